Context: an optimization exercise on an open-source flow, tuned for small area and a short achievable clock period. The choices shown serve that exercise and are no tape-out recipe. Where RTL was checked, it was by simulation tests only, not by an equivalence proof against the original. The runs stand in the order in which they began. Some may have run side by side, so a run need not build on the results above it, and the first need not be the original design. Some runs may be left out. An edit can pass the tests and still lose a function that they never use. The RTL of runs 3, 4, 9, 11 and 18 was laid out without a check of its function. Power and IR drop assume default switching activity.

## flow/config.mk

```make
export PLATFORM = sky130hd
export DESIGN_NAME = Execution
export DESIGN_NICKNAME = Execution
export VERILOG_FILES = /design/flow/design.v
export SDC_FILE = /design/flow/constraint.sdc
export NUM_CORES = 4
export LEC_CHECK = 0
export CAP_MARGIN = 20
export CORE_MARGIN = 2
export CORE_UTILIZATION = 40
export SLEW_MARGIN = 20
```

## flow/constraint.sdc

```tcl
create_clock -name core_clock -period 9.0 [get_ports {clk}]
set_input_delay 1.8000 -clock core_clock [delete_from_list [all_inputs] [get_ports {clk}]]
set_output_delay 1.8000 -clock core_clock [all_outputs]
set_load 0.01 [all_outputs]
```

## flow/design.v

```verilog
module Execution(
    input wire clk,
    input wire rst,  
    input wire [6:0] opcode,
    input wire [4:0] dstin,
    input wire [31:0] src1,
    input wire [31:0] src2,
    input wire [9:0] offsetlo,
    output reg [31:0] result,
    output reg [6:0] memOp,
    output reg [9:0]MemAddr,  
    input wire enable, 
    output wire Nop21     
    );
    reg Nop21_reg;
    reg doneMult;  
    reg multing;
    assign Nop21 = (doneMult==1'b1) ? 1'b0 : (opcode == 7'h02) ? 1'b1: Nop21_reg;
    reg [31:0]reg0;
    reg [31:0]reg1;
    reg [31:0]reg2;
    reg [31:0]reg3;
    reg [2:0]count;
    always @(posedge clk)begin
        if (rst==1'b1) begin  
            doneMult<=1'b0;
            multing<=1'b0;
            count<=3'd0;
            Nop21_reg<=1'b0;
            result<=32'd0;
        end else if(enable==1'b1) begin
            case(opcode)
                7'h00: result<=src1+src2;
                7'h01: result<=src1-src2;
                7'h02: begin  
                    if (multing==1'b0) begin
                        reg0<=src1*src2;
                        multing<=1'b1;
                        Nop21_reg<=1'b1;
                        count<=3'd0;
                    end else if (count==3'd4)begin
                        doneMult<=1'b1;
                        multing<=1'b0;
                        Nop21_reg<=1'b0;
                        count<=3'd0;
                    end else begin
                        count<=count+1;
                        reg1<=reg0;
                        reg2<=reg1;
                        reg3<=reg2;
                        result<=reg3;
                    end
                end
                7'h10: begin  
                    result<=src1;
                    MemAddr<=offsetlo+dstin;
                    memOp<=7'h10;
                end
                7'h11: begin  
                    result<=src1;
                    MemAddr<=offsetlo+dstin;
                    memOp<=7'h11;
                end
                7'h12: begin  
                    result<=src1;
                    MemAddr<=offsetlo+dstin;
                    memOp<=7'h12;
                end
                7'h13: begin  
                    result<=src1;
                    MemAddr<=offsetlo+dstin;
                    memOp<=7'h13;
                end
                7'h3F: ;
                default: result<=32'hFFFFFFFF;
            endcase
        end
    end
endmodule
```

## flow/run.sh

```bash
#!/bin/bash
# synth_recipe.tcl (not shown) runs the flow's synth.tcl, then flattens the netlist and writes it again
# the make line also repeats each setting of config.mk as NAME=value (left out here)
make -C /OpenROAD-flow-scripts/flow DESIGN_CONFIG=/design/flow/config.mk WORK_HOME=/design/flow/orfs CLKGATE_MAP_FILE= SYNTH_SCRIPT=/design/flow/synth_recipe.tcl finish
```

==> impl_summary.txt, run 1 <==
----------------------------------------------------
[Critical path]
  Cell type of the slowest stage on the worst timing path ... sky130_fd_sc_hd__fa_1
  Critical path data required time ... 9180 ps
  Dominant delay contributor by cell family on the critical path ... adder cells
  Data arrival time of the critical path ... 8840 ps
  CP Class ... in2reg
  Max FO, Critical Path ... 11
  Crit path buffers/inverters ... 8
  Endpoint kind of the worst setup timing path ... flip-flop
  Startpoint class of the critical path ... primary input
  Most frequent CP cell ... sky130_fd_sc_hd__fa_1
  Longest individual stage delay on the worst path ... 550 ps

[Final layout]
  Share of the core filled with cells ... 0.4703
  # diodes ... 0
  Fill cell count ... 5728
  Signed area change from the synthesized netlist to the final layout ... 16.60%
  Multi-input combinational cell area ... 17210 um^2
  Final Net Count ... 3330
  Layout cell share with drive strength beyond 1 ... 0.08619
  Footprint of the flip-flops and latches ... 4965 um^2

[CTS]
  Number of buffers created by CTS ... 17
  CTS tree ... yes
  CTS Root Cell ... sky130_fd_sc_hd__clkbuf_16
  Worst-skew pair later-pin latency ... 440 ps
  Deepest clock path buffer count ... 2
  CTS resizes ... 0
  Num Clock Sinks ... 178
  Hold buffer count at CTS ... 0
  Setup Fix Bufs, Post-CTS ... 0
  Clk slew on worst S/H paths ... 70 ps
  H-tree level count ... 4

[Global route]
  Overall track demand over capacity in global routing ... 0.2358
  Most crowded layer after global routing ... met2
  Pin count of the biggest net entering global routing ... 55
  Number of antenna violations at the first check in global routing ... 3
  Met2 usage in global routing ... 0.4040
  Overflow left after global routing ... 0
  Via count of the first global-routing pass ... 19390
  GRT met1 Usage ... 0.3199
  Met3 capacity usage during global routing ... 0.03284
  Global-route wire length before repair ... 113.0 mm

[Routing]
  Router iterations before antenna repair ... 7
  Via count ... 18090
  First DRT Iteration DRCs ... 1307
  Number of remaining DRC errors ... 0
  Via count normalized by instance count ... 5.224
  Post-DRT Antenna Nets ... 0
  Routed wire length ... 72.12 mm
  Wire length per cell ... 20.83 um

[Min path]
  Class of the worst hold path ... reg2reg

[Timing]
  Final hold slack ... 414.3 ps
  Number of endpoints failing setup at the final stage ... 0
  Post-route clock skew ... 10.86 ps
  Number of hold-slack violations in the final timing report ... 0
  Final number of max-transition violations ... 0
  Tcrit/Tclk final ... 0.9616
  Shortest period the worst path allows ... 8654 ps
  Rel. slew slack ... 0.4975
  Highest achievable clock rate ... 0.1156 GHz
  RSZ-0062 raised after global routing ... no
  Transition time at the pin with the least slew margin ... 752.0 ps

[Floorplan]
  Die area ... 62620 um^2
  Floorplan row count ... 90
  CORE AREA ... 60130 um^2
  Initial core utilization ... 0.4033
  Vert. Die Dim ... 250.2 um
  Horizontal die dimension ... 250.2 um
  I/O pins ... 139

[Synth]
  Number of warnings reported in the yosys synthesis log ... 1
  Main flop type after synthesis ... sky130_fd_sc_hd__edfxtp_1
  Fraction of synthesis flops using an asynchronous set or reset pin ... 0
  Number of distinct library cells after synthesis ... 67
  Post-synthesis cell count ... 2474
  Cell area after technology mapping ... 24250 um^2
  Post-synth EDFFs ... 140
  Synthesized area divided by synthesized cell count ... 9.803 um^2
  Post-synthesis sequential area ratio ... 0.2047
  Total of flip-flops plus latches after synthesis ... 178

[Placement]
  HPWL reported at the end of detailed placement ... 58.66 mm
  Routability Congestion ... 0.9266
  Number of I/O port buffers ... 133

[Job]
  Max-cap viol count ... 0

[Status]
  Outcome ... no timing/DRC/antenna violations

----------------------------------------------------
==> synth_stat cells, types with 27 or more instances <==
master | n | area, um^2
sky130_fd_sc_hd__and2_1 | 291 | 1821
sky130_fd_sc_hd__ha_1 | 163 | 2039
sky130_fd_sc_hd__xnor2_1 | 101 | 884.6
sky130_fd_sc_hd__dfxtp_1 | 38 | 760.7
sky130_fd_sc_hd__clkbuf_1 | 117 | 439.2
sky130_fd_sc_hd__o21ai_0 | 68 | 340.3
sky130_fd_sc_hd__a21oi_1 | 82 | 410.4
sky130_fd_sc_hd__edfxtp_1 | 140 | 4204
sky130_fd_sc_hd__nand2_1 | 298 | 1119
sky130_fd_sc_hd__a21o_1 | 27 | 202.7
sky130_fd_sc_hd__xor2_1 | 46 | 402.9
sky130_fd_sc_hd__fa_1 | 410 | 8208
sky130_fd_sc_hd__nor2_1 | 51 | 191.4
sky130_fd_sc_hd__a221oi_1 | 29 | 254.0
sky130_fd_sc_hd__inv_1 | 420 | 1577
==> cells by family after synthesis <==
kind of cell | Yosys count | share of synthesized area
buffers and inverters | 556 | 0.08755
XOR/XNOR | 147 | 0.05309
flip-flops | 178 | 0.2047
adder cells (fa/ha/maj) | 573 | 0.4225
other | 2 | 0.0003097
AND/OR/NAND/NOR | 731 | 0.1552
AO/OA/AOI/OAI | 286 | 0.07615
multiplexers | 1 | 0.0004127
==> cells in the final DEF (no fill, tap or decap), types with 38 or more instances in the layout <==
cell type / Yosys / final
sky130_fd_sc_hd__fa_1: 410 / 410
sky130_fd_sc_hd__nand2_1: 298 / 298
sky130_fd_sc_hd__xnor2_1: 101 / 101
sky130_fd_sc_hd__and2_1: 291 / 291
sky130_fd_sc_hd__clkdlybuf4s50_1: 0 / 131
sky130_fd_sc_hd__nor2_1: 51 / 50
sky130_fd_sc_hd__inv_1: 420 / 420
sky130_fd_sc_hd__o21ai_0: 68 / 67
sky130_fd_sc_hd__dfxtp_1: 38 / 38
sky130_fd_sc_hd__xor2_1: 46 / 46
sky130_fd_sc_hd__a21oi_1: 82 / 82
sky130_fd_sc_hd__edfxtp_1: 140 / 140
sky130_fd_sc_hd__buf_4: 5 / 150
sky130_fd_sc_hd__ha_1: 163 / 163
==> cell type report <==
| class | count | share of cell area |
|---|---|---|
| tap | 782 | 0.03460 |
| clock buffer | 17 | 0.01504 |
| multi-input combinational | 1743 | 0.6086 |
| clock inverter | 14 | 0.005398 |
| inverter | 420 | 0.05575 |
| sequential | 178 | 0.1756 |
| timing repair buffer | 308 | 0.1050 |
==> path summary, 6_finish.rpt <==
path / from / end / slack, ps / cells after the start
worst max-delay path: src1[15] / reg0[31]$_DFFE_PP_ / 350 / 27
worst min-delay path: reg2[30]$_DFFE_PP_ / reg3[30]$_DFFE_PP_ / 410 / 0
worst max register to register: count[0]$_SDFFE_PP0P_ / reg3[19]$_DFFE_PP_ / 6290 / 7
worst min register to register: reg2[30]$_DFFE_PP_ / reg3[30]$_DFFE_PP_ / 410 / 0
==> per-layer routing <==
layer	wire length, um	share of wire
met3	4289	0.059
met1	31340	0.43
met5	0	0
met2	34990	0.49
met4	1499	0.021
==> per-stage QoR <==
step                      setup TNS [ps]  cells  instance area [um^2]  worst slack (ps)
final                                  0   3462                 28280             345.8
after floorplan                        0   2477                 24270             548.9
after CTS                              0   3461                 28240             165.4
after global routing                   0   3462                 28280             1.163
after detailed placement           -1023   3430                 27660            -283.1
after global placement            -446.7   3430                 27660            -194.8
Power of run 1 is left out: the tool's default activity adds up to more than one toggle a clock period on the data nets, which glitch-free logic cannot reach.
==> inputs of run 2 (changes only) <==
==> flow/design.v (replaced) <==
module Execution(
    input wire clk,
    input wire rst,
    input wire [6:0] opcode,
    input wire [4:0] dstin,
    input wire [31:0] src1,
    input wire [31:0] src2,
    input wire [9:0] offsetlo,
    output reg [31:0] result,
    output wire [6:0] memOp,
    output reg [9:0] MemAddr,
    input wire enable,
    output wire Nop21
    );
    reg doneMult;
    reg [2:0] phase;    
    reg [31:0] ma;      
    reg [31:0] mb;      
    reg [1:0] mop;      
    wire multing = (phase != 3'd0);
    wire isMul = (opcode == 7'h02);
    assign Nop21 = ~doneMult & (isMul | multing);
    assign memOp = {5'b00100, mop};
    wire isLS = (opcode[6:2] == 5'b00100);
    wire [31:0] mac = result + ma * mb[7:0];
    always @(posedge clk) begin
        if (rst) begin
            doneMult <= 1'b0;
            phase <= 3'd0;
            result <= 32'd0;
        end else if (enable) begin
            case (opcode)
                7'h00: result <= src1 + src2;
                7'h01: result <= src1 - src2;
                7'h02: begin
                    if (phase == 3'd0) begin
                        result <= 32'd0;
                        phase <= 3'd1;
                    end else if (phase == 3'd5) begin
                        doneMult <= 1'b1;
                        phase <= 3'd0;
                    end else begin
                        result <= mac;
                        phase <= phase + 3'd1;
                    end
                end
                7'h10, 7'h11, 7'h12, 7'h13: result <= src1;
                7'h3F: ;
                default: result <= 32'hFFFFFFFF;
            endcase
        end
    end
    always @(posedge clk) begin
        if (enable & isMul) begin
            if (phase == 3'd0) begin
                ma <= src1;
                mb <= src2;
            end else begin
                ma <= {ma[23:0], 8'd0};
                mb <= {8'd0, mb[31:8]};
            end
        end
    end
    always @(posedge clk) begin
        if (~rst & enable & isLS) begin
            MemAddr <= offsetlo + {5'd0, dstin};
            mop <= opcode[1:0];
        end
    end
endmodule
==> run 2 against run 1 <==
Net effect: non-clock buffer count decreased by 160; first-iteration DRC count is 50% lower; utilization shrank 0.53 points; cell count shrank 36%; sequential share of layout area is essentially flat; critical endpoint is now result[28]$_SDFFE_PP0P_.
==> impl_summary.txt, run 2 <==
----------------------------------------------------
[Timing]
  Shortest period the worst path allows ... 6254 ps
  Final number of max-transition violations ... 0
  Transition time at the pin with the least slew margin ... 989.8 ps
  Post-route clock skew ... 8.872 ps
  RSZ-0062 raised after global routing ... no
  Setup total negative slack ... 0 ps
  Tcrit/Tclk final ... 0.6949
  Rel. slew slack ... 0.3401
  Highest achievable clock rate ... 0.1599 GHz
  Number of endpoints failing setup at the final stage ... 0
  Number of hold-slack violations in the final timing report ... 0

[Routing]
  Via count normalized by instance count ... 5.437
  Post-DRT Antenna Nets ... 0
  Routed wire length ... 42.72 mm
  Number of remaining DRC errors ... 0
  Via count ... 12080
  First DRT Iteration DRCs ... 647
  Wire length per cell ... 19.23 um
  Router iterations before antenna repair ... 5

[CTS]
  Setup Fix Bufs, Post-CTS ... 0
  Hold buffer count at CTS ... 0
  CTS tree ... yes
  CTS Root Cell ... sky130_fd_sc_hd__clkbuf_16
  Deepest clock path buffer count ... 2
  H-tree level count ... 3
  CTS resizes ... 0
  Number of buffers created by CTS ... 9
  Worst-skew pair later-pin latency ... 370 ps
  Clk slew on worst S/H paths ... 80 ps
  Num Clock Sinks ... 112

[Final layout]
  Area of all placed cells without fillers ... 17060 um^2
  Signed area change from the synthesized netlist to the final layout ... 14.09%
  # diodes ... 0
  Final Net Count ... 2104
  Commonest non-fill, non-tap cells in the layout ... sky130_fd_sc_hd__inv_1, sky130_fd_sc_hd__fa_1, sky130_fd_sc_hd__and2_1
  Footprint of the flip-flops and latches ... 3003 um^2
  Layout cell share with drive strength beyond 1 ... 0.05473
  Multi-input combinational cell area ... 10740 um^2
  Registers with the highest flip-flop counts ... ma: 32 flops, mb: 32 flops, result: 32 flops
  Most frequent standard cell in the layout excluding fill and tap cells ... sky130_fd_sc_hd__inv_1
  Fill cell count ... 3487

[Synth]
  Number of warnings reported in the yosys synthesis log ... 1
  Most area-hungry cell type in the Yosys netlist ... sky130_fd_sc_hd__fa_1
  Total of flip-flops plus latches after synthesis ... 112
  Number of distinct library cells after synthesis ... 71
  Most used standard cell by instance count after synthesis ... sky130_fd_sc_hd__inv_1
  Synthesized area divided by synthesized cell count ... 9.070 um^2
  Cell area after technology mapping ... 14960 um^2
  Post-synthesis cell count ... 1649
  Area share of the largest cell type after synthesis ... 0.2516
  Main flop type after synthesis ... sky130_fd_sc_hd__edfxtp_1
  Most frequent cells after synthesis ... sky130_fd_sc_hd__inv_1, sky130_fd_sc_hd__fa_1, sky130_fd_sc_hd__and2_1, sky130_fd_sc_hd__nand2_1, sky130_fd_sc_hd__a21oi_1
  Fraction of synthesis flops using an asynchronous set or reset pin ... 0
  Post-synth EDFFs ... 76
  Top area cells in the synthesized netlist ... sky130_fd_sc_hd__fa_1, sky130_fd_sc_hd__edfxtp_1, sky130_fd_sc_hd__and2_1, sky130_fd_sc_hd__inv_1, sky130_fd_sc_hd__ha_1
  Post-synthesis sequential area ratio ... 0.2008

[Pwr]
  Leakage power figure ... 0.007402 uW
  PwrDens ... 94.25 nW/um^2
  Worst vdd ir ... 75.67 uV

[Placement]
  Routability Congestion ... 0.8931
  Number of I/O port buffers ... 133
  HPWL reported at the end of detailed placement ... 33.36 mm
  Area after DPL ... 16780 um^2

[Floorplan]
  Initial core utilization ... 0.4076
  Floorplan row count ... 70
  I/O pins ... 139
  Die area ... 38950 um^2
  Horizontal die dimension ... 197.4 um
  CORE AREA ... 36700 um^2
  Vert. Die Dim ... 197.4 um

[Critical path]
  Cell count of the worst reg-to-reg path ... 17
  Dominant delay contributor by cell family on the critical path ... simple AND/OR/NAND/NOR gates
  Startpoint class of the critical path ... primary input
  Reg-to-Reg End ... result[28]$_SDFFE_PP0P_
  Cell type of the slowest stage on the worst timing path ... sky130_fd_sc_hd__and2_1
  Endpoint kind of the worst setup timing path ... flip-flop
  Critical path data required time ... 9250 ps
  Max FO, Critical Path ... 32
  Longest individual stage delay on the worst path ... 480 ps
  CP Cell Sequence ... clkdlybuf4s50_1 > nor4_1 > nor3b_2 > buf_4 > and2_1 > mux2i_1 > fa_1 > a211oi_1 > o21ai_0 > o211a_1 > o21ai_1 > a211oi_1 > or4_1 > a31oi_1 > o21ai_0
  Critical Path Stages ... 15
  CP Class ... in2reg
  Flop2flop setup slack ... 2980 ps
  Launch instance of the worst register-to-register path ... mb[7]$_DFFE_PP_
  Crit path buffers/inverters ... 2
  Data arrival time of the critical path ... 6500 ps
  First element of the critical path ... opcode[5]
  Setup crit end ... result[28]$_SDFFE_PP0P_

[Global route]
  Overall track demand over capacity in global routing ... 0.2275
  Overflow left after global routing ... 0
  Via count of the first global-routing pass ... 12310
  Number of antenna violations at the first check in global routing ... 0
  Global-route wire length before repair ... 68.57 mm
  Pin count of the biggest net entering global routing ... 68

[Job]
  Max-cap viol count ... 0

[Min path]
  Class of the worst hold path ... reg2reg

[Status]
  Outcome ... no timing/DRC/antenna violations

----------------------------------------------------
==> run 2: cell count changes after synthesis, moves of 48 or more <==
| cell | change |
|---|---|
| sky130_fd_sc_hd__fa_1 | -222 |
| sky130_fd_sc_hd__nand2_1 | -154 |
| sky130_fd_sc_hd__inv_1 | -152 |
| sky130_fd_sc_hd__and2_1 | -122 |
| sky130_fd_sc_hd__ha_1 | -85 |
| sky130_fd_sc_hd__edfxtp_1 | -64 |
| sky130_fd_sc_hd__clkbuf_1 | -63 |
| sky130_fd_sc_hd__xnor2_1 | -52 |
| sky130_fd_sc_hd__mux2_2 | +48 |
==> run 2: per-layer routing <==
metal | vias up | global-route usage | share of wire
met5 | - | 0 | 0
met4 | 0 | 0.05653 | 0.021
met3 | 56 | 0.02971 | 0.058
met2 | 394 | 0.3726 | 0.46
met1 | 5956 | 0.3194 | 0.46
li1 | 5675 | - | -
==> run 2: worst register-to-register path, delay by kind of cell (launching register included) <==
family                   cells  cell delay [ps]
adder cells (fa/ha/maj)      5             2280
AND/OR/NAND/NOR              3             1080
flip-flops                   1              980
AO/OA/AOI/OAI                4              960
buffers and inverters        4              350
multiplexers                 1              240
==> run 2: worst min-delay path by stage <==
| stage | depth (start not counted) | from | slack [ps] | endpoint |
|---|---|---|---|---|
| floorplan | 2 | doneMult$_SDFFE_PP0P_ | 440 | doneMult$_SDFFE_PP0P_ |
| global placement | 2 | doneMult$_SDFFE_PP0P_ | 450 | doneMult$_SDFFE_PP0P_ |
| detailed placement | 2 | doneMult$_SDFFE_PP0P_ | 450 | doneMult$_SDFFE_PP0P_ |
| CTS | 2 | doneMult$_SDFFE_PP0P_ | 470 | doneMult$_SDFFE_PP0P_ |
| global route | 2 | doneMult$_SDFFE_PP0P_ | 530 | doneMult$_SDFFE_PP0P_ |
| finish | 2 | doneMult$_SDFFE_PP0P_ | 470 | doneMult$_SDFFE_PP0P_ |
==> run 2: cell type report <==
class	count	share of cell area
well taps	468	0.03432
clock inverters	7	0.003666
clock buffers	9	0.01320
flip-flops and latches	112	0.1760
repair buffers	148	0.08462
multi-input cells	1210	0.6293
inverters	268	0.05895
==> run 2: through the flow <==
stage	utilization	power, uW	setup WS, ps	std cells	hold slack (ps)
after CTS	0.4650	1615	2796	2222	471.7
final	0.4650	1608	2746	2222	468.0
after global placement	0.4571	1201	2528	2206	454.4
after detailed placement	0.4571	1205	2402	2206	454.4
after floorplan	-	1008	3528	1652	437.6
after global routing	0.4650	1712	2305	2222	526.9
==> run 2: kinds of logic after synthesis <==
| logic type | share of synthesized area |
|---|---|
| AND/OR/NAND/NOR | 0.1784 |
| buffers and inverters | 0.08416 |
| other | 0.0005021 |
| AO/OA/AOI/OAI | 0.1276 |
| XOR/XNOR | 0.05028 |
| flip-flops | 0.2008 |
| adder cells (fa/ha/maj) | 0.3169 |
| multiplexers | 0.04149 |
==> run 2: report_power, final <==
group	switching (uW)	leakage, uW	internal, uW
Sequential	16.0	0.000984	561
Clock	194	0.000136	213
Combinational	350	0.00628	274
==> inputs of run 3 (changes only) <==
--- a/flow/design.v
+++ b/flow/design.v
@@ -16,13 +16,275 @@
     reg [2:0] phase;    
     reg [31:0] ma;      
     reg [31:0] mb;      
+    reg mbp;            
     reg [1:0] mop;      
     wire multing = (phase != 3'd0);
     wire isMul = (opcode == 7'h02);
     assign Nop21 = ~doneMult & (isMul | multing);
     assign memOp = {5'b00100, mop};
     wire isLS = (opcode[6:2] == 5'b00100);
-    wire [31:0] mac = result + ma * mb[7:0];
+    wire [8:0] bw = {mb[7:0], mbp};
+    wire [3:0] neg;
+    wire [31:0] pp0, pp1, pp2, pp3;
+    wire [32:0] ma0 = {ma, 1'b0};
+    genvar k;
+    generate for (k = 0; k < 4; k = k + 1) begin : g_booth
+        wire b0 = bw[2*k], b1 = bw[2*k+1], b2 = bw[2*k+2];
+        wire one = b1 ^ b0;
+        wire two = (b2 & ~b1 & ~b0) | (~b2 & b1 & b0);
+        assign neg[k] = b2;
+        wire [31:0] row;
+        genvar i;
+        for (i = 0; i < 32; i = i + 1) begin : g_bit
+            if (i < 2*k) begin : g_z
+                assign row[i] = 1'b0;
+            end else begin : g_s
+                assign row[i] = ((one & ma0[i-2*k+1]) | (two & ma0[i-2*k])) ^ b2;
+            end
+        end
+        if (k == 0) begin : g_r0 assign pp0 = row; end
+        if (k == 1) begin : g_r1 assign pp1 = row; end
+        if (k == 2) begin : g_r2 assign pp2 = row; end
+        if (k == 3) begin : g_r3 assign pp3 = row; end
+    end endgenerate
+    wire t1 = result[4] ^ pp0[4];
+    wire t2 = result[4] & pp0[4];
+    wire t3 = result[5] ^ pp0[5];
+    wire t4 = result[5] & pp0[5];
+    wire t5 = result[6] ^ pp0[6] ^ pp1[6];
+    wire t6 = (result[6] & pp0[6]) | (result[6] & pp1[6]) | (pp0[6] & pp1[6]);
+    wire t7 = pp2[6] ^ pp3[6];
+    wire t8 = pp2[6] & pp3[6];
+    wire t9 = result[7] ^ pp0[7] ^ pp1[7];
+    wire t10 = (result[7] & pp0[7]) | (result[7] & pp1[7]) | (pp0[7] & pp1[7]);
+    wire t11 = pp2[7] ^ pp3[7];
+    wire t12 = pp2[7] & pp3[7];
+    wire t13 = result[8] ^ pp0[8] ^ pp1[8];
+    wire t14 = (result[8] & pp0[8]) | (result[8] & pp1[8]) | (pp0[8] & pp1[8]);
+    wire t15 = pp2[8] ^ pp3[8];
+    wire t16 = pp2[8] & pp3[8];
+    wire t17 = result[9] ^ pp0[9] ^ pp1[9];
+    wire t18 = (result[9] & pp0[9]) | (result[9] & pp1[9]) | (pp0[9] & pp1[9]);
+    wire t19 = pp2[9] ^ pp3[9];
+    wire t20 = pp2[9] & pp3[9];
+    wire t21 = result[10] ^ pp0[10] ^ pp1[10];
+    wire t22 = (result[10] & pp0[10]) | (result[10] & pp1[10]) | (pp0[10] & pp1[10]);
+    wire t23 = pp2[10] ^ pp3[10];
+    wire t24 = pp2[10] & pp3[10];
+    wire t25 = result[11] ^ pp0[11] ^ pp1[11];
+    wire t26 = (result[11] & pp0[11]) | (result[11] & pp1[11]) | (pp0[11] & pp1[11]);
+    wire t27 = pp2[11] ^ pp3[11];
+    wire t28 = pp2[11] & pp3[11];
+    wire t29 = result[12] ^ pp0[12] ^ pp1[12];
+    wire t30 = (result[12] & pp0[12]) | (result[12] & pp1[12]) | (pp0[12] & pp1[12]);
+    wire t31 = pp2[12] ^ pp3[12];
+    wire t32 = pp2[12] & pp3[12];
+    wire t33 = result[13] ^ pp0[13] ^ pp1[13];
+    wire t34 = (result[13] & pp0[13]) | (result[13] & pp1[13]) | (pp0[13] & pp1[13]);
+    wire t35 = pp2[13] ^ pp3[13];
+    wire t36 = pp2[13] & pp3[13];
+    wire t37 = result[14] ^ pp0[14] ^ pp1[14];
+    wire t38 = (result[14] & pp0[14]) | (result[14] & pp1[14]) | (pp0[14] & pp1[14]);
+    wire t39 = pp2[14] ^ pp3[14];
+    wire t40 = pp2[14] & pp3[14];
+    wire t41 = result[15] ^ pp0[15] ^ pp1[15];
+    wire t42 = (result[15] & pp0[15]) | (result[15] & pp1[15]) | (pp0[15] & pp1[15]);
+    wire t43 = pp2[15] ^ pp3[15];
+    wire t44 = pp2[15] & pp3[15];
+    wire t45 = result[16] ^ pp0[16] ^ pp1[16];
+    wire t46 = (result[16] & pp0[16]) | (result[16] & pp1[16]) | (pp0[16] & pp1[16]);
+    wire t47 = pp2[16] ^ pp3[16];
+    wire t48 = pp2[16] & pp3[16];
+    wire t49 = result[17] ^ pp0[17] ^ pp1[17];
+    wire t50 = (result[17] & pp0[17]) | (result[17] & pp1[17]) | (pp0[17] & pp1[17]);
+    wire t51 = pp2[17] ^ pp3[17];
+    wire t52 = pp2[17] & pp3[17];
+    wire t53 = result[18] ^ pp0[18] ^ pp1[18];
+    wire t54 = (result[18] & pp0[18]) | (result[18] & pp1[18]) | (pp0[18] & pp1[18]);
+    wire t55 = pp2[18] ^ pp3[18];
+    wire t56 = pp2[18] & pp3[18];
+    wire t57 = result[19] ^ pp0[19] ^ pp1[19];
+    wire t58 = (result[19] & pp0[19]) | (result[19] & pp1[19]) | (pp0[19] & pp1[19]);
+    wire t59 = pp2[19] ^ pp3[19];
+    wire t60 = pp2[19] & pp3[19];
+    wire t61 = result[20] ^ pp0[20] ^ pp1[20];
+    wire t62 = (result[20] & pp0[20]) | (result[20] & pp1[20]) | (pp0[20] & pp1[20]);
+    wire t63 = pp2[20] ^ pp3[20];
+    wire t64 = pp2[20] & pp3[20];
+    wire t65 = result[21] ^ pp0[21] ^ pp1[21];
+    wire t66 = (result[21] & pp0[21]) | (result[21] & pp1[21]) | (pp0[21] & pp1[21]);
+    wire t67 = pp2[21] ^ pp3[21];
+    wire t68 = pp2[21] & pp3[21];
+    wire t69 = result[22] ^ pp0[22] ^ pp1[22];
+    wire t70 = (result[22] & pp0[22]) | (result[22] & pp1[22]) | (pp0[22] & pp1[22]);
+    wire t71 = pp2[22] ^ pp3[22];
+    wire t72 = pp2[22] & pp3[22];
+    wire t73 = result[23] ^ pp0[23] ^ pp1[23];
+    wire t74 = (result[23] & pp0[23]) | (result[23] & pp1[23]) | (pp0[23] & pp1[23]);
+    wire t75 = pp2[23] ^ pp3[23];
+    wire t76 = pp2[23] & pp3[23];
+    wire t77 = result[24] ^ pp0[24] ^ pp1[24];
+    wire t78 = (result[24] & pp0[24]) | (result[24] & pp1[24]) | (pp0[24] & pp1[24]);
+    wire t79 = pp2[24] ^ pp3[24];
+    wire t80 = pp2[24] & pp3[24];
+    wire t81 = result[25] ^ pp0[25] ^ pp1[25];
+    wire t82 = (result[25] & pp0[25]) | (result[25] & pp1[25]) | (pp0[25] & pp1[25]);
+    wire t83 = pp2[25] ^ pp3[25];
+    wire t84 = pp2[25] & pp3[25];
+    wire t85 = result[26] ^ pp0[26] ^ pp1[26];
+    wire t86 = (result[26] & pp0[26]) | (result[26] & pp1[26]) | (pp0[26] & pp1[26]);
+    wire t87 = pp2[26] ^ pp3[26];
+    wire t88 = pp2[26] & pp3[26];
+    wire t89 = result[27] ^ pp0[27] ^ pp1[27];
+    wire t90 = (result[27] & pp0[27]) | (result[27] & pp1[27]) | (pp0[27] & pp1[27]);
+    wire t91 = pp2[27] ^ pp3[27];
+    wire t92 = pp2[27] & pp3[27];
+    wire t93 = result[28] ^ pp0[28] ^ pp1[28];
+    wire t94 = (result[28] & pp0[28]) | (result[28] & pp1[28]) | (pp0[28] & pp1[28]);
+    wire t95 = pp2[28] ^ pp3[28];
+    wire t96 = pp2[28] & pp3[28];
+    wire t97 = result[29] ^ pp0[29] ^ pp1[29];
+    wire t98 = (result[29] & pp0[29]) | (result[29] & pp1[29]) | (pp0[29] & pp1[29]);
+    wire t99 = pp2[29] ^ pp3[29];
+    wire t100 = pp2[29] & pp3[29];
+    wire t101 = result[30] ^ pp0[30] ^ pp1[30];
+    wire t102 = (result[30] & pp0[30]) | (result[30] & pp1[30]) | (pp0[30] & pp1[30]);
+    wire t103 = pp2[30] ^ pp3[30];
+    wire t104 = pp2[30] & pp3[30];
+    wire t105 = result[31] ^ pp0[31] ^ pp1[31];
+    wire t106 = (result[31] & pp0[31]) | (result[31] & pp1[31]) | (pp0[31] & pp1[31]);
+    wire t107 = pp2[31] ^ pp3[31];
+    wire t108 = pp2[31] & pp3[31];
+    wire t109 = result[2] ^ pp0[2];
+    wire t110 = result[2] & pp0[2];
+    wire t111 = result[3] ^ pp0[3];
+    wire t112 = result[3] & pp0[3];
+    wire t113 = t1 ^ pp1[4] ^ pp2[4];
+    wire t114 = (t1 & pp1[4]) | (t1 & pp2[4]) | (pp1[4] & pp2[4]);
+    wire t115 = t2 ^ t3 ^ pp1[5];
+    wire t116 = (t2 & t3) | (t2 & pp1[5]) | (t3 & pp1[5]);
+    wire t117 = t4 ^ t5 ^ t7;
+    wire t118 = (t4 & t5) | (t4 & t7) | (t5 & t7);
+    wire t119 = t6 ^ t8 ^ t9;
+    wire t120 = (t6 & t8) | (t6 & t9) | (t8 & t9);
+    wire t121 = t10 ^ t12 ^ t13;
+    wire t122 = (t10 & t12) | (t10 & t13) | (t12 & t13);
+    wire t123 = t14 ^ t16 ^ t17;
+    wire t124 = (t14 & t16) | (t14 & t17) | (t16 & t17);
+    wire t125 = t18 ^ t20 ^ t21;
+    wire t126 = (t18 & t20) | (t18 & t21) | (t20 & t21);
+    wire t127 = t22 ^ t24 ^ t25;
+    wire t128 = (t22 & t24) | (t22 & t25) | (t24 & t25);
+    wire t129 = t26 ^ t28 ^ t29;
+    wire t130 = (t26 & t28) | (t26 & t29) | (t28 & t29);
+    wire t131 = t30 ^ t32 ^ t33;
+    wire t132 = (t30 & t32) | (t30 & t33) | (t32 & t33);
+    wire t133 = t34 ^ t36 ^ t37;
+    wire t134 = (t34 & t36) | (t34 & t37) | (t36 & t37);
+    wire t135 = t38 ^ t40 ^ t41;
+    wire t136 = (t38 & t40) | (t38 & t41) | (t40 & t41);
+    wire t137 = t42 ^ t44 ^ t45;
+    wire t138 = (t42 & t44) | (t42 & t45) | (t44 & t45);
+    wire t139 = t46 ^ t48 ^ t49;
+    wire t140 = (t46 & t48) | (t46 & t49) | (t48 & t49);
+    wire t141 = t50 ^ t52 ^ t53;
+    wire t142 = (t50 & t52) | (t50 & t53) | (t52 & t53);
+    wire t143 = t54 ^ t56 ^ t57;
+    wire t144 = (t54 & t56) | (t54 & t57) | (t56 & t57);
+    wire t145 = t58 ^ t60 ^ t61;
+    wire t146 = (t58 & t60) | (t58 & t61) | (t60 & t61);
+    wire t147 = t62 ^ t64 ^ t65;
+    wire t148 = (t62 & t64) | (t62 & t65) | (t64 & t65);
+    wire t149 = t66 ^ t68 ^ t69;
+    wire t150 = (t66 & t68) | (t66 & t69) | (t68 & t69);
+    wire t151 = t70 ^ t72 ^ t73;
+    wire t152 = (t70 & t72) | (t70 & t73) | (t72 & t73);
+    wire t153 = t74 ^ t76 ^ t77;
+    wire t154 = (t74 & t76) | (t74 & t77) | (t76 & t77);
+    wire t155 = t78 ^ t80 ^ t81;
+    wire t156 = (t78 & t80) | (t78 & t81) | (t80 & t81);
+    wire t157 = t82 ^ t84 ^ t85;
+    wire t158 = (t82 & t84) | (t82 & t85) | (t84 & t85);
+    wire t159 = t86 ^ t88 ^ t89;
+    wire t160 = (t86 & t88) | (t86 & t89) | (t88 & t89);
+    wire t161 = t90 ^ t92 ^ t93;
+    wire t162 = (t90 & t92) | (t90 & t93) | (t92 & t93);
+    wire t163 = t94 ^ t96 ^ t97;
+    wire t164 = (t94 & t96) | (t94 & t97) | (t96 & t97);
+    wire t165 = t98 ^ t100 ^ t101;
+    wire t166 = (t98 & t100) | (t98 & t101) | (t100 & t101);
+    wire t167 = t102 ^ t104 ^ t105;
+    wire t168 = (t102 & t104) | (t102 & t105) | (t104 & t105);
+    wire t169 = result[0] ^ pp0[0];
+    wire t170 = result[0] & pp0[0];
+    wire t171 = result[1] ^ pp0[1];
+    wire t172 = result[1] & pp0[1];
+    wire t173 = t109 ^ pp1[2] ^ neg[1];
+    wire t174 = (t109 & pp1[2]) | (t109 & neg[1]) | (pp1[2] & neg[1]);
+    wire t175 = t110 ^ t111 ^ pp1[3];
+    wire t176 = (t110 & t111) | (t110 & pp1[3]) | (t111 & pp1[3]);
+    wire t177 = t112 ^ t113 ^ neg[2];
+    wire t178 = (t112 & t113) | (t112 & neg[2]) | (t113 & neg[2]);
+    wire t179 = t114 ^ t115 ^ pp2[5];
+    wire t180 = (t114 & t115) | (t114 & pp2[5]) | (t115 & pp2[5]);
+    wire t181 = t116 ^ t117 ^ neg[3];
+    wire t182 = (t116 & t117) | (t116 & neg[3]) | (t117 & neg[3]);
+    wire t183 = t118 ^ t119 ^ t11;
+    wire t184 = (t118 & t119) | (t118 & t11) | (t119 & t11);
+    wire t185 = t120 ^ t121 ^ t15;
+    wire t186 = (t120 & t121) | (t120 & t15) | (t121 & t15);
+    wire t187 = t122 ^ t123 ^ t19;
+    wire t188 = (t122 & t123) | (t122 & t19) | (t123 & t19);
+    wire t189 = t124 ^ t125 ^ t23;
+    wire t190 = (t124 & t125) | (t124 & t23) | (t125 & t23);
+    wire t191 = t126 ^ t127 ^ t27;
+    wire t192 = (t126 & t127) | (t126 & t27) | (t127 & t27);
+    wire t193 = t128 ^ t129 ^ t31;
+    wire t194 = (t128 & t129) | (t128 & t31) | (t129 & t31);
+    wire t195 = t130 ^ t131 ^ t35;
+    wire t196 = (t130 & t131) | (t130 & t35) | (t131 & t35);
+    wire t197 = t132 ^ t133 ^ t39;
+    wire t198 = (t132 & t133) | (t132 & t39) | (t133 & t39);
+    wire t199 = t134 ^ t135 ^ t43;
+    wire t200 = (t134 & t135) | (t134 & t43) | (t135 & t43);
+    wire t201 = t136 ^ t137 ^ t47;
+    wire t202 = (t136 & t137) | (t136 & t47) | (t137 & t47);
+    wire t203 = t138 ^ t139 ^ t51;
+    wire t204 = (t138 & t139) | (t138 & t51) | (t139 & t51);
+    wire t205 = t140 ^ t141 ^ t55;
+    wire t206 = (t140 & t141) | (t140 & t55) | (t141 & t55);
+    wire t207 = t142 ^ t143 ^ t59;
+    wire t208 = (t142 & t143) | (t142 & t59) | (t143 & t59);
+    wire t209 = t144 ^ t145 ^ t63;
+    wire t210 = (t144 & t145) | (t144 & t63) | (t145 & t63);
+    wire t211 = t146 ^ t147 ^ t67;
+    wire t212 = (t146 & t147) | (t146 & t67) | (t147 & t67);
+    wire t213 = t148 ^ t149 ^ t71;
+    wire t214 = (t148 & t149) | (t148 & t71) | (t149 & t71);
+    wire t215 = t150 ^ t151 ^ t75;
+    wire t216 = (t150 & t151) | (t150 & t75) | (t151 & t75);
+    wire t217 = t152 ^ t153 ^ t79;
+    wire t218 = (t152 & t153) | (t152 & t79) | (t153 & t79);
+    wire t219 = t154 ^ t155 ^ t83;
+    wire t220 = (t154 & t155) | (t154 & t83) | (t155 & t83);
+    wire t221 = t156 ^ t157 ^ t87;
+    wire t222 = (t156 & t157) | (t156 & t87) | (t157 & t87);
+    wire t223 = t158 ^ t159 ^ t91;
+    wire t224 = (t158 & t159) | (t158 & t91) | (t159 & t91);
+    wire t225 = t160 ^ t161 ^ t95;
+    wire t226 = (t160 & t161) | (t160 & t95) | (t161 & t95);
+    wire t227 = t162 ^ t163 ^ t99;
+    wire t228 = (t162 & t163) | (t162 & t99) | (t163 & t99);
+    wire t229 = t164 ^ t165 ^ t103;
+    wire t230 = (t164 & t165) | (t164 & t103) | (t165 & t103);
+    wire t231 = t166 ^ t167 ^ t107;
+    wire t232 = (t166 & t167) | (t166 & t107) | (t167 & t107);
+    wire [31:0] csa = {t230, t228, t226, t224, t222, t220, t218, t216, t214, t212, t210, t208, t206, t204, t202, t200, t198, t196, t194, t192, t190, t188, t186, t184, t182, t180, t178, t176, t174, t172, t170, t169};
+    wire [31:0] csb = {t231, t229, t227, t225, t223, t221, t219, t217, t215, t213, t211, t209, t207, t205, t203, t201, t199, t197, t195, t193, t191, t189, t187, t185, t183, t181, t179, t177, t175, t173, t171, neg[0]};
+    wire [31:0] mac = csa + csb;
+    wire sub = opcode[0];
+    wire [32:0] alu33 = {src1, 1'b1} + {src2 ^ {32{sub}}, sub};
+    wire [31:0] alu = alu33[32:1];
     always @(posedge clk) begin
         if (rst) begin
             doneMult <= 1'b0;
@@ -30,8 +292,7 @@
             result <= 32'd0;
         end else if (enable) begin
             case (opcode)
-                7'h00: result <= src1 + src2;
-                7'h01: result <= src1 - src2;
+                7'h00, 7'h01: result <= alu;
                 7'h02: begin
                     if (phase == 3'd0) begin
                         result <= 32'd0;
@@ -55,9 +316,11 @@
             if (phase == 3'd0) begin
                 ma <= src1;
                 mb <= src2;
+                mbp <= 1'b0;
             end else begin
                 ma <= {ma[23:0], 8'd0};
                 mb <= {8'd0, mb[31:8]};
+                mbp <= mb[7];
             end
         end
     end
==> run 3 against run 2 <==
Net effect: combinational power grew 15%; clock-buffer cell count increased by 13; clock power increased by 73%; largest cell class unchanged.
==> impl_summary.txt, run 3 <==
----------------------------------------------------
[Global route]
  Pin count of the biggest net entering global routing ... 71
  Global-route wire length before repair ... 82.33 mm
  Number of antenna violations at the first check in global routing ... 0
  Overflow left after global routing ... 0
  Overall track demand over capacity in global routing ... 0.2572
  Via count of the first global-routing pass ... 14250

[Pwr]
  Worst vdd ir ... 105.1 uV
  Switching portion of total power ... 0.3372
  Internal power ... 1332 uW
  Sequential power share ... 0.291
  Share of power burned in combinational logic ... 0.357
  PwrDens ... 113.6 nW/um^2
  Leakage power figure ... 0.007138 uW
  Part of the power in the clock network ... 0.351
  Sw power ... 677.4 uW

[Critical path]
  Most frequent CP cell ... sky130_fd_sc_hd__fa_1
  Endpoint kind of the worst setup timing path ... flip-flop
  Startpoint class of the critical path ... flip-flop
  Reg-to-Reg End ... result[31]$_SDFFE_PP0P_
  Cell type of the slowest stage on the worst timing path ... sky130_fd_sc_hd__edfxtp_1
  Longest individual stage delay on the worst path ... 970 ps
  Launch instance of the worst register-to-register path ... mb[1]$_DFFE_PP_
  Data arrival time of the critical path ... 7330 ps
  Critical path data required time ... 9280 ps
  Max FO, Critical Path ... 28
  CP Class ... reg2reg
  First element of the critical path ... mb[1]$_DFFE_PP_
  Setup crit end ... result[31]$_SDFFE_PP0P_
  CP Cell Sequence ... nand2_1 > o22ai_1 > nor2_1 > nor2_1 > a221oi_1 > fa_1 > fa_1 > inv_1 > fa_1 > inv_1 > ha_1 > a21oi_1 > a21boi_0 > o31a_1 > o31ai_4 > a2111oi_4 > o41ai_1 > nand2b_1 > nor2b_1 > o21a_1 > a211oi_2
  Cell count of the worst reg-to-reg path ... 21
  Flop2flop setup slack ... 1950 ps

[Routing]
  Routed wire length ... 53.01 mm
  Via count ... 14810
  First DRT Iteration DRCs ... 1282
  Via count normalized by instance count ... 5.958
  Wire length per cell ... 21.33 um
  Number of remaining DRC errors ... 0
  Router iterations before antenna repair ... 7
  Post-DRT Antenna Nets ... 0

[Placement]
  Worst slack after detailed placement ... 2007 ps
  Number of I/O port buffers ... 133
  # placed instances ... 2453
  Routability Congestion ... 1.006
  HPWL reported at the end of detailed placement ... 39.95 mm

[CTS]
  Clk slew on worst S/H paths ... 60 ps
  CTS resizes ... 0
  Hold buffer count at CTS ... 0
  CTS Root Cell ... sky130_fd_sc_hd__clkbuf_16
  Deepest clock path buffer count ... 2
  CTS tree ... yes
  Number of buffers created by CTS ... 17
  Worst-skew pair later-pin latency ... 440 ps
  Num Clock Sinks ... 113
  H-tree level count ... 4
  Setup Fix Bufs, Post-CTS ... 0

[Synth]
  Area share of the largest cell type after synthesis ... 0.1481
  Post-synthesis cell count ... 1963
  Post-synthesis sequential area ratio ... 0.1943
  Fraction of synthesis flops using an asynchronous set or reset pin ... 0
  Synthesized area divided by synthesized cell count ... 7.952 um^2
  Top area cells in the synthesized netlist ... sky130_fd_sc_hd__edfxtp_1, sky130_fd_sc_hd__fa_1, sky130_fd_sc_hd__ha_1, sky130_fd_sc_hd__a21oi_1, sky130_fd_sc_hd__dfxtp_1
  Most used standard cell by instance count after synthesis ... sky130_fd_sc_hd__a21oi_1
  Total of flip-flops plus latches after synthesis ... 113
  Most area-hungry cell type in the Yosys netlist ... sky130_fd_sc_hd__edfxtp_1
  Cell area after technology mapping ... 15610 um^2
  Post-synth EDFFs ... 77
  Most frequent cells after synthesis ... sky130_fd_sc_hd__a21oi_1, sky130_fd_sc_hd__nor2_1, sky130_fd_sc_hd__inv_1, sky130_fd_sc_hd__clkbuf_1, sky130_fd_sc_hd__nand2_1
  Number of distinct library cells after synthesis ... 87
  Number of warnings reported in the yosys synthesis log ... 1
  Main flop type after synthesis ... sky130_fd_sc_hd__edfxtp_1

[Timing]
  Rel. slew slack ... 0.2238
  Final worst setup slack ... 1953 ps
  Highest achievable clock rate ... 0.1419 GHz
  Shortest period the worst path allows ... 7047 ps
  Final number of max-transition violations ... 0
  Setup total negative slack ... 0 ps
  Number of hold-slack violations in the final timing report ... 0
  Transition time at the pin with the least slew margin ... 1164 ps
  Post-route clock skew ... 6.839 ps
  RSZ-0062 raised after global routing ... no
  Final hold slack ... 475.8 ps
  Tcrit/Tclk final ... 0.7830
  Number of endpoints failing setup at the final stage ... 0

[Final layout]
  Final instance count without filler cells ... 2485
  Commonest non-fill, non-tap cells in the layout ... sky130_fd_sc_hd__a21oi_1, sky130_fd_sc_hd__inv_1, sky130_fd_sc_hd__nor2_1
  Final Net Count ... 2223
  Layout cell share with drive strength beyond 1 ... 0.07117
  Most frequent standard cell in the layout excluding fill and tap cells ... sky130_fd_sc_hd__a21oi_1
  Signed area change from the synthesized netlist to the final layout ... 13.24%
  Share of the core filled with cells ... 0.4585
  Registers with the highest flip-flop counts ... ma: 32 flops, mb: 32 flops, result: 32 flops
  # diodes ... 0

[Min path]
  Class of the worst hold path ... reg2reg

[Floorplan]
  Floorplan row count ... 72
  Die area ... 40620 um^2
  Vert. Die Dim ... 201.5 um
  CORE AREA ... 38560 um^2
  Horizontal die dimension ... 201.5 um
  Initial core utilization ... 0.4049
  I/O pins ... 139

[Job]
  Max-cap viol count ... 0

[Status]
  Outcome ... no timing/DRC/antenna violations

----------------------------------------------------
## run 3: how the worst min path moves through the flow
| stage | depth (start not counted) | endpoint | slack, ps | start |
|---|---|---|---|---|
| final | 2 | doneMult$_SDFFE_PP0P_ | 480 | doneMult$_SDFFE_PP0P_ |
| after global routing | 2 | doneMult$_SDFFE_PP0P_ | 500 | doneMult$_SDFFE_PP0P_ |
| after CTS | 2 | doneMult$_SDFFE_PP0P_ | 480 | doneMult$_SDFFE_PP0P_ |
| after detailed placement | 2 | doneMult$_SDFFE_PP0P_ | 470 | doneMult$_SDFFE_PP0P_ |
| after global placement | 2 | doneMult$_SDFFE_PP0P_ | 460 | doneMult$_SDFFE_PP0P_ |
| after floorplan | 2 | doneMult$_SDFFE_PP0P_ | 440 | doneMult$_SDFFE_PP0P_ |
## run 3: final cells by class
| class | instances | area (um^2) |
|---|---|---|
| fill | 3873 | 20880 |
| multi-input combinational | 1476 | 11180 |
| sequential | 113 | 3033 |
| timing repair buffer | 156 | 1494 |
| inverter | 190 | 713.2 |
| tap | 518 | 648.1 |
| clock buffer | 22 | 474.2 |
| clock inverter | 10 | 132.6 |
## run 3: metrics by stage
stage          cell area (um^2)  total power, uW
2_1_floorplan             15620             1074
3_3_place_gp              17060             1292
3_5_place_dp              17070             1298
4_1_cts                   17680             2007
5_1_grt                   17680             2111
6_report                  17680             2009
## run 3: cells by family (layout without fill, tap and decap cells)
logic type	Yosys count	in the layout	synth area share
fa+ha+maj	203	203	0.1985
other cells	2	5	0.0004811
mux	51	51	0.03663
simple gates	470	470	0.1404
xor+xnor	108	108	0.06148
flops	113	113	0.1943
buf+inv	377	378	0.09322
compound gates	639	639	0.2751
## run 3: worst max-delay path, delay by kind of cell, from the launching register on
kind                       cells  cell delay, ps
and+or+nand+nor                5            1400
DFF                            1             970
AOI/OAI and AO/OA             10            2460
adders and majority gates      4            1940
buffers and inverters          2             100
## run 3: metal layers
layer	up-vias	track usage	wire [um]
met5	-	0	0
met4	0	0.05252	693
met3	50	0.03110	3615
met2	593	0.4206	24720
met1	7188	0.3651	23980
li1	6974	-	-
## run 3: power by group through the flow
stage,Sequential (uW),Combinational (uW),Clock [uW]
4_1_cts,585,709,713
3_5_place_dp,596,703,0
3_3_place_gp,596,696,0
6_report,585,718,706
2_1_floorplan,592,482,0
5_1_grt,586,790,735
==> inputs of run 4 (changes only) <==
--- a/flow/config.mk
+++ b/flow/config.mk
@@ -8,4 +8,5 @@
 export CAP_MARGIN = 20
 export CORE_MARGIN = 2
 export CORE_UTILIZATION = 40
+export SETUP_SLACK_MARGIN = 4.5
 export SLEW_MARGIN = 20
==> run 4 against run 3 <==
Net effect: utilization rose by 6.3 points; final area rose by 14%; area after synthesis did not move; worst setup slack improved by 1400 ps; global-route usage rose by 3.2 points; still clean; power rose by 7.9%.
==> impl_summary.txt, run 4 <==
----------------------------------------------------
[Status]
  Outcome ... no timing/DRC/antenna violations

[Timing]
  Final worst setup slack ... 3387 ps
  Highest achievable clock rate ... 0.1782 GHz
  Rel. slew slack ... 0.3335
  Final hold slack ... 507.2 ps
  Post-route clock skew ... 11.71 ps
  Number of endpoints failing setup at the final stage ... 0
  Setup total negative slack ... 0 ps
  Tcrit/Tclk final ... 0.6237
  Number of hold-slack violations in the final timing report ... 0
  Transition time at the pin with the least slew margin ... 999.8 ps
  Shortest period the worst path allows ... 5613 ps
  RSZ-0062 raised after global routing ... yes
  Final number of max-transition violations ... 0

[Pwr]
  Leakage power figure ... 0.008146 uW
  PwrDens ... 107.8 nW/um^2
  Worst vdd ir ... 138.3 uV

[Final layout]
  Most frequent standard cell in the layout excluding fill and tap cells ... sky130_fd_sc_hd__inv_1
  Layout cell share with drive strength beyond 1 ... 0.1934
  Share of the core filled with cells ... 0.5214
  Final Net Count ... 2345
  Registers with the highest flip-flop counts ... ma: 32 flops, mb: 32 flops, result: 32 flops
  Fill cell count ... 3658
  Commonest non-fill, non-tap cells in the layout ... sky130_fd_sc_hd__inv_1, sky130_fd_sc_hd__nor2_1, sky130_fd_sc_hd__a21oi_1
  Signed area change from the synthesized netlist to the final layout ... 28.79%
  # diodes ... 0
  Final instance count without filler cells ... 2607

[Floorplan]
  CORE AREA ... 38560 um^2
  Horizontal die dimension ... 201.5 um
  Die area ... 40620 um^2
  Floorplan row count ... 72
  Vert. Die Dim ... 201.5 um
  I/O pins ... 139
  Initial core utilization ... 0.4049

[Critical path]
  Critical path data required time ... 9300 ps
  Longest individual stage delay on the worst path ... 560 ps
  Endpoint kind of the worst setup timing path ... flip-flop
  CP Class ... reg2reg
  Most frequent CP cell ... sky130_fd_sc_hd__buf_6
  Dominant delay contributor by cell family on the critical path ... adder cells
  Crit path buffers/inverters ... 8
  Cell type of the slowest stage on the worst timing path ... sky130_fd_sc_hd__fa_1
  Startpoint class of the critical path ... flip-flop
  Max FO, Critical Path ... 4
  Data arrival time of the critical path ... 5910 ps

[CTS]
  Clk slew on worst S/H paths ... 60 ps
  Deepest clock path buffer count ... 2
  CTS tree ... yes
  Number of buffers created by CTS ... 17
  CTS Root Cell ... sky130_fd_sc_hd__clkbuf_16
  Num Clock Sinks ... 113
  H-tree level count ... 4
  Worst-skew pair later-pin latency ... 440 ps

[Global route]
  Overall track demand over capacity in global routing ... 0.2887
  Pin count of the biggest net entering global routing ... 69
  Via count of the first global-routing pass ... 14960
  Number of antenna violations at the first check in global routing ... 0
  Global-route wire length before repair ... 90.58 mm
  Overflow left after global routing ... 0

[Synth]
  Most frequent cells after synthesis ... sky130_fd_sc_hd__a21oi_1, sky130_fd_sc_hd__nor2_1, sky130_fd_sc_hd__inv_1, sky130_fd_sc_hd__clkbuf_1, sky130_fd_sc_hd__nand2_1
  Compound-cell area share of the yosys netlist ... 0.2751
  Post-synthesis cell count ... 1963
  Most used standard cell by instance count after synthesis ... sky130_fd_sc_hd__a21oi_1
  Area share of the largest cell type after synthesis ... 0.1481
  Cell area after technology mapping ... 15610 um^2
  Number of warnings reported in the yosys synthesis log ... 1
  Fraction of synthesized area in multiplexers ... 0.03663
  Dominant combinational cell family by area after synthesis ... compound AO/OA/AOI/OAI gates
  XOR/XNOR share of the synthesized area ... 0.06148
  Adder and majority cell fraction of the synthesized area ... 0.1985
  Total of flip-flops plus latches after synthesis ... 113
  Fraction of synthesis flops using an asynchronous set or reset pin ... 0
  Number of distinct library cells after synthesis ... 87
  Main flop type after synthesis ... sky130_fd_sc_hd__edfxtp_1
  Most area-hungry cell type in the Yosys netlist ... sky130_fd_sc_hd__edfxtp_1
  Post-synth EDFFs ... 77
  Synthesized area divided by synthesized cell count ... 7.952 um^2
  Top area cells in the synthesized netlist ... sky130_fd_sc_hd__edfxtp_1, sky130_fd_sc_hd__fa_1, sky130_fd_sc_hd__ha_1, sky130_fd_sc_hd__a21oi_1, sky130_fd_sc_hd__dfxtp_1
  Post-synthesis sequential area ratio ... 0.1943
  Simple-gate area share of the yosys netlist ... 0.1403

[Routing]
  First DRT Iteration DRCs ... 1298
  Via count normalized by instance count ... 6.043
  Router iterations before antenna repair ... 5
  Routed wire length ... 60.58 mm
  Via count ... 15760
  Number of remaining DRC errors ... 0
  Wire length per cell ... 23.24 um
  Post-DRT Antenna Nets ... 0

[Placement]
  Routability Congestion ... 0.9065
  Number of I/O port buffers ... 133
  Worst slack after detailed placement ... 2335 ps
  # placed instances ... 2454
  HPWL reported at the end of detailed placement ... 40.11 mm

[Min path]
  Class of the worst hold path ... reg2reg

[Job]
  Max-cap viol count ... 0

----------------------------------------------------
## run 4: logic make-up after synthesis
| logic type | count (synthesis) |
|---|---|
| buf+inv | 377 |
| compound gates | 639 |
| xor+xnor | 108 |
| other cells | 2 |
| flops | 113 |
| fa+ha+maj | 203 |
| simple gates | 470 |
| mux | 51 |
## run 4: layout make-up
class | instances | area [um^2] | share of cell area
Inverter | 190 | 721.9 | 0.03591
Multi-Input combinational cell | 1478 | 12190 | 0.6065
Clock buffer | 18 | 429.2 | 0.02135
Tap cell | 518 | 648.1 | 0.03224
Clock inverter | 14 | 122.6 | 0.006099
Sequential cell | 113 | 3033 | 0.1509
Timing Repair Buffer | 276 | 2955 | 0.1470
## run 4: repair_timing
item,4_1_cts,5_1_grt
endpoints found under the setup margin,83,27
gates resized for setup,188,96
pin swaps,50,81
hold buffers,0,0
cloned,14,1
setup buffers,78,28
## run 4: through the flow
step	instance area, um^2	total power, uW
floorplan	15830	1095
global placement	17210	1319
detailed placement	17210	1322
CTS	19400	2064
global route	20100	2262
finish	20100	2167
## run 4: tightest hold or removal path, cell delays in order, from the launching register on
cell and delay, ps:
sky130_fd_sc_hd__dfxtp_1 350, sky130_fd_sc_hd__a21oi_1 50, sky130_fd_sc_hd__nor2_1 70
## run 4: where the power goes
part	internal, uW	total, uW	leakage, uW	switching [uW]
clock network	400	667	0.000265	267
registers	567	586	0.000995	18.6
logic	421	914	0.00689	494
total	1390	2170	0.00815	780
## run 4: worst paths after layout
| kind | start | end | slack, ps | cells after the start |
|---|---|---|---|---|
| worst min register to register | doneMult$_SDFFE_PP0P_ | doneMult$_SDFFE_PP0P_ | 510 | 2 |
| worst max register to register | mb[2]$_DFFE_PP_ | result[29]$_SDFFE_PP0P_ | 3390 | 26 |
| worst min-delay path | doneMult$_SDFFE_PP0P_ | doneMult$_SDFFE_PP0P_ | 510 | 2 |
| worst max-delay path | mb[2]$_DFFE_PP_ | result[29]$_SDFFE_PP0P_ | 3390 | 26 |
## run 4: routing by layer
metal	wire [um]	global-route usage	vias up
met5	0	0	-
met4	2123	0.09244	0
met3	4648	0.04211	126
met2	27550	0.4658	762
met1	26260	0.3980	7643
li1	-	-	7224
==> inputs of run 5 (changes only) <==
==> flow/design.v (replaced) <==
module Execution(
    input wire clk,
    input wire rst,
    input wire [6:0] opcode,
    input wire [4:0] dstin,
    input wire [31:0] src1,
    input wire [31:0] src2,
    input wire [9:0] offsetlo,
    output reg [31:0] result,
    output wire [6:0] memOp,
    output reg [9:0] MemAddr,
    input wire enable,
    output wire Nop21
    );
    reg doneMult;
    reg [2:0] phase;    
    reg [31:0] ma;      
    reg [23:0] mb;      
    reg [8:0] bq;       
    reg [23:0] cs;      
    reg cy;             
    reg [1:0] mop;      
    wire multing = (phase != 3'd0);
    wire isMul = (opcode == 7'h02);
    assign Nop21 = ~doneMult & (isMul | multing);
    assign memOp = {5'b00100, mop};
    wire isLS = (opcode[6:2] == 5'b00100);
    wire [3:0] neg;
    wire [31:0] pp0, pp1, pp2, pp3;
    wire [32:0] ma0 = {ma, 1'b0};
    genvar k, i;
    generate for (k = 0; k < 4; k = k + 1) begin : g_booth
        wire b0 = bq[2*k], b1 = bq[2*k+1], b2 = bq[2*k+2];
        wire one = b1 ^ b0;
        wire two = (b2 & ~b1 & ~b0) | (~b2 & b1 & b0);
        assign neg[k] = b2;
        wire [31:0] row;
        for (i = 0; i < 32; i = i + 1) begin : g_bit
            if (i < 2*k) begin : g_z
                assign row[i] = 1'b0;
            end else begin : g_s
                assign row[i] = ((one & ma0[i-2*k+1]) | (two & ma0[i-2*k])) ^ b2;
            end
        end
        if (k == 0) begin : g_r0 assign pp0 = row; end
        if (k == 1) begin : g_r1 assign pp1 = row; end
        if (k == 2) begin : g_r2 assign pp2 = row; end
        if (k == 3) begin : g_r3 assign pp3 = row; end
    end endgenerate
    wire t1 = result[6] ^ cs[6];
    wire t2 = result[6] & cs[6];
    wire t3 = result[7] ^ cs[7];
    wire t4 = result[7] & cs[7];
    wire t5 = result[8] ^ cs[8];
    wire t6 = result[8] & cs[8];
    wire t7 = result[9] ^ cs[9];
    wire t8 = result[9] & cs[9];
    wire t9 = result[10] ^ cs[10];
    wire t10 = result[10] & cs[10];
    wire t11 = result[11] ^ cs[11];
    wire t12 = result[11] & cs[11];
    wire t13 = result[12] ^ cs[12];
    wire t14 = result[12] & cs[12];
    wire t15 = result[13] ^ cs[13];
    wire t16 = result[13] & cs[13];
    wire t17 = result[14] ^ cs[14];
    wire t18 = result[14] & cs[14];
    wire t19 = result[15] ^ cs[15];
    wire t20 = result[15] & cs[15];
    wire t21 = result[16] ^ cs[16];
    wire t22 = result[16] & cs[16];
    wire t23 = result[17] ^ cs[17];
    wire t24 = result[17] & cs[17];
    wire t25 = result[18] ^ cs[18];
    wire t26 = result[18] & cs[18];
    wire t27 = result[19] ^ cs[19];
    wire t28 = result[19] & cs[19];
    wire t29 = result[20] ^ cs[20];
    wire t30 = result[20] & cs[20];
    wire t31 = result[21] ^ cs[21];
    wire t32 = result[21] & cs[21];
    wire t33 = result[22] ^ cs[22];
    wire t34 = result[22] & cs[22];
    wire t35 = result[23] ^ cs[23];
    wire t36 = result[23] & cs[23];
    wire t37 = result[2] ^ cs[2];
    wire t38 = result[2] & cs[2];
    wire t39 = result[3] ^ cs[3];
    wire t40 = result[3] & cs[3];
    wire t41 = result[4] ^ cs[4] ^ pp0[4];
    wire t42 = (result[4] & cs[4]) | (result[4] & pp0[4]) | (cs[4] & pp0[4]);
    wire t43 = pp1[4] ^ pp2[4];
    wire t44 = pp1[4] & pp2[4];
    wire t45 = result[5] ^ cs[5] ^ pp0[5];
    wire t46 = (result[5] & cs[5]) | (result[5] & pp0[5]) | (cs[5] & pp0[5]);
    wire t47 = pp1[5] ^ pp2[5];
    wire t48 = pp1[5] & pp2[5];
    wire t49 = t1 ^ pp0[6] ^ pp1[6];
    wire t50 = (t1 & pp0[6]) | (t1 & pp1[6]) | (pp0[6] & pp1[6]);
    wire t51 = pp2[6] ^ pp3[6] ^ neg[3];
    wire t52 = (pp2[6] & pp3[6]) | (pp2[6] & neg[3]) | (pp3[6] & neg[3]);
    wire t53 = t2 ^ t3 ^ pp0[7];
    wire t54 = (t2 & t3) | (t2 & pp0[7]) | (t3 & pp0[7]);
    wire t55 = pp1[7] ^ pp2[7] ^ pp3[7];
    wire t56 = (pp1[7] & pp2[7]) | (pp1[7] & pp3[7]) | (pp2[7] & pp3[7]);
    wire t57 = t4 ^ t5 ^ pp0[8];
    wire t58 = (t4 & t5) | (t4 & pp0[8]) | (t5 & pp0[8]);
    wire t59 = pp1[8] ^ pp2[8] ^ pp3[8];
    wire t60 = (pp1[8] & pp2[8]) | (pp1[8] & pp3[8]) | (pp2[8] & pp3[8]);
    wire t61 = t6 ^ t7 ^ pp0[9];
    wire t62 = (t6 & t7) | (t6 & pp0[9]) | (t7 & pp0[9]);
    wire t63 = pp1[9] ^ pp2[9] ^ pp3[9];
    wire t64 = (pp1[9] & pp2[9]) | (pp1[9] & pp3[9]) | (pp2[9] & pp3[9]);
    wire t65 = t8 ^ t9 ^ pp0[10];
    wire t66 = (t8 & t9) | (t8 & pp0[10]) | (t9 & pp0[10]);
    wire t67 = pp1[10] ^ pp2[10] ^ pp3[10];
    wire t68 = (pp1[10] & pp2[10]) | (pp1[10] & pp3[10]) | (pp2[10] & pp3[10]);
    wire t69 = t10 ^ t11 ^ pp0[11];
    wire t70 = (t10 & t11) | (t10 & pp0[11]) | (t11 & pp0[11]);
    wire t71 = pp1[11] ^ pp2[11] ^ pp3[11];
    wire t72 = (pp1[11] & pp2[11]) | (pp1[11] & pp3[11]) | (pp2[11] & pp3[11]);
    wire t73 = t12 ^ t13 ^ pp0[12];
    wire t74 = (t12 & t13) | (t12 & pp0[12]) | (t13 & pp0[12]);
    wire t75 = pp1[12] ^ pp2[12] ^ pp3[12];
    wire t76 = (pp1[12] & pp2[12]) | (pp1[12] & pp3[12]) | (pp2[12] & pp3[12]);
    wire t77 = t14 ^ t15 ^ pp0[13];
    wire t78 = (t14 & t15) | (t14 & pp0[13]) | (t15 & pp0[13]);
    wire t79 = pp1[13] ^ pp2[13] ^ pp3[13];
    wire t80 = (pp1[13] & pp2[13]) | (pp1[13] & pp3[13]) | (pp2[13] & pp3[13]);
    wire t81 = t16 ^ t17 ^ pp0[14];
    wire t82 = (t16 & t17) | (t16 & pp0[14]) | (t17 & pp0[14]);
    wire t83 = pp1[14] ^ pp2[14] ^ pp3[14];
    wire t84 = (pp1[14] & pp2[14]) | (pp1[14] & pp3[14]) | (pp2[14] & pp3[14]);
    wire t85 = t18 ^ t19 ^ pp0[15];
    wire t86 = (t18 & t19) | (t18 & pp0[15]) | (t19 & pp0[15]);
    wire t87 = pp1[15] ^ pp2[15] ^ pp3[15];
    wire t88 = (pp1[15] & pp2[15]) | (pp1[15] & pp3[15]) | (pp2[15] & pp3[15]);
    wire t89 = t20 ^ t21 ^ pp0[16];
    wire t90 = (t20 & t21) | (t20 & pp0[16]) | (t21 & pp0[16]);
    wire t91 = pp1[16] ^ pp2[16] ^ pp3[16];
    wire t92 = (pp1[16] & pp2[16]) | (pp1[16] & pp3[16]) | (pp2[16] & pp3[16]);
    wire t93 = t22 ^ t23 ^ pp0[17];
    wire t94 = (t22 & t23) | (t22 & pp0[17]) | (t23 & pp0[17]);
    wire t95 = pp1[17] ^ pp2[17] ^ pp3[17];
    wire t96 = (pp1[17] & pp2[17]) | (pp1[17] & pp3[17]) | (pp2[17] & pp3[17]);
    wire t97 = t24 ^ t25 ^ pp0[18];
    wire t98 = (t24 & t25) | (t24 & pp0[18]) | (t25 & pp0[18]);
    wire t99 = pp1[18] ^ pp2[18] ^ pp3[18];
    wire t100 = (pp1[18] & pp2[18]) | (pp1[18] & pp3[18]) | (pp2[18] & pp3[18]);
    wire t101 = t26 ^ t27 ^ pp0[19];
    wire t102 = (t26 & t27) | (t26 & pp0[19]) | (t27 & pp0[19]);
    wire t103 = pp1[19] ^ pp2[19] ^ pp3[19];
    wire t104 = (pp1[19] & pp2[19]) | (pp1[19] & pp3[19]) | (pp2[19] & pp3[19]);
    wire t105 = t28 ^ t29 ^ pp0[20];
    wire t106 = (t28 & t29) | (t28 & pp0[20]) | (t29 & pp0[20]);
    wire t107 = pp1[20] ^ pp2[20] ^ pp3[20];
    wire t108 = (pp1[20] & pp2[20]) | (pp1[20] & pp3[20]) | (pp2[20] & pp3[20]);
    wire t109 = t30 ^ t31 ^ pp0[21];
    wire t110 = (t30 & t31) | (t30 & pp0[21]) | (t31 & pp0[21]);
    wire t111 = pp1[21] ^ pp2[21] ^ pp3[21];
    wire t112 = (pp1[21] & pp2[21]) | (pp1[21] & pp3[21]) | (pp2[21] & pp3[21]);
    wire t113 = t32 ^ t33 ^ pp0[22];
    wire t114 = (t32 & t33) | (t32 & pp0[22]) | (t33 & pp0[22]);
    wire t115 = pp1[22] ^ pp2[22] ^ pp3[22];
    wire t116 = (pp1[22] & pp2[22]) | (pp1[22] & pp3[22]) | (pp2[22] & pp3[22]);
    wire t117 = t34 ^ t35 ^ pp0[23];
    wire t118 = (t34 & t35) | (t34 & pp0[23]) | (t35 & pp0[23]);
    wire t119 = pp1[23] ^ pp2[23] ^ pp3[23];
    wire t120 = (pp1[23] & pp2[23]) | (pp1[23] & pp3[23]) | (pp2[23] & pp3[23]);
    wire t121 = t36 ^ result[24] ^ pp0[24];
    wire t122 = (t36 & result[24]) | (t36 & pp0[24]) | (result[24] & pp0[24]);
    wire t123 = pp1[24] ^ pp2[24] ^ pp3[24];
    wire t124 = (pp1[24] & pp2[24]) | (pp1[24] & pp3[24]) | (pp2[24] & pp3[24]);
    wire t125 = result[25] ^ pp0[25] ^ pp1[25];
    wire t126 = (result[25] & pp0[25]) | (result[25] & pp1[25]) | (pp0[25] & pp1[25]);
    wire t127 = pp2[25] ^ pp3[25];
    wire t128 = pp2[25] & pp3[25];
    wire t129 = result[26] ^ pp0[26] ^ pp1[26];
    wire t130 = (result[26] & pp0[26]) | (result[26] & pp1[26]) | (pp0[26] & pp1[26]);
    wire t131 = pp2[26] ^ pp3[26];
    wire t132 = pp2[26] & pp3[26];
    wire t133 = result[27] ^ pp0[27] ^ pp1[27];
    wire t134 = (result[27] & pp0[27]) | (result[27] & pp1[27]) | (pp0[27] & pp1[27]);
    wire t135 = pp2[27] ^ pp3[27];
    wire t136 = pp2[27] & pp3[27];
    wire t137 = result[28] ^ pp0[28] ^ pp1[28];
    wire t138 = (result[28] & pp0[28]) | (result[28] & pp1[28]) | (pp0[28] & pp1[28]);
    wire t139 = pp2[28] ^ pp3[28];
    wire t140 = pp2[28] & pp3[28];
    wire t141 = result[29] ^ pp0[29] ^ pp1[29];
    wire t142 = (result[29] & pp0[29]) | (result[29] & pp1[29]) | (pp0[29] & pp1[29]);
    wire t143 = pp2[29] ^ pp3[29];
    wire t144 = pp2[29] & pp3[29];
    wire t145 = result[30] ^ pp0[30] ^ pp1[30];
    wire t146 = (result[30] & pp0[30]) | (result[30] & pp1[30]) | (pp0[30] & pp1[30]);
    wire t147 = pp2[30] ^ pp3[30];
    wire t148 = pp2[30] & pp3[30];
    wire t149 = result[31] ^ pp0[31] ^ pp1[31];
    wire t150 = (result[31] & pp0[31]) | (result[31] & pp1[31]) | (pp0[31] & pp1[31]);
    wire t151 = pp2[31] ^ pp3[31];
    wire t152 = pp2[31] & pp3[31];
    wire t153 = result[0] ^ cs[0];
    wire t154 = result[0] & cs[0];
    wire t155 = result[1] ^ cs[1];
    wire t156 = result[1] & cs[1];
    wire t157 = t37 ^ pp0[2] ^ pp1[2];
    wire t158 = (t37 & pp0[2]) | (t37 & pp1[2]) | (pp0[2] & pp1[2]);
    wire t159 = t38 ^ t39 ^ pp0[3];
    wire t160 = (t38 & t39) | (t38 & pp0[3]) | (t39 & pp0[3]);
    wire t161 = t40 ^ t41 ^ t43;
    wire t162 = (t40 & t41) | (t40 & t43) | (t41 & t43);
    wire t163 = t42 ^ t44 ^ t45;
    wire t164 = (t42 & t44) | (t42 & t45) | (t44 & t45);
    wire t165 = t46 ^ t48 ^ t49;
    wire t166 = (t46 & t48) | (t46 & t49) | (t48 & t49);
    wire t167 = t50 ^ t52 ^ t53;
    wire t168 = (t50 & t52) | (t50 & t53) | (t52 & t53);
    wire t169 = t54 ^ t56 ^ t57;
    wire t170 = (t54 & t56) | (t54 & t57) | (t56 & t57);
    wire t171 = t58 ^ t60 ^ t61;
    wire t172 = (t58 & t60) | (t58 & t61) | (t60 & t61);
    wire t173 = t62 ^ t64 ^ t65;
    wire t174 = (t62 & t64) | (t62 & t65) | (t64 & t65);
    wire t175 = t66 ^ t68 ^ t69;
    wire t176 = (t66 & t68) | (t66 & t69) | (t68 & t69);
    wire t177 = t70 ^ t72 ^ t73;
    wire t178 = (t70 & t72) | (t70 & t73) | (t72 & t73);
    wire t179 = t74 ^ t76 ^ t77;
    wire t180 = (t74 & t76) | (t74 & t77) | (t76 & t77);
    wire t181 = t78 ^ t80 ^ t81;
    wire t182 = (t78 & t80) | (t78 & t81) | (t80 & t81);
    wire t183 = t82 ^ t84 ^ t85;
    wire t184 = (t82 & t84) | (t82 & t85) | (t84 & t85);
    wire t185 = t86 ^ t88 ^ t89;
    wire t186 = (t86 & t88) | (t86 & t89) | (t88 & t89);
    wire t187 = t90 ^ t92 ^ t93;
    wire t188 = (t90 & t92) | (t90 & t93) | (t92 & t93);
    wire t189 = t94 ^ t96 ^ t97;
    wire t190 = (t94 & t96) | (t94 & t97) | (t96 & t97);
    wire t191 = t98 ^ t100 ^ t101;
    wire t192 = (t98 & t100) | (t98 & t101) | (t100 & t101);
    wire t193 = t102 ^ t104 ^ t105;
    wire t194 = (t102 & t104) | (t102 & t105) | (t104 & t105);
    wire t195 = t106 ^ t108 ^ t109;
    wire t196 = (t106 & t108) | (t106 & t109) | (t108 & t109);
    wire t197 = t110 ^ t112 ^ t113;
    wire t198 = (t110 & t112) | (t110 & t113) | (t112 & t113);
    wire t199 = t114 ^ t116 ^ t117;
    wire t200 = (t114 & t116) | (t114 & t117) | (t116 & t117);
    wire t201 = t118 ^ t120 ^ t121;
    wire t202 = (t118 & t120) | (t118 & t121) | (t120 & t121);
    wire t203 = t122 ^ t124 ^ t125;
    wire t204 = (t122 & t124) | (t122 & t125) | (t124 & t125);
    wire t205 = t126 ^ t128 ^ t129;
    wire t206 = (t126 & t128) | (t126 & t129) | (t128 & t129);
    wire t207 = t130 ^ t132 ^ t133;
    wire t208 = (t130 & t132) | (t130 & t133) | (t132 & t133);
    wire t209 = t134 ^ t136 ^ t137;
    wire t210 = (t134 & t136) | (t134 & t137) | (t136 & t137);
    wire t211 = t138 ^ t140 ^ t141;
    wire t212 = (t138 & t140) | (t138 & t141) | (t140 & t141);
    wire t213 = t142 ^ t144 ^ t145;
    wire t214 = (t142 & t144) | (t142 & t145) | (t144 & t145);
    wire t215 = t146 ^ t148 ^ t149;
    wire t216 = (t146 & t148) | (t146 & t149) | (t148 & t149);
    wire t217 = t153 ^ pp0[0];
    wire t218 = t153 & pp0[0];
    wire t219 = t154 ^ t155 ^ pp0[1];
    wire t220 = (t154 & t155) | (t154 & pp0[1]) | (t155 & pp0[1]);
    wire t221 = t156 ^ t157 ^ neg[1];
    wire t222 = (t156 & t157) | (t156 & neg[1]) | (t157 & neg[1]);
    wire t223 = t158 ^ t159 ^ pp1[3];
    wire t224 = (t158 & t159) | (t158 & pp1[3]) | (t159 & pp1[3]);
    wire t225 = t160 ^ t161 ^ neg[2];
    wire t226 = (t160 & t161) | (t160 & neg[2]) | (t161 & neg[2]);
    wire t227 = t162 ^ t163 ^ t47;
    wire t228 = (t162 & t163) | (t162 & t47) | (t163 & t47);
    wire t229 = t164 ^ t165 ^ t51;
    wire t230 = (t164 & t165) | (t164 & t51) | (t165 & t51);
    wire t231 = t166 ^ t167 ^ t55;
    wire t232 = (t166 & t167) | (t166 & t55) | (t167 & t55);
    wire t233 = t168 ^ t169 ^ t59;
    wire t234 = (t168 & t169) | (t168 & t59) | (t169 & t59);
    wire t235 = t170 ^ t171 ^ t63;
    wire t236 = (t170 & t171) | (t170 & t63) | (t171 & t63);
    wire t237 = t172 ^ t173 ^ t67;
    wire t238 = (t172 & t173) | (t172 & t67) | (t173 & t67);
    wire t239 = t174 ^ t175 ^ t71;
    wire t240 = (t174 & t175) | (t174 & t71) | (t175 & t71);
    wire t241 = t176 ^ t177 ^ t75;
    wire t242 = (t176 & t177) | (t176 & t75) | (t177 & t75);
    wire t243 = t178 ^ t179 ^ t79;
    wire t244 = (t178 & t179) | (t178 & t79) | (t179 & t79);
    wire t245 = t180 ^ t181 ^ t83;
    wire t246 = (t180 & t181) | (t180 & t83) | (t181 & t83);
    wire t247 = t182 ^ t183 ^ t87;
    wire t248 = (t182 & t183) | (t182 & t87) | (t183 & t87);
    wire t249 = t184 ^ t185 ^ t91;
    wire t250 = (t184 & t185) | (t184 & t91) | (t185 & t91);
    wire t251 = t186 ^ t187 ^ t95;
    wire t252 = (t186 & t187) | (t186 & t95) | (t187 & t95);
    wire t253 = t188 ^ t189 ^ t99;
    wire t254 = (t188 & t189) | (t188 & t99) | (t189 & t99);
    wire t255 = t190 ^ t191 ^ t103;
    wire t256 = (t190 & t191) | (t190 & t103) | (t191 & t103);
    wire t257 = t192 ^ t193 ^ t107;
    wire t258 = (t192 & t193) | (t192 & t107) | (t193 & t107);
    wire t259 = t194 ^ t195 ^ t111;
    wire t260 = (t194 & t195) | (t194 & t111) | (t195 & t111);
    wire t261 = t196 ^ t197 ^ t115;
    wire t262 = (t196 & t197) | (t196 & t115) | (t197 & t115);
    wire t263 = t198 ^ t199 ^ t119;
    wire t264 = (t198 & t199) | (t198 & t119) | (t199 & t119);
    wire t265 = t200 ^ t201 ^ t123;
    wire t266 = (t200 & t201) | (t200 & t123) | (t201 & t123);
    wire t267 = t202 ^ t203 ^ t127;
    wire t268 = (t202 & t203) | (t202 & t127) | (t203 & t127);
    wire t269 = t204 ^ t205 ^ t131;
    wire t270 = (t204 & t205) | (t204 & t131) | (t205 & t131);
    wire t271 = t206 ^ t207 ^ t135;
    wire t272 = (t206 & t207) | (t206 & t135) | (t207 & t135);
    wire t273 = t208 ^ t209 ^ t139;
    wire t274 = (t208 & t209) | (t208 & t139) | (t209 & t139);
    wire t275 = t210 ^ t211 ^ t143;
    wire t276 = (t210 & t211) | (t210 & t143) | (t211 & t143);
    wire t277 = t212 ^ t213 ^ t147;
    wire t278 = (t212 & t213) | (t212 & t147) | (t213 & t147);
    wire t279 = t214 ^ t215 ^ t151;
    wire t280 = (t214 & t215) | (t214 & t151) | (t215 & t151);
    wire [31:0] sa = {t278, t276, t274, t272, t270, t268, t266, t264, t262, t260, t258, t256, t254, t252, t250, t248, t246, t244, t242, t240, t238, t236, t234, t232, t230, t228, t226, t224, t222, t220, t218, t217};
    wire [31:0] sb = {t279, t277, t275, t273, t271, t269, t267, t265, t263, t261, t259, t257, t255, t253, t251, t249, t247, t245, t243, t241, t239, t237, t235, t233, t231, t229, t227, t225, t223, t221, t219, neg[0]};
    wire [8:0] fin = sa[7:0] + sb[7:0] + {7'd0, cy};
    wire [31:0] keep = (phase == 3'd2) ? 32'hFF000000 :
                       (phase == 3'd3) ? 32'hFFFF0000 :
                       (phase == 3'd4) ? 32'hFFFFFF00 : 32'h00000000;
    wire [31:0] acc = {(keep[31:8] & result[31:8]) | (~keep[31:8] & sa[31:8]), fin[7:0]};
    wire [31:0] accr = {acc[7:0], acc[31:8]};
    wire [7:0] nb = (phase == 3'd1) ? mb[7:0] : (phase == 3'd2) ? mb[15:8] : mb[23:16];
    wire sub = opcode[0];
    wire [32:0] alu33 = {src1, 1'b1} + {src2 ^ {32{sub}}, sub};
    wire [31:0] alu = alu33[32:1];
    always @(posedge clk) begin
        if (rst) begin
            doneMult <= 1'b0;
            phase <= 3'd0;
            result <= 32'd0;
        end else if (enable) begin
            case (opcode)
                7'h00, 7'h01: result <= alu;
                7'h02: begin
                    if (phase == 3'd0) begin
                        result <= 32'd0;
                        phase <= 3'd1;
                    end else if (phase == 3'd5) begin
                        doneMult <= 1'b1;
                        phase <= 3'd0;
                    end else begin
                        result <= accr;
                        phase <= phase + 3'd1;
                    end
                end
                7'h10, 7'h11, 7'h12, 7'h13: result <= src1;
                7'h3F: ;
                default: result <= 32'hFFFFFFFF;
            endcase
        end
    end
    always @(posedge clk) begin
        if (enable & isMul) begin
            if (phase == 3'd0) begin
                ma <= src1;
                mb <= src2[31:8];
                bq <= {src2[7:0], 1'b0};
                cs <= 24'd0;
                cy <= 1'b0;
            end else begin
                bq <= {nb, bq[8]};
                cs <= sb[31:8];
                cy <= fin[8];
            end
        end
    end
    always @(posedge clk) begin
        if (~rst & enable & isLS) begin
            MemAddr <= offsetlo + {5'd0, dstin};
            mop <= opcode[1:0];
        end
    end
endmodule
--- a/flow/config.mk
+++ b/flow/config.mk
@@ -8,5 +8,4 @@
 export CAP_MARGIN = 20
 export CORE_MARGIN = 2
 export CORE_UTILIZATION = 40
-export SETUP_SLACK_MARGIN = 4.5
 export SLEW_MARGIN = 20
==> run 5 against run 4 <==
Net effect: still clean; worst setup slack got worse by 500 ps; final area fell by 11%; critical path depth fell by 21; critical path type is now in2out; largest cell class unchanged; routed wire length fell by 9.6%; flip-flop and latch count rose by 25; cell count fell by 6.9%; register-to-register slack got worse by 140 ps.
==> impl_summary.txt, run 5 <==
----------------------------------------------------
[Timing]
  Highest achievable clock rate ... 0.1635 GHz
  Final worst setup slack ... 2882 ps
  Shortest period the worst path allows ... 6118 ps
  Number of hold-slack violations in the final timing report ... 0
  Transition time at the pin with the least slew margin ... 1071 ps
  Rel. slew slack ... 0.2860
  Final number of max-transition violations ... 0
  RSZ-0062 raised after global routing ... no
  Tcrit/Tclk final ... 0.6797
  Setup total negative slack ... 0 ps
  Number of endpoints failing setup at the final stage ... 0
  Post-route clock skew ... 12.93 ps

[CTS]
  Hold buffer count at CTS ... 0
  CTS tree ... yes
  Clk slew on worst S/H paths ... 70 ps
  Setup Fix Bufs, Post-CTS ... 0
  Deepest clock path buffer count ... 2
  H-tree level count ... 4
  Number of buffers created by CTS ... 17
  CTS Root Cell ... sky130_fd_sc_hd__clkbuf_16
  CTS resizes ... 0
  Worst-skew pair later-pin latency ... 450 ps
  Num Clock Sinks ... 138

[Placement]
  Number of I/O port buffers ... 133
  HPWL reported at the end of detailed placement ... 40.76 mm
  Routability Congestion ... 0.9398
  Worst slack after detailed placement ... 2908 ps

[Synth]
  Post-synthesis sequential area ratio ... 0.2413
  Most frequent cells after synthesis ... sky130_fd_sc_hd__a21oi_1, sky130_fd_sc_hd__nand2_1, sky130_fd_sc_hd__inv_1, sky130_fd_sc_hd__clkbuf_1, sky130_fd_sc_hd__nor2_1
  Total of flip-flops plus latches after synthesis ... 138
  Area share of the largest cell type after synthesis ... 0.1954
  Fraction of synthesis flops using an asynchronous set or reset pin ... 0
  Number of distinct library cells after synthesis ... 69
  Most area-hungry cell type in the Yosys netlist ... sky130_fd_sc_hd__edfxtp_1
  Number of warnings reported in the yosys synthesis log ... 1
  Most used standard cell by instance count after synthesis ... sky130_fd_sc_hd__a21oi_1
  Post-synth EDFFs ... 102
  Post-synthesis cell count ... 1901
  Top area cells in the synthesized netlist ... sky130_fd_sc_hd__edfxtp_1, sky130_fd_sc_hd__fa_1, sky130_fd_sc_hd__a21oi_1, sky130_fd_sc_hd__ha_1, sky130_fd_sc_hd__dfxtp_1
  Synthesized area divided by synthesized cell count ... 8.247 um^2
  Main flop type after synthesis ... sky130_fd_sc_hd__edfxtp_1
  Cell area after technology mapping ... 15680 um^2

[Critical path]
  Startpoint class of the critical path ... primary input
  Critical path data required time ... 7200 ps
  Reg-to-Reg End ... result[30]$_SDFFE_PP0P_
  Data arrival time of the critical path ... 4320 ps
  Max FO, Critical Path ... 11
  Endpoint kind of the worst setup timing path ... output pin
  Cell count of the worst reg-to-reg path ... 16
  Flop2flop setup slack ... 3250 ps
  Launch instance of the worst register-to-register path ... bq[1]$_DFFE_PP_
  CP Class ... in2out

[Floorplan]
  Initial core utilization ... 0.4057
  Vert. Die Dim ... 202.0 um
  CORE AREA ... 38650 um^2
  Floorplan row count ... 72
  Die area ... 40790 um^2
  I/O pins ... 139
  Horizontal die dimension ... 202.0 um

[Routing]
  Wire length per cell ... 22.57 um
  Router iterations before antenna repair ... 6
  Post-DRT Antenna Nets ... 0
  First DRT Iteration DRCs ... 1547
  Routed wire length ... 54.75 mm
  Via count normalized by instance count ... 6.033
  Number of remaining DRC errors ... 0
  Via count ... 14640

[Global route]
  Overflow left after global routing ... 0
  Global-route wire length before repair ... 83.23 mm
  Via count of the first global-routing pass ... 13750
  Number of antenna violations at the first check in global routing ... 0
  Pin count of the biggest net entering global routing ... 81
  Overall track demand over capacity in global routing ... 0.2661

[Min path]
  WHS Path Cells ... 2
  Worst Min Path Start ... doneMult$_SDFFE_PP0P_
  Class of the worst hold path ... reg2reg
  End point of the worst hold path ... doneMult$_SDFFE_PP0P_

[Final layout]
  Fill cell count ... 3701
  Most frequent standard cell in the layout excluding fill and tap cells ... sky130_fd_sc_hd__a21oi_1
  Signed area change from the synthesized netlist to the final layout ... 13.55%
  Registers with the highest flip-flop counts ... ma: 32 flops, result: 32 flops
  Layout cell share with drive strength beyond 1 ... 0.04717
  # diodes ... 0
  Commonest non-fill, non-tap cells in the layout ... sky130_fd_sc_hd__a21oi_1, sky130_fd_sc_hd__nand2_1, sky130_fd_sc_hd__inv_1
  Final Net Count ... 2165

[Pwr]
  Leakage power figure ... 0.006866 uW
  Worst vdd ir ... 106.9 uV
  PwrDens ... 113.6 nW/um^2

[Job]
  Max-cap viol count ... 0

[Status]
  Outcome ... no timing/DRC/antenna violations

----------------------------------------------------
[run 5: cell types whose count changed after synthesis, sizes merged, moves of 25 or more]
| cell | before | now |
|---|---|---|
| nor2 | 191 | 120 |
| inv | 189 | 163 |
| edfxtp | 77 | 102 |
| fa | 82 | 107 |
| nor2b | 29 | 61 |
| nand2 | 110 | 180 |
| mux2 | 49 | 9 |
[run 5: logic make-up (layout without fill, tap and decap cells)]
| group | after synthesis | count (layout) | synth area share |
|---|---|---|---|
| XOR/XNOR | 81 | 81 | 0.04525 |
| adder cells (fa/ha/maj) | 225 | 225 | 0.2238 |
| other | 2 | 5 | 0.0004790 |
| buffers and inverters | 356 | 360 | 0.08715 |
| AND/OR/NAND/NOR | 463 | 463 | 0.1359 |
| flip-flops | 138 | 138 | 0.2413 |
| multiplexers | 22 | 22 | 0.01476 |
| AO/OA/AOI/OAI | 614 | 614 | 0.2513 |
[run 5: area by class of cell]
cell class	instances	area, um^2	area share
inverters	164	615.6	0.03458
flip-flops and latches	138	3784	0.2125
multi-input cells	1410	10600	0.5954
clock inverters	15	170.2	0.009559
repair buffers	164	1559	0.08757
clock buffers	17	425.4	0.02390
well taps	518	648.1	0.03641
[run 5: power breakdown]
part	switching (uW)	internal [uW]
logic	329	250
registers	28.0	694
clock network	346	375
total	703	1320
[run 5: worst max-delay path, stage by stage]
cell                              delay, ps
sky130_fd_sc_hd__clkdlybuf4s50_1        420
sky130_fd_sc_hd__or3_1                  490
sky130_fd_sc_hd__or4_1                  760
sky130_fd_sc_hd__a21oi_1                270
sky130_fd_sc_hd__clkdlybuf4s50_1        570
[run 5: worst max path at each step]
stage,to,cells after the start,from
5_1_grt,Nop21,5,opcode[3]
3_5_place_dp,Nop21,5,opcode[3]
2_1_floorplan,phase[1]$_SDFFE_PP0P_,9,opcode[3]
3_3_place_gp,Nop21,5,opcode[3]
4_1_cts,Nop21,5,opcode[3]
6_report,Nop21,5,opcode[3]
[run 5: stage by stage]
stage                     instances  cell area (um^2)    util  hold slack [ps]  power (uW)
final                          2426             17800  0.4606            475.9        2023
after global routing           2426             17800  0.4606            498.2        2108
after CTS                      2426             17800  0.4606            476.7        2027
after detailed placement       2394             17210  0.4452            460.0        1308
after global placement         2394             17210  0.4452            467.1        1305
after floorplan                1904             15690       -            437.6        1072
[run 5: layer usage]
layer / track usage / up-vias / wire length (um) / part of all wire
li1: - / 6698 / - / -
met1: 0.3522 / 7116 / 22420 / 0.41
met2: 0.4491 / 727 / 26340 / 0.48
met3: 0.03612 / 96 / 4240 / 0.077
met4: 0.08745 / 0 / 1749 / 0.032
met5: 0 / - / 0 / 0
==> inputs of run 6 (changes only) <==
--- a/flow/config.mk
+++ b/flow/config.mk
@@ -8,4 +8,5 @@
 export CAP_MARGIN = 20
 export CORE_MARGIN = 2
 export CORE_UTILIZATION = 40
+export SETUP_SLACK_MARGIN = 4.5
 export SLEW_MARGIN = 20
==> run 6 against run 5 <==
Net effect: synthesized cell count stayed put; area after synthesis stayed put; largest power group is now the clock network; clock skew is 3.3 ps lower; clock-buffer cell count stayed put; power is 4.4% higher; utilization is 1.3 points higher; flip-flop and latch count stayed put; cell count is 1.2% higher; global-route usage is 0.22 points higher; critical path depth stayed put; largest cell class unchanged.
==> impl_summary.txt, run 6 <==
----------------------------------------------------
[Pwr]
  PwrDens ... 115.3 nW/um^2
  Total power of the final layout ... 2112 uW
  Leakage power figure ... 0.007120 uW
  Worst vdd ir ... 92.37 uV

[Critical path]
  Data arrival time of the critical path ... 2960 ps
  Startpoint class of the critical path ... primary input
  Cell type of the slowest stage on the worst timing path ... sky130_fd_sc_hd__or4_4
  Endpoint kind of the worst setup timing path ... output pin
  Flop2flop setup slack ... 4530 ps
  Dominant delay contributor by cell family on the critical path ... simple AND/OR/NAND/NOR gates
  CP Class ... in2out
  Reg-to-Reg End ... result[30]$_SDFFE_PP0P_
  Crit path buffers/inverters ... 2
  CP Cell Sequence ... buf_6 > or3_4 > or4_4 > a21oi_4 > buf_6
  Critical path data required time ... 7200 ps
  Cell count of the worst reg-to-reg path ... 18
  Longest individual stage delay on the worst path ... 440 ps
  Most frequent CP cell ... sky130_fd_sc_hd__buf_6
  Max FO, Critical Path ... 2
  Launch instance of the worst register-to-register path ... bq[1]$_DFFE_PP_

[Timing]
  RSZ-0062 raised after global routing ... yes
  Transition time at the pin with the least slew margin ... 920.4 ps
  Number of endpoints failing setup at the final stage ... 0
  Post-route clock skew ... 9.647 ps
  Setup total negative slack ... 0 ps
  Final worst setup slack ... 4240 ps
  Rel. slew slack ... 0.3856
  Shortest period the worst path allows ... 4760 ps
  Number of hold-slack violations in the final timing report ... 0
  Final number of max-transition violations ... 0
  Highest achievable clock rate ... 0.2101 GHz
  Tcrit/Tclk final ... 0.5289

[Synth]
  Post-synthesis cell count ... 1901
  Area share of the largest cell type after synthesis ... 0.1954
  Total of flip-flops plus latches after synthesis ... 138
  Number of warnings reported in the yosys synthesis log ... 1
  Top area cells in the synthesized netlist ... sky130_fd_sc_hd__edfxtp_1, sky130_fd_sc_hd__fa_1, sky130_fd_sc_hd__a21oi_1, sky130_fd_sc_hd__ha_1, sky130_fd_sc_hd__dfxtp_1
  Post-synth EDFFs ... 102
  Most area-hungry cell type in the Yosys netlist ... sky130_fd_sc_hd__edfxtp_1
  Main flop type after synthesis ... sky130_fd_sc_hd__edfxtp_1
  Number of distinct library cells after synthesis ... 69
  Most frequent cells after synthesis ... sky130_fd_sc_hd__a21oi_1, sky130_fd_sc_hd__nand2_1, sky130_fd_sc_hd__inv_1, sky130_fd_sc_hd__clkbuf_1, sky130_fd_sc_hd__nor2_1
  Cell area after technology mapping ... 15680 um^2
  Post-synthesis sequential area ratio ... 0.2413
  Fraction of synthesis flops using an asynchronous set or reset pin ... 0
  Most used standard cell by instance count after synthesis ... sky130_fd_sc_hd__a21oi_1
  Synthesized area divided by synthesized cell count ... 8.247 um^2

[Min path]
  Class of the worst hold path ... reg2reg
  WHS Path Cells ... 2
  Worst Min Path Start ... mb[22]$_DFFE_PP_
  End point of the worst hold path ... bq[7]$_DFFE_PP_

[Floorplan]
  Vert. Die Dim ... 202.0 um
  Initial core utilization ... 0.4057
  CORE AREA ... 38650 um^2
  I/O pins ... 139
  Horizontal die dimension ... 202.0 um
  Floorplan row count ... 72
  Die area ... 40790 um^2

[Placement]
  Routability Congestion ... 0.9253
  HPWL reported at the end of detailed placement ... 40.92 mm
  Worst slack after detailed placement ... 3120 ps
  Number of I/O port buffers ... 133

[Global route]
  Overflow left after global routing ... 0
  Pin count of the biggest net entering global routing ... 89
  Global-route wire length before repair ... 84.16 mm
  Via count of the first global-routing pass ... 13840
  Number of antenna violations at the first check in global routing ... 0
  Overall track demand over capacity in global routing ... 0.2683

[CTS]
  H-tree level count ... 4
  Clk slew on worst S/H paths ... 60 ps
  Deepest clock path buffer count ... 2
  CTS tree ... yes
  CTS Root Cell ... sky130_fd_sc_hd__clkbuf_16
  Number of buffers created by CTS ... 17
  Worst-skew pair later-pin latency ... 440 ps
  Num Clock Sinks ... 138
  Hold buffer count at CTS ... 0

[Final layout]
  Signed area change from the synthesized netlist to the final layout ... 16.86%
  Registers with the highest flip-flop counts ... ma: 32 flops, result: 32 flops
  Final Net Count ... 2194
  Commonest non-fill, non-tap cells in the layout ... sky130_fd_sc_hd__a21oi_1, sky130_fd_sc_hd__nand2_1, sky130_fd_sc_hd__inv_1
  Most frequent standard cell in the layout excluding fill and tap cells ... sky130_fd_sc_hd__a21oi_1
  Layout cell share with drive strength beyond 1 ... 0.07537

[Routing]
  Met2 WL ... 26.47 mm
  Length of routed wiring on met1 ... 23.40 mm
  Wire length per cell ... 22.77 um
  Post-DRT Antenna Nets ... 0
  Router iterations before antenna repair ... 9
  Routed wire length ... 55.93 mm
  Uppermost layer routed ... met4
  First DRT Iteration DRCs ... 1341
  Wire length on met3 ... 4.343 mm
  Number of remaining DRC errors ... 0
  Via count normalized by instance count ... 6.004
  Via count ... 14750

[Job]
  Max-cap viol count ... 0

[Status]
  Outcome ... no timing/DRC/antenna violations

----------------------------------------------------
## run 6: cell types whose count changed in the layout (fill, tap and decap cells not counted), moves of 3 or more
| cell | previous run | this run |
|---|---|---|
| sky130_fd_sc_hd__buf_4 | 31 | 48 |
| sky130_fd_sc_hd__clkdlybuf4s50_1 | 132 | 123 |
| sky130_fd_sc_hd__buf_6 | 0 | 7 |
| sky130_fd_sc_hd__buf_12 | 0 | 5 |
| sky130_fd_sc_hd__inv_8 | 7 | 2 |
| sky130_fd_sc_hd__bufinv_16 | 0 | 4 |
| sky130_fd_sc_hd__a21oi_1 | 203 | 200 |
| sky130_fd_sc_hd__clkinv_8 | 3 | 0 |
## run 6: per-layer routing
metal | up-vias | global-route usage
met5 | - | 0
met4 | 0 | 0.08535
met3 | 87 | 0.03934
met2 | 670 | 0.4412
met1 | 7210 | 0.3638
li1 | 6779 | -
## run 6: worst reg2reg max path, stage by stage (launching register included)
cell and delay [ps]:
sky130_fd_sc_hd__edfxtp_1 370, sky130_fd_sc_hd__buf_4 200, sky130_fd_sc_hd__xor2_1 170, sky130_fd_sc_hd__and2_4 240, sky130_fd_sc_hd__buf_16 180, sky130_fd_sc_hd__a22oi_1 160, sky130_fd_sc_hd__o21ai_0 160, sky130_fd_sc_hd__fa_1 500
sky130_fd_sc_hd__inv_1 50, sky130_fd_sc_hd__fa_1 530, sky130_fd_sc_hd__inv_1 50, sky130_fd_sc_hd__fa_1 490, sky130_fd_sc_hd__inv_1 40, sky130_fd_sc_hd__ha_1 340, sky130_fd_sc_hd__a21oi_2 250, sky130_fd_sc_hd__xnor2_2 160
sky130_fd_sc_hd__o21ai_2 100, sky130_fd_sc_hd__a311oi_1 240, sky130_fd_sc_hd__a21oi_1 100
## run 6: cells by family (layout without fill, tap and decap cells)
| kind of cell | after synthesis | after routing | share of synthesized area |
|---|---|---|---|
| other | 2 | 6 | 0.0004790 |
| DFF | 138 | 138 | 0.2413 |
| adders and majority gates | 225 | 225 | 0.2238 |
| muxes | 22 | 22 | 0.01476 |
| and+or+nand+nor | 463 | 464 | 0.1359 |
| AOI/OAI and AO/OA | 614 | 614 | 0.2513 |
| buffers and inverters | 356 | 388 | 0.08715 |
| xor gates and xnor gates | 81 | 81 | 0.04525 |
## run 6: area by class of cell
type	instances	area, um^2
Fill cell	3743	20330
Multi-Input combinational cell	1411	10750
Clock buffer	17	425.4
Inverter	164	615.6
Sequential cell	138	3784
Antenna cell	1	2.502
Timing Repair Buffer	192	1887
Clock inverter	15	209.0
Tap cell	518	648.1
## run 6: worst max path at each step
| stage | cells after the start | slack [ps] | endpoint | startpoint |
|---|---|---|---|---|
| finish | 5 | 4240 | Nop21 | opcode[5] |
| floorplan | 5 | 4100 | Nop21 | opcode[3] |
| global route | 5 | 4210 | Nop21 | opcode[5] |
| global placement | 5 | 3140 | Nop21 | opcode[3] |
| detailed placement | 5 | 3120 | Nop21 | opcode[3] |
| CTS | 5 | 4230 | Nop21 | opcode[5] |
## run 6: through the flow
stage	std cells	cell area, um^2	hold WS (ps)	util
floorplan	1904	15750	496.3	-
global placement	2391	17200	526.1	0.4451
detailed placement	2392	17230	531.5	0.4458
CTS	2436	18040	546.8	0.4667
global route	2455	18320	578.3	0.4740
finish	2456	18320	542.8	0.4740
## run 6: power breakdown
part           switching, uW  internal [uW]
Clock                    316            470
Sequential              28.8            694
Combinational            337            266
Total                    682           1430
## run 6: what timing repair did
action,in CTS,in global routing
hold endpoints to repair,0,0
setup endpoints to repair,65,13
pin swaps,6,9
gates cloned,0,3
setup buffers,12,16
gates resized for setup,49,28
==> inputs of run 7 (changes only) <==
==> flow/design.v (replaced) <==
module Execution(
    input wire clk,
    input wire rst,
    input wire [6:0] opcode,
    input wire [4:0] dstin,
    input wire [31:0] src1,
    input wire [31:0] src2,
    input wire [9:0] offsetlo,
    output reg [31:0] result,
    output wire [6:0] memOp,
    output reg [9:0] MemAddr,
    input wire enable,
    output wire Nop21
    );
    reg doneMult;       
    reg multing;        
    reg [2:0] phase;    
    reg [31:0] ma;      
    reg [23:0] mb;      
    reg [3:0] bone, btwo, neg;   
    reg bprev;          
    reg [23:0] cs;      
    reg cy;             
    reg [1:0] mop;      
    wire isMul = (opcode == 7'h02);
    assign Nop21 = ~doneMult & (isMul | multing);
    assign memOp = {5'b00100, mop};
    wire isLS = (opcode[6:2] == 5'b00100);
    wire [31:0] pp0, pp1, pp2, pp3;
    wire [32:0] ma0 = {ma, 1'b0};
    genvar k, i;
    generate for (k = 0; k < 4; k = k + 1) begin : g_booth
        wire [31:0] row;
        for (i = 0; i < 32; i = i + 1) begin : g_bit
            if (i < 2*k) begin : g_z
                assign row[i] = 1'b0;
            end else begin : g_s
                assign row[i] = ((bone[k] & ma0[i-2*k+1]) | (btwo[k] & ma0[i-2*k])) ^ neg[k];
            end
        end
        if (k == 0) begin : g_r0 assign pp0 = row; end
        if (k == 1) begin : g_r1 assign pp1 = row; end
        if (k == 2) begin : g_r2 assign pp2 = row; end
        if (k == 3) begin : g_r3 assign pp3 = row; end
    end endgenerate
    wire t1, t2;
    assign {t2, t1} = cs[0] + result[0] + neg[0];
    wire t3, t4;
    assign {t4, t3} = cs[1] + result[1] + t2;
    wire t5, t6;
    assign {t6, t5} = cs[2] + result[2] + neg[1];
    wire t7, t8;
    assign {t8, t7} = t5 + pp0[2] + pp1[2];
    wire t9, t10;
    assign {t10, t9} = cs[3] + result[3] + t6;
    wire t11, t12;
    assign {t12, t11} = pp0[3] + pp1[3] + t9;
    wire t13, t14;
    assign {t14, t13} = cs[4] + result[4] + neg[2];
    wire t15, t16;
    assign {t16, t15} = t13 + pp0[4] + pp1[4];
    wire t17, t18;
    assign {t18, t17} = pp2[4] + t10 + t15;
    wire t19, t20;
    assign {t20, t19} = cs[5] + result[5] + t14;
    wire t21, t22;
    assign {t22, t21} = pp0[5] + pp1[5] + pp2[5];
    wire t23, t24;
    assign {t24, t23} = t19 + t16 + t21;
    wire t25, t26;
    assign {t26, t25} = cs[6] + result[6] + neg[3];
    wire t27, t28;
    assign {t28, t27} = t25 + pp0[6] + pp1[6];
    wire t29, t30;
    assign {t30, t29} = pp2[6] + pp3[6] + t20;
    wire t31, t32;
    assign {t32, t31} = t22 + t27 + t29;
    wire t33, t34;
    assign {t34, t33} = cs[7] + result[7] + t26;
    wire t35, t36;
    assign {t36, t35} = pp0[7] + pp1[7] + pp2[7];
    wire t37, t38;
    assign {t38, t37} = pp3[7] + t33 + t28;
    wire t39, t40;
    assign {t40, t39} = t35 + t30 + t37;
    wire t41, t42;
    assign {t42, t41} = cs[8] + result[8] + pp0[8];
    wire t43, t44;
    assign {t44, t43} = pp1[8] + pp2[8] + pp3[8];
    wire t45, t46;
    assign {t46, t45} = t34 + t36 + t41;
    wire t47, t48;
    assign {t48, t47} = t43 + t38 + t45;
    wire t49, t50;
    assign {t50, t49} = cs[9] + result[9] + pp0[9];
    wire t51, t52;
    assign {t52, t51} = pp1[9] + pp2[9] + pp3[9];
    wire t53, t54;
    assign {t54, t53} = t42 + t44 + t49;
    wire t55, t56;
    assign {t56, t55} = t51 + t46 + t53;
    wire t57, t58;
    assign {t58, t57} = cs[10] + result[10] + pp0[10];
    wire t59, t60;
    assign {t60, t59} = pp1[10] + pp2[10] + pp3[10];
    wire t61, t62;
    assign {t62, t61} = t50 + t52 + t57;
    wire t63, t64;
    assign {t64, t63} = t59 + t54 + t61;
    wire t65, t66;
    assign {t66, t65} = cs[11] + result[11] + pp0[11];
    wire t67, t68;
    assign {t68, t67} = pp1[11] + pp2[11] + pp3[11];
    wire t69, t70;
    assign {t70, t69} = t58 + t60 + t65;
    wire t71, t72;
    assign {t72, t71} = t67 + t62 + t69;
    wire t73, t74;
    assign {t74, t73} = cs[12] + result[12] + pp0[12];
    wire t75, t76;
    assign {t76, t75} = pp1[12] + pp2[12] + pp3[12];
    wire t77, t78;
    assign {t78, t77} = t66 + t68 + t73;
    wire t79, t80;
    assign {t80, t79} = t75 + t70 + t77;
    wire t81, t82;
    assign {t82, t81} = cs[13] + result[13] + pp0[13];
    wire t83, t84;
    assign {t84, t83} = pp1[13] + pp2[13] + pp3[13];
    wire t85, t86;
    assign {t86, t85} = t74 + t76 + t81;
    wire t87, t88;
    assign {t88, t87} = t83 + t78 + t85;
    wire t89, t90;
    assign {t90, t89} = cs[14] + result[14] + pp0[14];
    wire t91, t92;
    assign {t92, t91} = pp1[14] + pp2[14] + pp3[14];
    wire t93, t94;
    assign {t94, t93} = t82 + t84 + t89;
    wire t95, t96;
    assign {t96, t95} = t91 + t86 + t93;
    wire t97, t98;
    assign {t98, t97} = cs[15] + result[15] + pp0[15];
    wire t99, t100;
    assign {t100, t99} = pp1[15] + pp2[15] + pp3[15];
    wire t101, t102;
    assign {t102, t101} = t90 + t92 + t97;
    wire t103, t104;
    assign {t104, t103} = t99 + t94 + t101;
    wire t105, t106;
    assign {t106, t105} = cs[16] + result[16] + pp0[16];
    wire t107, t108;
    assign {t108, t107} = pp1[16] + pp2[16] + pp3[16];
    wire t109, t110;
    assign {t110, t109} = t100 + t98 + t105;
    wire t111, t112;
    assign {t112, t111} = t107 + t102 + t109;
    wire t113, t114;
    assign {t114, t113} = cs[17] + result[17] + pp0[17];
    wire t115, t116;
    assign {t116, t115} = pp1[17] + pp2[17] + pp3[17];
    wire t117, t118;
    assign {t118, t117} = t106 + t108 + t113;
    wire t119, t120;
    assign {t120, t119} = t115 + t110 + t117;
    wire t121, t122;
    assign {t122, t121} = cs[18] + result[18] + pp0[18];
    wire t123, t124;
    assign {t124, t123} = pp1[18] + pp2[18] + pp3[18];
    wire t125, t126;
    assign {t126, t125} = t114 + t116 + t121;
    wire t127, t128;
    assign {t128, t127} = t123 + t118 + t125;
    wire t129, t130;
    assign {t130, t129} = cs[19] + result[19] + pp0[19];
    wire t131, t132;
    assign {t132, t131} = pp1[19] + pp2[19] + pp3[19];
    wire t133, t134;
    assign {t134, t133} = t122 + t124 + t129;
    wire t135, t136;
    assign {t136, t135} = t131 + t126 + t133;
    wire t137, t138;
    assign {t138, t137} = cs[20] + result[20] + pp0[20];
    wire t139, t140;
    assign {t140, t139} = pp1[20] + pp2[20] + pp3[20];
    wire t141, t142;
    assign {t142, t141} = t130 + t132 + t137;
    wire t143, t144;
    assign {t144, t143} = t139 + t134 + t141;
    wire t145, t146;
    assign {t146, t145} = cs[21] + result[21] + pp0[21];
    wire t147, t148;
    assign {t148, t147} = pp1[21] + pp2[21] + pp3[21];
    wire t149, t150;
    assign {t150, t149} = t138 + t140 + t145;
    wire t151, t152;
    assign {t152, t151} = t147 + t142 + t149;
    wire t153, t154;
    assign {t154, t153} = cs[22] + result[22] + pp0[22];
    wire t155, t156;
    assign {t156, t155} = pp1[22] + pp2[22] + pp3[22];
    wire t157, t158;
    assign {t158, t157} = t146 + t148 + t153;
    wire t159, t160;
    assign {t160, t159} = t155 + t150 + t157;
    wire t161, t162;
    assign {t162, t161} = cs[23] + result[23] + pp0[23];
    wire t163, t164;
    assign {t164, t163} = pp1[23] + pp2[23] + pp3[23];
    wire t165, t166;
    assign {t166, t165} = t154 + t156 + t161;
    wire t167, t168;
    assign {t168, t167} = t163 + t158 + t165;
    wire t169, t170;
    assign {t170, t169} = result[24] + pp0[24] + pp1[24];
    wire t171, t172;
    assign {t172, t171} = pp2[24] + pp3[24] + t162;
    wire t173, t174;
    assign {t174, t173} = t164 + t169 + t166;
    wire t175, t176;
    assign {t176, t175} = t171 + t168;
    wire t177, t178;
    assign {t178, t177} = result[25] + pp0[25] + pp1[25];
    wire t179, t180;
    assign {t180, t179} = pp2[25] + pp3[25] + t170;
    wire t181, t182;
    assign {t182, t181} = t177 + t172 + t179;
    wire t183, t184;
    assign {t184, t183} = t174 + t181;
    wire t185, t186;
    assign {t186, t185} = result[26] + pp0[26] + pp1[26];
    wire t187, t188;
    assign {t188, t187} = pp2[26] + pp3[26] + t178;
    wire t189, t190;
    assign {t190, t189} = t185 + t180 + t187;
    wire t191, t192;
    assign {t192, t191} = t182 + t189;
    wire t193, t194;
    assign {t194, t193} = result[27] + pp0[27] + pp1[27];
    wire t195, t196;
    assign {t196, t195} = pp2[27] + pp3[27] + t186;
    wire t197, t198;
    assign {t198, t197} = t193 + t188 + t195;
    wire t199, t200;
    assign {t200, t199} = t190 + t197;
    wire t201, t202;
    assign {t202, t201} = result[28] + pp0[28] + pp1[28];
    wire t203, t204;
    assign {t204, t203} = pp2[28] + pp3[28] + t194;
    wire t205, t206;
    assign {t206, t205} = t201 + t196 + t203;
    wire t207, t208;
    assign {t208, t207} = t198 + t205;
    wire t209, t210;
    assign {t210, t209} = result[29] + pp0[29] + pp1[29];
    wire t211, t212;
    assign {t212, t211} = pp2[29] + pp3[29] + t202;
    wire t213, t214;
    assign {t214, t213} = t209 + t204 + t211;
    wire t215, t216;
    assign {t216, t215} = t206 + t213;
    wire t217, t218;
    assign {t218, t217} = result[30] + pp0[30] + pp1[30];
    wire t219, t220;
    assign {t220, t219} = pp2[30] + pp3[30] + t210;
    wire t221, t222;
    assign {t222, t221} = t217 + t212 + t219;
    wire t223, t224;
    assign {t224, t223} = t214 + t221;
    wire t225, t226;
    assign {t226, t225} = result[31] + pp0[31] + pp1[31];
    wire t227, t228;
    assign {t228, t227} = pp2[31] + pp3[31] + t218;
    wire t229, t230;
    assign {t230, t229} = t225 + t220 + t227;
    wire t231, t232;
    assign {t232, t231} = t222 + t229;
    wire [31:0] sa = {t224, t216, t208, t200, t192, t184, t176, t173, t160, t152, t144, t136, t128, t120, t112, t104, t96, t88, t80, t72, t64, t56, t48, t40, t32, t24, t18, t12, t8, t4, pp0[1], pp0[0]};
    wire [31:0] sb = {t231, t223, t215, t207, t199, t191, t183, t175, t167, t159, t151, t143, t135, t127, t119, t111, t103, t95, t87, t79, t71, t63, t55, t47, t39, t31, t23, t17, t11, t7, t3, t1};
    wire [8:0] fin = sa[7:0] + sb[7:0] + {7'd0, cy};
    wire [23:0] keep = (phase == 3'd2) ? 24'hFF0000 :
                       (phase == 3'd3) ? 24'hFFFF00 :
                       (phase == 3'd4) ? 24'hFFFFFF : 24'h000000;
    wire [31:0] acc = {(keep & result[31:8]) | (~keep & sa[31:8]), fin[7:0]};
    wire [31:0] accr = {acc[7:0], acc[31:8]};
    wire [7:0] nbyte = (phase == 3'd0) ? src2[7:0] :
                       (phase == 3'd1) ? mb[7:0] :
                       (phase == 3'd2) ? mb[15:8] : mb[23:16];
    wire [8:0] nw9 = {nbyte, (phase == 3'd0) ? 1'b0 : bprev};
    wire [3:0] none, ntwo, nneg;
    generate for (k = 0; k < 4; k = k + 1) begin : g_enc
        wire b0 = nw9[2*k], b1 = nw9[2*k+1], b2 = nw9[2*k+2];
        assign none[k] = b1 ^ b0;
        assign ntwo[k] = (b2 & ~b1 & ~b0) | (~b2 & b1 & b0);
        assign nneg[k] = b2;
    end endgenerate
    wire sub = opcode[0];
    wire [32:0] alu33 = {src1, 1'b1} + {src2 ^ {32{sub}}, sub};
    wire [31:0] alu = alu33[32:1];
    always @(posedge clk) begin
        if (rst) begin
            doneMult <= 1'b0;
            multing <= 1'b0;
            phase <= 3'd0;
            result <= 32'd0;
        end else if (enable) begin
            case (opcode)
                7'h00, 7'h01: result <= alu;
                7'h02: begin
                    if (phase == 3'd0) begin
                        result <= 32'd0;
                        phase <= 3'd1;
                        multing <= 1'b1;
                    end else if (phase == 3'd5) begin
                        doneMult <= 1'b1;
                        multing <= 1'b0;
                        phase <= 3'd0;
                    end else begin
                        result <= accr;
                        phase <= phase + 3'd1;
                    end
                end
                7'h10, 7'h11, 7'h12, 7'h13: result <= src1;
                7'h3F: ;
                default: result <= 32'hFFFFFFFF;
            endcase
        end
    end
    always @(posedge clk) begin
        if (enable & isMul) begin
            if (phase == 3'd0) begin
                ma <= src1;
                mb <= src2[31:8];
                cs <= 24'd0;
                cy <= 1'b0;
            end else begin
                cs <= sb[31:8];
                cy <= fin[8];
            end
            bone <= none;
            btwo <= ntwo;
            neg <= nneg;
            bprev <= nbyte[7];
        end
    end
    always @(posedge clk) begin
        if (~rst & enable & isLS) begin
            MemAddr <= offsetlo + {5'd0, dstin};
            mop <= opcode[1:0];
        end
    end
endmodule
==> flow/flow/run.sh (new file) <==
#!/bin/bash
# The standard layout, with plain buffers (buf_1) on the ports instead of
# the delay cells buffer_ports picks by default. Timing repair resizes them.
set -euo pipefail
export BUFFER_PORTS_ARGS="-buffer_cell sky130_fd_sc_hd__buf_1"
bash standard.sh > standard_flow.log 2>&1
==> flow/standard.sh (new file) <==
#!/bin/bash
# synth_recipe.tcl (not shown) runs the flow's synth.tcl, then flattens the netlist and writes it again
# the make line also repeats each setting of config.mk as NAME=value (left out here)
make -C /OpenROAD-flow-scripts/flow DESIGN_CONFIG=/design/flow/config.mk WORK_HOME=/design/flow/orfs CLKGATE_MAP_FILE= SYNTH_SCRIPT=/design/flow/synth_recipe.tcl "${@:-finish}"
removed: flow/run.sh
==> run 7 against run 6 <==
Net effect: still clean; critical path depth increased by 2; worst setup slack improved by 33 ps; final area fell by 20%; largest power group is now sequential cells; highest routed layer unchanged.
==> impl_summary.txt, run 7 <==
----------------------------------------------------
[Status]
  Outcome ... no timing/DRC/antenna violations

[Final layout]
  Commonest non-fill, non-tap cells in the layout ... sky130_fd_sc_hd__xor2_1, sky130_fd_sc_hd__buf_1, sky130_fd_sc_hd__inv_1
  Final Net Count ... 1678
  Multi-input combinational cell area ... 8538 um^2
  Area of all placed cells without fillers ... 14670 um^2
  Final instance count without filler cells ... 1885
  Most frequent standard cell in the layout excluding fill and tap cells ... sky130_fd_sc_hd__xor2_1
  Signed area change from the synthesized netlist to the final layout ... 10.97%
  Footprint of the flip-flops and latches ... 3894 um^2
  Layout cell share with drive strength beyond 1 ... 0.06029
  # diodes ... 0
  Fill cell count ... 3199
  Registers with the highest flip-flop counts ... ma: 32 flops, result: 32 flops

[Placement]
  Area after DPL ... 14010 um^2
  # placed instances ... 1848
  Routability Congestion ... 0.9031
  Number of I/O port buffers ... 133
  HPWL reported at the end of detailed placement ... 32.15 mm

[Routing]
  Via count ... 10790
  Post-DRT Antenna Nets ... 0
  Via count normalized by instance count ... 5.725
  Wire length per cell ... 22.84 um
  First DRT Iteration DRCs ... 1073
  Router iterations before antenna repair ... 6
  Routed wire length ... 43.05 mm
  Number of remaining DRC errors ... 0

[Global route]
  Number of antenna violations at the first check in global routing ... 0
  Via count of the first global-routing pass ... 10630
  Overflow left after global routing ... 0
  Overall track demand over capacity in global routing ... 0.2542
  Pin count of the biggest net entering global routing ... 57
  Global-route wire length before repair ... 64.94 mm

[Critical path]
  Cell type of the slowest stage on the worst timing path ... sky130_fd_sc_hd__nor4_4
  Cell count of the worst reg-to-reg path ... 12
  Data arrival time of the critical path ... 2930 ps
  Critical path data required time ... 7200 ps
  Most frequent CP cell ... sky130_fd_sc_hd__nor2_1
  First element of the critical path ... opcode[0]
  Startpoint class of the critical path ... primary input
  Flop2flop setup slack ... 4870 ps
  Launch instance of the worst register-to-register path ... neg[2]$_DFFE_PP_
  CP Cell Sequence ... clkbuf_2 > buf_12 > nand2b_4 > nor4_4 > nor2_1 > nor2_1 > buf_2
  Max FO, Critical Path ... 2
  Reg-to-Reg End ... result[29]$_SDFFE_PP0P_
  Setup crit end ... Nop21
  Endpoint kind of the worst setup timing path ... output pin
  CP Class ... in2out
  Longest individual stage delay on the worst path ... 350 ps

[Synth]
  Post-synthesis cell count ... 1358
  Cell area after technology mapping ... 13220 um^2
  Post-synth EDFFs ... 105
  Post-synthesis sequential area ratio ... 0.2945
  Total of flip-flops plus latches after synthesis ... 142
  Area share of the largest cell type after synthesis ... 0.2385
  Fraction of synthesis flops using an asynchronous set or reset pin ... 0
  Main flop type after synthesis ... sky130_fd_sc_hd__edfxtp_1
  Number of warnings reported in the yosys synthesis log ... 1
  Top area cells in the synthesized netlist ... sky130_fd_sc_hd__edfxtp_1, sky130_fd_sc_hd__fa_1, sky130_fd_sc_hd__xor2_1, sky130_fd_sc_hd__a22oi_1, sky130_fd_sc_hd__dfxtp_1
  Most frequent cells after synthesis ... sky130_fd_sc_hd__xor2_1, sky130_fd_sc_hd__inv_1, sky130_fd_sc_hd__a22oi_1, sky130_fd_sc_hd__fa_1, sky130_fd_sc_hd__edfxtp_1
  Most used standard cell by instance count after synthesis ... sky130_fd_sc_hd__xor2_1
  Number of distinct library cells after synthesis ... 76
  Most area-hungry cell type in the Yosys netlist ... sky130_fd_sc_hd__edfxtp_1
  Synthesized area divided by synthesized cell count ... 9.737 um^2

[CTS]
  CTS tree ... yes
  Number of buffers created by CTS ... 17
  Num Clock Sinks ... 142
  H-tree level count ... 4
  Clk slew on worst S/H paths ... 60 ps
  CTS Root Cell ... sky130_fd_sc_hd__clkbuf_16
  Worst-skew pair later-pin latency ... 430 ps
  Deepest clock path buffer count ... 2

[Floorplan]
  Vert. Die Dim ... 185.8 um
  I/O pins ... 139
  Die area ... 34530 um^2
  Initial core utilization ... 0.4064
  Floorplan row count ... 66
  Horizontal die dimension ... 185.8 um
  CORE AREA ... 32540 um^2

[Timing]
  Post-route clock skew ... 8.446 ps
  Tcrit/Tclk final ... 0.5253
  Number of hold-slack violations in the final timing report ... 0
  Number of endpoints failing setup at the final stage ... 0
  Final number of max-transition violations ... 0
  Setup total negative slack ... 0 ps
  Transition time at the pin with the least slew margin ... 1125 ps
  Rel. slew slack ... 0.2475
  Highest achievable clock rate ... 0.2115 GHz
  Shortest period the worst path allows ... 4727 ps
  RSZ-0062 raised after global routing ... yes

[Pwr]
  Switching portion of total power ... 0.3360
  Internal power ... 1268 uW
  Sw power ... 641.5 uW
  Part of the power in the clock network ... 0.343
  Share of power burned in combinational logic ... 0.269
  PwrDens ... 130.1 nW/um^2
  Sequential power share ... 0.388
  Worst vdd ir ... 80.04 uV
  Leakage power figure ... 0.005671 uW

[Min path]
  WHS Path Cells ... 2
  Class of the worst hold path ... reg2reg
  Worst Min Path Start ... doneMult$_SDFFE_PP0P_

[Job]
  Max-cap viol count ... 0

----------------------------------------------------
==> run 7: cell count changes in the layout (fill, tap and decap cells not counted), sizes merged, moves of 47 or more <==
cell,delta
a21oi,-134
clkdlybuf4s50,-123
nand2,-120
xor2,+96
buf,+92
a22oi,+74
o21ai,-58
inv,-53
o22ai,-52
nor2b,-47
==> run 7: timing repair <==
item | in CTS | in global routing
hold endpoints to repair | 0 | 0
gates cloned | 1 | 1
pin swaps | 3 | 0
gates resized for setup | 6 | 9
buffers inserted | 3 | 0
setup endpoints to repair | 57 | 16
hold buffers | 0 | 0
==> run 7: metrics by stage <==
step             util  hold slack (ps)  total power [uW]  setup slack, ps
2_1_floorplan       -            437.5              1069             4393
3_5_place_dp   0.4305            501.5              1247             3822
4_1_cts        0.4492            516.5              1901             4253
5_1_grt        0.4510            540.7              1990             4215
3_3_place_gp   0.4305            451.3              1243             3842
6_report       0.4510            509.0              1909             4273
==> run 7: cell type report <==
cell class                      instances  area share
Clock buffer                           21     0.03002
Sequential cell                       142      0.2654
Tap cell                              442     0.03769
Timing Repair Buffer                  158     0.04988
Inverter                              114     0.02916
Clock inverter                         11    0.005969
Multi-Input combinational cell        997      0.5819
==> run 7: critical path: cells and delay by family <==
kind,cells,cell delay [ps]
simple gates,4,700
buf+inv,3,430
==> run 7: worst min-delay path by stage <==
stage / endpoint
2_1_floorplan: doneMult$_SDFFE_PP0P_
3_3_place_gp: doneMult$_SDFFE_PP0P_
3_5_place_dp: doneMult$_SDFFE_PP0P_
4_1_cts: doneMult$_SDFFE_PP0P_
5_1_grt: doneMult$_SDFFE_PP0P_
6_report: doneMult$_SDFFE_PP0P_
==> run 7: logic make-up (layout without fill, tap and decap cells) <==
group / Yosys count / in the layout / synth area share
flops: 142 / 142 / 0.2945
buf+inv: 223 / 304 / 0.06851
fa+ha+maj: 159 / 159 / 0.2118
other cells: 2 / 5 / 0.0005680
xor+xnor: 196 / 196 / 0.1298
compound gates: 363 / 364 / 0.1905
mux: 18 / 18 / 0.01381
simple gates: 255 / 255 / 0.09056
==> run 7: power groups by stage <==
| stage | Combinational (uW) | Sequential [uW] | Clock (uW) |
|---|---|---|---|
| CTS | 500 | 741 | 661 |
| finish | 513 | 741 | 655 |
| global route | 562 | 742 | 686 |
| detailed placement | 492 | 755 | 0 |
| global placement | 487 | 755 | 0 |
| floorplan | 323 | 745 | 0 |
==> run 7: layer usage <==
metal | share of wire | vias to the layer above | track usage
li1 | - | 4893 | -
met1 | 0.43 | 5300 | 0.3529
met2 | 0.44 | 540 | 0.3771
met3 | 0.089 | 58 | 0.05654
met4 | 0.045 | 0 | 0.1172
met5 | 0 | - | 0
==> inputs of run 8 (changes only) <==
==> flow/run.sh (new file) <==
#!/bin/bash
# synth_recipe.tcl (not shown) runs the flow's synth.tcl, then flattens the netlist and writes it again
# the make line also repeats each setting of config.mk as NAME=value (left out here)
make -C /OpenROAD-flow-scripts/flow DESIGN_CONFIG=/design/flow/config.mk WORK_HOME=/design/flow/orfs CLKGATE_MAP_FILE= SYNTH_SCRIPT=/design/flow/synth_recipe.tcl finish
removed: flow/flow/run.sh
removed: flow/standard.sh
==> run 8 against run 7 <==
Net effect: utilization increased by 2.6 points; first-iteration DRC count decreased by 4.8%; synthesized cell count unchanged; highest routed layer unchanged; cell count about the same; combinational power increased by 6.6%; largest cell class unchanged; flip-flop and latch count unchanged.
==> impl_summary.txt, run 8 <==
----------------------------------------------------
[Final layout]
  Multi-input combinational cell area ... 8549 um^2
  Footprint of the flip-flops and latches ... 3894 um^2
  Area of all placed cells without fillers ... 15520 um^2
  # diodes ... 0
  Commonest non-fill, non-tap cells in the layout ... sky130_fd_sc_hd__xor2_1, sky130_fd_sc_hd__clkdlybuf4s50_1, sky130_fd_sc_hd__inv_1
  Final Net Count ... 1679
  Registers with the highest flip-flop counts ... ma: 32 flops, result: 32 flops
  Layout cell share with drive strength beyond 1 ... 0.06648
  Signed area change from the synthesized netlist to the final layout ... 17.40%
  Most frequent standard cell in the layout excluding fill and tap cells ... sky130_fd_sc_hd__xor2_1
  Fill cell count ... 3085

[Timing]
  Rel. slew slack ... 0.3183
  RSZ-0062 raised after global routing ... yes
  Number of endpoints failing setup at the final stage ... 0
  Transition time at the pin with the least slew margin ... 1019 ps
  Final hold slack ... 485.9 ps
  Highest achievable clock rate ... 0.2120 GHz
  Setup total negative slack ... 0 ps
  Tcrit/Tclk final ... 0.5241
  Final number of max-transition violations ... 0
  Number of hold-slack violations in the final timing report ... 0
  Shortest period the worst path allows ... 4717 ps
  Post-route clock skew ... 16.90 ps

[Synth]
  Post-synthesis cell count ... 1358
  Top area cells in the synthesized netlist ... sky130_fd_sc_hd__edfxtp_1, sky130_fd_sc_hd__fa_1, sky130_fd_sc_hd__xor2_1, sky130_fd_sc_hd__a22oi_1, sky130_fd_sc_hd__dfxtp_1
  Main flop type after synthesis ... sky130_fd_sc_hd__edfxtp_1
  Area share of the largest cell type after synthesis ... 0.2385
  Post-synth EDFFs ... 105
  Number of warnings reported in the yosys synthesis log ... 1
  Post-synthesis sequential area ratio ... 0.2945
  Number of distinct library cells after synthesis ... 76
  Fraction of synthesis flops using an asynchronous set or reset pin ... 0
  Total of flip-flops plus latches after synthesis ... 142
  Synthesized area divided by synthesized cell count ... 9.737 um^2
  Most area-hungry cell type in the Yosys netlist ... sky130_fd_sc_hd__edfxtp_1
  Cell area after technology mapping ... 13220 um^2
  Most frequent cells after synthesis ... sky130_fd_sc_hd__xor2_1, sky130_fd_sc_hd__inv_1, sky130_fd_sc_hd__a22oi_1, sky130_fd_sc_hd__fa_1, sky130_fd_sc_hd__edfxtp_1
  Most used standard cell by instance count after synthesis ... sky130_fd_sc_hd__xor2_1

[Placement]
  Routability Congestion ... 0.8945
  Area after DPL ... 14840 um^2
  HPWL reported at the end of detailed placement ... 32.02 mm
  Number of I/O port buffers ... 133

[Critical path]
  Cell type of the slowest stage on the worst timing path ... sky130_fd_sc_hd__or3_4
  Flop2flop setup slack ... 4830 ps
  Launch instance of the worst register-to-register path ... neg[2]$_DFFE_PP_
  CP Class ... in2out
  Max FO, Critical Path ... 2
  Cell count of the worst reg-to-reg path ... 12
  Startpoint class of the critical path ... primary input
  Reg-to-Reg End ... result[29]$_SDFFE_PP0P_
  Longest individual stage delay on the worst path ... 390 ps
  Endpoint kind of the worst setup timing path ... output pin
  Most frequent CP cell ... sky130_fd_sc_hd__nor2_1
  Data arrival time of the critical path ... 2920 ps
  CP Cell Sequence ... buf_6 > or3_4 > nor4_4 > buf_4 > nor2_1 > nor2_1 > buf_2
  Critical path data required time ... 7200 ps

[Global route]
  Overall track demand over capacity in global routing ... 0.2564
  Number of antenna violations at the first check in global routing ... 1
  Via count of the first global-routing pass ... 10760
  Global-route wire length before repair ... 65.67 mm
  Overflow left after global routing ... 0
  Pin count of the biggest net entering global routing ... 57

[Min path]
  End point of the worst hold path ... doneMult$_SDFFE_PP0P_
  Worst Min Path Start ... doneMult$_SDFFE_PP0P_
  WHS Path Cells ... 2
  Class of the worst hold path ... reg2reg

[CTS]
  H-tree level count ... 4
  Worst-skew pair later-pin latency ... 440 ps
  Number of buffers created by CTS ... 17
  CTS tree ... yes
  CTS Root Cell ... sky130_fd_sc_hd__clkbuf_16
  Hold buffer count at CTS ... 0
  Deepest clock path buffer count ... 2
  Num Clock Sinks ... 142
  Clk slew on worst S/H paths ... 70 ps

[Routing]
  Via count normalized by instance count ... 5.662
  Number of remaining DRC errors ... 0
  Router iterations before antenna repair ... 6
  Wire length per cell ... 22.70 um
  Via count ... 10680
  First DRT Iteration DRCs ... 1022
  Routed wire length ... 42.82 mm
  Post-DRT Antenna Nets ... 0

[Pwr]
  Leakage power figure ... 0.006071 uW
  Worst vdd ir ... 96.73 uV
  PwrDens ... 127.0 nW/um^2

[Floorplan]
  Vert. Die Dim ... 185.8 um
  Horizontal die dimension ... 185.8 um
  I/O pins ... 139
  CORE AREA ... 32540 um^2
  Initial core utilization ... 0.4064
  Floorplan row count ... 66
  Die area ... 34530 um^2

[Job]
  Max-cap viol count ... 0

[Status]
  Outcome ... no timing/DRC/antenna violations

----------------------------------------------------
-- run 8: cell counts after synthesis --
Identical to the previous run, type by type.
-- run 8: kinds of logic after synthesis --
| group | synth area share |
|---|---|
| AOI/OAI and AO/OA | 0.1905 |
| and+or+nand+nor | 0.09056 |
| buffers and inverters | 0.06851 |
| xor gates and xnor gates | 0.1298 |
| adders and majority gates | 0.2118 |
| DFF | 0.2945 |
| muxes | 0.01381 |
| other | 0.0005680 |
-- run 8: worst max-delay path, delay by kind of cell --
kind,cells,cell delay [ps]
buf+inv,3,420
simple gates,4,690
-- run 8: worst max-delay path by stage --
stage	to	start	cells after the start
2_1_floorplan	Nop21	opcode[3]	4
6_report	Nop21	opcode[5]	7
3_5_place_dp	Nop21	opcode[3]	6
3_3_place_gp	Nop21	opcode[3]	6
4_1_cts	Nop21	opcode[5]	7
5_1_grt	Nop21	opcode[2]	7
-- run 8: per-stage QoR --
| stage | setup WS (ps) | cells | power, uW | utilization |
|---|---|---|---|---|
| after floorplan | 4393 | 1361 | 1069 | - |
| after global placement | 3078 | 1849 | 1278 | 0.4561 |
| after detailed placement | 3095 | 1849 | 1283 | 0.4561 |
| after CTS | 4264 | 1886 | 1968 | 0.4750 |
| after global routing | 4237 | 1886 | 2058 | 0.4771 |
| final | 4283 | 1886 | 1972 | 0.4771 |
-- run 8: power by group --
part,total [uW],internal [uW],switching [uW]
Clock,685,361,324
Sequential,740,714,25.6
Combinational,547,237,310
-- run 8: layer usage --
layer / wire length [um] / global-route usage / up-vias / share of wire
met5: 0 / 0 / - / 0
met4: 1474 / 0.09449 / 0 / 0.034
met3: 4018 / 0.06183 / 54 / 0.094
met2: 19160 / 0.3894 / 520 / 0.45
met1: 18170 / 0.3546 / 5208 / 0.42
li1: - / - / 4896 / -
-- run 8: final cells by class --
cell class,instances,share of cell area
clock inverter,15,0.007738
inverter,114,0.02757
timing repair buffer,160,0.1001
sequential,142,0.2508
clock buffer,17,0.02740
multi-input combinational,996,0.5507
tap,442,0.03563
-- run 8: repair_timing --
item | CTS | global route
resized for setup | 25 | 14
setup buffers | 4 | 0
cloned | 1 | 0
setup endpoints to repair | 57 | 11
pin swaps | 4 | 2
endpoints found under the hold margin | 0 | 0
==> inputs of run 9 (changes only) <==
--- a/flow/design.v
+++ b/flow/design.v
@@ -23,7 +23,7 @@
     reg cy;             
     reg [1:0] mop;      
     wire isMul = (opcode == 7'h02);
-    assign Nop21 = ~doneMult & (isMul | multing);
+    assign Nop21 = ~doneMult & isMul;
     assign memOp = {5'b00100, mop};
     wire isLS = (opcode[6:2] == 5'b00100);
     wire [31:0] pp0, pp1, pp2, pp3;
@@ -283,10 +283,10 @@
                        (phase == 3'd4) ? 24'hFFFFFF : 24'h000000;
     wire [31:0] acc = {(keep & result[31:8]) | (~keep & sa[31:8]), fin[7:0]};
     wire [31:0] accr = {acc[7:0], acc[31:8]};
-    wire [7:0] nbyte = (phase == 3'd0) ? src2[7:0] :
+    wire [7:0] nbyte = ~multing ? src2[7:0] :
                        (phase == 3'd1) ? mb[7:0] :
                        (phase == 3'd2) ? mb[15:8] : mb[23:16];
-    wire [8:0] nw9 = {nbyte, (phase == 3'd0) ? 1'b0 : bprev};
+    wire [8:0] nw9 = {nbyte, multing & bprev};
     wire [3:0] none, ntwo, nneg;
     generate for (k = 0; k < 4; k = k + 1) begin : g_enc
         wire b0 = nw9[2*k], b1 = nw9[2*k+1], b2 = nw9[2*k+2];
@@ -295,7 +295,172 @@
         assign nneg[k] = b2;
     end endgenerate
     wire sub = opcode[0];
-    wire [32:0] alu33 = {src1, 1'b1} + {src2 ^ {32{sub}}, sub};
+    wire [32:0] alu_x = {src1, 1'b1};
+    wire [32:0] alu_y = {src2 ^ {32{sub}}, sub};
+    wire [32:0] alu33_g = alu_x & alu_y;
+    wire [32:0] alu33_p = alu_x ^ alu_y;
+    wire alu33_G1 = alu33_g[1] | (alu33_p[1] & alu33_g[0]);
+    wire alu33_P1 = alu33_p[1] & alu33_p[0];
+    wire alu33_G2 = alu33_g[3] | (alu33_p[3] & alu33_g[2]);
+    wire alu33_P2 = alu33_p[3] & alu33_p[2];
+    wire alu33_G3 = alu33_g[5] | (alu33_p[5] & alu33_g[4]);
+    wire alu33_P3 = alu33_p[5] & alu33_p[4];
+    wire alu33_G4 = alu33_g[7] | (alu33_p[7] & alu33_g[6]);
+    wire alu33_P4 = alu33_p[7] & alu33_p[6];
+    wire alu33_G5 = alu33_g[9] | (alu33_p[9] & alu33_g[8]);
+    wire alu33_P5 = alu33_p[9] & alu33_p[8];
+    wire alu33_G6 = alu33_g[11] | (alu33_p[11] & alu33_g[10]);
+    wire alu33_P6 = alu33_p[11] & alu33_p[10];
+    wire alu33_G7 = alu33_g[13] | (alu33_p[13] & alu33_g[12]);
+    wire alu33_P7 = alu33_p[13] & alu33_p[12];
+    wire alu33_G8 = alu33_g[15] | (alu33_p[15] & alu33_g[14]);
+    wire alu33_P8 = alu33_p[15] & alu33_p[14];
+    wire alu33_G9 = alu33_g[17] | (alu33_p[17] & alu33_g[16]);
+    wire alu33_P9 = alu33_p[17] & alu33_p[16];
+    wire alu33_G10 = alu33_g[19] | (alu33_p[19] & alu33_g[18]);
+    wire alu33_P10 = alu33_p[19] & alu33_p[18];
+    wire alu33_G11 = alu33_g[21] | (alu33_p[21] & alu33_g[20]);
+    wire alu33_P11 = alu33_p[21] & alu33_p[20];
+    wire alu33_G12 = alu33_g[23] | (alu33_p[23] & alu33_g[22]);
+    wire alu33_P12 = alu33_p[23] & alu33_p[22];
+    wire alu33_G13 = alu33_g[25] | (alu33_p[25] & alu33_g[24]);
+    wire alu33_P13 = alu33_p[25] & alu33_p[24];
+    wire alu33_G14 = alu33_g[27] | (alu33_p[27] & alu33_g[26]);
+    wire alu33_P14 = alu33_p[27] & alu33_p[26];
+    wire alu33_G15 = alu33_g[29] | (alu33_p[29] & alu33_g[28]);
+    wire alu33_P15 = alu33_p[29] & alu33_p[28];
+    wire alu33_G16 = alu33_g[31] | (alu33_p[31] & alu33_g[30]);
+    wire alu33_P16 = alu33_p[31] & alu33_p[30];
+    wire alu33_G17 = alu33_g[2] | (alu33_p[2] & alu33_G1);
+    wire alu33_P17 = alu33_p[2] & alu33_P1;
+    wire alu33_G18 = alu33_G2 | (alu33_P2 & alu33_G1);
+    wire alu33_P18 = alu33_P2 & alu33_P1;
+    wire alu33_G19 = alu33_g[6] | (alu33_p[6] & alu33_G3);
+    wire alu33_P19 = alu33_p[6] & alu33_P3;
+    wire alu33_G20 = alu33_G4 | (alu33_P4 & alu33_G3);
+    wire alu33_P20 = alu33_P4 & alu33_P3;
+    wire alu33_G21 = alu33_g[10] | (alu33_p[10] & alu33_G5);
+    wire alu33_P21 = alu33_p[10] & alu33_P5;
+    wire alu33_G22 = alu33_G6 | (alu33_P6 & alu33_G5);
+    wire alu33_P22 = alu33_P6 & alu33_P5;
+    wire alu33_G23 = alu33_g[14] | (alu33_p[14] & alu33_G7);
+    wire alu33_P23 = alu33_p[14] & alu33_P7;
+    wire alu33_G24 = alu33_G8 | (alu33_P8 & alu33_G7);
+    wire alu33_P24 = alu33_P8 & alu33_P7;
+    wire alu33_G25 = alu33_g[18] | (alu33_p[18] & alu33_G9);
+    wire alu33_P25 = alu33_p[18] & alu33_P9;
+    wire alu33_G26 = alu33_G10 | (alu33_P10 & alu33_G9);
+    wire alu33_P26 = alu33_P10 & alu33_P9;
+    wire alu33_G27 = alu33_g[22] | (alu33_p[22] & alu33_G11);
+    wire alu33_P27 = alu33_p[22] & alu33_P11;
+    wire alu33_G28 = alu33_G12 | (alu33_P12 & alu33_G11);
+    wire alu33_P28 = alu33_P12 & alu33_P11;
+    wire alu33_G29 = alu33_g[26] | (alu33_p[26] & alu33_G13);
+    wire alu33_P29 = alu33_p[26] & alu33_P13;
+    wire alu33_G30 = alu33_G14 | (alu33_P14 & alu33_G13);
+    wire alu33_P30 = alu33_P14 & alu33_P13;
+    wire alu33_G31 = alu33_g[30] | (alu33_p[30] & alu33_G15);
+    wire alu33_P31 = alu33_p[30] & alu33_P15;
+    wire alu33_G32 = alu33_G16 | (alu33_P16 & alu33_G15);
+    wire alu33_P32 = alu33_P16 & alu33_P15;
+    wire alu33_G33 = alu33_g[4] | (alu33_p[4] & alu33_G18);
+    wire alu33_P33 = alu33_p[4] & alu33_P18;
+    wire alu33_G34 = alu33_G3 | (alu33_P3 & alu33_G18);
+    wire alu33_P34 = alu33_P3 & alu33_P18;
+    wire alu33_G35 = alu33_G19 | (alu33_P19 & alu33_G18);
+    wire alu33_P35 = alu33_P19 & alu33_P18;
+    wire alu33_G36 = alu33_G20 | (alu33_P20 & alu33_G18);
+    wire alu33_P36 = alu33_P20 & alu33_P18;
+    wire alu33_G37 = alu33_g[12] | (alu33_p[12] & alu33_G22);
+    wire alu33_P37 = alu33_p[12] & alu33_P22;
+    wire alu33_G38 = alu33_G7 | (alu33_P7 & alu33_G22);
+    wire alu33_P38 = alu33_P7 & alu33_P22;
+    wire alu33_G39 = alu33_G23 | (alu33_P23 & alu33_G22);
+    wire alu33_P39 = alu33_P23 & alu33_P22;
+    wire alu33_G40 = alu33_G24 | (alu33_P24 & alu33_G22);
+    wire alu33_P40 = alu33_P24 & alu33_P22;
+    wire alu33_G41 = alu33_g[20] | (alu33_p[20] & alu33_G26);
+    wire alu33_P41 = alu33_p[20] & alu33_P26;
+    wire alu33_G42 = alu33_G11 | (alu33_P11 & alu33_G26);
+    wire alu33_P42 = alu33_P11 & alu33_P26;
+    wire alu33_G43 = alu33_G27 | (alu33_P27 & alu33_G26);
+    wire alu33_P43 = alu33_P27 & alu33_P26;
+    wire alu33_G44 = alu33_G28 | (alu33_P28 & alu33_G26);
+    wire alu33_P44 = alu33_P28 & alu33_P26;
+    wire alu33_G45 = alu33_g[28] | (alu33_p[28] & alu33_G30);
+    wire alu33_P45 = alu33_p[28] & alu33_P30;
+    wire alu33_G46 = alu33_G15 | (alu33_P15 & alu33_G30);
+    wire alu33_P46 = alu33_P15 & alu33_P30;
+    wire alu33_G47 = alu33_G31 | (alu33_P31 & alu33_G30);
+    wire alu33_P47 = alu33_P31 & alu33_P30;
+    wire alu33_G48 = alu33_G32 | (alu33_P32 & alu33_G30);
+    wire alu33_P48 = alu33_P32 & alu33_P30;
+    wire alu33_G49 = alu33_g[8] | (alu33_p[8] & alu33_G36);
+    wire alu33_P49 = alu33_p[8] & alu33_P36;
+    wire alu33_G50 = alu33_G5 | (alu33_P5 & alu33_G36);
+    wire alu33_P50 = alu33_P5 & alu33_P36;
+    wire alu33_G51 = alu33_G21 | (alu33_P21 & alu33_G36);
+    wire alu33_P51 = alu33_P21 & alu33_P36;
+    wire alu33_G52 = alu33_G22 | (alu33_P22 & alu33_G36);
+    wire alu33_P52 = alu33_P22 & alu33_P36;
+    wire alu33_G53 = alu33_G37 | (alu33_P37 & alu33_G36);
+    wire alu33_P53 = alu33_P37 & alu33_P36;
+    wire alu33_G54 = alu33_G38 | (alu33_P38 & alu33_G36);
+    wire alu33_P54 = alu33_P38 & alu33_P36;
+    wire alu33_G55 = alu33_G39 | (alu33_P39 & alu33_G36);
+    wire alu33_P55 = alu33_P39 & alu33_P36;
+    wire alu33_G56 = alu33_G40 | (alu33_P40 & alu33_G36);
+    wire alu33_P56 = alu33_P40 & alu33_P36;
+    wire alu33_G57 = alu33_g[24] | (alu33_p[24] & alu33_G44);
+    wire alu33_P57 = alu33_p[24] & alu33_P44;
+    wire alu33_G58 = alu33_G13 | (alu33_P13 & alu33_G44);
+    wire alu33_P58 = alu33_P13 & alu33_P44;
+    wire alu33_G59 = alu33_G29 | (alu33_P29 & alu33_G44);
+    wire alu33_P59 = alu33_P29 & alu33_P44;
+    wire alu33_G60 = alu33_G30 | (alu33_P30 & alu33_G44);
+    wire alu33_P60 = alu33_P30 & alu33_P44;
+    wire alu33_G61 = alu33_G45 | (alu33_P45 & alu33_G44);
+    wire alu33_P61 = alu33_P45 & alu33_P44;
+    wire alu33_G62 = alu33_G46 | (alu33_P46 & alu33_G44);
+    wire alu33_P62 = alu33_P46 & alu33_P44;
+    wire alu33_G63 = alu33_G47 | (alu33_P47 & alu33_G44);
+    wire alu33_P63 = alu33_P47 & alu33_P44;
+    wire alu33_G64 = alu33_G48 | (alu33_P48 & alu33_G44);
+    wire alu33_P64 = alu33_P48 & alu33_P44;
+    wire alu33_G65 = alu33_g[16] | (alu33_p[16] & alu33_G56);
+    wire alu33_P65 = alu33_p[16] & alu33_P56;
+    wire alu33_G66 = alu33_G9 | (alu33_P9 & alu33_G56);
+    wire alu33_P66 = alu33_P9 & alu33_P56;
+    wire alu33_G67 = alu33_G25 | (alu33_P25 & alu33_G56);
+    wire alu33_P67 = alu33_P25 & alu33_P56;
+    wire alu33_G68 = alu33_G26 | (alu33_P26 & alu33_G56);
+    wire alu33_P68 = alu33_P26 & alu33_P56;
+    wire alu33_G69 = alu33_G41 | (alu33_P41 & alu33_G56);
+    wire alu33_P69 = alu33_P41 & alu33_P56;
+    wire alu33_G70 = alu33_G42 | (alu33_P42 & alu33_G56);
+    wire alu33_P70 = alu33_P42 & alu33_P56;
+    wire alu33_G71 = alu33_G43 | (alu33_P43 & alu33_G56);
+    wire alu33_P71 = alu33_P43 & alu33_P56;
+    wire alu33_G72 = alu33_G44 | (alu33_P44 & alu33_G56);
+    wire alu33_P72 = alu33_P44 & alu33_P56;
+    wire alu33_G73 = alu33_G57 | (alu33_P57 & alu33_G56);
+    wire alu33_P73 = alu33_P57 & alu33_P56;
+    wire alu33_G74 = alu33_G58 | (alu33_P58 & alu33_G56);
+    wire alu33_P74 = alu33_P58 & alu33_P56;
+    wire alu33_G75 = alu33_G59 | (alu33_P59 & alu33_G56);
+    wire alu33_P75 = alu33_P59 & alu33_P56;
+    wire alu33_G76 = alu33_G60 | (alu33_P60 & alu33_G56);
+    wire alu33_P76 = alu33_P60 & alu33_P56;
+    wire alu33_G77 = alu33_G61 | (alu33_P61 & alu33_G56);
+    wire alu33_P77 = alu33_P61 & alu33_P56;
+    wire alu33_G78 = alu33_G62 | (alu33_P62 & alu33_G56);
+    wire alu33_P78 = alu33_P62 & alu33_P56;
+    wire alu33_G79 = alu33_G63 | (alu33_P63 & alu33_G56);
+    wire alu33_P79 = alu33_P63 & alu33_P56;
+    wire alu33_G80 = alu33_G64 | (alu33_P64 & alu33_G56);
+    wire alu33_P80 = alu33_P64 & alu33_P56;
+    wire [32:0] alu33_c = {alu33_G80, alu33_G79, alu33_G78, alu33_G77, alu33_G76, alu33_G75, alu33_G74, alu33_G73, alu33_G72, alu33_G71, alu33_G70, alu33_G69, alu33_G68, alu33_G67, alu33_G66, alu33_G65, alu33_G56, alu33_G55, alu33_G54, alu33_G53, alu33_G52, alu33_G51, alu33_G50, alu33_G49, alu33_G36, alu33_G35, alu33_G34, alu33_G33, alu33_G18, alu33_G17, alu33_G1, alu33_g[0], 1'b0};
+    wire [32:0] alu33 = alu33_p ^ alu33_c;
     wire [31:0] alu = alu33[32:1];
     always @(posedge clk) begin
         if (rst) begin
@@ -327,8 +492,8 @@
         end
     end
     always @(posedge clk) begin
-        if (enable & isMul) begin
-            if (phase == 3'd0) begin
+        if (enable) begin
+            if (~multing) begin
                 ma <= src1;
                 mb <= src2[31:8];
                 cs <= 24'd0;
==> flow/flow/run.sh (new file) <==
#!/bin/bash
# The standard layout, with plain buffers (buf_1) on the ports instead of
# the delay cells buffer_ports picks by default. Timing repair resizes them.
set -euo pipefail
export BUFFER_PORTS_ARGS="-buffer_cell sky130_fd_sc_hd__buf_1"
bash standard.sh > standard_flow.log 2>&1
==> flow/standard.sh (new file) <==
#!/bin/bash
# synth_recipe.tcl (not shown) runs the flow's synth.tcl, then flattens the netlist and writes it again
# the make line also repeats each setting of config.mk as NAME=value (left out here)
make -C /OpenROAD-flow-scripts/flow DESIGN_CONFIG=/design/flow/config.mk WORK_HOME=/design/flow/orfs CLKGATE_MAP_FILE= SYNTH_SCRIPT=/design/flow/synth_recipe.tcl "${@:-finish}"
removed: flow/run.sh
==> run 9 against run 8 <==
Net effect: still clean; critical path depth fell by 2; first-iteration DRC count fell by 5.1%; die area is 0.38% higher; cell count shrank 2.0%; area after synthesis up 0.39%; register-to-register slack better by 30 ps; critical path type unchanged; largest power group is now combinational logic; highest routed layer unchanged.
==> impl_summary.txt, run 9 <==
----------------------------------------------------
[Status]
  Outcome ... no timing/DRC/antenna violations

[Synth]
  Fraction of synthesized area in multiplexers ... 0.01461
  Cell area after technology mapping ... 13270 um^2
  Most used standard cell by instance count after synthesis ... sky130_fd_sc_hd__inv_1
  Post-synthesis sequential area ratio ... 0.2933
  Area share of the largest cell type after synthesis ... 0.2375
  Dominant combinational cell family by area after synthesis ... adder cells
  Top area cells in the synthesized netlist ... sky130_fd_sc_hd__edfxtp_1, sky130_fd_sc_hd__fa_1, sky130_fd_sc_hd__xor2_1, sky130_fd_sc_hd__a22oi_1, sky130_fd_sc_hd__dfxtp_1
  Compound-cell area share of the yosys netlist ... 0.1967
  Number of warnings reported in the yosys synthesis log ... 1
  Number of distinct library cells after synthesis ... 86
  Most frequent cells after synthesis ... sky130_fd_sc_hd__inv_1, sky130_fd_sc_hd__a22oi_1, sky130_fd_sc_hd__xor2_1, sky130_fd_sc_hd__fa_1, sky130_fd_sc_hd__edfxtp_1
  Main flop type after synthesis ... sky130_fd_sc_hd__edfxtp_1
  Synthesized area divided by synthesized cell count ... 10.10 um^2
  XOR/XNOR share of the synthesized area ... 0.1194
  Fraction of synthesis flops using an asynchronous set or reset pin ... 0
  Adder and majority cell fraction of the synthesized area ... 0.2160
  Simple-gate area share of the yosys netlist ... 0.08992
  Most area-hungry cell type in the Yosys netlist ... sky130_fd_sc_hd__edfxtp_1
  Total of flip-flops plus latches after synthesis ... 142
  Post-synth EDFFs ... 105
  Post-synthesis cell count ... 1314

[Floorplan]
  I/O pins ... 139
  Horizontal die dimension ... 186.2 um
  Floorplan row count ... 66
  Vert. Die Dim ... 186.2 um
  Die area ... 34660 um^2
  CORE AREA ... 32620 um^2
  Initial core utilization ... 0.4069

[Routing]
  Uppermost layer routed ... met4
  Wire length on met3 ... 4.006 mm
  Router iterations before antenna repair ... 6
  Met2 WL ... 20.51 mm
  Wire length per cell ... 23.46 um
  First DRT Iteration DRCs ... 970
  Post-DRT Antenna Nets ... 0
  Routed wire length ... 43.36 mm
  Via count normalized by instance count ... 5.840
  Number of remaining DRC errors ... 0
  Length of routed wiring on met1 ... 17.53 mm
  Via count ... 10790

[Timing]
  Final number of max-transition violations ... 0
  Transition time at the pin with the least slew margin ... 1025 ps
  Post-route clock skew ... 9.139 ps
  Number of endpoints failing setup at the final stage ... 0
  RSZ-0062 raised after global routing ... yes
  Number of hold-slack violations in the final timing report ... 0
  Highest achievable clock rate ... 0.2169 GHz
  Shortest period the worst path allows ... 4609 ps
  Setup total negative slack ... 0 ps
  Final worst setup slack ... 4391 ps
  Rel. slew slack ... 0.3130
  Final hold slack ... 491.9 ps
  Tcrit/Tclk final ... 0.5122

[Min path]
  Class of the worst hold path ... reg2reg
  End point of the worst hold path ... doneMult$_SDFFE_PP0P_
  WHS Path Cells ... 2
  Worst Min Path Start ... doneMult$_SDFFE_PP0P_

[Final layout]
  Signed area change from the synthesized netlist to the final layout ... 11.05%
  # diodes ... 0
  Commonest non-fill, non-tap cells in the layout ... sky130_fd_sc_hd__buf_1, sky130_fd_sc_hd__inv_1, sky130_fd_sc_hd__a22oi_1, sky130_fd_sc_hd__xor2_1, sky130_fd_sc_hd__fa_1
  Registers with the highest flip-flop counts ... ma: 32 flops, result: 32 flops
  Final Net Count ... 1644
  Share of the core filled with cells ... 0.4519
  Most frequent standard cell in the layout excluding fill and tap cells ... sky130_fd_sc_hd__buf_1
  Fill cell count ... 3137
  Layout cell share with drive strength beyond 1 ... 0.07326

[Global route]
  Pin count of the biggest net entering global routing ... 57
  Global-route wire length before repair ... 66.03 mm
  Via count of the first global-routing pass ... 10620
  Overall track demand over capacity in global routing ... 0.2584
  Number of antenna violations at the first check in global routing ... 0
  Overflow left after global routing ... 0

[Pwr]
  PwrDens ... 209.0 nW/um^2
  Worst vdd ir ... 131.7 uV
  Leakage power figure ... 0.005643 uW
  Total power of the final layout ... 3081 uW

[Critical path]
  Cell count of the worst reg-to-reg path ... 12
  Startpoint class of the critical path ... primary input
  Critical path data required time ... 7200 ps
  Launch instance of the worst register-to-register path ... neg[2]$_DFFE_PP_
  Max FO, Critical Path ... 2
  Reg-to-Reg End ... result[31]$_SDFFE_PP0P_
  CP Class ... in2out
  Flop2flop setup slack ... 4860 ps
  Endpoint kind of the worst setup timing path ... output pin
  Data arrival time of the critical path ... 2810 ps

[CTS]
  Worst-skew pair later-pin latency ... 440 ps
  Number of buffers created by CTS ... 17
  CTS Root Cell ... sky130_fd_sc_hd__clkbuf_16
  H-tree level count ... 4
  Num Clock Sinks ... 142
  Hold buffer count at CTS ... 0
  CTS tree ... yes
  Clk slew on worst S/H paths ... 70 ps
  Deepest clock path buffer count ... 2

[Placement]
  HPWL reported at the end of detailed placement ... 32.24 mm
  Worst slack after detailed placement ... 3840 ps
  Routability Congestion ... 0.9450
  Number of I/O port buffers ... 133

[Job]
  Max-cap viol count ... 0

----------------------------------------------------
run 9: cell count changes after synthesis, sizes merged, moves of 6 or more:
cell	previous run	this run
nor3	26	14
o211ai	4	15
a21o	22	13
nor2b	14	24
a21oi	69	53
and2	7	13
a221oi	15	22
xnor2	52	68
nand3	10	18
nor2	97	52
a2111oi	0	6
xor2	144	113
run 9: timing repair:
action,in CTS,in global routing
buffers inserted,6,1
pin swaps,4,1
resized for setup,6,5
gates cloned,1,0
setup endpoints to repair,3,7
run 9: cell type report:
cell class                      count  area, um^2  area share
Tap cell                          442       553.0     0.03752
Clock inverter                     11       85.08    0.005772
Timing Repair Buffer              165       788.3     0.05348
Sequential cell                   142        3894      0.2642
Clock buffer                       21       450.4     0.03056
Multi-Input combinational cell    951        8534      0.5790
Inverter                          116       435.4     0.02954
run 9: power breakdown:
| part | switching, uW | internal (uW) | total [uW] | leakage, uW |
|---|---|---|---|---|
| Sequential | 62.2 | 766 | 828 | 0.00134 |
| Clock | 305 | 363 | 668 | 0.000259 |
| Combinational | 927 | 657 | 1580 | 0.00404 |
run 9: worst max path at each step:
stage,depth (start not counted),startpoint,end
5_1_grt,5,opcode[5],Nop21
3_3_place_gp,6,opcode[0],Nop21
3_5_place_dp,6,opcode[0],Nop21
6_report,5,opcode[5],Nop21
4_1_cts,5,opcode[5],Nop21
2_1_floorplan,3,opcode[2],Nop21
run 9: logic make-up after synthesis:
group                      Yosys count
AOI/OAI and AO/OA                  355
buffers and inverters              224
DFF                                142
adders and majority gates          162
muxes                               19
other                                2
and+or+nand+nor                    229
xor gates and xnor gates           181
run 9: routing by layer:
layer | global-route usage | vias to the layer above
li1 | - | 4793
met1 | 0.3478 | 5343
met2 | 0.4177 | 569
met3 | 0.05315 | 87
met4 | 0.08409 | 0
met5 | 0 | -
run 9: through the flow:
step	cells	instance area [um^2]
finish	1848	14740
global route	1848	14740
CTS	1847	14710
detailed placement	1808	14070
global placement	1808	14070
floorplan	1317	13300
run 9: worst max-delay path, stage by stage:
cell,delay [ps]
sky130_fd_sc_hd__buf_1,90
sky130_fd_sc_hd__or3_4,400
sky130_fd_sc_hd__nor4_4,200
sky130_fd_sc_hd__nor2b_1,170
sky130_fd_sc_hd__buf_2,140
==> inputs of run 10 (changes only) <==
--- a/flow/design.v
+++ b/flow/design.v
@@ -295,172 +295,7 @@
         assign nneg[k] = b2;
     end endgenerate
     wire sub = opcode[0];
-    wire [32:0] alu_x = {src1, 1'b1};
-    wire [32:0] alu_y = {src2 ^ {32{sub}}, sub};
-    wire [32:0] alu33_g = alu_x & alu_y;
-    wire [32:0] alu33_p = alu_x ^ alu_y;
-    wire alu33_G1 = alu33_g[1] | (alu33_p[1] & alu33_g[0]);
-    wire alu33_P1 = alu33_p[1] & alu33_p[0];
-    wire alu33_G2 = alu33_g[3] | (alu33_p[3] & alu33_g[2]);
-    wire alu33_P2 = alu33_p[3] & alu33_p[2];
-    wire alu33_G3 = alu33_g[5] | (alu33_p[5] & alu33_g[4]);
-    wire alu33_P3 = alu33_p[5] & alu33_p[4];
-    wire alu33_G4 = alu33_g[7] | (alu33_p[7] & alu33_g[6]);
-    wire alu33_P4 = alu33_p[7] & alu33_p[6];
-    wire alu33_G5 = alu33_g[9] | (alu33_p[9] & alu33_g[8]);
-    wire alu33_P5 = alu33_p[9] & alu33_p[8];
-    wire alu33_G6 = alu33_g[11] | (alu33_p[11] & alu33_g[10]);
-    wire alu33_P6 = alu33_p[11] & alu33_p[10];
-    wire alu33_G7 = alu33_g[13] | (alu33_p[13] & alu33_g[12]);
-    wire alu33_P7 = alu33_p[13] & alu33_p[12];
-    wire alu33_G8 = alu33_g[15] | (alu33_p[15] & alu33_g[14]);
-    wire alu33_P8 = alu33_p[15] & alu33_p[14];
-    wire alu33_G9 = alu33_g[17] | (alu33_p[17] & alu33_g[16]);
-    wire alu33_P9 = alu33_p[17] & alu33_p[16];
-    wire alu33_G10 = alu33_g[19] | (alu33_p[19] & alu33_g[18]);
-    wire alu33_P10 = alu33_p[19] & alu33_p[18];
-    wire alu33_G11 = alu33_g[21] | (alu33_p[21] & alu33_g[20]);
-    wire alu33_P11 = alu33_p[21] & alu33_p[20];
-    wire alu33_G12 = alu33_g[23] | (alu33_p[23] & alu33_g[22]);
-    wire alu33_P12 = alu33_p[23] & alu33_p[22];
-    wire alu33_G13 = alu33_g[25] | (alu33_p[25] & alu33_g[24]);
-    wire alu33_P13 = alu33_p[25] & alu33_p[24];
-    wire alu33_G14 = alu33_g[27] | (alu33_p[27] & alu33_g[26]);
-    wire alu33_P14 = alu33_p[27] & alu33_p[26];
-    wire alu33_G15 = alu33_g[29] | (alu33_p[29] & alu33_g[28]);
-    wire alu33_P15 = alu33_p[29] & alu33_p[28];
-    wire alu33_G16 = alu33_g[31] | (alu33_p[31] & alu33_g[30]);
-    wire alu33_P16 = alu33_p[31] & alu33_p[30];
-    wire alu33_G17 = alu33_g[2] | (alu33_p[2] & alu33_G1);
-    wire alu33_P17 = alu33_p[2] & alu33_P1;
-    wire alu33_G18 = alu33_G2 | (alu33_P2 & alu33_G1);
-    wire alu33_P18 = alu33_P2 & alu33_P1;
-    wire alu33_G19 = alu33_g[6] | (alu33_p[6] & alu33_G3);
-    wire alu33_P19 = alu33_p[6] & alu33_P3;
-    wire alu33_G20 = alu33_G4 | (alu33_P4 & alu33_G3);
-    wire alu33_P20 = alu33_P4 & alu33_P3;
-    wire alu33_G21 = alu33_g[10] | (alu33_p[10] & alu33_G5);
-    wire alu33_P21 = alu33_p[10] & alu33_P5;
-    wire alu33_G22 = alu33_G6 | (alu33_P6 & alu33_G5);
-    wire alu33_P22 = alu33_P6 & alu33_P5;
-    wire alu33_G23 = alu33_g[14] | (alu33_p[14] & alu33_G7);
-    wire alu33_P23 = alu33_p[14] & alu33_P7;
-    wire alu33_G24 = alu33_G8 | (alu33_P8 & alu33_G7);
-    wire alu33_P24 = alu33_P8 & alu33_P7;
-    wire alu33_G25 = alu33_g[18] | (alu33_p[18] & alu33_G9);
-    wire alu33_P25 = alu33_p[18] & alu33_P9;
-    wire alu33_G26 = alu33_G10 | (alu33_P10 & alu33_G9);
-    wire alu33_P26 = alu33_P10 & alu33_P9;
-    wire alu33_G27 = alu33_g[22] | (alu33_p[22] & alu33_G11);
-    wire alu33_P27 = alu33_p[22] & alu33_P11;
-    wire alu33_G28 = alu33_G12 | (alu33_P12 & alu33_G11);
-    wire alu33_P28 = alu33_P12 & alu33_P11;
-    wire alu33_G29 = alu33_g[26] | (alu33_p[26] & alu33_G13);
-    wire alu33_P29 = alu33_p[26] & alu33_P13;
-    wire alu33_G30 = alu33_G14 | (alu33_P14 & alu33_G13);
-    wire alu33_P30 = alu33_P14 & alu33_P13;
-    wire alu33_G31 = alu33_g[30] | (alu33_p[30] & alu33_G15);
-    wire alu33_P31 = alu33_p[30] & alu33_P15;
-    wire alu33_G32 = alu33_G16 | (alu33_P16 & alu33_G15);
-    wire alu33_P32 = alu33_P16 & alu33_P15;
-    wire alu33_G33 = alu33_g[4] | (alu33_p[4] & alu33_G18);
-    wire alu33_P33 = alu33_p[4] & alu33_P18;
-    wire alu33_G34 = alu33_G3 | (alu33_P3 & alu33_G18);
-    wire alu33_P34 = alu33_P3 & alu33_P18;
-    wire alu33_G35 = alu33_G19 | (alu33_P19 & alu33_G18);
-    wire alu33_P35 = alu33_P19 & alu33_P18;
-    wire alu33_G36 = alu33_G20 | (alu33_P20 & alu33_G18);
-    wire alu33_P36 = alu33_P20 & alu33_P18;
-    wire alu33_G37 = alu33_g[12] | (alu33_p[12] & alu33_G22);
-    wire alu33_P37 = alu33_p[12] & alu33_P22;
-    wire alu33_G38 = alu33_G7 | (alu33_P7 & alu33_G22);
-    wire alu33_P38 = alu33_P7 & alu33_P22;
-    wire alu33_G39 = alu33_G23 | (alu33_P23 & alu33_G22);
-    wire alu33_P39 = alu33_P23 & alu33_P22;
-    wire alu33_G40 = alu33_G24 | (alu33_P24 & alu33_G22);
-    wire alu33_P40 = alu33_P24 & alu33_P22;
-    wire alu33_G41 = alu33_g[20] | (alu33_p[20] & alu33_G26);
-    wire alu33_P41 = alu33_p[20] & alu33_P26;
-    wire alu33_G42 = alu33_G11 | (alu33_P11 & alu33_G26);
-    wire alu33_P42 = alu33_P11 & alu33_P26;
-    wire alu33_G43 = alu33_G27 | (alu33_P27 & alu33_G26);
-    wire alu33_P43 = alu33_P27 & alu33_P26;
-    wire alu33_G44 = alu33_G28 | (alu33_P28 & alu33_G26);
-    wire alu33_P44 = alu33_P28 & alu33_P26;
-    wire alu33_G45 = alu33_g[28] | (alu33_p[28] & alu33_G30);
-    wire alu33_P45 = alu33_p[28] & alu33_P30;
-    wire alu33_G46 = alu33_G15 | (alu33_P15 & alu33_G30);
-    wire alu33_P46 = alu33_P15 & alu33_P30;
-    wire alu33_G47 = alu33_G31 | (alu33_P31 & alu33_G30);
-    wire alu33_P47 = alu33_P31 & alu33_P30;
-    wire alu33_G48 = alu33_G32 | (alu33_P32 & alu33_G30);
-    wire alu33_P48 = alu33_P32 & alu33_P30;
-    wire alu33_G49 = alu33_g[8] | (alu33_p[8] & alu33_G36);
-    wire alu33_P49 = alu33_p[8] & alu33_P36;
-    wire alu33_G50 = alu33_G5 | (alu33_P5 & alu33_G36);
-    wire alu33_P50 = alu33_P5 & alu33_P36;
-    wire alu33_G51 = alu33_G21 | (alu33_P21 & alu33_G36);
-    wire alu33_P51 = alu33_P21 & alu33_P36;
-    wire alu33_G52 = alu33_G22 | (alu33_P22 & alu33_G36);
-    wire alu33_P52 = alu33_P22 & alu33_P36;
-    wire alu33_G53 = alu33_G37 | (alu33_P37 & alu33_G36);
-    wire alu33_P53 = alu33_P37 & alu33_P36;
-    wire alu33_G54 = alu33_G38 | (alu33_P38 & alu33_G36);
-    wire alu33_P54 = alu33_P38 & alu33_P36;
-    wire alu33_G55 = alu33_G39 | (alu33_P39 & alu33_G36);
-    wire alu33_P55 = alu33_P39 & alu33_P36;
-    wire alu33_G56 = alu33_G40 | (alu33_P40 & alu33_G36);
-    wire alu33_P56 = alu33_P40 & alu33_P36;
-    wire alu33_G57 = alu33_g[24] | (alu33_p[24] & alu33_G44);
-    wire alu33_P57 = alu33_p[24] & alu33_P44;
-    wire alu33_G58 = alu33_G13 | (alu33_P13 & alu33_G44);
-    wire alu33_P58 = alu33_P13 & alu33_P44;
-    wire alu33_G59 = alu33_G29 | (alu33_P29 & alu33_G44);
-    wire alu33_P59 = alu33_P29 & alu33_P44;
-    wire alu33_G60 = alu33_G30 | (alu33_P30 & alu33_G44);
-    wire alu33_P60 = alu33_P30 & alu33_P44;
-    wire alu33_G61 = alu33_G45 | (alu33_P45 & alu33_G44);
-    wire alu33_P61 = alu33_P45 & alu33_P44;
-    wire alu33_G62 = alu33_G46 | (alu33_P46 & alu33_G44);
-    wire alu33_P62 = alu33_P46 & alu33_P44;
-    wire alu33_G63 = alu33_G47 | (alu33_P47 & alu33_G44);
-    wire alu33_P63 = alu33_P47 & alu33_P44;
-    wire alu33_G64 = alu33_G48 | (alu33_P48 & alu33_G44);
-    wire alu33_P64 = alu33_P48 & alu33_P44;
-    wire alu33_G65 = alu33_g[16] | (alu33_p[16] & alu33_G56);
-    wire alu33_P65 = alu33_p[16] & alu33_P56;
-    wire alu33_G66 = alu33_G9 | (alu33_P9 & alu33_G56);
-    wire alu33_P66 = alu33_P9 & alu33_P56;
-    wire alu33_G67 = alu33_G25 | (alu33_P25 & alu33_G56);
-    wire alu33_P67 = alu33_P25 & alu33_P56;
-    wire alu33_G68 = alu33_G26 | (alu33_P26 & alu33_G56);
-    wire alu33_P68 = alu33_P26 & alu33_P56;
-    wire alu33_G69 = alu33_G41 | (alu33_P41 & alu33_G56);
-    wire alu33_P69 = alu33_P41 & alu33_P56;
-    wire alu33_G70 = alu33_G42 | (alu33_P42 & alu33_G56);
-    wire alu33_P70 = alu33_P42 & alu33_P56;
-    wire alu33_G71 = alu33_G43 | (alu33_P43 & alu33_G56);
-    wire alu33_P71 = alu33_P43 & alu33_P56;
-    wire alu33_G72 = alu33_G44 | (alu33_P44 & alu33_G56);
-    wire alu33_P72 = alu33_P44 & alu33_P56;
-    wire alu33_G73 = alu33_G57 | (alu33_P57 & alu33_G56);
-    wire alu33_P73 = alu33_P57 & alu33_P56;
-    wire alu33_G74 = alu33_G58 | (alu33_P58 & alu33_G56);
-    wire alu33_P74 = alu33_P58 & alu33_P56;
-    wire alu33_G75 = alu33_G59 | (alu33_P59 & alu33_G56);
-    wire alu33_P75 = alu33_P59 & alu33_P56;
-    wire alu33_G76 = alu33_G60 | (alu33_P60 & alu33_G56);
-    wire alu33_P76 = alu33_P60 & alu33_P56;
-    wire alu33_G77 = alu33_G61 | (alu33_P61 & alu33_G56);
-    wire alu33_P77 = alu33_P61 & alu33_P56;
-    wire alu33_G78 = alu33_G62 | (alu33_P62 & alu33_G56);
-    wire alu33_P78 = alu33_P62 & alu33_P56;
-    wire alu33_G79 = alu33_G63 | (alu33_P63 & alu33_G56);
-    wire alu33_P79 = alu33_P63 & alu33_P56;
-    wire alu33_G80 = alu33_G64 | (alu33_P64 & alu33_G56);
-    wire alu33_P80 = alu33_P64 & alu33_P56;
-    wire [32:0] alu33_c = {alu33_G80, alu33_G79, alu33_G78, alu33_G77, alu33_G76, alu33_G75, alu33_G74, alu33_G73, alu33_G72, alu33_G71, alu33_G70, alu33_G69, alu33_G68, alu33_G67, alu33_G66, alu33_G65, alu33_G56, alu33_G55, alu33_G54, alu33_G53, alu33_G52, alu33_G51, alu33_G50, alu33_G49, alu33_G36, alu33_G35, alu33_G34, alu33_G33, alu33_G18, alu33_G17, alu33_G1, alu33_g[0], 1'b0};
-    wire [32:0] alu33 = alu33_p ^ alu33_c;
+    wire [32:0] alu33 = {src1, 1'b1} + {src2 ^ {32{sub}}, sub};
     wire [31:0] alu = alu33[32:1];
     always @(posedge clk) begin
         if (rst) begin
--- a/flow/config.mk
+++ b/flow/config.mk
@@ -8,5 +8,5 @@
 export CAP_MARGIN = 20
 export CORE_MARGIN = 2
 export CORE_UTILIZATION = 40
-export SETUP_SLACK_MARGIN = 4.5
+export SETUP_SLACK_MARGIN = 5.0
 export SLEW_MARGIN = 20
==> run 10 against run 9 <==
Net effect: register-to-register slack improved by 70 ps; critical path type unchanged; highest routed layer is now met5; sequential share of layout area fell by 1.3 points; largest power group unchanged; fmax is 2.9% higher; via count is 1.4% higher; power rose by 8.5%; critical path depth is the same.
==> impl_summary.txt, run 10 <==
----------------------------------------------------
[Floorplan]
  Die area ... 34250 um^2
  Horizontal die dimension ... 185.1 um
  Vert. Die Dim ... 185.1 um
  CORE AREA ... 32370 um^2
  Initial core utilization ... 0.4051
  Floorplan row count ... 66
  I/O pins ... 139

[Critical path]
  Flop2flop setup slack ... 4930 ps
  Critical path data required time ... 7200 ps
  Max FO, Critical Path ... 2
  Data arrival time of the critical path ... 2680 ps
  Startpoint class of the critical path ... primary input
  Endpoint kind of the worst setup timing path ... output pin
  CP Class ... in2out

[Pwr]
  PwrDens ... 215.5 nW/um^2
  Leakage power figure ... 0.006134 uW
  Worst vdd ir ... 114.1 uV

[Timing]
  Shortest period the worst path allows ... 4478 ps
  Transition time at the pin with the least slew margin ... 987.9 ps
  Post-route clock skew ... 11.00 ps
  Number of endpoints failing setup at the final stage ... 0
  Rel. slew slack ... 0.3414
  Number of hold-slack violations in the final timing report ... 0
  Highest achievable clock rate ... 0.2233 GHz
  Setup total negative slack ... 0 ps
  Final hold slack ... 515.6 ps
  Tcrit/Tclk final ... 0.4976
  RSZ-0062 raised after global routing ... yes
  Final number of max-transition violations ... 0
  Final worst setup slack ... 4522 ps

[Placement]
  Number of I/O port buffers ... 133
  Routability Congestion ... 0.9472
  HPWL reported at the end of detailed placement ... 31.81 mm
  Worst slack after detailed placement ... 3911 ps

[Global route]
  Via count of the first global-routing pass ... 10800
  Global-route wire length before repair ... 65.92 mm
  Number of antenna violations at the first check in global routing ... 1
  Overall track demand over capacity in global routing ... 0.2603
  Overflow left after global routing ... 0
  Pin count of the biggest net entering global routing ... 52

[Status]
  Outcome ... no timing/DRC/antenna violations

[Synth]
  Post-synthesis sequential area ratio ... 0.2969
  Most frequent cells after synthesis ... sky130_fd_sc_hd__xor2_1, sky130_fd_sc_hd__inv_1, sky130_fd_sc_hd__a22oi_1, sky130_fd_sc_hd__fa_1, sky130_fd_sc_hd__edfxtp_1
  Most area-hungry cell type in the Yosys netlist ... sky130_fd_sc_hd__edfxtp_1
  Most used standard cell by instance count after synthesis ... sky130_fd_sc_hd__xor2_1
  Post-synthesis cell count ... 1317
  Main flop type after synthesis ... sky130_fd_sc_hd__edfxtp_1
  Number of distinct library cells after synthesis ... 70
  Synthesized area divided by synthesized cell count ... 9.957 um^2
  Total of flip-flops plus latches after synthesis ... 142
  Fraction of synthesis flops using an asynchronous set or reset pin ... 0
  Post-synth EDFFs ... 105
  Area share of the largest cell type after synthesis ... 0.2404
  Cell area after technology mapping ... 13110 um^2
  Top area cells in the synthesized netlist ... sky130_fd_sc_hd__edfxtp_1, sky130_fd_sc_hd__fa_1, sky130_fd_sc_hd__xor2_1, sky130_fd_sc_hd__a22oi_1, sky130_fd_sc_hd__dfxtp_1
  Number of warnings reported in the yosys synthesis log ... 1

[CTS]
  CTS Root Cell ... sky130_fd_sc_hd__clkbuf_16
  CTS tree ... yes
  Worst-skew pair later-pin latency ... 440 ps
  H-tree level count ... 4
  Deepest clock path buffer count ... 2
  Num Clock Sinks ... 142
  Hold buffer count at CTS ... 0
  Number of buffers created by CTS ... 17
  Clk slew on worst S/H paths ... 60 ps

[Job]
  Max-cap viol count ... 0

[Routing]
  Post-DRT Antenna Nets ... 0
  Routed wire length ... 44.34 mm
  Wire length per cell ... 23.55 um
  Via count normalized by instance count ... 5.810
  First DRT Iteration DRCs ... 1248
  Via count ... 10940
  Number of remaining DRC errors ... 0
  Router iterations before antenna repair ... 5

[Final layout]
  Final Net Count ... 1676
  Fill cell count ... 3098
  # diodes ... 0
  Commonest non-fill, non-tap cells in the layout ... sky130_fd_sc_hd__xor2_1, sky130_fd_sc_hd__buf_1, sky130_fd_sc_hd__inv_1
  Layout cell share with drive strength beyond 1 ... 0.1325
  Most frequent standard cell in the layout excluding fill and tap cells ... sky130_fd_sc_hd__xor2_1
  Registers with the highest flip-flop counts ... ma: 32 flops, result: 32 flops
  Signed area change from the synthesized netlist to the final layout ... 18.26%

[Min path]
  Class of the worst hold path ... reg2reg

----------------------------------------------------
run 10: cell count changes after synthesis, sizes merged, moves of 8 or more:
cell / delta
a21o: +19
nand2: -20
nand3: -12
nor2: +15
nor3: +11
o211ai: -12
o21bai: +8
xnor2: -11
xor2: +26
run 10: logic make-up (layout without fill, tap and decap cells):
kind of cell,after synthesis,after routing,share of synthesized area
buffers and inverters,224,345,0.06755
AOI/OAI and AO/OA,364,364,0.1965
adders and majority gates,159,159,0.2135
other,2,5,0.0005727
xor gates and xnor gates,196,196,0.1309
and+or+nand+nor,213,213,0.08081
DFF,142,142,0.2969
muxes,17,17,0.01326
run 10: critical path: stages:
cell                       delay [ps]
sky130_fd_sc_hd__buf_8            100
sky130_fd_sc_hd__nor4_4           270
sky130_fd_sc_hd__and4bb_2         270
sky130_fd_sc_hd__nor2b_4          140
sky130_fd_sc_hd__buf_6            100
run 10: routing by layer:
metal  part of all wire  wire length [um]  global-route usage  vias to the layer above
met5            0.00018                 8                   0                        -
met1               0.42             18490              0.3580                     5457
li1                   -                 -                   -                     4838
met3              0.085              3753             0.04581                       80
met2               0.47             20770              0.4136                      563
met4              0.030              1320             0.09048                        2
run 10: final timing paths:
| kind | start | endpoint | depth (start not counted) |
|---|---|---|---|
| worst max register to register | bprev$_DFFE_PP_ | result[31]$_SDFFE_PP0P_ | 13 |
| worst max-delay path | opcode[2] | Nop21 | 5 |
| worst min-delay path | multing$_SDFFE_PP0P_ | multing$_SDFFE_PP0P_ | 2 |
| worst min register to register | multing$_SDFFE_PP0P_ | multing$_SDFFE_PP0P_ | 2 |
run 10: final cells by class:
| cell class | instances | area (um^2) | share of cell area |
|---|---|---|---|
| multi-input combinational | 954 | 8936 | 0.5762 |
| sequential | 142 | 3894 | 0.2511 |
| timing repair buffer | 196 | 1145 | 0.07382 |
| tap | 442 | 553.0 | 0.03566 |
| inverter | 117 | 439.2 | 0.02832 |
| clock buffer | 19 | 432.9 | 0.02791 |
| clock inverter | 13 | 108.9 | 0.007019 |
run 10: repair_timing:
action / 4_1_cts / 5_1_grt
buffers inserted: 26 / 9
cloned: 3 / 0
gates resized for setup: 56 / 54
endpoints found under the setup margin: 26 / 26
pin swaps: 42 / 41
run 10: through the flow:
step                total power (uW)  instance area (um^2)    util  instances
global route                    3559                 15510  0.4791       1883
finish                          3342                 15510  0.4791       1883
floorplan                       1972                 13320       -       1320
global placement                2505                 14060  0.4345       1813
CTS                             3254                 15160  0.4683       1874
detailed placement              2522                 14060  0.4345       1813
run 10: power breakdown:
group	internal, uW	switching (uW)
clock	358	311
combinational	772	1080
sequential	766	57.5
total	1900	1450
==> inputs of run 11 (changes only) <==
--- a/flow/design.v
+++ b/flow/design.v
@@ -297,33 +297,35 @@
     wire sub = opcode[0];
     wire [32:0] alu33 = {src1, 1'b1} + {src2 ^ {32{sub}}, sub};
     wire [31:0] alu = alu33[32:1];
+    wire isAS = (opcode[6:1] == 6'd0);
+    wire isNop = (opcode == 7'h3F);
+    wire isOther = ~isAS & ~isMul & ~isLS & ~isNop;
+    wire mstep = multing & (phase != 3'd5);
+    wire selA = ~rst & isAS;
+    wire selL = ~rst & isLS;
+    wire selM = ~rst & isMul & mstep;
+    wire selO = ~rst & isOther;
+    wire rHold = ~rst & (~enable | isNop | (isMul & (phase == 3'd5)));
+    wire [31:0] rd = ({32{selA}} & alu) | ({32{selL}} & src1) | ({32{selM}} & accr) | {32{selO}};
+    always @(posedge clk) begin
+        if (~rHold) result <= rd;
+    end
     always @(posedge clk) begin
         if (rst) begin
             doneMult <= 1'b0;
             multing <= 1'b0;
             phase <= 3'd0;
-            result <= 32'd0;
-        end else if (enable) begin
-            case (opcode)
-                7'h00, 7'h01: result <= alu;
-                7'h02: begin
-                    if (phase == 3'd0) begin
-                        result <= 32'd0;
-                        phase <= 3'd1;
-                        multing <= 1'b1;
-                    end else if (phase == 3'd5) begin
-                        doneMult <= 1'b1;
-                        multing <= 1'b0;
-                        phase <= 3'd0;
-                    end else begin
-                        result <= accr;
-                        phase <= phase + 3'd1;
-                    end
-                end
-                7'h10, 7'h11, 7'h12, 7'h13: result <= src1;
-                7'h3F: ;
-                default: result <= 32'hFFFFFFFF;
-            endcase
+        end else if (enable & isMul) begin
+            if (phase == 3'd0) begin
+                phase <= 3'd1;
+                multing <= 1'b1;
+            end else if (phase == 3'd5) begin
+                doneMult <= 1'b1;
+                multing <= 1'b0;
+                phase <= 3'd0;
+            end else begin
+                phase <= phase + 3'd1;
+            end
         end
     end
     always @(posedge clk) begin
--- a/flow/config.mk
+++ b/flow/config.mk
@@ -8,5 +8,5 @@
 export CAP_MARGIN = 20
 export CORE_MARGIN = 2
 export CORE_UTILIZATION = 40
-export SETUP_SLACK_MARGIN = 5.0
+export SETUP_SLACK_MARGIN = 4.5
 export SLEW_MARGIN = 20
==> run 11 against run 10 <==
Net effect: flip-flop and latch count is the same; largest power group unchanged; clock skew grew 7.9 ps; routed wire length decreased by 3.4%; still clean; highest routed layer is now met4; final area down 4.4%; non-clock buffer count down 39; critical path depth down 1; first-iteration DRC count down 19%; power shrank 1.8%; fmax decreased by 1.7%; utilization shrank 3.4 points.
==> impl_summary.txt, run 11 <==
----------------------------------------------------
[Pwr]
  Switching portion of total power ... 0.4292
  Sequential power share ... 0.263
  Worst vdd ir ... 176.6 uV
  PwrDens ... 221.3 nW/um^2
  Sw power ... 1408 uW
  Leakage power figure ... 0.005825 uW
  Part of the power in the clock network ... 0.219
  Share of power burned in combinational logic ... 0.518
  Internal power ... 1872 uW

[Critical path]
  Crit path buffers/inverters ... 2
  Critical path data required time ... 7200 ps
  Reg-to-Reg End ... result[31]$_DFFE_PN_
  Data arrival time of the critical path ... 2750 ps
  Dominant delay contributor by cell family on the critical path ... simple AND/OR/NAND/NOR gates
  Startpoint class of the critical path ... primary input
  CP Class ... in2out
  Cell type of the slowest stage on the worst timing path ... sky130_fd_sc_hd__or4_4
  Endpoint kind of the worst setup timing path ... output pin
  CP Cell Sequence ... buf_6 > or4_4 > nor4_4 > buf_2
  Longest individual stage delay on the worst path ... 560 ps
  Launch instance of the worst register-to-register path ... bone[0]$_DFFE_PP_
  Cell count of the worst reg-to-reg path ... 12
  Flop2flop setup slack ... 4730 ps
  Max FO, Critical Path ... 2

[Min path]
  WHS Path Cells ... 2
  End point of the worst hold path ... doneMult$_SDFFE_PP0P_
  Class of the worst hold path ... reg2reg
  Worst Min Path Start ... doneMult$_SDFFE_PP0P_

[Timing]
  RSZ-0062 raised after global routing ... yes
  Setup total negative slack ... 0 ps
  Highest achievable clock rate ... 0.2196 GHz
  Post-route clock skew ... 18.85 ps
  Final number of max-transition violations ... 0
  Shortest period the worst path allows ... 4554 ps
  Number of endpoints failing setup at the final stage ... 0
  Tcrit/Tclk final ... 0.5060
  Transition time at the pin with the least slew margin ... 1073 ps
  Rel. slew slack ... 0.2832
  Number of hold-slack violations in the final timing report ... 0

[Final layout]
  # diodes ... 0
  Signed area change from the synthesized netlist to the final layout ... 10.39%
  Layout cell share with drive strength beyond 1 ... 0.06700
  Registers with the highest flip-flop counts ... ma: 32 flops, result: 32 flops
  Final Net Count ... 1637
  Share of the core filled with cells ... 0.4454
  Most frequent standard cell in the layout excluding fill and tap cells ... sky130_fd_sc_hd__xor2_1
  Commonest non-fill, non-tap cells in the layout ... sky130_fd_sc_hd__xor2_1, sky130_fd_sc_hd__edfxtp_1, sky130_fd_sc_hd__buf_1

[Global route]
  Global-route wire length before repair ... 65.05 mm
  Pin count of the biggest net entering global routing ... 54
  Overflow left after global routing ... 0
  Via count of the first global-routing pass ... 10530
  Overall track demand over capacity in global routing ... 0.2458
  Number of antenna violations at the first check in global routing ... 0

[Synth]
  Top area cells in the synthesized netlist ... sky130_fd_sc_hd__edfxtp_1, sky130_fd_sc_hd__fa_1, sky130_fd_sc_hd__xor2_1, sky130_fd_sc_hd__a22oi_1, sky130_fd_sc_hd__ha_1
  Fraction of synthesis flops using an asynchronous set or reset pin ... 0
  Post-synth EDFFs ... 137
  Most area-hungry cell type in the Yosys netlist ... sky130_fd_sc_hd__edfxtp_1
  Number of distinct library cells after synthesis ... 75
  Area share of the largest cell type after synthesis ... 0.3063
  Main flop type after synthesis ... sky130_fd_sc_hd__edfxtp_1
  Total of flip-flops plus latches after synthesis ... 142
  Number of warnings reported in the yosys synthesis log ... 1
  Cell area after technology mapping ... 13430 um^2
  Most frequent cells after synthesis ... sky130_fd_sc_hd__xor2_1, sky130_fd_sc_hd__edfxtp_1, sky130_fd_sc_hd__inv_1, sky130_fd_sc_hd__a22oi_1, sky130_fd_sc_hd__fa_1
  Synthesized area divided by synthesized cell count ... 10.15 um^2
  Post-synthesis cell count ... 1323
  Post-synthesis sequential area ratio ... 0.3138
  Most used standard cell by instance count after synthesis ... sky130_fd_sc_hd__xor2_1

[Routing]
  Routed wire length ... 42.85 mm
  Via count ... 10590
  First DRT Iteration DRCs ... 1015
  Post-DRT Antenna Nets ... 0
  Wire length per cell ... 23.15 um
  Number of remaining DRC errors ... 0
  Router iterations before antenna repair ... 5
  Via count normalized by instance count ... 5.721

[CTS]
  CTS Root Cell ... sky130_fd_sc_hd__clkbuf_16
  CTS tree ... yes
  Worst-skew pair later-pin latency ... 440 ps
  Num Clock Sinks ... 142
  Clk slew on worst S/H paths ... 70 ps
  Number of buffers created by CTS ... 17
  Hold buffer count at CTS ... 0
  Deepest clock path buffer count ... 2
  H-tree level count ... 4

[Placement]
  HPWL reported at the end of detailed placement ... 31.98 mm
  Number of I/O port buffers ... 133
  Routability Congestion ... 0.9385

[Floorplan]
  Vert. Die Dim ... 187.2 um
  I/O pins ... 139
  Floorplan row count ... 67
  Initial core utilization ... 0.4035
  CORE AREA ... 33280 um^2
  Die area ... 35060 um^2
  Horizontal die dimension ... 187.2 um

[Status]
  Outcome ... no timing/DRC/antenna violations

[Job]
  Max-cap viol count ... 0

----------------------------------------------------
## run 11: kinds of logic (layout without fill, tap and decap cells)
logic type	count (synthesis)	count (layout)	synth area share
multiplexers	18	18	0.01426
buffers and inverters	233	310	0.07183
AND/OR/NAND/NOR	209	209	0.07845
flip-flops	142	142	0.3138
other	2	5	0.0005592
adder cells (fa/ha/maj)	158	158	0.2076
AO/OA/AOI/OAI	360	360	0.1824
XOR/XNOR	201	201	0.1311
## run 11: worst max-delay path by stage
| stage | start | end | slack, ps | cells past startpoint |
|---|---|---|---|---|
| 6_report | opcode[5] | Nop21 | 4450 | 4 |
| 5_1_grt | opcode[5] | Nop21 | 4430 | 4 |
| 4_1_cts | opcode[5] | Nop21 | 4430 | 4 |
| 3_5_place_dp | opcode[0] | result[29]$_DFFE_PN_ | 3940 | 12 |
| 3_3_place_gp | opcode[0] | result[29]$_DFFE_PN_ | 3940 | 12 |
| 2_1_floorplan | opcode[0] | result[29]$_DFFE_PN_ | 4520 | 13 |
## run 11: final cells by class
type / instances / area, um^2
clock buffers: 17 / 425.4
flip-flops and latches: 142 / 4214
multi-input cells: 951 / 8313
repair buffers: 157 / 703.2
inverters: 121 / 454.2
clock inverters: 15 / 153.9
fillers: 3201 / 18460
well taps: 448 / 560.5
## run 11: per-layer routing
layer  vias to the layer above  GRT usage  wire [um]
li1                       4754          -          -
met1                      5310     0.3411      18520
met2                       467     0.3972      20270
met3                        58    0.03846       3149
met4                         0    0.07387        917
met5                         -          0          0
## run 11: worst register-to-register path: cells and delay by family, from the launching register on
kind	cells	cell delay [ps]
adders and majority gates	3	1350
AOI/OAI and AO/OA	5	1080
DFF	1	800
buffers and inverters	2	420
xor gates and xnor gates	2	370
## run 11: through the flow
stage	instance area [um^2]	hold WS (ps)	std cells	total power (uW)	worst slack, ps
CTS	14790	540.2	1850	3275	4432
floorplan	13460	496.9	1326	1986	4519
detailed placement	14200	527.1	1817	2544	3944
finish	14820	537.8	1851	3280	4446
global route	14820	575.1	1851	3507	4427
global placement	14200	522.8	1817	2531	3943
## run 11: what timing repair did
item	4_1_cts	5_1_grt
setup buffers	1	1
endpoints found under the setup margin	7	10
gates resized for setup	3	6
pin swaps	1	0
## run 11: power groups by stage
stage | Sequential, uW | Combinational (uW) | Clock (uW)
3_5_place_dp | 876 | 1670 | 0
6_report | 863 | 1700 | 720
3_3_place_gp | 877 | 1650 | 0
5_1_grt | 868 | 1890 | 747
2_1_floorplan | 839 | 1150 | 0
4_1_cts | 862 | 1690 | 725
==> inputs of run 12 (changes only) <==
--- a/flow/design.v
+++ b/flow/design.v
@@ -297,35 +297,33 @@
     wire sub = opcode[0];
     wire [32:0] alu33 = {src1, 1'b1} + {src2 ^ {32{sub}}, sub};
     wire [31:0] alu = alu33[32:1];
-    wire isAS = (opcode[6:1] == 6'd0);
-    wire isNop = (opcode == 7'h3F);
-    wire isOther = ~isAS & ~isMul & ~isLS & ~isNop;
-    wire mstep = multing & (phase != 3'd5);
-    wire selA = ~rst & isAS;
-    wire selL = ~rst & isLS;
-    wire selM = ~rst & isMul & mstep;
-    wire selO = ~rst & isOther;
-    wire rHold = ~rst & (~enable | isNop | (isMul & (phase == 3'd5)));
-    wire [31:0] rd = ({32{selA}} & alu) | ({32{selL}} & src1) | ({32{selM}} & accr) | {32{selO}};
-    always @(posedge clk) begin
-        if (~rHold) result <= rd;
-    end
     always @(posedge clk) begin
         if (rst) begin
             doneMult <= 1'b0;
             multing <= 1'b0;
             phase <= 3'd0;
-        end else if (enable & isMul) begin
-            if (phase == 3'd0) begin
-                phase <= 3'd1;
-                multing <= 1'b1;
-            end else if (phase == 3'd5) begin
-                doneMult <= 1'b1;
-                multing <= 1'b0;
-                phase <= 3'd0;
-            end else begin
-                phase <= phase + 3'd1;
-            end
+            result <= 32'd0;
+        end else if (enable) begin
+            case (opcode)
+                7'h00, 7'h01: result <= alu;
+                7'h02: begin
+                    if (phase == 3'd0) begin
+                        result <= 32'd0;
+                        phase <= 3'd1;
+                        multing <= 1'b1;
+                    end else if (phase == 3'd5) begin
+                        doneMult <= 1'b1;
+                        multing <= 1'b0;
+                        phase <= 3'd0;
+                    end else begin
+                        result <= accr;
+                        phase <= phase + 3'd1;
+                    end
+                end
+                7'h10, 7'h11, 7'h12, 7'h13: result <= src1;
+                7'h3F: ;
+                default: result <= 32'hFFFFFFFF;
+            endcase
         end
     end
     always @(posedge clk) begin
--- a/flow/config.mk
+++ b/flow/config.mk
@@ -8,5 +8,5 @@
 export CAP_MARGIN = 20
 export CORE_MARGIN = 2
 export CORE_UTILIZATION = 40
-export SETUP_SLACK_MARGIN = 4.5
+export SETUP_SLACK_MARGIN = 4.0
 export SLEW_MARGIN = 20
==> run 12 against run 11 <==
Net effect: still clean; non-clock buffer count rose by 2; routed wire length fell by 1.6%; cell count fell by 0.27%; via count fell by 0.99%; combinational power fell by 2%; clock-buffer cell count rose by 2; first-iteration DRC count rose by 31%; worst setup slack got worse by 220 ps; flip-flop and latch count did not move; area after synthesis fell by 2.3%; sequential power fell by 4.2%.
==> impl_summary.txt, run 12 <==
----------------------------------------------------
[Routing]
  Via count ... 10480
  First DRT Iteration DRCs ... 1332
  Router iterations before antenna repair ... 6
  Number of remaining DRC errors ... 0
  Wire length per cell ... 22.84 um
  Routed wire length ... 42.16 mm
  Post-DRT Antenna Nets ... 0
  Via count normalized by instance count ... 5.679

[Critical path]
  Longest individual stage delay on the worst path ... 400 ps
  Startpoint class of the critical path ... primary input
  Endpoint kind of the worst setup timing path ... output pin
  Flop2flop setup slack ... 4680 ps
  Max FO, Critical Path ... 5
  Most frequent CP cell ... sky130_fd_sc_hd__buf_1
  Crit path buffers/inverters ... 2
  Cell count of the worst reg-to-reg path ... 13
  CP Class ... in2out
  Cell type of the slowest stage on the worst timing path ... sky130_fd_sc_hd__nor4_2
  Reg-to-Reg End ... result[31]$_SDFFE_PP0P_
  Dominant delay contributor by cell family on the critical path ... simple AND/OR/NAND/NOR gates
  Data arrival time of the critical path ... 2970 ps
  Critical path data required time ... 7200 ps
  CP Cell Sequence ... buf_1 > nor4_2 > and4bb_2 > nor2b_1 > buf_1
  Launch instance of the worst register-to-register path ... bprev$_DFFE_PP_

[Placement]
  HPWL reported at the end of detailed placement ... 32.32 mm
  Worst slack after detailed placement ... 3818 ps
  Routability Congestion ... 0.9461
  Area after DPL ... 13950 um^2
  # placed instances ... 1814
  Number of I/O port buffers ... 133

[Synth]
  Top area cells in the synthesized netlist ... sky130_fd_sc_hd__edfxtp_1, sky130_fd_sc_hd__fa_1, sky130_fd_sc_hd__xor2_1, sky130_fd_sc_hd__a22oi_1, sky130_fd_sc_hd__dfxtp_1
  Most frequent cells after synthesis ... sky130_fd_sc_hd__xor2_1, sky130_fd_sc_hd__inv_1, sky130_fd_sc_hd__a22oi_1, sky130_fd_sc_hd__fa_1, sky130_fd_sc_hd__edfxtp_1
  Fraction of synthesis flops using an asynchronous set or reset pin ... 0
  Post-synthesis cell count ... 1317
  Post-synth EDFFs ... 105
  Cell area after technology mapping ... 13110 um^2
  Synthesized area divided by synthesized cell count ... 9.957 um^2
  Area share of the largest cell type after synthesis ... 0.2404
  Main flop type after synthesis ... sky130_fd_sc_hd__edfxtp_1
  Number of warnings reported in the yosys synthesis log ... 1
  Total of flip-flops plus latches after synthesis ... 142
  Post-synthesis sequential area ratio ... 0.2969
  Most area-hungry cell type in the Yosys netlist ... sky130_fd_sc_hd__edfxtp_1
  Most used standard cell by instance count after synthesis ... sky130_fd_sc_hd__xor2_1
  Number of distinct library cells after synthesis ... 70

[Min path]
  WHS Path Cells ... 2
  Worst Min Path Start ... doneMult$_SDFFE_PP0P_
  Class of the worst hold path ... reg2reg
  End point of the worst hold path ... doneMult$_SDFFE_PP0P_

[Timing]
  Rel. slew slack ... 0.4883
  Final number of max-transition violations ... 0
  Post-route clock skew ... 13.45 ps
  Number of hold-slack violations in the final timing report ... 0
  Number of endpoints failing setup at the final stage ... 0
  Tcrit/Tclk final ... 0.5301
  Shortest period the worst path allows ... 4771 ps
  Final worst setup slack ... 4229 ps
  Highest achievable clock rate ... 0.2096 GHz
  Transition time at the pin with the least slew margin ... 748.3 ps
  Setup total negative slack ... 0 ps
  RSZ-0062 raised after global routing ... no

[CTS]
  CTS Root Cell ... sky130_fd_sc_hd__clkbuf_16
  H-tree level count ... 4
  Deepest clock path buffer count ... 2
  Number of buffers created by CTS ... 17
  Hold buffer count at CTS ... 0
  Clk slew on worst S/H paths ... 60 ps
  Setup Fix Bufs, Post-CTS ... 0
  Num Clock Sinks ... 142
  CTS resizes ... 0
  CTS tree ... yes
  Worst-skew pair later-pin latency ... 440 ps

[Pwr]
  PwrDens ... 222.8 nW/um^2
  Leakage power figure ... 0.005845 uW
  Worst vdd ir ... 125.4 uV

[Floorplan]
  Horizontal die dimension ... 185.1 um
  Vert. Die Dim ... 185.1 um
  I/O pins ... 139
  CORE AREA ... 32370 um^2
  Initial core utilization ... 0.4051
  Die area ... 34250 um^2
  Floorplan row count ... 66

[Global route]
  Overall track demand over capacity in global routing ... 0.2534
  Global-route wire length before repair ... 64.11 mm
  Number of antenna violations at the first check in global routing ... 0
  Overflow left after global routing ... 0
  Via count of the first global-routing pass ... 10410
  Pin count of the biggest net entering global routing ... 49

[Final layout]
  Multi-input combinational cell area ... 8371 um^2
  Layout cell share with drive strength beyond 1 ... 0.05627
  Share of the core filled with cells ... 0.4500
  Footprint of the flip-flops and latches ... 3894 um^2
  Final instance count without filler cells ... 1846
  Commonest non-fill, non-tap cells in the layout ... sky130_fd_sc_hd__xor2_1, sky130_fd_sc_hd__buf_1, sky130_fd_sc_hd__inv_1
  Registers with the highest flip-flop counts ... ma: 32 flops, result: 32 flops
  Signed area change from the synthesized netlist to the final layout ... 11.09%
  Fill cell count ... 3207
  Most frequent standard cell in the layout excluding fill and tap cells ... sky130_fd_sc_hd__xor2_1
  Area of all placed cells without fillers ... 14570 um^2
  Final Net Count ... 1639
  # diodes ... 0

[Status]
  Outcome ... no timing/DRC/antenna violations

[Job]
  Max-cap viol count ... 0

----------------------------------------------------
==> run 12: changes by cell type in the layout (fill, tap and decap cells not counted), sizes merged, moves of 13 or more <==
cell    before  now
a21oi       72   59
nand2       60   37
dfxtp        5   37
o21ai       66   48
edfxtp     137  105
nor3        12   25
==> run 12: logic make-up (layout without fill, tap and decap cells) <==
family | after synthesis | in the layout | share of synthesized area
adders and majority gates | 159 | 159 | 0.2135
xor gates and xnor gates | 196 | 196 | 0.1309
DFF | 142 | 142 | 0.2969
AOI/OAI and AO/OA | 364 | 364 | 0.1965
and+or+nand+nor | 213 | 213 | 0.08081
other | 2 | 5 | 0.0005727
buffers and inverters | 224 | 308 | 0.06755
muxes | 17 | 17 | 0.01326
==> run 12: how the worst max path moves through the flow <==
| stage | start | end | slack (ps) | depth (start not counted) |
|---|---|---|---|---|
| 2_1_floorplan | opcode[0] | result[31]$_SDFFE_PP0P_ | 4060 | 12 |
| 3_3_place_gp | opcode[0] | result[15]$_SDFFE_PP0P_ | 3870 | 12 |
| 3_5_place_dp | opcode[0] | result[24]$_SDFFE_PP0P_ | 3820 | 12 |
| 4_1_cts | opcode[3] | Nop21 | 4080 | 5 |
| 5_1_grt | opcode[3] | Nop21 | 4120 | 5 |
| 6_report | opcode[3] | Nop21 | 4230 | 5 |
==> run 12: cell type report <==
type	count	area share
Tap cell	442	0.03796
Clock inverter	13	0.01211
Timing Repair Buffer	159	0.04818
Inverter	117	0.03015
Multi-Input combinational cell	954	0.5746
Clock buffer	19	0.02972
Sequential cell	142	0.2673
==> run 12: metal layers <==
metal / GRT usage / wire, um / up-vias
met3: 0.04699 / 3103 / 46
met1: 0.3540 / 18460 / 5229
met4: 0.06476 / 790 / 0
met2: 0.4055 / 19810 / 440
met5: 0 / 0 / -
li1: - / - / 4769
==> run 12: tightest hold or removal path, stage by stage, from the launching register on <==
cell                      delay, ps
sky130_fd_sc_hd__dfxtp_1        330
sky130_fd_sc_hd__a31oi_1         40
sky130_fd_sc_hd__nor2_1          70
==> run 12: power breakdown <==
part	internal [uW]	switching (uW)	leakage, uW
Sequential	766	61.1	0.00134
Combinational	682	981	0.00422
Clock	443	312	0.000288
Total	1890	1350	0.00585
==> run 12: per-stage QoR <==
step | power, uW | hold slack [ps]
floorplan | 1952 | 437.4
global placement | 2472 | 466.1
detailed placement | 2485 | 467.9
CTS | 3245 | 482.5
global route | 3490 | 518.1
finish | 3245 | 475.5
==> inputs of run 13 (changes only) <==
--- a/flow/config.mk
+++ b/flow/config.mk
@@ -8,5 +8,5 @@
 export CAP_MARGIN = 20
 export CORE_MARGIN = 2
 export CORE_UTILIZATION = 40
-export SETUP_SLACK_MARGIN = 4.0
+export SETUP_SLACK_MARGIN = 4.5
 export SLEW_MARGIN = 20
==> run 13 against run 12 <==
Net effect: still clean on timing, DRC and antenna; clock skew increased by 1.2 ps; clock-buffer cell count decreased by 1; sequential share of layout area decreased by 0.20 points; non-clock buffer count increased by 8; sequential power about the same; worst setup slack improved by 210 ps; combinational power increased by 2%; first-iteration DRC count decreased by 7.4%; routed wire length increased by 0.46%; synthesized cell count unchanged; largest cell class unchanged; highest routed layer unchanged.
==> impl_summary.txt, run 13 <==
----------------------------------------------------
[Routing]
  Routed wire length ... 42.36 mm
  Post-DRT Antenna Nets ... 0
  Wire length per cell ... 22.84 um
  Router iterations before antenna repair ... 6
  Via count ... 10700
  Via count normalized by instance count ... 5.768
  Number of remaining DRC errors ... 0
  First DRT Iteration DRCs ... 1234

[Placement]
  Number of I/O port buffers ... 133
  Routability Congestion ... 0.9355
  HPWL reported at the end of detailed placement ... 32.01 mm

[Timing]
  Number of endpoints failing setup at the final stage ... 0
  Final number of max-transition violations ... 0
  Setup total negative slack ... 0 ps
  Rel. slew slack ... 0.5015
  Post-route clock skew ... 14.69 ps
  Shortest period the worst path allows ... 4558 ps
  Transition time at the pin with the least slew margin ... 728.9 ps
  RSZ-0062 raised after global routing ... yes
  Highest achievable clock rate ... 0.2194 GHz
  Number of hold-slack violations in the final timing report ... 0
  Tcrit/Tclk final ... 0.5065

[Floorplan]
  CORE AREA ... 32370 um^2
  Vert. Die Dim ... 185.1 um
  Floorplan row count ... 66
  I/O pins ... 139
  Initial core utilization ... 0.4051
  Horizontal die dimension ... 185.1 um
  Die area ... 34250 um^2

[Pwr]
  Total power of the final layout ... 3206 uW
  Leakage power figure ... 0.005903 uW
  PwrDens ... 218.5 nW/um^2
  Worst vdd ir ... 101.9 uV

[Final layout]
  Footprint of the flip-flops and latches ... 3894 um^2
  Commonest non-fill, non-tap cells in the layout ... sky130_fd_sc_hd__xor2_1, sky130_fd_sc_hd__buf_1, sky130_fd_sc_hd__inv_1
  Multi-input combinational cell area ... 8416 um^2
  Share of the core filled with cells ... 0.4533
  Signed area change from the synthesized netlist to the final layout ... 11.91%
  Fill cell count ... 3186
  Layout cell share with drive strength beyond 1 ... 0.06728
  Most frequent standard cell in the layout excluding fill and tap cells ... sky130_fd_sc_hd__xor2_1
  Registers with the highest flip-flop counts ... ma: 32 flops, result: 32 flops
  Final Net Count ... 1647

[Synth]
  Most area-hungry cell type in the Yosys netlist ... sky130_fd_sc_hd__edfxtp_1
  Post-synthesis cell count ... 1317
  Top area cells in the synthesized netlist ... sky130_fd_sc_hd__edfxtp_1, sky130_fd_sc_hd__fa_1, sky130_fd_sc_hd__xor2_1, sky130_fd_sc_hd__a22oi_1, sky130_fd_sc_hd__dfxtp_1
  Cell area after technology mapping ... 13110 um^2
  Number of distinct library cells after synthesis ... 70
  Post-synthesis sequential area ratio ... 0.2969
  Area share of the largest cell type after synthesis ... 0.2404
  Fraction of synthesis flops using an asynchronous set or reset pin ... 0
  Total of flip-flops plus latches after synthesis ... 142
  Most frequent cells after synthesis ... sky130_fd_sc_hd__xor2_1, sky130_fd_sc_hd__inv_1, sky130_fd_sc_hd__a22oi_1, sky130_fd_sc_hd__fa_1, sky130_fd_sc_hd__edfxtp_1
  Synthesized area divided by synthesized cell count ... 9.957 um^2
  Number of warnings reported in the yosys synthesis log ... 1
  Most used standard cell by instance count after synthesis ... sky130_fd_sc_hd__xor2_1
  Post-synth EDFFs ... 105
  Main flop type after synthesis ... sky130_fd_sc_hd__edfxtp_1

[Status]
  Outcome ... no timing/DRC/antenna violations

[CTS]
  Number of buffers created by CTS ... 17
  Hold buffer count at CTS ... 0
  CTS tree ... yes
  Num Clock Sinks ... 142
  Worst-skew pair later-pin latency ... 440 ps
  Deepest clock path buffer count ... 2
  CTS Root Cell ... sky130_fd_sc_hd__clkbuf_16
  H-tree level count ... 4
  Clk slew on worst S/H paths ... 60 ps

[Global route]
  Number of antenna violations at the first check in global routing ... 2
  Overflow left after global routing ... 0
  Via count of the first global-routing pass ... 10480
  Overall track demand over capacity in global routing ... 0.2533
  Global-route wire length before repair ... 64.26 mm
  Pin count of the biggest net entering global routing ... 51

[Critical path]
  Endpoint kind of the worst setup timing path ... output pin
  Critical path data required time ... 7200 ps
  Data arrival time of the critical path ... 2760 ps
  CP Class ... in2out
  Max FO, Critical Path ... 4
  Startpoint class of the critical path ... primary input

[Min path]
  Class of the worst hold path ... reg2reg

[Job]
  Max-cap viol count ... 0

----------------------------------------------------
==> run 13: cell counts after synthesis <==
Identical to the previous run, type by type.
==> run 13: final cells by class <==
type,instances,area share
Timing Repair Buffer,167,0.05567
Clock inverter,14,0.008526
Inverter,117,0.02993
Sequential cell,142,0.2653
Antenna cell,1,0.0001705
Clock buffer,18,0.02924
Multi-Input combinational cell,954,0.5735
Tap cell,442,0.03768
==> run 13: logic make-up (layout without fill, tap and decap cells) <==
group / after synthesis / in the layout / share of synthesized area
xor+xnor: 196 / 196 / 0.1309
compound gates: 364 / 364 / 0.1965
fa+ha+maj: 159 / 159 / 0.2135
buf+inv: 224 / 316 / 0.06755
simple gates: 213 / 213 / 0.08081
flops: 142 / 142 / 0.2969
other cells: 2 / 6 / 0.0005727
mux: 17 / 17 / 0.01326
==> run 13: path summary, 6_finish.rpt <==
| kind | startpoint | to | slack, ps | cells after the start |
|---|---|---|---|---|
| max reg2reg | bprev$_DFFE_PP_ | result[31]$_SDFFE_PP0P_ | 4770 | 13 |
| min | doneMult$_SDFFE_PP0P_ | doneMult$_SDFFE_PP0P_ | 480 | 2 |
| max | opcode[2] | Nop21 | 4440 | 5 |
| min reg2reg | doneMult$_SDFFE_PP0P_ | doneMult$_SDFFE_PP0P_ | 480 | 2 |
==> run 13: timing repair <==
| item | CTS | global route |
|---|---|---|
| cloned | 0 | 2 |
| setup endpoints to repair | 15 | 14 |
| resized for setup | 5 | 11 |
| pin swaps | 1 | 7 |
| setup buffers | 1 | 5 |
==> run 13: per-stage QoR <==
| stage | cell area [um^2] | instances | hold WS (ps) | setup slack [ps] |
|---|---|---|---|---|
| 4_1_cts | 14560 | 1847 | 487.2 | 4374 |
| 6_report | 14680 | 1855 | 481.0 | 4442 |
| 2_1_floorplan | 13170 | 1320 | 437.4 | 4412 |
| 3_3_place_gp | 13970 | 1814 | 458.5 | 3859 |
| 5_1_grt | 14680 | 1855 | 536.3 | 4384 |
| 3_5_place_dp | 13970 | 1814 | 470.4 | 3797 |
==> run 13: critical path: stages <==
cell	delay (ps)
sky130_fd_sc_hd__buf_1	110
sky130_fd_sc_hd__nor4_4	320
sky130_fd_sc_hd__and4bb_2	270
sky130_fd_sc_hd__nor2b_1	120
sky130_fd_sc_hd__buf_2	140
==> run 13: report_power, final <==
| part | internal [uW] | leakage (uW) | switching [uW] |
|---|---|---|---|
| combinational | 695 | 0.00429 | 1010 |
| sequential | 766 | 0.00134 | 58.8 |
| clock | 363 | 0.000272 | 319 |
==> run 13: per-layer routing <==
metal	part of all wire	GRT usage
met1	0.42	0.3505
met2	0.45	0.3925
met3	0.086	0.05309
met4	0.034	0.09079
met5	0	0
==> inputs of run 14 (changes only) <==
--- a/flow/config.mk
+++ b/flow/config.mk
@@ -8,5 +8,6 @@
 export CAP_MARGIN = 20
 export CORE_MARGIN = 2
 export CORE_UTILIZATION = 40
+export CTS_BUF_LIST = sky130_fd_sc_hd__clkbuf_4 sky130_fd_sc_hd__clkbuf_8
 export SETUP_SLACK_MARGIN = 4.5
 export SLEW_MARGIN = 20
==> run 14 against run 13 <==
Net effect: routed wire length is 0.32% higher; sequential power hardly changed; global-route usage barely moved; sequential share of layout area increased by 0.32 points; cell count stayed put; critical path depth unchanged; fmax rose by 1.4%; clock power shrank 27%; first-iteration DRC count up 0.65%; clock-buffer cell count did not move; area after synthesis unchanged.
==> impl_summary.txt, run 14 <==
----------------------------------------------------
[Critical path]
  CP Class ... in2out
  Longest individual stage delay on the worst path ... 270 ps
  Flop2flop setup slack ... 4810 ps
  CP Cell Sequence ... buf_8 > nor4_4 > and4bb_2 > nor2b_1 > buf_2
  Cell type of the slowest stage on the worst timing path ... sky130_fd_sc_hd__nor4_4
  Data arrival time of the critical path ... 2700 ps
  Critical path data required time ... 7200 ps
  First element of the critical path ... opcode[2]
  Max FO, Critical Path ... 2
  Launch instance of the worst register-to-register path ... bprev$_DFFE_PP_
  Startpoint class of the critical path ... primary input
  Cell count of the worst reg-to-reg path ... 13
  Endpoint kind of the worst setup timing path ... output pin

[Floorplan]
  CORE AREA ... 32370 um^2
  Floorplan row count ... 66
  Horizontal die dimension ... 185.1 um
  Initial core utilization ... 0.4051
  I/O pins ... 139
  Vert. Die Dim ... 185.1 um
  Die area ... 34250 um^2

[CTS]
  Worst-skew pair later-pin latency ... 480 ps
  Deepest clock path buffer count ... 2
  CTS tree ... yes
  Clk slew on worst S/H paths ... 90 ps
  Num Clock Sinks ... 142
  Number of buffers created by CTS ... 17
  H-tree level count ... 4
  CTS Root Cell ... sky130_fd_sc_hd__clkbuf_8

[Timing]
  Highest achievable clock rate ... 0.2224 GHz
  Rel. slew slack ... 0.4915
  Number of hold-slack violations in the final timing report ... 0
  Tcrit/Tclk final ... 0.4997
  Setup total negative slack ... 0 ps
  Post-route clock skew ... 15.81 ps
  Transition time at the pin with the least slew margin ... 743.5 ps
  RSZ-0062 raised after global routing ... yes
  Number of endpoints failing setup at the final stage ... 0
  Final hold slack ... 495.9 ps
  Shortest period the worst path allows ... 4497 ps
  Final worst setup slack ... 4503 ps
  Final number of max-transition violations ... 0

[Synth]
  Number of distinct library cells after synthesis ... 70
  Post-synthesis sequential area ratio ... 0.2969
  Post-synthesis cell count ... 1317
  Main flop type after synthesis ... sky130_fd_sc_hd__edfxtp_1
  Most frequent cells after synthesis ... sky130_fd_sc_hd__xor2_1, sky130_fd_sc_hd__inv_1, sky130_fd_sc_hd__a22oi_1, sky130_fd_sc_hd__fa_1, sky130_fd_sc_hd__edfxtp_1
  Fraction of synthesis flops using an asynchronous set or reset pin ... 0
  Most area-hungry cell type in the Yosys netlist ... sky130_fd_sc_hd__edfxtp_1
  Total of flip-flops plus latches after synthesis ... 142
  Cell area after technology mapping ... 13110 um^2
  Area share of the largest cell type after synthesis ... 0.2404
  Post-synth EDFFs ... 105
  Most used standard cell by instance count after synthesis ... sky130_fd_sc_hd__xor2_1
  Number of warnings reported in the yosys synthesis log ... 1
  Synthesized area divided by synthesized cell count ... 9.957 um^2
  Top area cells in the synthesized netlist ... sky130_fd_sc_hd__edfxtp_1, sky130_fd_sc_hd__fa_1, sky130_fd_sc_hd__xor2_1, sky130_fd_sc_hd__a22oi_1, sky130_fd_sc_hd__dfxtp_1

[Placement]
  HPWL reported at the end of detailed placement ... 32.01 mm
  Worst slack after detailed placement ... 3797 ps
  Routability Congestion ... 0.9355
  Number of I/O port buffers ... 133

[Final layout]
  Signed area change from the synthesized netlist to the final layout ... 10.56%
  Commonest non-fill, non-tap cells in the layout ... sky130_fd_sc_hd__xor2_1, sky130_fd_sc_hd__buf_1, sky130_fd_sc_hd__inv_1
  Share of the core filled with cells ... 0.4479
  Final Net Count ... 1647
  Registers with the highest flip-flop counts ... ma: 32 flops, result: 32 flops
  Most frequent standard cell in the layout excluding fill and tap cells ... sky130_fd_sc_hd__xor2_1
  Layout cell share with drive strength beyond 1 ... 0.06870
  Fill cell count ... 3208

[Routing]
  Post-DRT Antenna Nets ... 0
  First DRT Iteration DRCs ... 1242
  Router iterations before antenna repair ... 8
  Via count normalized by instance count ... 5.715
  Wire length per cell ... 22.91 um
  Number of remaining DRC errors ... 0
  Routed wire length ... 42.49 mm
  Via count ... 10600

[Status]
  Outcome ... no timing/DRC/antenna violations

[Global route]
  Via count of the first global-routing pass ... 10440
  Overflow left after global routing ... 0
  Overall track demand over capacity in global routing ... 0.2529
  Pin count of the biggest net entering global routing ... 51
  Number of antenna violations at the first check in global routing ... 1
  Global-route wire length before repair ... 64.06 mm

[Pwr]
  Leakage power figure ... 0.005825 uW
  Worst vdd ir ... 100.3 uV
  PwrDens ... 208.5 nW/um^2
  Total power of the final layout ... 3023 uW

[Job]
  Max-cap viol count ... 0

[Min path]
  WHS Path Cells ... 2
  Class of the worst hold path ... reg2reg
  Worst Min Path Start ... doneMult$_SDFFE_PP0P_

----------------------------------------------------
-- run 14: metal layers --
layer	global-route usage	wire [um]	share of wire	vias up
met5	0	0	0	-
met1	0.3473	18110	0.43	5227
met2	0.3925	19410	0.46	507
met3	0.05466	3585	0.084	78
met4	0.09302	1389	0.033	0
li1	-	-	-	4790
-- run 14: cell type report --
type | count | area [um^2] | share of cell area
clock buffers | 18 | 241.5 | 0.01666
clock inverters | 14 | 125.1 | 0.008630
repair buffers | 167 | 828.3 | 0.05713
diodes | 1 | 2.502 | 0.0001726
flip-flops and latches | 142 | 3894 | 0.2686
well taps | 442 | 553.0 | 0.03814
inverters | 117 | 439.2 | 0.03029
multi-input cells | 954 | 8416 | 0.5804
-- run 14: where the power goes --
part           internal, uW  switching (uW)  total, uW
Combinational           696            1000       1700
Sequential              765            59.1        824
Clock                   204             295        499
-- run 14: stage by stage --
| step | instance area, um^2 | instances |
|---|---|---|
| final | 14500 | 1855 |
| after global routing | 14500 | 1855 |
| after CTS | 14380 | 1848 |
| after detailed placement | 13970 | 1814 |
| after global placement | 13970 | 1814 |
| after floorplan | 13170 | 1320 |
-- run 14: logic make-up (layout without fill, tap and decap cells) --
logic type,count (synthesis),after routing,share of synthesized area
XOR/XNOR,196,196,0.1309
AND/OR/NAND/NOR,213,213,0.08081
buffers and inverters,224,316,0.06755
AO/OA/AOI/OAI,364,364,0.1965
other,2,6,0.0005727
multiplexers,17,17,0.01326
adder cells (fa/ha/maj),159,159,0.2135
flip-flops,142,142,0.2969
-- run 14: repair_timing --
action	4_1_cts	5_1_grt
resized for setup	7	12
hold buffers	0	0
buffers inserted	2	4
pin swaps	2	5
endpoints found under the setup margin	14	11
cloned	0	2
-- run 14: worst paths after layout --
path / end
hold / removal: doneMult$_SDFFE_PP0P_
hold reg to reg: doneMult$_SDFFE_PP0P_
setup / recovery: Nop21
setup reg to reg: result[31]$_SDFFE_PP0P_
-- run 14: critical path: cells and delay by family --
family | cells | cell delay [ps]
buf+inv | 2 | 240
simple gates | 3 | 650
==> inputs of run 15 (changes only) <==
--- a/flow/design.v
+++ b/flow/design.v
@@ -19,13 +19,15 @@
     reg [23:0] mb;      
     reg [3:0] bone, btwo, neg;   
     reg bprev;          
-    reg [23:0] cs;      
+    reg [7:0] cs8;      
     reg cy;             
     reg [1:0] mop;      
     wire isMul = (opcode == 7'h02);
     assign Nop21 = ~doneMult & isMul;
     assign memOp = {5'b00100, mop};
     wire isLS = (opcode[6:2] == 5'b00100);
+    wire first = (phase == 3'd1);
+    wire [23:0] cs = {ma[31:24] & {8{~first}}, mb[7:0] & {8{~first}}, cs8};
     wire [31:0] pp0, pp1, pp2, pp3;
     wire [32:0] ma0 = {ma, 1'b0};
     genvar k, i;
@@ -297,44 +299,53 @@
     wire sub = opcode[0];
     wire [32:0] alu33 = {src1, 1'b1} + {src2 ^ {32{sub}}, sub};
     wire [31:0] alu = alu33[32:1];
+    wire isAS = (opcode[6:1] == 6'd0);
+    wire isNop = (opcode == 7'h3F);
+    wire isOther = ~isAS & ~isMul & ~isLS & ~isNop;
+    wire mstep = multing & (phase != 3'd5);
+    wire selA = ~rst & isAS;
+    wire selL = ~rst & isLS;
+    wire selM = ~rst & isMul & mstep;
+    wire selO = ~rst & isOther;
+    wire rHold = ~rst & (~enable | isNop | (isMul & (phase == 3'd5)));
+    wire [31:0] rd = ({32{selA}} & alu) | ({32{selL}} & src1) | ({32{selM}} & accr) | {32{selO}};
+    always @(posedge clk) begin
+        if (~rHold) result <= rd;
+    end
     always @(posedge clk) begin
         if (rst) begin
             doneMult <= 1'b0;
             multing <= 1'b0;
             phase <= 3'd0;
-            result <= 32'd0;
+        end else if (enable & isMul) begin
+            if (phase == 3'd0) begin
+                phase <= 3'd1;
+                multing <= 1'b1;
+            end else if (phase == 3'd5) begin
+                doneMult <= 1'b1;
+                multing <= 1'b0;
+                phase <= 3'd0;
+            end else begin
+                phase <= phase + 3'd1;
+            end
+        end
+    end
+    always @(posedge clk) begin
+        if (~multing) begin
+            ma <= src1;
+            mb <= src2[31:8];
         end else if (enable) begin
-            case (opcode)
-                7'h00, 7'h01: result <= alu;
-                7'h02: begin
-                    if (phase == 3'd0) begin
-                        result <= 32'd0;
-                        phase <= 3'd1;
-                        multing <= 1'b1;
-                    end else if (phase == 3'd5) begin
-                        doneMult <= 1'b1;
-                        multing <= 1'b0;
-                        phase <= 3'd0;
-                    end else begin
-                        result <= accr;
-                        phase <= phase + 3'd1;
-                    end
-                end
-                7'h10, 7'h11, 7'h12, 7'h13: result <= src1;
-                7'h3F: ;
-                default: result <= 32'hFFFFFFFF;
-            endcase
+            ma[31:24] <= sb[31:24];
+            mb[7:0] <= sb[23:16];
         end
     end
     always @(posedge clk) begin
         if (enable) begin
             if (~multing) begin
-                ma <= src1;
-                mb <= src2[31:8];
-                cs <= 24'd0;
+                cs8 <= 8'd0;
                 cy <= 1'b0;
             end else begin
-                cs <= sb[31:8];
+                cs8 <= sb[15:8];
                 cy <= fin[8];
             end
             bone <= none;
==> run 15 against run 14 <==
Net effect: die area shrank 3.6%; via count shrank 4.5%; clock-buffer cell count grew 1; worst setup slack lost 56 ps; non-clock buffer count shrank 9; power grew 13%.
==> impl_summary.txt, run 15 <==
----------------------------------------------------
[Status]
  Outcome ... no timing/DRC/antenna violations

[Global route]
  Overflow left after global routing ... 0
  Global-route wire length before repair ... 61.47 mm
  Number of antenna violations at the first check in global routing ... 0
  Pin count of the biggest net entering global routing ... 59
  Overall track demand over capacity in global routing ... 0.2482
  Via count of the first global-routing pass ... 10030

[Floorplan]
  Die area ... 33030 um^2
  Floorplan row count ... 65
  I/O pins ... 139
  Initial core utilization ... 0.4036
  Horizontal die dimension ... 181.8 um
  Vert. Die Dim ... 181.8 um
  CORE AREA ... 31310 um^2

[Synth]
  Synthesized area divided by synthesized cell count ... 10.11 um^2
  Post-synth EDFFs ... 121
  Cell area after technology mapping ... 12640 um^2
  Main flop type after synthesis ... sky130_fd_sc_hd__edfxtp_1
  Post-synthesis sequential area ratio ... 0.2954
  Fraction of synthesis flops using an asynchronous set or reset pin ... 0
  Most area-hungry cell type in the Yosys netlist ... sky130_fd_sc_hd__edfxtp_1
  Total of flip-flops plus latches after synthesis ... 126
  Most frequent cells after synthesis ... sky130_fd_sc_hd__xor2_1, sky130_fd_sc_hd__edfxtp_1, sky130_fd_sc_hd__a22oi_1, sky130_fd_sc_hd__fa_1, sky130_fd_sc_hd__inv_1
  Post-synthesis cell count ... 1250
  Number of distinct library cells after synthesis ... 64
  Most used standard cell by instance count after synthesis ... sky130_fd_sc_hd__xor2_1
  Area share of the largest cell type after synthesis ... 0.2875
  Number of warnings reported in the yosys synthesis log ... 1
  Top area cells in the synthesized netlist ... sky130_fd_sc_hd__edfxtp_1, sky130_fd_sc_hd__fa_1, sky130_fd_sc_hd__xor2_1, sky130_fd_sc_hd__a22oi_1, sky130_fd_sc_hd__ha_1

[Job]
  Max-cap viol count ... 0

[Critical path]
  Data arrival time of the critical path ... 2750 ps
  Cell type of the slowest stage on the worst timing path ... sky130_fd_sc_hd__nor3b_4
  Critical path data required time ... 7200 ps
  Longest individual stage delay on the worst path ... 230 ps
  Startpoint class of the critical path ... primary input
  Crit path buffers/inverters ... 2
  CP Class ... in2out
  Endpoint kind of the worst setup timing path ... output pin
  Dominant delay contributor by cell family on the critical path ... simple AND/OR/NAND/NOR gates
  Max FO, Critical Path ... 3
  CP Cell Sequence ... buf_1 > nor3_2 > nand2b_1 > nor3b_4 > nor2b_1 > buf_2

[Pwr]
  Leakage power figure ... 0.005488 uW
  Total power of the final layout ... 3410 uW
  Worst vdd ir ... 158.7 uV
  PwrDens ... 245.8 nW/um^2

[Routing]
  Router iterations before antenna repair ... 6
  Number of remaining DRC errors ... 0
  Via count ... 10120
  Wire length per cell ... 23.07 um
  Routed wire length ... 40.21 mm
  Via count normalized by instance count ... 5.808
  Post-DRT Antenna Nets ... 0
  First DRT Iteration DRCs ... 1034

[Final layout]
  Final Net Count ... 1575
  Most frequent standard cell in the layout excluding fill and tap cells ... sky130_fd_sc_hd__xor2_1
  Registers with the highest flip-flop counts ... ma: 32 flops, result: 32 flops, mb: 24 flops
  Signed area change from the synthesized netlist to the final layout ... 9.771%
  Layout cell share with drive strength beyond 1 ... 0.07084
  Multi-input combinational cell area ... 8178 um^2
  Footprint of the flip-flops and latches ... 3734 um^2
  Share of the core filled with cells ... 0.4431
  Fill cell count ... 2986
  Commonest non-fill, non-tap cells in the layout ... sky130_fd_sc_hd__xor2_1, sky130_fd_sc_hd__buf_1, sky130_fd_sc_hd__edfxtp_1
  # diodes ... 0

[Placement]
  Routability Congestion ... 0.9083
  Number of I/O port buffers ... 133
  HPWL reported at the end of detailed placement ... 30.44 mm

[Timing]
  RSZ-0062 raised after global routing ... yes
  Transition time at the pin with the least slew margin ... 1098 ps
  Shortest period the worst path allows ... 4553 ps
  Number of endpoints failing setup at the final stage ... 0
  Post-route clock skew ... 13.22 ps
  Final number of max-transition violations ... 0
  Tcrit/Tclk final ... 0.5058
  Final hold slack ... 470.7 ps
  Rel. slew slack ... 0.2682
  Highest achievable clock rate ... 0.2197 GHz
  Number of hold-slack violations in the final timing report ... 0
  Setup total negative slack ... 0 ps

[CTS]
  Num Clock Sinks ... 126
  CTS tree ... yes
  Worst-skew pair later-pin latency ... 480 ps
  Deepest clock path buffer count ... 2
  H-tree level count ... 4
  CTS Root Cell ... sky130_fd_sc_hd__clkbuf_8
  Number of buffers created by CTS ... 17
  Clk slew on worst S/H paths ... 70 ps

[Min path]
  Class of the worst hold path ... reg2reg

----------------------------------------------------
run 15: cell count changes after synthesis, moves of 11 or more:
cell	delta
sky130_fd_sc_hd__dfxtp_1	-32
sky130_fd_sc_hd__nor3_1	-18
sky130_fd_sc_hd__a21oi_1	+16
sky130_fd_sc_hd__mux2_2	+12
sky130_fd_sc_hd__nand3_1	+11
sky130_fd_sc_hd__and2_1	-11
sky130_fd_sc_hd__nor2b_1	-16
sky130_fd_sc_hd__inv_1	-21
sky130_fd_sc_hd__edfxtp_1	+16
sky130_fd_sc_hd__nand2_1	+26
run 15: cell families after synthesis:
kind of cell	synth area share
AOI/OAI and AO/OA	0.1850
xor gates and xnor gates	0.1372
buffers and inverters	0.06217
and+or+nand+nor	0.07188
adders and majority gates	0.2206
DFF	0.2954
muxes	0.02713
other	0.0005942
run 15: tightest hold or removal path: cells and delay by family (launching register included):
| family | cells | cell delay (ps) |
|---|---|---|
| DFF | 1 | 330 |
| AOI/OAI and AO/OA | 1 | 40 |
| and+or+nand+nor | 1 | 70 |
run 15: worst paths after layout:
| kind | startpoint | end | slack (ps) | cells after the start |
|---|---|---|---|---|
| max | opcode[5] | Nop21 | 4450 | 6 |
| min | doneMult$_SDFFE_PP0P_ | doneMult$_SDFFE_PP0P_ | 470 | 2 |
| max reg2reg | bprev$_DFFE_PP_ | result[31]$_DFFE_PN_ | 4720 | 14 |
| min reg2reg | doneMult$_SDFFE_PP0P_ | doneMult$_SDFFE_PP0P_ | 470 | 2 |
run 15: area by class of cell:
type	count	share of cell area
clock buffer	19	0.01795
clock inverter	13	0.01064
inverter	96	0.02597
multi-input combinational	929	0.5895
sequential	126	0.2691
tap	402	0.03626
timing repair buffer	158	0.05060
run 15: power breakdown:
| group | internal (uW) | total (uW) | switching [uW] |
|---|---|---|---|
| sequential | 723 | 809 | 86.4 |
| combinational | 834 | 2080 | 1250 |
| clock | 275 | 522 | 247 |
| total | 1830 | 3410 | 1580 |
run 15: per-stage QoR:
step	cell area, um^2	setup slack [ps]	std cells
2_1_floorplan	12660	4484	1253
3_3_place_gp	13430	3965	1709
3_5_place_dp	13430	3888	1709
4_1_cts	13850	4463	1742
5_1_grt	13870	4390	1743
6_report	13870	4447	1743
run 15: per-layer routing:
metal	up-vias	share of wire	track usage	wire [um]
met5	-	0	0	0
met4	0	0.031	0.08715	1265
met3	81	0.083	0.04974	3352
met2	509	0.45	0.3853	18240
met1	4996	0.43	0.3459	17360
li1	4537	-	-	-
run 15: repair_timing:
item                                    CTS  global route
endpoints found under the setup margin    4             6
hold buffers                              0             0
resized for setup                         4             6
hold endpoints to repair                  0             0
pin swaps                                 2             1
setup buffers                             1             1
==> inputs of run 16 (changes only) <==
--- a/flow/config.mk
+++ b/flow/config.mk
@@ -7,7 +7,7 @@
 export LEC_CHECK = 0
 export CAP_MARGIN = 20
 export CORE_MARGIN = 2
-export CORE_UTILIZATION = 40
+export CORE_UTILIZATION = 60
 export CTS_BUF_LIST = sky130_fd_sc_hd__clkbuf_4 sky130_fd_sc_hd__clkbuf_8
 export SETUP_SLACK_MARGIN = 4.5
 export SLEW_MARGIN = 20
==> run 16 against run 15 <==
Net effect: synthesized cell count did not move; utilization up 22 points; fmax up 2.1%; via count grew 1.0%; clock-buffer cell count did not move; critical path type unchanged; critical endpoint unchanged; largest cell class unchanged; largest power group unchanged.
==> impl_summary.txt, run 16 <==
----------------------------------------------------
[Timing]
  Setup total negative slack ... 0 ps
  Rel. slew slack ... 0.2999
  Final number of max-transition violations ... 0
  Highest achievable clock rate ... 0.2244 GHz
  Tcrit/Tclk final ... 0.4952
  Shortest period the worst path allows ... 4457 ps
  Number of endpoints failing setup at the final stage ... 0
  RSZ-0062 raised after global routing ... yes
  Final worst setup slack ... 4543 ps
  Number of hold-slack violations in the final timing report ... 0
  Post-route clock skew ... 20.05 ps
  Transition time at the pin with the least slew margin ... 1050 ps

[Floorplan]
  Floorplan row count ... 53
  CORE AREA ... 20820 um^2
  Die area ... 22240 um^2
  I/O pins ... 139
  Vert. Die Dim ... 149.1 um
  Initial core utilization ... 0.6070
  Horizontal die dimension ... 149.1 um

[Synth]
  Post-synth EDFFs ... 121
  Most frequent cells after synthesis ... sky130_fd_sc_hd__xor2_1, sky130_fd_sc_hd__edfxtp_1, sky130_fd_sc_hd__a22oi_1, sky130_fd_sc_hd__fa_1, sky130_fd_sc_hd__inv_1
  Post-synthesis cell count ... 1250
  Main flop type after synthesis ... sky130_fd_sc_hd__edfxtp_1
  Top area cells in the synthesized netlist ... sky130_fd_sc_hd__edfxtp_1, sky130_fd_sc_hd__fa_1, sky130_fd_sc_hd__xor2_1, sky130_fd_sc_hd__a22oi_1, sky130_fd_sc_hd__ha_1
  Cell area after technology mapping ... 12640 um^2
  Most used standard cell by instance count after synthesis ... sky130_fd_sc_hd__xor2_1
  Number of warnings reported in the yosys synthesis log ... 1
  Post-synthesis sequential area ratio ... 0.2954
  Synthesized area divided by synthesized cell count ... 10.11 um^2
  Total of flip-flops plus latches after synthesis ... 126
  Area share of the largest cell type after synthesis ... 0.2875
  Fraction of synthesis flops using an asynchronous set or reset pin ... 0
  Most area-hungry cell type in the Yosys netlist ... sky130_fd_sc_hd__edfxtp_1
  Number of distinct library cells after synthesis ... 64

[Pwr]
  Leakage power figure ... 0.005513 uW
  PwrDens ... 252.2 nW/um^2
  Total power of the final layout ... 3471 uW
  Worst vdd ir ... 160.0 uV

[Final layout]
  Signed area change from the synthesized netlist to the final layout ... 8.900%
  # diodes ... 0
  Registers with the highest flip-flop counts ... ma: 32 flops, result: 32 flops, mb: 24 flops
  Area of all placed cells without fillers ... 13760 um^2
  Commonest non-fill, non-tap cells in the layout ... sky130_fd_sc_hd__xor2_1, sky130_fd_sc_hd__buf_1, sky130_fd_sc_hd__edfxtp_1
  Layout cell share with drive strength beyond 1 ... 0.07308
  Final Net Count ... 1576
  Most frequent standard cell in the layout excluding fill and tap cells ... sky130_fd_sc_hd__xor2_1
  Fill cell count ... 1748

[Global route]
  Overflow left after global routing ... 0
  Global-route wire length before repair ... 58.20 mm
  Number of antenna violations at the first check in global routing ... 2
  Pin count of the biggest net entering global routing ... 58
  Via count of the first global-routing pass ... 9619
  Overall track demand over capacity in global routing ... 0.3547

[Routing]
  Via count normalized by instance count ... 6.328
  First DRT Iteration DRCs ... 1156
  Routed wire length ... 38.79 mm
  Via count ... 10230
  Wire length per cell ... 24.00 um
  Post-DRT Antenna Nets ... 0
  Router iterations before antenna repair ... 6
  Number of remaining DRC errors ... 0

[Critical path]
  Data arrival time of the critical path ... 2660 ps
  Endpoint kind of the worst setup timing path ... output pin
  Max FO, Critical Path ... 2
  Critical path data required time ... 7200 ps
  CP Class ... in2out
  Startpoint class of the critical path ... primary input

[CTS]
  Number of buffers created by CTS ... 17
  Num Clock Sinks ... 126
  CTS Root Cell ... sky130_fd_sc_hd__clkbuf_8
  Worst-skew pair later-pin latency ... 470 ps
  Deepest clock path buffer count ... 2
  H-tree level count ... 4
  Clk slew on worst S/H paths ... 80 ps
  CTS tree ... yes

[Min path]
  Class of the worst hold path ... reg2reg

[Placement]
  Area after DPL ... 13270 um^2
  HPWL reported at the end of detailed placement ... 29.17 mm
  Routability Congestion ... 0.9591
  Worst slack after detailed placement ... 3931 ps
  Number of I/O port buffers ... 133

[Status]
  Outcome ... no timing/DRC/antenna violations

[Job]
  Max-cap viol count ... 0

----------------------------------------------------
[run 16: cell counts after synthesis]
Identical to the previous run, type by type.
[run 16: logic make-up (layout without fill, tap and decap cells)]
logic type | after synthesis | count (layout) | share of synthesized area
compound gates | 340 | 340 | 0.1850
xor+xnor | 198 | 198 | 0.1372
buf+inv | 198 | 286 | 0.06217
simple gates | 196 | 196 | 0.07188
fa+ha+maj | 158 | 158 | 0.2206
flops | 126 | 126 | 0.2954
mux | 32 | 32 | 0.02713
other cells | 2 | 5 | 0.0005942
[run 16: final cells by class]
type / instances / area, um^2 / area share
clock buffers: 19 / 249.0 / 0.01809
well taps: 275 / 344.1 / 0.02500
inverters: 96 / 360.3 / 0.02618
repair buffers: 159 / 733.2 / 0.05327
clock inverters: 12 / 170.2 / 0.01236
flip-flops and latches: 126 / 3734 / 0.2713
multi-input cells: 929 / 8173 / 0.5938
[run 16: per-layer routing]
layer | GRT usage | share of wire | up-vias
met1 | 0.5352 | 0.42 | 4982
li1 | - | - | 4545
met3 | 0.07859 | 0.12 | 66
met2 | 0.5249 | 0.45 | 629
met4 | 0.08190 | 0.020 | 4
met5 | 0 | 0.00067 | -
[run 16: metrics by stage]
stage / util / hold WS (ps) / std cells
after detailed placement: 0.6372 / 459.7 / 1582
after global placement: 0.6372 / 448.1 / 1582
after global routing: 0.6610 / 503.5 / 1616
after CTS: 0.6585 / 478.6 / 1615
after floorplan: - / 437.4 / 1253
final: 0.6610 / 473.1 / 1616
[run 16: critical path, stage by stage]
cell and delay [ps]:
sky130_fd_sc_hd__buf_8 100, sky130_fd_sc_hd__nor3_4 170, sky130_fd_sc_hd__nand2b_1 100, sky130_fd_sc_hd__nor3b_2 210, sky130_fd_sc_hd__nor2b_1 150, sky130_fd_sc_hd__buf_2 130
[run 16: timing repair]
action,CTS,global route
setup buffers,2,1
resized for setup,2,18
pin swaps,1,2
endpoints found under the hold margin,0,0
hold buffers,0,0
endpoints found under the setup margin,3,4
[run 16: path summary, 6_finish.rpt]
kind,to,depth (start not counted),slack [ps],start
min reg2reg,doneMult$_SDFFE_PP0P_,2,470,doneMult$_SDFFE_PP0P_
max reg2reg,result[31]$_DFFE_PN_,14,4760,bprev$_DFFE_PP_
max,Nop21,6,4540,opcode[5]
min,doneMult$_SDFFE_PP0P_,2,470,doneMult$_SDFFE_PP0P_
[run 16: where the power goes]
part           switching, uW  internal, uW
clock                    248           304
sequential              85.0           723
combinational           1260           847
==> inputs of run 17 (changes only) <==
--- a/flow/config.mk
+++ b/flow/config.mk
@@ -7,7 +7,8 @@
 export LEC_CHECK = 0
 export CAP_MARGIN = 20
 export CORE_MARGIN = 2
-export CORE_UTILIZATION = 60
+export CORE_UTILIZATION = 40
 export CTS_BUF_LIST = sky130_fd_sc_hd__clkbuf_4 sky130_fd_sc_hd__clkbuf_8
 export SETUP_SLACK_MARGIN = 4.5
 export SLEW_MARGIN = 20
+export TNS_END_PERCENT = 0
==> run 17 against run 16 <==
Net effect: clock power fell by 3%; first-iteration DRC count down 2.7%; flip-flop and latch count stayed put; worst hold slack better by 24 ps; sequential share of layout area shrank 0.23 points; area after synthesis is the same; utilization is 22 points lower; non-clock buffer count unchanged; final area is 0.85% higher; combinational power hardly changed; routed wire length increased by 4.0%; highest routed layer is now met4; worst setup slack worse by 30 ps.
==> impl_summary.txt, run 17 <==
----------------------------------------------------
[Routing]
  Router iterations before antenna repair ... 5
  Wire length per cell ... 23.17 um
  Via count ... 10160
  Number of remaining DRC errors ... 0
  Routed wire length ... 40.35 mm
  Via count normalized by instance count ... 5.830
  First DRT Iteration DRCs ... 1125
  Post-DRT Antenna Nets ... 0

[Placement]
  Number of I/O port buffers ... 133
  Worst slack after detailed placement ... 3940 ps
  HPWL reported at the end of detailed placement ... 30.44 mm
  Routability Congestion ... 0.9309
  # placed instances ... 1709

[Synth]
  Fraction of synthesis flops using an asynchronous set or reset pin ... 0
  Cell area after technology mapping ... 12640 um^2
  Most frequent cells after synthesis ... sky130_fd_sc_hd__xor2_1, sky130_fd_sc_hd__edfxtp_1, sky130_fd_sc_hd__a22oi_1, sky130_fd_sc_hd__fa_1, sky130_fd_sc_hd__inv_1
  Main flop type after synthesis ... sky130_fd_sc_hd__edfxtp_1
  Synthesized area divided by synthesized cell count ... 10.11 um^2
  Top area cells in the synthesized netlist ... sky130_fd_sc_hd__edfxtp_1, sky130_fd_sc_hd__fa_1, sky130_fd_sc_hd__xor2_1, sky130_fd_sc_hd__a22oi_1, sky130_fd_sc_hd__ha_1
  Most area-hungry cell type in the Yosys netlist ... sky130_fd_sc_hd__edfxtp_1
  Post-synth EDFFs ... 121
  Number of distinct library cells after synthesis ... 64
  Most used standard cell by instance count after synthesis ... sky130_fd_sc_hd__xor2_1
  Total of flip-flops plus latches after synthesis ... 126
  Post-synthesis cell count ... 1250
  Post-synthesis sequential area ratio ... 0.2954
  Area share of the largest cell type after synthesis ... 0.2875
  Number of warnings reported in the yosys synthesis log ... 1

[Timing]
  Setup total negative slack ... 0 ps
  Number of hold-slack violations in the final timing report ... 0
  RSZ-0062 raised after global routing ... yes
  Shortest period the worst path allows ... 4487 ps
  Rel. slew slack ... 0.2969
  Final number of max-transition violations ... 0
  Highest achievable clock rate ... 0.2229 GHz
  Final worst setup slack ... 4513 ps
  Number of endpoints failing setup at the final stage ... 0
  Tcrit/Tclk final ... 0.4986
  Transition time at the pin with the least slew margin ... 1055 ps
  Post-route clock skew ... 17.65 ps

[CTS]
  CTS Root Cell ... sky130_fd_sc_hd__clkbuf_8
  H-tree level count ... 4
  Clk slew on worst S/H paths ... 70 ps
  Number of buffers created by CTS ... 17
  Hold buffer count at CTS ... 0
  CTS tree ... yes
  Deepest clock path buffer count ... 2
  Num Clock Sinks ... 126
  Worst-skew pair later-pin latency ... 470 ps

[Floorplan]
  I/O pins ... 139
  Vert. Die Dim ... 181.8 um
  Initial core utilization ... 0.4036
  Die area ... 33030 um^2
  Horizontal die dimension ... 181.8 um
  Floorplan row count ... 65
  CORE AREA ... 31310 um^2

[Final layout]
  Registers with the highest flip-flop counts ... ma: 32 flops, result: 32 flops, mb: 24 flops
  Final instance count without filler cells ... 1742
  Fill cell count ... 3054
  Layout cell share with drive strength beyond 1 ... 0.06945
  Multi-input combinational cell area ... 8168 um^2
  Signed area change from the synthesized netlist to the final layout ... 9.831%
  Commonest non-fill, non-tap cells in the layout ... sky130_fd_sc_hd__xor2_1, sky130_fd_sc_hd__buf_1, sky130_fd_sc_hd__edfxtp_1
  Final Net Count ... 1576
  Most frequent standard cell in the layout excluding fill and tap cells ... sky130_fd_sc_hd__xor2_1
  Footprint of the flip-flops and latches ... 3734 um^2

[Critical path]
  Data arrival time of the critical path ... 2690 ps
  Endpoint kind of the worst setup timing path ... output pin
  CP Class ... in2out
  Startpoint class of the critical path ... primary input
  Critical path data required time ... 7200 ps
  Cell type of the slowest stage on the worst timing path ... sky130_fd_sc_hd__nor3b_2
  Crit path buffers/inverters ... 2
  Max FO, Critical Path ... 2
  Dominant delay contributor by cell family on the critical path ... simple AND/OR/NAND/NOR gates
  CP Cell Sequence ... buf_6 > nor3_2 > nand2b_1 > nor3b_2 > nor2b_2 > buf_2
  Longest individual stage delay on the worst path ... 220 ps

[Global route]
  Number of antenna violations at the first check in global routing ... 1
  Overall track demand over capacity in global routing ... 0.2500
  Met2 usage in global routing ... 0.3897
  GRT met1 Usage ... 0.3481
  Most crowded layer after global routing ... met2
  Pin count of the biggest net entering global routing ... 58
  Global-route wire length before repair ... 61.86 mm
  Overflow left after global routing ... 0
  Met3 capacity usage during global routing ... 0.04793
  Via count of the first global-routing pass ... 10120

[Pwr]
  Worst vdd ir ... 206.8 uV
  Leakage power figure ... 0.005494 uW
  PwrDens ... 246.5 nW/um^2

[Min path]
  Class of the worst hold path ... reg2reg

[Status]
  Outcome ... no timing/DRC/antenna violations

[Job]
  Max-cap viol count ... 0

----------------------------------------------------
-- run 17: per-stage QoR --
stage	util	area, um^2	hold WS (ps)	power [uW]
2_1_floorplan	-	12660	437.4	2112
3_3_place_gp	0.4287	13420	454.6	2850
3_5_place_dp	0.4287	13420	467.6	2866
4_1_cts	0.4424	13850	484.5	3416
5_1_grt	0.4432	13880	545.1	3679
6_report	0.4433	13880	497.1	3422
-- run 17: report_power, final --
group	internal, uW	switching [uW]	total [uW]
sequential	723	86.7	809
clock	299	236	534
combinational	835	1240	2080
total	1860	1570	3420
-- run 17: worst reg2reg max path: cells and delay by family (launching register included) --
| kind | cells | cell delay (ps) |
|---|---|---|
| flops | 1 | 340 |
| compound gates | 4 | 780 |
| fa+ha+maj | 4 | 1790 |
| xor+xnor | 1 | 390 |
| buf+inv | 3 | 590 |
| simple gates | 1 | 100 |
-- run 17: area by class of cell --
cell class,count,share of cell area
antenna,1,0.0001803
clock buffer,19,0.01794
clock inverter,10,0.01064
inverter,96,0.02596
multi-input combinational,929,0.5884
sequential,126,0.2690
tap,402,0.03624
timing repair buffer,159,0.05165
-- run 17: cell families after synthesis --
family | after synthesis | synth area share
flip-flops | 126 | 0.2954
buffers and inverters | 198 | 0.06217
AND/OR/NAND/NOR | 196 | 0.07188
adder cells (fa/ha/maj) | 158 | 0.2206
other | 2 | 0.0005942
AO/OA/AOI/OAI | 340 | 0.1850
XOR/XNOR | 198 | 0.1372
multiplexers | 32 | 0.02713
-- run 17: path summary, 6_finish.rpt --
path | slack, ps | to | cells after the start | startpoint
min reg2reg | 500 | doneMult$_SDFFE_PP0P_ | 2 | doneMult$_SDFFE_PP0P_
min | 500 | doneMult$_SDFFE_PP0P_ | 2 | doneMult$_SDFFE_PP0P_
max reg2reg | 4760 | result[30]$_DFFE_PN_ | 13 | neg[2]$_DFFE_PP_
max | 4510 | Nop21 | 6 | opcode[5]
-- run 17: timing repair --
action                                  CTS  global route
gates resized for setup                   4            10
buffers inserted                          2             1
endpoints found under the setup margin    3             4
pin swaps                                 1             2
-- run 17: per-layer routing --
metal	wire [um]	vias to the layer above
li1	-	4518
met5	0	-
met1	17040	5036
met3	3564	64
met2	18670	537
met4	1081	0
==> inputs of run 18 (changes only) <==
--- a/flow/design.v
+++ b/flow/design.v
@@ -23,7 +23,7 @@
     reg cy;             
     reg [1:0] mop;      
     wire isMul = (opcode == 7'h02);
-    assign Nop21 = ~doneMult & isMul;
+    exec_nop u_nop (.opcode(opcode), .done(doneMult), .nop(Nop21));
     assign memOp = {5'b00100, mop};
     wire isLS = (opcode[6:2] == 5'b00100);
     wire first = (phase == 3'd1);
@@ -361,3 +361,10 @@
         end
     end
 endmodule
+module exec_nop(
+    input wire [6:0] opcode,
+    input wire done,
+    output wire nop
+    );
+    assign nop = ~done & (opcode == 7'h02);
+endmodule
--- a/flow/config.mk
+++ b/flow/config.mk
@@ -7,8 +7,8 @@
 export LEC_CHECK = 0
 export CAP_MARGIN = 20
 export CORE_MARGIN = 2
-export CORE_UTILIZATION = 40
+export CORE_UTILIZATION = 60
 export CTS_BUF_LIST = sky130_fd_sc_hd__clkbuf_4 sky130_fd_sc_hd__clkbuf_8
 export SETUP_SLACK_MARGIN = 4.5
 export SLEW_MARGIN = 20
-export TNS_END_PERCENT = 0
+export SYNTH_HIERARCHICAL = 1
==> run 18 against run 17 <==
Net effect: die area fell by 32%; clock skew about the same; fmax increased by 1.8%; critical path depth is 6 higher; critical path type is now in2reg.
==> impl_summary.txt, run 18 <==
----------------------------------------------------
[Synth]
  Post-synth EDFFs ... 121
  Post-synthesis cell count ... 1273
  Number of warnings reported in the yosys synthesis log ... 7
  Most frequent cells after synthesis ... sky130_fd_sc_hd__xor2_1, sky130_fd_sc_hd__edfxtp_1, sky130_fd_sc_hd__a22oi_1, sky130_fd_sc_hd__fa_1, sky130_fd_sc_hd__inv_1
  Cell area after technology mapping ... 12700 um^2
  Area share of the largest cell type after synthesis ... 0.2862
  Fraction of synthesis flops using an asynchronous set or reset pin ... 0
  Total of flip-flops plus latches after synthesis ... 126
  Most used standard cell by instance count after synthesis ... sky130_fd_sc_hd__xor2_1
  Number of distinct library cells after synthesis ... 68
  Main flop type after synthesis ... sky130_fd_sc_hd__edfxtp_1
  Top area cells in the synthesized netlist ... sky130_fd_sc_hd__edfxtp_1, sky130_fd_sc_hd__fa_1, sky130_fd_sc_hd__xor2_1, sky130_fd_sc_hd__a22oi_1, sky130_fd_sc_hd__ha_1
  Synthesized area divided by synthesized cell count ... 9.973 um^2
  Most area-hungry cell type in the Yosys netlist ... sky130_fd_sc_hd__edfxtp_1
  Post-synthesis sequential area ratio ... 0.2941

[CTS]
  H-tree level count ... 4
  Num Clock Sinks ... 126
  Clk slew on worst S/H paths ... 80 ps
  Number of buffers created by CTS ... 17
  Worst-skew pair later-pin latency ... 460 ps
  Setup Fix Bufs, Post-CTS ... 0
  CTS Root Cell ... sky130_fd_sc_hd__clkbuf_8
  Deepest clock path buffer count ... 2
  CTS tree ... yes

[Pwr]
  Total power of the final layout ... 3574 uW
  PwrDens ... 258.4 nW/um^2
  Worst vdd ir ... 212.1 uV
  Leakage power figure ... 0.005511 uW

[Routing]
  Routed wire length ... 40.12 mm
  Wire length per cell ... 24.49 um
  First DRT Iteration DRCs ... 1347
  Via count normalized by instance count ... 6.360
  Router iterations before antenna repair ... 7
  Via count ... 10420
  Post-DRT Antenna Nets ... 0
  Number of remaining DRC errors ... 0

[Placement]
  HPWL reported at the end of detailed placement ... 30.67 mm
  Number of I/O port buffers ... 133
  Worst slack after detailed placement ... 3842 ps
  # placed instances ... 1606
  Routability Congestion ... 0.9624

[Job]
  Max-cap viol count ... 0

[Floorplan]
  Horizontal die dimension ... 149.5 um
  I/O pins ... 139
  Initial core utilization ... 0.6078
  Die area ... 22340 um^2
  Vert. Die Dim ... 149.5 um
  CORE AREA ... 20890 um^2
  Floorplan row count ... 53

[Timing]
  Transition time at the pin with the least slew margin ... 994.3 ps
  Number of endpoints failing setup at the final stage ... 0
  Shortest period the worst path allows ... 4406 ps
  Final number of max-transition violations ... 0
  RSZ-0062 raised after global routing ... yes
  Final hold slack ... 487.8 ps
  Highest achievable clock rate ... 0.2270 GHz
  Rel. slew slack ... 0.3342
  Setup total negative slack ... 0 ps
  Tcrit/Tclk final ... 0.4896
  Final worst setup slack ... 4594 ps
  Number of hold-slack violations in the final timing report ... 0
  Post-route clock skew ... 18.14 ps

[Critical path]
  Longest individual stage delay on the worst path ... 450 ps
  CP Class ... in2reg
  Crit path buffers/inverters ... 2
  CP Cell Sequence ... clkbuf_2 > buf_12 > xor2_1 > ha_1 > nand4_2 > nor4_2 > o21ai_0 > a31o_1 > a21o_1 > a211oi_2 > nor3_1 > a211o_1
  Critical path data required time ... 9210 ps
  Startpoint class of the critical path ... primary input
  Max FO, Critical Path ... 41
  Endpoint kind of the worst setup timing path ... flip-flop
  Cell type of the slowest stage on the worst timing path ... sky130_fd_sc_hd__ha_1
  Data arrival time of the critical path ... 4610 ps
  Dominant delay contributor by cell family on the critical path ... compound AO/OA/AOI/OAI gates

[Final layout]
  Most frequent standard cell in the layout excluding fill and tap cells ... sky130_fd_sc_hd__xor2_1
  Layout cell share with drive strength beyond 1 ... 0.06530
  Registers with the highest flip-flop counts ... ma: 32 flops, result: 32 flops, mb: 24 flops
  # diodes ... 0
  Commonest non-fill, non-tap cells in the layout ... sky130_fd_sc_hd__xor2_1, sky130_fd_sc_hd__buf_1, sky130_fd_sc_hd__edfxtp_1
  Final Net Count ... 1597
  Signed area change from the synthesized netlist to the final layout ... 8.959%
  Final instance count without filler cells ... 1638

[Global route]
  Number of antenna violations at the first check in global routing ... 0
  Global-route wire length before repair ... 60.24 mm
  Overall track demand over capacity in global routing ... 0.3653
  Pin count of the biggest net entering global routing ... 58
  Overflow left after global routing ... 0
  Via count of the first global-routing pass ... 10160

[Status]
  Outcome ... no timing/DRC/antenna violations

[Min path]
  Class of the worst hold path ... reg2reg

----------------------------------------------------
## run 18: cell families after synthesis
family                     after synthesis  share of synthesized area
AOI/OAI and AO/OA                      349                     0.1838
xor gates and xnor gates               197                     0.1359
adders and majority gates              158                     0.2196
buffers and inverters                  209                    0.06544
DFF                                    126                     0.2941
muxes                                   33                    0.02799
other                                    2                  0.0005915
and+or+nand+nor                        199                    0.07263
## run 18: power by group
part	internal [uW]	switching, uW	leakage [uW]
Combinational	839	1310	0.00400
Sequential	722	85.2	0.00128
Clock	362	258	0.000238
Total	1920	1650	0.00551
## run 18: Yosys stat by module, one instance, submodules excluded
module     cell area [um^2]  copies in the design
Execution             12680                     1
exec_nop              20.02                     1
## run 18: path summary, 6_finish.rpt
kind / start / endpoint / slack, ps / cells after the start
max: opcode[0] / result[29]$_DFFE_PN_ / 4590 / 12
min reg2reg: doneMult$_SDFFE_PP0P_ / doneMult$_SDFFE_PP0P_ / 490 / 2
min: doneMult$_SDFFE_PP0P_ / doneMult$_SDFFE_PP0P_ / 490 / 2
max reg2reg: bprev$_DFFE_PP_ / result[31]$_DFFE_PN_ / 4750 / 14
## run 18: per-stage QoR
stage | utilization | instance area (um^2)
after floorplan | - | 12720
after global placement | 0.6376 | 13320
after detailed placement | 0.6376 | 13320
after CTS | 0.6610 | 13810
after global routing | 0.6622 | 13830
final | 0.6622 | 13830
## run 18: layout make-up
class                   count  area, um^2
well taps                 275       344.1
clock inverters            14       240.2
clock buffers              18       241.5
flip-flops and latches    126        3734
fillers                  1771        7056
inverters                 108       405.4
repair buffers            156       689.4
multi-input cells         941        8179
## run 18: worst min-delay path, stage by stage, from the launching register on
cell and delay (ps):
sky130_fd_sc_hd__dfxtp_1 340, sky130_fd_sc_hd__a21oi_1 40, sky130_fd_sc_hd__nor2_1 70
## run 18: timing repair
action	in CTS	in global routing
resized for setup	3	6
pin swaps	0	0
hold buffers	0	0
endpoints found under the setup margin	5	5
gates cloned	0	0
## run 18: per-layer routing
| metal | vias up | part of all wire | track usage |
|---|---|---|---|
| met5 | - | 0 | 0 |
| met3 | 82 | 0.11 | 0.08476 |
| li1 | 4632 | - | - |
| met4 | 0 | 0.026 | 0.09619 |
| met1 | 5057 | 0.42 | 0.5388 |
| met2 | 647 | 0.44 | 0.5443 |
==> inputs of run 19 (changes only) <==
--- a/flow/design.v
+++ b/flow/design.v
@@ -23,7 +23,7 @@
     reg cy;             
     reg [1:0] mop;      
     wire isMul = (opcode == 7'h02);
-    exec_nop u_nop (.opcode(opcode), .done(doneMult), .nop(Nop21));
+    assign Nop21 = ~doneMult & isMul;
     assign memOp = {5'b00100, mop};
     wire isLS = (opcode[6:2] == 5'b00100);
     wire first = (phase == 3'd1);
@@ -361,10 +361,3 @@
         end
     end
 endmodule
-module exec_nop(
-    input wire [6:0] opcode,
-    input wire done,
-    output wire nop
-    );
-    assign nop = ~done & (opcode == 7'h02);
-endmodule
==> flow/flow/run.sh (replaced) <==
#!/bin/bash
# The standard layout with two changes:
#  - plain buffers (buf_1) on the ports instead of the delay cells that
#    buffer_ports picks by default (timing repair resizes them);
#  - after the standard synthesis, the gates driving Nop21 are rewritten as a
#    two-level gate by nop21.py (same function; registers untouched).
set -euo pipefail
export BUFFER_PORTS_ARGS="-buffer_cell sky130_fd_sc_hd__buf_1"
R="$PWD/orfs/results/${FLOW_PLATFORM}/Execution/base"
bash standard.sh synth > standard_synth.log 2>&1
python3 flow/nop21.py "$R/1_2_yosys.v" > nop21.log 2>&1
rm -f "$R/1_synth.odb" "$R/1_synth.sdc"
bash standard.sh > standard_flow.log 2>&1
==> flow/flow/nop21.py (new file) <==
#!/usr/bin/env python3
"""Rewrite the logic that drives Nop21 in the synthesized netlist as a
two-level gate: Nop21 = ~doneMult & (opcode == 7'h02).

ABC shares the opcode decoder between Nop21 and the rest of the design and
builds a four-level chain for it, because it does not know that Nop21 is an
input-to-output path with both port delays on it. The old driver is left
unconnected; floorplan's eliminate_dead_logic removes what only it used.
Registers are not touched. Usage: nop21.py NETLIST (edited in place)."""
import re, sys

path = sys.argv[1]
src = open(path).read()

cell_re = re.compile(r'(\n  (sky130_fd_sc_hd__\w+)\s+(\S+)\s*\((.*?)\);)', re.S)
out_pins = {'X', 'Y', 'Q', 'Q_N', 'SUM', 'COUT', 'HI', 'LO'}

driver = None
done_q = None
for whole, typ, name, body in cell_re.findall(src):
    pins = dict((p, n.strip()) for p, n in re.findall(r'\.(\w+)\(([^()]*)\)', body))
    for p, n in pins.items():
        if p in out_pins and n == 'Nop21':
            driver = whole
    if 'doneMult' in name and 'Q' in pins:
        done_q = pins['Q']
assert driver is not None, 'no driver of Nop21'
assert done_q is not None, 'no doneMult register'
print('old driver:', driver.strip().splitlines()[0])
print('doneMult Q net:', done_q)

new_driver = re.sub(r'\(\s*Nop21\s*\)', '(Nop21_old)', driver)
src = src.replace(driver, new_driver, 1)

cells = f'''
  sky130_fd_sc_hd__nor4_1 nop21_hi (
    .A(opcode[6]),
    .B(opcode[5]),
    .C(opcode[4]),
    .D(opcode[3]),
    .Y(nop21_hi_zero)
  );
  sky130_fd_sc_hd__nor3b_1 nop21_lo (
    .A(opcode[2]),
    .B(opcode[0]),
    .C_N(opcode[1]),
    .Y(nop21_lo_two)
  );
  sky130_fd_sc_hd__and3b_1 nop21_out (
    .A_N({done_q}),
    .B(nop21_hi_zero),
    .C(nop21_lo_two),
    .X(Nop21)
  );
'''
decl = '\n  wire Nop21_old;\n  wire nop21_hi_zero;\n  wire nop21_lo_two;\n'
m = re.search(r'\n\s*output Nop21;', src)
assert m
src = src[:m.end()] + decl + src[m.end():]
i = src.rindex('endmodule')
src = src[:i] + cells.lstrip('\n') + src[i:]
open(path, 'w').write(src)
print('rewritten')
--- a/flow/config.mk
+++ b/flow/config.mk
@@ -11,4 +11,3 @@
 export CTS_BUF_LIST = sky130_fd_sc_hd__clkbuf_4 sky130_fd_sc_hd__clkbuf_8
 export SETUP_SLACK_MARGIN = 4.5
 export SLEW_MARGIN = 20
-export SYNTH_HIERARCHICAL = 1
==> run 19 against run 18 <==
Net effect: still clean on timing, DRC and antenna; fmax is 0.52% higher; clock skew is 5.3 ps lower; sequential power barely moved; worst hold slack better by 3.2 ps.
==> impl_summary.txt, run 19 <==
----------------------------------------------------
[Status]
  Outcome ... no timing/DRC/antenna violations

[Timing]
  Highest achievable clock rate ... 0.2281 GHz
  Number of endpoints failing setup at the final stage ... 0
  Number of hold-slack violations in the final timing report ... 0
  Setup total negative slack ... 0 ps
  Tcrit/Tclk final ... 0.4871
  Post-route clock skew ... 12.86 ps
  Transition time at the pin with the least slew margin ... 988.0 ps
  RSZ-0062 raised after global routing ... no
  Final number of max-transition violations ... 0
  Rel. slew slack ... 0.3414
  Shortest period the worst path allows ... 4384 ps

[Routing]
  Post-DRT Antenna Nets ... 0
  Router iterations before antenna repair ... 5
  Number of remaining DRC errors ... 0
  Wire length per cell ... 24.07 um
  Via count ... 10240
  Via count normalized by instance count ... 6.341
  Routed wire length ... 38.87 mm
  First DRT Iteration DRCs ... 1311

[CTS]
  Worst-skew pair later-pin latency ... 460 ps
  Clk slew on worst S/H paths ... 80 ps
  CTS tree ... yes
  Number of buffers created by CTS ... 17
  Num Clock Sinks ... 126
  H-tree level count ... 4
  Deepest clock path buffer count ... 2
  CTS Root Cell ... sky130_fd_sc_hd__clkbuf_8

[Global route]
  Overflow left after global routing ... 0
  Global-route wire length before repair ... 59.12 mm
  Number of antenna violations at the first check in global routing ... 1
  Overall track demand over capacity in global routing ... 0.3605
  Via count of the first global-routing pass ... 9923
  Pin count of the biggest net entering global routing ... 58

[Placement]
  HPWL reported at the end of detailed placement ... 29.28 mm
  Number of I/O port buffers ... 133
  Routability Congestion ... 0.9554

[Job]
  Max-cap viol count ... 0

[Floorplan]
  Vert. Die Dim ... 149.2 um
  I/O pins ... 139
  Die area ... 22270 um^2
  Floorplan row count ... 53
  Initial core utilization ... 0.6058
  Horizontal die dimension ... 149.2 um
  CORE AREA ... 20890 um^2

[Critical path]
  CP Class ... in2out
  Data arrival time of the critical path ... 2580 ps
  Startpoint class of the critical path ... primary input
  Max FO, Critical Path ... 40
  Critical path data required time ... 7200 ps
  Endpoint kind of the worst setup timing path ... output pin

[Final layout]
  Most frequent standard cell in the layout excluding fill and tap cells ... sky130_fd_sc_hd__xor2_1
  Layout cell share with drive strength beyond 1 ... 0.06716
  Signed area change from the synthesized netlist to the final layout ... 7.940%
  Final Net Count ... 1574
  Commonest non-fill, non-tap cells in the layout ... sky130_fd_sc_hd__xor2_1, sky130_fd_sc_hd__buf_1, sky130_fd_sc_hd__edfxtp_1
  # diodes ... 0
  Registers with the highest flip-flop counts ... ma: 32 flops, result: 32 flops, mb: 24 flops

[Synth]
  Number of warnings reported in the yosys synthesis log ... 1
  Post-synthesis cell count ... 1252
  Cell area after technology mapping ... 12650 um^2
  Synthesized area divided by synthesized cell count ... 10.11 um^2

[Pwr]
  PwrDens ... 246.5 nW/um^2
  Worst vdd ir ... 185.3 uV
  Total power of the final layout ... 3367 uW
  Leakage power figure ... 0.005461 uW

[Min path]
  Class of the worst hold path ... reg2reg

----------------------------------------------------
[run 19: layer usage]
layer  global-route usage  part of all wire
met5                    0                 0
met4              0.09476             0.022
met3              0.07584              0.11
met2               0.5341              0.44
met1               0.5405              0.42
[run 19: final timing paths]
path                                       startpoint  slack, ps  cells past startpoint                     to
worst max register to register        bprev$_DFFE_PP_       4700                     14   result[31]$_DFFE_PN_
worst min-delay path            doneMult$_SDFFE_PP0P_        490                      2  doneMult$_SDFFE_PP0P_
worst min register to register  doneMult$_SDFFE_PP0P_        490                      2  doneMult$_SDFFE_PP0P_
worst max-delay path                        opcode[0]       4620                      5                  Nop21
[run 19: final cells by class]
cell class | instances | area [um^2]
Clock buffer | 18 | 241.5
Clock inverter | 14 | 120.1
Fill cell | 1793 | 7229
Inverter | 96 | 360.3
Multi-Input combinational cell | 931 | 8178
Sequential cell | 126 | 3734
Tap cell | 275 | 344.1
Timing Repair Buffer | 155 | 681.9
[run 19: stage by stage]
stage | instance area [um^2] | utilization | cells | worst slack [ps] | hold WS (ps)
6_report | 13660 | 0.6539 | 1615 | 4616 | 491.0
5_1_grt | 13660 | 0.6539 | 1615 | 4550 | 522.4
4_1_cts | 13640 | 0.6529 | 1615 | 4538 | 502.3
3_5_place_dp | 13270 | 0.6354 | 1583 | 3939 | 484.2
3_3_place_gp | 13270 | 0.6354 | 1583 | 4038 | 464.6
2_1_floorplan | 12680 | - | 1255 | 4489 | 429.4
[run 19: timing repair]
action	4_1_cts	5_1_grt
gates resized for setup	1	5
setup endpoints to repair	3	9
buffers inserted	0	0
hold buffers	0	0
[run 19: report_power, final]
part / switching (uW) / internal [uW] / leakage, uW / total, uW
clock: 255 / 221 / 0.000185 / 476
combinational: 1250 / 836 / 0.00400 / 2080
sequential: 85.7 / 722 / 0.00128 / 808
total: 1590 / 1780 / 0.00546 / 3370
[run 19: critical path: stages]
cell and delay, ps:
sky130_fd_sc_hd__clkbuf_2 100, sky130_fd_sc_hd__buf_12 190, sky130_fd_sc_hd__nor3b_1 180, sky130_fd_sc_hd__and3b_1 170, sky130_fd_sc_hd__buf_1 150
==> inputs of run 20 (changes only) <==
--- a/flow/config.mk
+++ b/flow/config.mk
@@ -9,5 +9,7 @@
 export CORE_MARGIN = 2
 export CORE_UTILIZATION = 60
 export CTS_BUF_LIST = sky130_fd_sc_hd__clkbuf_4 sky130_fd_sc_hd__clkbuf_8
+export CTS_CLUSTER_DIAMETER = 100
+export CTS_CLUSTER_SIZE = 30
 export SETUP_SLACK_MARGIN = 4.5
 export SLEW_MARGIN = 20
==> run 20 against run 19 <==
Net effect: still clean on timing, DRC and antenna; register-to-register slack hardly changed; worst setup slack stayed put; final area stayed put; utilization stayed put; worst hold slack stayed put; area after synthesis stayed put; clock-buffer cell count stayed put; power stayed put; via count stayed put; critical path depth stayed put; critical path type unchanged; largest power group unchanged.
==> impl_summary.txt, run 20 <==
----------------------------------------------------
[Floorplan]
  Horizontal die dimension ... 149.2 um
  Die area ... 22270 um^2
  Initial core utilization ... 0.6058
  Floorplan row count ... 53
  I/O pins ... 139
  CORE AREA ... 20890 um^2
  Vert. Die Dim ... 149.2 um

[Routing]
  Router iterations before antenna repair ... 5
  Routed wire length ... 38.87 mm
  Via count normalized by instance count ... 6.341
  First DRT Iteration DRCs ... 1311
  Number of remaining DRC errors ... 0
  Post-DRT Antenna Nets ... 0
  Via count ... 10240
  Wire length per cell ... 24.07 um

[Synth]
  Synthesized area divided by synthesized cell count ... 10.11 um^2
  Cell area after technology mapping ... 12650 um^2
  Post-synthesis cell count ... 1252
  Number of warnings reported in the yosys synthesis log ... 1

[Final layout]
  # diodes ... 0
  Final Net Count ... 1574
  Registers with the highest flip-flop counts ... ma: 32 flops, result: 32 flops, mb: 24 flops
  Most frequent standard cell in the layout excluding fill and tap cells ... sky130_fd_sc_hd__xor2_1
  Signed area change from the synthesized netlist to the final layout ... 7.940%
  Final instance count without filler cells ... 1615
  Commonest non-fill, non-tap cells in the layout ... sky130_fd_sc_hd__xor2_1, sky130_fd_sc_hd__buf_1, sky130_fd_sc_hd__edfxtp_1
  Layout cell share with drive strength beyond 1 ... 0.06716

[Pwr]
  Share of power burned in combinational logic ... 0.619
  Internal power ... 1779 uW
  PwrDens ... 246.5 nW/um^2
  Leakage power figure ... 0.005461 uW
  Sequential power share ... 0.240
  Worst vdd ir ... 185.3 uV
  Part of the power in the clock network ... 0.141
  Sw power ... 1588 uW
  Switching portion of total power ... 0.4717

[CTS]
  CTS Root Cell ... sky130_fd_sc_hd__clkbuf_8
  Deepest clock path buffer count ... 2
  Worst-skew pair later-pin latency ... 460 ps
  H-tree level count ... 4
  Num Clock Sinks ... 126
  Setup Fix Bufs, Post-CTS ... 0
  Hold buffer count at CTS ... 0
  CTS tree ... yes
  Number of buffers created by CTS ... 17
  Clk slew on worst S/H paths ... 80 ps

[Timing]
  Final hold slack ... 491.0 ps
  Setup total negative slack ... 0 ps
  Number of hold-slack violations in the final timing report ... 0
  Number of endpoints failing setup at the final stage ... 0
  RSZ-0062 raised after global routing ... no
  Highest achievable clock rate ... 0.2281 GHz
  Shortest period the worst path allows ... 4384 ps
  Post-route clock skew ... 12.86 ps
  Tcrit/Tclk final ... 0.4871
  Final number of max-transition violations ... 0
  Rel. slew slack ... 0.3414
  Transition time at the pin with the least slew margin ... 988.0 ps

[Job]
  Max-cap viol count ... 0

[Critical path]
  Startpoint class of the critical path ... primary input
  Data arrival time of the critical path ... 2580 ps
  Reg-to-Reg End ... result[31]$_DFFE_PN_
  CP Class ... in2out
  Critical path data required time ... 7200 ps
  Flop2flop setup slack ... 4700 ps
  Cell count of the worst reg-to-reg path ... 14
  Launch instance of the worst register-to-register path ... bprev$_DFFE_PP_
  Max FO, Critical Path ... 40
  Endpoint kind of the worst setup timing path ... output pin

[Global route]
  Via count of the first global-routing pass ... 9923
  Overall track demand over capacity in global routing ... 0.3605
  Number of antenna violations at the first check in global routing ... 1
  Global-route wire length before repair ... 59.12 mm
  Overflow left after global routing ... 0
  Pin count of the biggest net entering global routing ... 58

[Placement]
  HPWL reported at the end of detailed placement ... 29.28 mm
  Number of I/O port buffers ... 133
  Routability Congestion ... 0.9554
  # placed instances ... 1583

[Status]
  Outcome ... no timing/DRC/antenna violations

[Min path]
  Worst Min Path Start ... doneMult$_SDFFE_PP0P_
  End point of the worst hold path ... doneMult$_SDFFE_PP0P_
  WHS Path Cells ... 2
  Class of the worst hold path ... reg2reg

----------------------------------------------------
run 20: cell counts in the layout (fill, tap and decap cells not counted):
Identical to the previous run, type by type.
run 20: worst max-delay path by stage:
stage                     startpoint                    to  slack [ps]  cells past startpoint
after global placement     opcode[0]  result[26]$_DFFE_PN_        4040                     13
after global routing       opcode[0]                 Nop21        4550                      5
after floorplan            opcode[0]  result[26]$_DFFE_PN_        4490                     14
final                      opcode[0]                 Nop21        4620                      5
after detailed placement   opcode[0]  result[26]$_DFFE_PN_        3940                     13
after CTS                  opcode[0]                 Nop21        4540                      5
run 20: layout make-up:
type	count	area [um^2]
clock inverter	14	120.1
timing repair buffer	155	681.9
sequential	126	3734
clock buffer	18	241.5
multi-input combinational	931	8178
fill	1793	7229
tap	275	344.1
inverter	96	360.3
run 20: metal layers:
layer / wire length, um / GRT usage / vias to the layer above / share of wire
met5: 0 / 0 / - / 0
met4: 873 / 0.09476 / 0 / 0.022
met3: 4441 / 0.07584 / 67 / 0.11
met2: 17200 / 0.5341 / 628 / 0.44
met1: 16360 / 0.5405 / 4999 / 0.42
li1: - / - / 4546 / -
run 20: timing repair:
action,4_1_cts,5_1_grt
endpoints found under the hold margin,0,0
setup endpoints to repair,3,9
gates resized for setup,1,5
run 20: critical path, cell delays in order:
cell	delay (ps)
sky130_fd_sc_hd__clkbuf_2	100
sky130_fd_sc_hd__buf_12	190
sky130_fd_sc_hd__nor3b_1	180
sky130_fd_sc_hd__and3b_1	170
sky130_fd_sc_hd__buf_1	150
run 20: metrics by stage:
stage	setup WS, ps	area [um^2]	util	power, uW
after floorplan	4489	12680	-	2113
after global placement	4038	13270	0.6354	2833
after detailed placement	3939	13270	0.6354	2843
after CTS	4538	13640	0.6529	3330
after global routing	4550	13660	0.6539	3623
final	4616	13660	0.6539	3367
run 20: power by group through the flow:
stage                     Clock (uW)  Combinational [uW]  Sequential, uW
after floorplan                    0                1350             767
after global placement             0                2020             817
after detailed placement           0                2030             817
after CTS                        477                2050             804
after global routing             505                2310             812
final                            476                2080             808
==> inputs of run 21 (changes only) <==
--- a/flow/config.mk
+++ b/flow/config.mk
@@ -9,7 +9,5 @@
 export CORE_MARGIN = 2
 export CORE_UTILIZATION = 60
 export CTS_BUF_LIST = sky130_fd_sc_hd__clkbuf_4 sky130_fd_sc_hd__clkbuf_8
-export CTS_CLUSTER_DIAMETER = 100
-export CTS_CLUSTER_SIZE = 30
-export SETUP_SLACK_MARGIN = 4.5
+export SETUP_SLACK_MARGIN = 4.6
 export SLEW_MARGIN = 20
==> run 21 against run 20 <==
Net effect: still clean on timing, DRC and antenna; clock skew grew 4.9 ps; area after synthesis unchanged; global-route usage hardly changed; die area unchanged; clock power increased by 6.7%; synthesized cell count unchanged; clock-buffer cell count rose by 1; worst hold slack got worse by 2.2 ps; power increased by 2.9%.
==> impl_summary.txt, run 21 <==
----------------------------------------------------
[Min path]
  End point of the worst hold path ... doneMult$_SDFFE_PP0P_
  Class of the worst hold path ... reg2reg
  Worst Min Path Start ... doneMult$_SDFFE_PP0P_
  WHS Path Cells ... 2

[Global route]
  Pin count of the biggest net entering global routing ... 58
  Number of antenna violations at the first check in global routing ... 0
  Overflow left after global routing ... 0
  Global-route wire length before repair ... 58.63 mm
  Overall track demand over capacity in global routing ... 0.3601
  Via count of the first global-routing pass ... 9777

[Final layout]
  Multi-input combinational cell area ... 8190 um^2
  Signed area change from the synthesized netlist to the final layout ... 8.938%
  Registers with the highest flip-flop counts ... ma: 32 flops, result: 32 flops, mb: 24 flops
  # diodes ... 0
  Share of the core filled with cells ... 0.6600
  Commonest non-fill, non-tap cells in the layout ... sky130_fd_sc_hd__xor2_1, sky130_fd_sc_hd__buf_1, sky130_fd_sc_hd__edfxtp_1
  Fill cell count ... 1761
  Footprint of the flip-flops and latches ... 3734 um^2
  Area of all placed cells without fillers ... 13790 um^2
  Final Net Count ... 1578
  Most frequent standard cell in the layout excluding fill and tap cells ... sky130_fd_sc_hd__xor2_1
  Final instance count without filler cells ... 1619
  Layout cell share with drive strength beyond 1 ... 0.07217

[Pwr]
  Leakage power figure ... 0.005516 uW
  Total power of the final layout ... 3465 uW
  PwrDens ... 251.4 nW/um^2
  Worst vdd ir ... 223.8 uV

[Placement]
  Area after DPL ... 13280 um^2
  Number of I/O port buffers ... 133
  Routability Congestion ... 0.9718
  HPWL reported at the end of detailed placement ... 29.21 mm
  # placed instances ... 1584

[Timing]
  Number of endpoints failing setup at the final stage ... 0
  Final number of max-transition violations ... 0
  Setup total negative slack ... 0 ps
  Rel. slew slack ... 0.3349
  Shortest period the worst path allows ... 4335 ps
  Post-route clock skew ... 17.80 ps
  Tcrit/Tclk final ... 0.4817
  Number of hold-slack violations in the final timing report ... 0
  Highest achievable clock rate ... 0.2307 GHz
  RSZ-0062 raised after global routing ... yes
  Transition time at the pin with the least slew margin ... 993.3 ps

[Job]
  Max-cap viol count ... 0

[Floorplan]
  CORE AREA ... 20890 um^2
  Vert. Die Dim ... 149.2 um
  Floorplan row count ... 53
  Horizontal die dimension ... 149.2 um
  Die area ... 22270 um^2
  Initial core utilization ... 0.6058
  I/O pins ... 139

[Routing]
  Router iterations before antenna repair ... 6
  Via count ... 10240
  Wire length per cell ... 24.11 um
  Number of remaining DRC errors ... 0
  First DRT Iteration DRCs ... 1148
  Via count normalized by instance count ... 6.324
  Post-DRT Antenna Nets ... 0
  Routed wire length ... 39.03 mm

[CTS]
  CTS Root Cell ... sky130_fd_sc_hd__clkbuf_8
  Clk slew on worst S/H paths ... 80 ps
  H-tree level count ... 4
  Num Clock Sinks ... 126
  Setup Fix Bufs, Post-CTS ... 0
  Hold buffer count at CTS ... 0
  Deepest clock path buffer count ... 2
  Number of buffers created by CTS ... 17
  CTS tree ... yes
  Worst-skew pair later-pin latency ... 460 ps

[Critical path]
  Endpoint kind of the worst setup timing path ... output pin
  Longest individual stage delay on the worst path ... 170 ps
  CP Class ... in2out
  Data arrival time of the critical path ... 2540 ps
  Reg-to-Reg End ... result[31]$_DFFE_PN_
  Flop2flop setup slack ... 4760 ps
  Cell count of the worst reg-to-reg path ... 14
  First element of the critical path ... opcode[0]
  Cell type of the slowest stage on the worst timing path ... sky130_fd_sc_hd__and3b_1
  Launch instance of the worst register-to-register path ... bprev$_DFFE_PP_
  CP Cell Sequence ... buf_4 > buf_12 > nor3b_2 > and3b_1 > buf_2
  Startpoint class of the critical path ... primary input
  Critical path data required time ... 7200 ps
  Max FO, Critical Path ... 5

[Synth]
  Post-synthesis cell count ... 1252
  Synthesized area divided by synthesized cell count ... 10.11 um^2
  Cell area after technology mapping ... 12650 um^2
  Number of warnings reported in the yosys synthesis log ... 1

[Status]
  Outcome ... no timing/DRC/antenna violations

----------------------------------------------------
[run 21: routing by layer]
layer | part of all wire | vias up | global-route usage
li1 | - | 4551 | -
met4 | 0.024 | 0 | 0.09762
met3 | 0.14 | 56 | 0.1229
met2 | 0.43 | 637 | 0.5203
met1 | 0.40 | 4995 | 0.5190
met5 | 0 | - | 0
[run 21: layout make-up]
class                   count  share of cell area
flip-flops and latches    126              0.2708
clock inverters            13             0.01017
well taps                 275             0.02496
repair buffers            159             0.05573
inverters                  96             0.02614
clock buffers              19             0.01806
multi-input cells         931              0.5941
[run 21: power breakdown]
part	switching, uW	total, uW	internal, uW	leakage, uW
combinational	1290	2150	857	0.00405
sequential	83.4	806	722	0.00128
clock	255	508	253	0.000193
total	1630	3470	1830	0.00552
[run 21: worst max-delay path by stage]
stage / slack [ps] / cells after the start / end
floorplan: 4600 / 12 / result[23]$_DFFE_PN_
global placement: 4060 / 13 / result[26]$_DFFE_PN_
detailed placement: 4000 / 13 / result[26]$_DFFE_PN_
CTS: 4620 / 5 / Nop21
global route: 4600 / 14 / result[31]$_DFFE_PN_
finish: 4660 / 5 / Nop21
[run 21: timing repair]
action	4_1_cts	5_1_grt
cloned	0	3
pin swaps	0	0
resized for setup	5	8
endpoints found under the setup margin	7	8
[run 21: stage by stage]
stage	hold slack [ps]	setup WS, ps
final	488.9	4665
after global routing	515.5	4598
after CTS	489.5	4617
after detailed placement	466.3	4003
after global placement	466.7	4059
after floorplan	429.4	4604
[run 21: critical path, delay by kind of cell]
kind	cells	cell delay (ps)
simple gates	2	310
buf+inv	3	430
==> inputs of run 22 (changes only) <==
--- a/flow/config.mk
+++ b/flow/config.mk
@@ -9,5 +9,5 @@
 export CORE_MARGIN = 2
 export CORE_UTILIZATION = 60
 export CTS_BUF_LIST = sky130_fd_sc_hd__clkbuf_4 sky130_fd_sc_hd__clkbuf_8
-export SETUP_SLACK_MARGIN = 4.6
+export SETUP_SLACK_MARGIN = 4.8
 export SLEW_MARGIN = 20
==> run 22 against run 21 <==
Net effect: still clean; first-iteration DRC count up 3.9%; via count about the same; synthesized cell count unchanged; critical path type unchanged.
==> impl_summary.txt, run 22 <==
----------------------------------------------------
[Global route]
  Global-route wire length before repair ... 59.09 mm
  Pin count of the biggest net entering global routing ... 58
  Number of antenna violations at the first check in global routing ... 0
  Overall track demand over capacity in global routing ... 0.3608
  Overflow left after global routing ... 0
  Via count of the first global-routing pass ... 9863

[Floorplan]
  Horizontal die dimension ... 149.2 um
  CORE AREA ... 20890 um^2
  I/O pins ... 139
  Initial core utilization ... 0.6058
  Die area ... 22270 um^2
  Vert. Die Dim ... 149.2 um
  Floorplan row count ... 53

[Timing]
  Final number of max-transition violations ... 0
  Number of hold-slack violations in the final timing report ... 0
  Shortest period the worst path allows ... 4243 ps
  Transition time at the pin with the least slew margin ... 1069 ps
  Setup total negative slack ... 0 ps
  Highest achievable clock rate ... 0.2357 GHz
  Tcrit/Tclk final ... 0.4715
  Number of endpoints failing setup at the final stage ... 0
  Final hold slack ... 484.8 ps
  Rel. slew slack ... 0.2844
  Post-route clock skew ... 14.77 ps
  RSZ-0062 raised after global routing ... yes

[Final layout]
  Registers with the highest flip-flop counts ... ma: 32 flops, result: 32 flops, mb: 24 flops
  Signed area change from the synthesized netlist to the final layout ... 11.54%
  Final Net Count ... 1592
  # diodes ... 0
  Commonest non-fill, non-tap cells in the layout ... sky130_fd_sc_hd__xor2_1, sky130_fd_sc_hd__buf_1, sky130_fd_sc_hd__edfxtp_1
  Most frequent standard cell in the layout excluding fill and tap cells ... sky130_fd_sc_hd__xor2_1
  Layout cell share with drive strength beyond 1 ... 0.1010

[Routing]
  Post-DRT Antenna Nets ... 0
  Via count ... 10250
  Number of remaining DRC errors ... 0
  Wire length per cell ... 24.31 um
  Routed wire length ... 39.67 mm
  Router iterations before antenna repair ... 8
  First DRT Iteration DRCs ... 1193
  Via count normalized by instance count ... 6.279

[Critical path]
  Endpoint kind of the worst setup timing path ... output pin
  Flop2flop setup slack ... 4940 ps
  Data arrival time of the critical path ... 2440 ps
  First element of the critical path ... opcode[6]
  CP Class ... in2out
  Max FO, Critical Path ... 2
  Launch instance of the worst register-to-register path ... neg[2]$_DFFE_PP_
  Critical path data required time ... 7200 ps
  Startpoint class of the critical path ... primary input

[Synth]
  Number of warnings reported in the yosys synthesis log ... 1
  Post-synthesis cell count ... 1252
  Cell area after technology mapping ... 12650 um^2
  Synthesized area divided by synthesized cell count ... 10.11 um^2

[CTS]
  CTS Root Cell ... sky130_fd_sc_hd__clkbuf_8
  Number of buffers created by CTS ... 17
  H-tree level count ... 4
  Worst-skew pair later-pin latency ... 450 ps
  Deepest clock path buffer count ... 2
  Clk slew on worst S/H paths ... 70 ps
  CTS tree ... yes
  Num Clock Sinks ... 126

[Pwr]
  Switching portion of total power ... 0.4643
  Total power of the final layout ... 3560 uW
  Sw power ... 1653 uW
  PwrDens ... 252.2 nW/um^2
  Leakage power figure ... 0.005618 uW
  Worst vdd ir ... 234.4 uV
  Internal power ... 1907 uW
  Sequential power share ... 0.227
  Part of the power in the clock network ... 0.145
  Share of power burned in combinational logic ... 0.628

[Status]
  Outcome ... no timing/DRC/antenna violations

[Placement]
  HPWL reported at the end of detailed placement ... 29.61 mm
  Routability Congestion ... 0.9361
  Number of I/O port buffers ... 133

[Min path]
  Worst Min Path Start ... doneMult$_SDFFE_PP0P_
  Class of the worst hold path ... reg2reg

[Job]
  Max-cap viol count ... 0

----------------------------------------------------
[run 22: critical path: stages]
cell and delay, ps:
sky130_fd_sc_hd__buf_8 100, sky130_fd_sc_hd__nor4_4 240, sky130_fd_sc_hd__and3b_1 180, sky130_fd_sc_hd__buf_2 120
[run 22: per-layer routing]
metal  global-route usage  up-vias  wire [um]
li1                     -     4577          -
met1               0.5204     4984      16290
met2               0.5348      614      17710
met3               0.1052       72       4573
met4              0.09667        0       1099
met5                    0        -          0
[run 22: final cells by class]
cell class	instances	area, um^2
clock buffers	19	249.0
clock inverters	12	146.4
fillers	1736	6774
inverters	96	360.3
multi-input cells	931	8398
flip-flops and latches	126	3734
well taps	275	344.1
repair buffers	173	883.3
[run 22: timing repair]
action / in CTS / in global routing
hold buffers: 0 / 0
gates cloned: 1 / 1
pin swaps: 10 / 19
buffers inserted: 8 / 7
resized for setup: 20 / 34
setup endpoints to repair: 20 / 17
[run 22: worst paths after layout]
path         depth (start not counted)                    end
max                                  4                  Nop21
min                                  2  doneMult$_SDFFE_PP0P_
min reg2reg                          2  doneMult$_SDFFE_PP0P_
max reg2reg                         12   result[31]$_DFFE_PN_
[run 22: power by group through the flow]
stage          Clock (uW)  Sequential [uW]  Combinational [uW]
2_1_floorplan           0              767                1350
5_1_grt               536              813                2430
3_3_place_gp            0              817                2030
6_report              515              808                2240
3_5_place_dp            0              816                2060
4_1_cts               516              803                2120
[run 22: through the flow]
stage	setup slack, ps	util	cells	area (um^2)
floorplan	4610	-	1255	12710
global placement	4033	0.6360	1584	13290
detailed placement	3866	0.6360	1584	13290
CTS	4765	0.6635	1624	13860
global route	4714	0.6757	1632	14110
finish	4757	0.6757	1632	14110

afterwards: timing with drivers on the ports:
In the flow no input, the clock included, has a driving cell. The finished layouts below were timed again as built, in two steps.
Step 1: set_driving_cell puts a clkbuf_16 on clk and a buf_2 on each other input, an assumption about the parent block.
Step 2, shift: input delay + t, output delay - t, t = (earliest + latest rising clock arrival at the registers) / 2. This alone moves slack from input paths to output paths.
a / b / c = no drivers / after step 1 / after step 2; a / b = the first two.
run	shift t [ns]	setup slack, ns	clock arrival spread, ns	worst register clock-pin slew, ns	pins driven straight from the clock port
run 1	0.479	0.346 / 0.371 / -0.109	0.011 / 0.011	0.07 / 0.07	1
run 2	0.409	2.746 / 2.771 / 2.362	0.009 / 0.010	0.08 / 0.08	1
run 3	0.479	1.953 / 1.953 / 1.953	0.007 / 0.007	0.06 / 0.06	1
run 4	0.482	3.387 / 3.387 / 3.387	0.012 / 0.011	0.07 / 0.07	1
run 5	0.495	2.882 / 2.862 / 2.862	0.016 / 0.016	0.08 / 0.08	1
run 6	0.487	4.240 / 4.209 / 4.143	0.011 / 0.011	0.07 / 0.07	1
run 7	0.475	4.273 / 4.253 / 4.154	0.012 / 0.011	0.07 / 0.07	1
run 8	0.484	4.283 / 4.251 / 4.113	0.017 / 0.017	0.08 / 0.08	1
run 9	0.482	4.391 / 4.370 / 4.176	0.010 / 0.011	0.07 / 0.07	1
run 10	0.481	4.522 / 4.478 / 4.163	0.012 / 0.013	0.07 / 0.07	1
run 11	0.484	4.446 / 4.411 / 4.191	0.019 / 0.018	0.08 / 0.08	1
run 12	0.479	4.229 / 4.208 / 3.877	0.014 / 0.014	0.07 / 0.07	1
run 13	0.477	4.442 / 4.411 / 4.175	0.015 / 0.015	0.07 / 0.07	1
run 14	0.510	4.503 / 4.464 / 4.148	0.017 / 0.017	0.10 / 0.10	1
run 15	0.526	4.447 / 4.426 / 4.174	0.013 / 0.014	0.09 / 0.09	1
run 16	0.503	4.543 / 4.505 / 4.194	0.020 / 0.020	0.09 / 0.09	1
run 17	0.514	4.513 / 4.479 / 4.159	0.018 / 0.018	0.09 / 0.09	1
run 18	0.494	4.594 / 4.617 / 4.122	0.019 / 0.019	0.09 / 0.09	1
run 19	0.499	4.616 / 4.595 / 4.274	0.013 / 0.013	0.09 / 0.09	1
run 20	0.499	4.616 / 4.595 / 4.274	0.013 / 0.013	0.09 / 0.09	1
run 21	0.502	4.665 / 4.643 / 4.294	0.019 / 0.018	0.09 / 0.09	1
run 22	0.490	4.757 / 4.718 / 4.421	0.015 / 0.015	0.08 / 0.08	1
With both steps, setup timing fails in run 1, where it was met with ideal ports. For run 18, which loses most, drivers alone change the setup slack by +0.023 ns; drivers and shift together by -0.472 ns.
